Background: an optimization exercise with open tools, aiming at small area. Do not read the settings as production practice.
In this exercise RTL edits were held to simulation tests only and were not proved equivalent to the original.
The runs stand in the order in which they began. Some may have run side by side, so a run need not build on the results above it, and the first need not be the original design.
Some runs may be left out. An edit can pass the tests and still lose a function that they never use.

==> design/flow/design.v <==
`timescale 1ns / 1ps
module SpeedM(
	clk120,
 	rst_n,
 	Hall_a,
 	Hall_b,
 	Hall_c,
 	Speed_Value,
 	sv_h,
 	time_sv
    );
input clk120,rst_n;
input Hall_a,Hall_b,Hall_c;
output reg [30:0] Speed_Value;  
output reg [31:0] sv_h;		 
output reg[30:0] time_sv;		 
wire hallwave;
assign hallwave=(Hall_a^Hall_b)^Hall_c;
reg hallwave1,hallwave2,hallwave3,hallwave4;
always @(posedge clk120 or negedge rst_n)
   if(!rst_n) begin
	  hallwave1 <= 1'b0;
   	  hallwave2 <= 1'b0;
      hallwave3 <= 1'b0;
	  hallwave4 <= 1'b0;
	end
   else  begin
      hallwave1 <= hallwave;
	  hallwave2 <= hallwave1;
	  hallwave3 <= hallwave2;
	  hallwave4 <= hallwave3;
   end
wire hallwave_neg = hallwave4 & ~hallwave3;
wire hallwave_pos = ~hallwave4 & hallwave3;
wire hallwave_pn = hallwave_neg | hallwave_pos;
parameter SV_IDLE_PN = 3'd0,WT_POS_PN = 3'd1,WT_POS2_PN = 3'd2,
          SpeedZero_PN = 3'd3; 
reg[29:0] SVCnt_PN;
reg[29:0] SVMema_PN[1:0];
reg SV_EN_FLAG_PN;
reg [2:0] SVstate_PN;
always @(posedge clk120 or negedge rst_n)			 
  if(!rst_n)
  	begin
  	  SVCnt_PN <=30'd0;
  	  SVMema_PN[0] <= 30'd0;
      SVMema_PN[1] <= 30'd0;
	  SV_EN_FLAG_PN <= 1'b0;			 
	  SVstate_PN <= SV_IDLE_PN;
  	end
  else 
  	begin
  	  case(SVstate_PN)
  		SV_IDLE_PN:
  	    begin
		  if(hallwave_pn) 
		    begin
   		  	  SVstate_PN <= WT_POS_PN;
			  SVCnt_PN <=30'b0;
			end
          else if(SVCnt_PN > 30'd240000)	 
		    begin
			  SVstate_PN <= WT_POS_PN;
			  SVCnt_PN <= 30'd0;
			 end
		  else 
            begin		  
		      SVstate_PN <= SV_IDLE_PN;
			  SVCnt_PN <= SVCnt_PN + 1'b1;		  
            end				
        end
        WT_POS_PN:
        begin
		  if(hallwave_pn)
		    begin
		      SVstate_PN <= WT_POS2_PN;	
			  SVCnt_PN <=30'b0;
            end				
          else if(SVCnt_PN > 30'd240000)  
		    begin
		      SVstate_PN <= SpeedZero_PN;
			  SVCnt_PN <= 30'd0;
			end
		  else
            begin
			   SVstate_PN <= WT_POS_PN;
			   SVCnt_PN <= SVCnt_PN + 1'b1;
			end
		end
		WT_POS2_PN:
	    begin
          if(hallwave_pn)
		  	begin
		  	  SV_EN_FLAG_PN <= 1'b1;
		      SVstate_PN <= WT_POS2_PN;		      
              SVMema_PN[0] <= SVCnt_PN;
              SVMema_PN[1] <= SVMema_PN[0];
	          SVCnt_PN <= 30'd0;
          	end	
          else if(SVCnt_PN > 30'd240000)  
		  	begin 
			  SVCnt_PN <= 30'd0;
			  SVstate_PN <= SpeedZero_PN;
		  	end
		  else 
		  	begin
			  SVCnt_PN <= SVCnt_PN + 1'b1;
			  SVstate_PN <=  WT_POS2_PN;    	
          	end				
       	end
       	SpeedZero_PN:
       	begin
       	  SV_EN_FLAG_PN <= 1'b0;				 
       	  SVstate_PN <= SV_IDLE_PN;      	  
       	end
       	default:
       	begin
       	  SV_EN_FLAG_PN <= 1'b0;				 
       	  SVstate_PN <= SV_IDLE_PN;    	
       	end
      endcase
  	end
parameter Filter_IDLE = 2'd0,FILTER_A = 2'd1;
reg [1:0] Filter_State;
always @ (posedge clk120 or negedge rst_n)
if(!rst_n)
  begin
    Filter_State <= Filter_IDLE; 
    Speed_Value <= 31'd0;
  end
else 
  begin
	case(Filter_State)
	Filter_IDLE:
	  begin	    
	  	if(SV_EN_FLAG_PN == 1'b1)
	  	  Filter_State <= FILTER_A;
	  	else 
	  	  begin
	  		Filter_State <= Filter_IDLE;
	  		Speed_Value <= 31'd0;
	  	  end	  		
	  end
	FILTER_A:
	  begin
	  	Speed_Value <= {1'b0,SVMema_PN[0]} + {1'b0,SVMema_PN[1]};
	  	Filter_State <= Filter_IDLE;	  		
	  end
	default:
      begin
      	Filter_State <= Filter_IDLE;       	    	
      end
    endcase 	
  end
parameter SV_IDLE_H = 3'd0,WT_NEG_H = 3'd1,WT_POS_H = 3'd2,WT_POS2_H = 3'd3; 
parameter COUNT0 = 6'd0,COUNT1 = 6'd1,COUNT2 = 6'd2,COUNT3 = 6'd3, COUNT4 = 6'd4,COUNT5 = 6'd5,COUNT6 = 6'd6,COUNT7 = 6'd7,
		  COUNT8 = 6'd8,COUNT9 = 6'd9,COUNT10 = 6'd10,COUNT11 = 6'd11,COUNT12 = 6'd12,COUNT13 = 6'd13, COUNT14 = 6'd14,COUNT15 = 6'd15,
		  COUNT16 = 6'd16,COUNT17 = 6'd17,COUNT18 = 6'd18,COUNT19 = 6'd19,COUNT20 = 6'd20,COUNT21 = 6'd21,COUNT22 = 6'd22,COUNT23 = 6'd23, 
		  COUNT24 = 6'd24,COUNT25 = 6'd25,COUNT26 = 6'd26,COUNT27 = 6'd27,COUNT28 = 6'd28,COUNT29 = 6'd29,COUNT30 = 6'd30,COUNT31 = 6'd31,
		  COUNT32 = 6'd32,COUNT33 = 6'd33,COUNT34 = 6'd34,COUNT35 = 6'd35;
reg[5:0] cnt_count; 		 
reg [35:0] count_start_flag;
reg[5:0] refresh_flag;
reg[2:0] SVstate_H;
reg[28:0] SVCnt_H;
always @(posedge clk120 or negedge rst_n)			 
  if(!rst_n)
  	begin
  	  cnt_count <= COUNT0;
	  count_start_flag  <= 36'b0; 	   
	  refresh_flag <= 6'd60;
	  SVstate_H <= SV_IDLE_H;
	  SVCnt_H <=29'd0;
  	end
  else 
  	begin
  	  case(SVstate_H)
  		SV_IDLE_H:
  		begin
  		  cnt_count <= COUNT0;
  		  count_start_flag  <= 36'b0;	 
		  refresh_flag <= 6'b111111;	 
		  SVstate_H <= WT_NEG_H;
		  SVCnt_H <=29'd0;
  		end
  		WT_NEG_H:
  	    begin
		  if(hallwave_pn) 
		    begin
   		  	  SVstate_H <= WT_POS_H;
			  SVCnt_H <=29'd0;
			end
          	else if(SVCnt_H > 29'd400008)		 
		    begin
			  SVstate_H <= WT_POS_H;
			  SVCnt_H <= 29'd0;
			 end
		  else 
			  SVCnt_H <= SVCnt_H + 1'b1;			
        end
        WT_POS_H:
        begin
		  if(hallwave_pn)
		    begin
		      SVstate_H <= WT_POS2_H;	
			  SVCnt_H <=29'b0;
            end				
          else if(SVCnt_H > 29'd400008)
		    begin
		      SVstate_H <= SV_IDLE_H;	 
			  SVCnt_H <= 29'd0;
			end
		  else
			   SVCnt_H <= SVCnt_H + 1'b1;
		end
		WT_POS2_H:
		begin
		  case(cnt_count)		 
		  	COUNT0:
		  	begin
		  	  count_start_flag[0]  <= 1'b1;
		  	  if(hallwave_pn)
		  	  	begin
		  	  	  cnt_count <= COUNT1;
		  	  	  SVCnt_H <= 29'd0;
		  	  	  if(count_start_flag[1] == 1'b1) refresh_flag <= 6'd1;  
		  	  	  else refresh_flag <= 6'd60;		 
		  	  	end
		  	  else if(SVCnt_H > 29'd400008)
		  	  	begin 
				  SVCnt_H <= 29'd0;
				  SVstate_H <= SV_IDLE_H;
				end
			  else 
			  	begin
			  	  SVCnt_H <= SVCnt_H + 1'b1;
			  	  refresh_flag <= 6'd60;			  	 	
			  	end 
		  	end
		  	COUNT1:
		  	begin
		  	  count_start_flag[1] <= 1'b1;	 
		  	  if(hallwave_pn)
		  	  	begin
		  	  	  cnt_count <= COUNT2;
		  	  	  SVCnt_H <= 29'd0;
		  	  	  if(count_start_flag[2] == 1'b1) refresh_flag <= 6'd2;  
		  	  	  else refresh_flag <= 6'd60;		 
		  	  	end		  	  	
		  	  else if(SVCnt_H > 29'd400008)
		  	  	begin 
				  SVCnt_H <= 29'd0;
				  SVstate_H <= SV_IDLE_H;
				end
			  else
			  	begin
			  	  SVCnt_H <= SVCnt_H + 1'b1;
			  	  refresh_flag <= 6'd60;			  	 	
			  	end 
		  	end
		  	COUNT2:
		  	begin
		  	  count_start_flag[2] <= 1'b1;	 
		  	  if(hallwave_pn)
		  	  	begin
		  	  	  cnt_count <= COUNT3;
		  	  	  SVCnt_H <= 29'd0;
		  	  	  if(count_start_flag[3] == 1'b1) refresh_flag <= 6'd3;  
		  	  	  else refresh_flag <= 6'd60;		 
		  	  	end		  	  
		  	  else if(SVCnt_H > 29'd400008)
		  	  	begin 
				  SVCnt_H <= 29'd0;
				  SVstate_H <= SV_IDLE_H;
				end
			  else 
				begin
			  	  SVCnt_H <= SVCnt_H + 1'b1;
			  	  refresh_flag <= 6'd60;
			  	end
		  	end
		  	COUNT3:
		  	begin
		  	  count_start_flag[3] <= 1'b1;	 
		  	  if(hallwave_pn)
		  	  	begin
		  	  	  cnt_count <= COUNT4;
		  	  	  SVCnt_H <= 29'd0;
		  	  	  if(count_start_flag[4] == 1'b1) refresh_flag <= 6'd4;  
		  	  	  else refresh_flag <= 6'd60;		 
		  	  	end
		  	  else if(SVCnt_H > 29'd400008)
		  	  	begin 
				  SVCnt_H <= 29'd0;
				  SVstate_H <= SV_IDLE_H;
				end
			  else 
				begin
			  	  SVCnt_H <= SVCnt_H + 1'b1;
			  	  refresh_flag <= 6'd60;
			  	end
		  	end
		  	COUNT4:
		  	begin
		  	  count_start_flag[4] <= 1'b1;	 
		  	  if(hallwave_pn)
		  	  	begin
		  	  	  cnt_count <= COUNT5;
		  	  	  SVCnt_H <= 29'd0;
		  	  	  if(count_start_flag[5] == 1'b1) refresh_flag <= 6'd5;  
		  	  	  else refresh_flag <= 6'd60;		 
		  	  	end
		  	  else if(SVCnt_H > 29'd400008)
		  	  	begin 
				  SVCnt_H <= 29'd0;
				  SVstate_H <= SV_IDLE_H;
				end
			  else 
				begin
			  	  SVCnt_H <= SVCnt_H + 1'b1;
			  	  refresh_flag <= 6'd60;
			  	end
		  	end
		  	COUNT5:
		  	begin
		  	  count_start_flag[5] <= 1'b1;	 
		  	  if(hallwave_pn)
		  	  	begin
		  	  	  cnt_count <= COUNT6;
		  	  	  SVCnt_H <= 29'd0;
		  	  	  if(count_start_flag[6] == 1'b1) refresh_flag <= 6'd6;  
		  	  	  else refresh_flag <= 6'd60;		 
		  	  	end
		  	  else if(SVCnt_H > 29'd400008)
		  	  	begin 
				  SVCnt_H <= 29'd0;
				  SVstate_H <= SV_IDLE_H;
				end
			  else 
				begin
			  	  SVCnt_H <= SVCnt_H + 1'b1;
			  	  refresh_flag <= 6'd60;
			  	end
		  	end
		  	COUNT6:
		  	begin
		  	  count_start_flag[6] <= 1'b1;	 
		  	  if(hallwave_pn)
		  	  	begin
		  	  	  cnt_count <= COUNT7;
		  	  	  SVCnt_H <= 29'd0;
		  	  	  if(count_start_flag[7] == 1'b1) refresh_flag <= 6'd7;  
		  	  	  else refresh_flag <= 6'd60;		 
		  	  	end
		  	  else if(SVCnt_H > 29'd400008)
		  	  	begin 
				  SVCnt_H <= 29'd0;
				  SVstate_H <= SV_IDLE_H;
				end
			  else 
				begin
			  	  SVCnt_H <= SVCnt_H + 1'b1;
			  	  refresh_flag <= 6'd60;
			  	end
		  	end
		  	COUNT7:
		  	begin
		  	  count_start_flag[7] <= 1'b1;	 
		  	  if(hallwave_pn)
		  	  	begin
		  	  	  cnt_count <= COUNT8;
		  	  	  SVCnt_H <= 29'd0;
		  	  	  if(count_start_flag[8] == 1'b1) refresh_flag <= 6'd8;  
		  	  	  else refresh_flag <= 6'd60;		 
		  	  	end
		  	  else if(SVCnt_H > 29'd400008)
		  	  	begin 
				  SVCnt_H <= 29'd0;
				  SVstate_H <= SV_IDLE_H;
				end
			  else 
				begin
			  	  SVCnt_H <= SVCnt_H + 1'b1;
			  	  refresh_flag <= 6'd60;
			  	end
		  	end
		  	COUNT8:
		  	begin
		  	  count_start_flag[8] <= 1'b1;	 
		  	  if(hallwave_pn)
		  	  	begin
		  	  	  cnt_count <= COUNT9;
		  	  	  SVCnt_H <= 29'd0;
		  	  	  if(count_start_flag[9] == 1'b1) refresh_flag <= 6'd9;  
		  	  	  else refresh_flag <= 6'd60;		 
		  	  	end
		  	  else if(SVCnt_H > 29'd400008)
		  	  	begin 
				  SVCnt_H <= 29'd0;
				  SVstate_H <= SV_IDLE_H;
				end
			  else 
				begin
			  	  SVCnt_H <= SVCnt_H + 1'b1;
			  	  refresh_flag <= 6'd60;
			  	end
		  	end
		  	COUNT9:
		  	begin
		  	  count_start_flag[9] <= 1'b1;	 
		  	  if(hallwave_pn)
		  	  	begin
		  	  	  cnt_count <= COUNT10;
		  	  	  SVCnt_H <= 29'd0;
		  	  	  if(count_start_flag[10] == 1'b1) refresh_flag <= 6'd10;  
		  	  	  else refresh_flag <= 6'd60;		 
		  	  	end
		  	  else if(SVCnt_H > 29'd400008)
		  	  	begin 
				  SVCnt_H <= 29'd0;
				  SVstate_H <= SV_IDLE_H;
				end
			  else 
				begin
			  	  SVCnt_H <= SVCnt_H + 1'b1;
			  	  refresh_flag <= 6'd60;
			  	end
		  	end
		  	COUNT10:
		  	begin
		  	  count_start_flag[10] <= 1'b1;	 
		  	  if(hallwave_pn)
		  	  	begin
		  	  	  cnt_count <= COUNT11;
		  	  	  SVCnt_H <= 29'd0;
		  	  	  if(count_start_flag[11] == 1'b1) refresh_flag <= 6'd11;  
		  	  	  else refresh_flag <= 6'd60;		 
		  	  	end
		  	  else if(SVCnt_H > 29'd400008)
		  	  	begin 
				  SVCnt_H <= 29'd0;
				  SVstate_H <= SV_IDLE_H;
				end
			  else 
				begin
			  	  SVCnt_H <= SVCnt_H + 1'b1;
			  	  refresh_flag <= 6'd60;
			  	end
		  	end
		  	COUNT11:
		  	begin
		  	  count_start_flag[11] <= 1'b1;	 
		  	  if(hallwave_pn)
		  	  	begin
		  	  	  cnt_count <= COUNT12;
		  	  	  SVCnt_H <= 29'd0;
		  	  	  if(count_start_flag[12] == 1'b1) refresh_flag <= 6'd12;  
		  	  	  else refresh_flag <= 6'd60;		 
		  	  	end
		  	  else if(SVCnt_H > 29'd400008)
		  	  	begin 
				  SVCnt_H <= 29'd0;
				  SVstate_H <= SV_IDLE_H;
				end
			  else 
				begin
			  	  SVCnt_H <= SVCnt_H + 1'b1;
			  	  refresh_flag <= 6'd60;
			  	end
		  	end
		  	COUNT12:
		  	begin
		  	  count_start_flag[12] <= 1'b1;	 
		  	  if(hallwave_pn)
		  	  	begin
		  	  	  cnt_count <= COUNT13;
		  	  	  SVCnt_H <= 29'd0;
		  	  	  if(count_start_flag[13] == 1'b1) refresh_flag <= 6'd13;  
		  	  	  else refresh_flag <= 6'd60;		 
		  	  	end
		  	  else if(SVCnt_H > 29'd400008)
		  	  	begin 
				  SVCnt_H <= 29'd0;
				  SVstate_H <= SV_IDLE_H;
				end
			  else 
				begin
			  	  SVCnt_H <= SVCnt_H + 1'b1;
			  	  refresh_flag <= 6'd60;
			  	end
		  	end
		  	COUNT13:
		  	begin
		  	  count_start_flag[13] <= 1'b1;	 
		  	  if(hallwave_pn)
		  	  	begin
		  	  	  cnt_count <= COUNT14;
		  	  	  SVCnt_H <= 29'd0;
		  	  	  if(count_start_flag[14] == 1'b1) refresh_flag <= 6'd14;  
		  	  	  else refresh_flag <= 6'd60;		 
		  	  	end
		  	  else if(SVCnt_H > 29'd400008)
		  	  	begin 
				  SVCnt_H <= 29'd0;
				  SVstate_H <= SV_IDLE_H;
				end
			  else 
				begin
			  	  SVCnt_H <= SVCnt_H + 1'b1;
			  	  refresh_flag <= 6'd60;
			  	end
		  	end
		  	COUNT14:
		  	begin
		  	  count_start_flag[14] <= 1'b1;	 
		  	  if(hallwave_pn)
		  	  	begin
		  	  	  cnt_count <= COUNT15;
		  	  	  SVCnt_H <= 29'd0;
		  	  	  if(count_start_flag[15] == 1'b1) refresh_flag <= 6'd15;  
		  	  	  else refresh_flag <= 6'd60;		 
		  	  	end
		  	  else if(SVCnt_H > 29'd400008)
		  	  	begin 
				  SVCnt_H <= 29'd0;
				  SVstate_H <= SV_IDLE_H;
				end
			  else 
				begin
			  	  SVCnt_H <= SVCnt_H + 1'b1;
			  	  refresh_flag <= 6'd60;
			  	end
		  	end
		  	COUNT15:
		  	begin
		  	  count_start_flag[15] <= 1'b1;	 
		  	  if(hallwave_pn)
		  	  	begin
		  	  	  cnt_count <= COUNT16;
		  	  	  SVCnt_H <= 29'd0;
		  	  	  if(count_start_flag[16] == 1'b1) refresh_flag <= 6'd16;  
		  	  	  else refresh_flag <= 6'd60;		 
		  	  	end
		  	  else if(SVCnt_H > 29'd400008)
		  	  	begin 
				  SVCnt_H <= 29'd0;
				  SVstate_H <= SV_IDLE_H;
				end
			  else 
				begin
			  	  SVCnt_H <= SVCnt_H + 1'b1;
			  	  refresh_flag <= 6'd60;
			  	end
		  	end
		  	COUNT16:
		  	begin
		  	  count_start_flag[16] <= 1'b1;	 
		  	  if(hallwave_pn)
		  	  	begin
		  	  	  cnt_count <= COUNT17;
		  	  	  SVCnt_H <= 29'd0;
		  	  	  if(count_start_flag[17] == 1'b1) refresh_flag <= 6'd17;  
		  	  	  else refresh_flag <= 6'd60;		 
		  	  	end
		  	  else if(SVCnt_H > 29'd400008)
		  	  	begin 
				  SVCnt_H <= 29'd0;
				  SVstate_H <= SV_IDLE_H;
				end
			  else 
				begin
			  	  SVCnt_H <= SVCnt_H + 1'b1;
			  	  refresh_flag <= 6'd60;
			  	end
		  	end
		  	COUNT17:
		  	begin
		  	  count_start_flag[17] <= 1'b1;	 
		  	  if(hallwave_pn)
		  	  	begin
		  	  	  cnt_count <= COUNT18;
		  	  	  SVCnt_H <= 29'd0;
		  	  	  if(count_start_flag[18] == 1'b1) refresh_flag <= 6'd18;  
		  	  	  else refresh_flag <= 6'd60;		 
		  	  	end
		  	  else if(SVCnt_H > 29'd400008)
		  	  	begin 
				  SVCnt_H <= 29'd0;
				  SVstate_H <= SV_IDLE_H;
				end
			  else 
				begin
			  	  SVCnt_H <= SVCnt_H + 1'b1;
			  	  refresh_flag <= 6'd60;
			  	end
		  	end
		  	COUNT18:
		  	begin
		  	  count_start_flag[18] <= 1'b1;	 
		  	  if(hallwave_pn)
		  	  	begin
		  	  	  cnt_count <= COUNT19;
		  	  	  SVCnt_H <= 29'd0;
		  	  	  if(count_start_flag[19] == 1'b1) refresh_flag <= 6'd19;  
		  	  	  else refresh_flag <= 6'd60;		 
		  	  	end
		  	  else if(SVCnt_H > 29'd400008)
		  	  	begin 
				  SVCnt_H <= 29'd0;
				  SVstate_H <= SV_IDLE_H;
				end
			  else 
				begin
			  	  SVCnt_H <= SVCnt_H + 1'b1;
			  	  refresh_flag <= 6'd60;
			  	end
		  	end
		  	COUNT19:
		  	begin
		  	  count_start_flag[19] <= 1'b1;	 
		  	  if(hallwave_pn)
		  	  	begin
		  	  	  cnt_count <= COUNT20;
		  	  	  SVCnt_H <= 29'd0;
		  	  	  if(count_start_flag[20] == 1'b1) refresh_flag <= 6'd20;  
		  	  	  else refresh_flag <= 6'd60;		 
		  	  	end
		  	  else if(SVCnt_H > 29'd400008)
		  	  	begin 
				  SVCnt_H <= 29'd0;
				  SVstate_H <= SV_IDLE_H;
				end
			  else 
				begin
			  	  SVCnt_H <= SVCnt_H + 1'b1;
			  	  refresh_flag <= 6'd60;
			  	end
		  	end
		  	COUNT20:
		  	begin
		  	  count_start_flag[20] <= 1'b1;	 
		  	  if(hallwave_pn)
		  	  	begin
		  	  	  cnt_count <= COUNT21;
		  	  	  SVCnt_H <= 29'd0;
		  	  	  if(count_start_flag[21] == 1'b1) refresh_flag <= 6'd21;  
		  	  	  else refresh_flag <= 6'd60;		 
		  	  	end
		  	  else if(SVCnt_H > 29'd400008)
		  	  	begin 
				  SVCnt_H <= 29'd0;
				  SVstate_H <= SV_IDLE_H;
				end
			  else 
				begin
			  	  SVCnt_H <= SVCnt_H + 1'b1;
			  	  refresh_flag <= 6'd60;
			  	end
		  	end
		  	COUNT21:
		  	begin
		  	  count_start_flag[21] <= 1'b1;	 
		  	  if(hallwave_pn)
		  	  	begin
		  	  	  cnt_count <= COUNT22;
		  	  	  SVCnt_H <= 29'd0;
		  	  	  if(count_start_flag[22] == 1'b1) refresh_flag <= 6'd22;  
		  	  	  else refresh_flag <= 6'd60;		 
		  	  	end
		  	  else if(SVCnt_H > 29'd400008)
		  	  	begin 
				  SVCnt_H <= 29'd0;
				  SVstate_H <= SV_IDLE_H;
				end
			  else 
				begin
			  	  SVCnt_H <= SVCnt_H + 1'b1;
			  	  refresh_flag <= 6'd60;
			  	end
		  	end
		  	COUNT22:
		  	begin
		  	  count_start_flag[22] <= 1'b1;	 
		  	  if(hallwave_pn)
		  	  	begin
		  	  	  cnt_count <= COUNT23;
		  	  	  SVCnt_H <= 29'd0;
		  	  	  if(count_start_flag[23] == 1'b1) refresh_flag <= 6'd23;  
		  	  	  else refresh_flag <= 6'd60;		 
		  	  	end
		  	  else if(SVCnt_H > 29'd400008)
		  	  	begin 
				  SVCnt_H <= 29'd0;
				  SVstate_H <= SV_IDLE_H;
				end
			  else 
				begin
			  	  SVCnt_H <= SVCnt_H + 1'b1;
			  	  refresh_flag <= 6'd60;
			  	end
		  	end
		  	COUNT23:
		  	begin
		  	  count_start_flag[23] <= 1'b1;	 
		  	  if(hallwave_pn)
		  	  	begin
		  	  	  cnt_count <= COUNT24;
		  	  	  SVCnt_H <= 29'd0;
		  	  	  if(count_start_flag[24] == 1'b1) refresh_flag <= 6'd24;  
		  	  	  else refresh_flag <= 6'd60;		 
		  	  	end
		  	  else if(SVCnt_H > 29'd400008)
		  	  	begin 
				  SVCnt_H <= 29'd0;
				  SVstate_H <= SV_IDLE_H;
				end
			  else 
				begin
			  	  SVCnt_H <= SVCnt_H + 1'b1;
			  	  refresh_flag <= 6'd60;
			  	end
		  	end
		  	COUNT24:
		  	begin
		  	  count_start_flag[24] <= 1'b1;	 
		  	  if(hallwave_pn)
		  	  	begin
		  	  	  cnt_count <= COUNT25;
		  	  	  SVCnt_H <= 29'd0;
		  	  	  if(count_start_flag[25] == 1'b1) refresh_flag <= 6'd25;  
		  	  	  else refresh_flag <= 6'd60;		 
		  	  	end
		  	  else if(SVCnt_H > 29'd400008)
		  	  	begin 
				  SVCnt_H <= 29'd0;
				  SVstate_H <= SV_IDLE_H;
				end
			  else 
				begin
			  	  SVCnt_H <= SVCnt_H + 1'b1;
			  	  refresh_flag <= 6'd60;
			  	end
		  	end
		  	COUNT25:
		  	begin
		  	  count_start_flag[25] <= 1'b1;	 
		  	  if(hallwave_pn)
		  	  	begin
		  	  	  cnt_count <= COUNT26;
		  	  	  SVCnt_H <= 29'd0;
		  	  	  if(count_start_flag[26] == 1'b1) refresh_flag <= 6'd26;  
		  	  	  else refresh_flag <= 6'd60;		 
		  	  	end
		  	  else if(SVCnt_H > 29'd400008)
		  	  	begin 
				  SVCnt_H <= 29'd0;
				  SVstate_H <= SV_IDLE_H;
				end
			  else 
				begin
			  	  SVCnt_H <= SVCnt_H + 1'b1;
			  	  refresh_flag <= 6'd60;
			  	end
		  	end
		  	COUNT26:
		  	begin
		  	  count_start_flag[26] <= 1'b1;	 
		  	  if(hallwave_pn)
		  	  	begin
		  	  	  cnt_count <= COUNT27;
		  	  	  SVCnt_H <= 29'd0;
		  	  	  if(count_start_flag[27] == 1'b1) refresh_flag <= 6'd27;  
		  	  	  else refresh_flag <= 6'd60;		 
		  	  	end
		  	  else if(SVCnt_H > 29'd400008)
		  	  	begin 
				  SVCnt_H <= 29'd0;
				  SVstate_H <= SV_IDLE_H;
				end
			  else 
				begin
			  	  SVCnt_H <= SVCnt_H + 1'b1;
			  	  refresh_flag <= 6'd60;
			  	end
		  	end
		  	COUNT27:
		  	begin
		  	  count_start_flag[27] <= 1'b1;	 
		  	  if(hallwave_pn)
		  	  	begin
		  	  	  cnt_count <= COUNT28;
		  	  	  SVCnt_H <= 29'd0;
		  	  	  if(count_start_flag[28] == 1'b1) refresh_flag <= 6'd28;  
		  	  	  else refresh_flag <= 6'd60;		 
		  	  	end
		  	  else if(SVCnt_H > 29'd400008)
		  	  	begin 
				  SVCnt_H <= 29'd0;
				  SVstate_H <= SV_IDLE_H;
				end
			  else 
				begin
			  	  SVCnt_H <= SVCnt_H + 1'b1;
			  	  refresh_flag <= 6'd60;
			  	end
		  	end
		  	COUNT28:
		  	begin
		  	  count_start_flag[28] <= 1'b1;	 
		  	  if(hallwave_pn)
		  	  	begin
		  	  	  cnt_count <= COUNT29;
		  	  	  SVCnt_H <= 29'd0;
		  	  	  if(count_start_flag[29] == 1'b1) refresh_flag <= 6'd29;  
		  	  	  else refresh_flag <= 6'd60;		 
		  	  	end
		  	  else if(SVCnt_H > 29'd400008)
		  	  	begin 
				  SVCnt_H <= 29'd0;
				  SVstate_H <= SV_IDLE_H;
				end
			  else 
				begin
			  	  SVCnt_H <= SVCnt_H + 1'b1;
			  	  refresh_flag <= 6'd60;
			  	end
		  	end
		  	COUNT29:
		  	begin
		  	  count_start_flag[29] <= 1'b1;	 
		  	  if(hallwave_pn)
		  	  	begin
		  	  	  cnt_count <= COUNT30;
		  	  	  SVCnt_H <= 29'd0;
		  	  	  if(count_start_flag[30] == 1'b1) refresh_flag <= 6'd30;  
		  	  	  else refresh_flag <= 6'd60;		 
		  	  	end
		  	  else if(SVCnt_H > 29'd400008)
		  	  	begin 
				  SVCnt_H <= 29'd0;
				  SVstate_H <= SV_IDLE_H;
				end
			  else 
				begin
			  	  SVCnt_H <= SVCnt_H + 1'b1;
			  	  refresh_flag <= 6'd60;
			  	end
		  	end
		  	COUNT30:
		  	begin
		  	  count_start_flag[30] <= 1'b1;	 
		  	  if(hallwave_pn)
		  	  	begin
		  	  	  cnt_count <= COUNT31;
		  	  	  SVCnt_H <= 29'd0;
		  	  	  if(count_start_flag[31] == 1'b1) refresh_flag <= 6'd31;  
		  	  	  else refresh_flag <= 6'd60;		 
		  	  	end
		  	  else if(SVCnt_H > 29'd400008)
		  	  	begin 
				  SVCnt_H <= 29'd0;
				  SVstate_H <= SV_IDLE_H;
				end
			  else 
				begin
			  	  SVCnt_H <= SVCnt_H + 1'b1;
			  	  refresh_flag <= 6'd60;
			  	end
		  	end
		  	COUNT31:
		  	begin
		  	  count_start_flag[31] <= 1'b1;	 
		  	  if(hallwave_pn)
		  	  	begin
		  	  	  cnt_count <= COUNT32;
		  	  	  SVCnt_H <= 29'd0;
		  	  	  if(count_start_flag[32] == 1'b1) refresh_flag <= 6'd32;  
		  	  	  else refresh_flag <= 6'd60;		 
		  	  	end
		  	  else if(SVCnt_H > 29'd400008)
		  	  	begin 
				  SVCnt_H <= 29'd0;
				  SVstate_H <= SV_IDLE_H;
				end
			  else 
				begin
			  	  SVCnt_H <= SVCnt_H + 1'b1;
			  	  refresh_flag <= 6'd60;
			  	end
		  	end
		  	COUNT32:
		  	begin
		  	  count_start_flag[32] <= 1'b1;	 
		  	  if(hallwave_pn)
		  	  	begin
		  	  	  cnt_count <= COUNT33;
		  	  	  SVCnt_H <= 29'd0;
		  	  	  if(count_start_flag[33] == 1'b1) refresh_flag <= 6'd33;  
		  	  	  else refresh_flag <= 6'd60;		 
		  	  	end
		  	  else if(SVCnt_H > 29'd400008)
		  	  	begin 
				  SVCnt_H <= 29'd0;
				  SVstate_H <= SV_IDLE_H;
				end
			  else 
				begin
			  	  SVCnt_H <= SVCnt_H + 1'b1;
			  	  refresh_flag <= 6'd60;
			  	end
		  	end
		  	COUNT33:
		  	begin
		  	  count_start_flag[33] <= 1'b1;	 
		  	  if(hallwave_pn)
		  	  	begin
		  	  	  cnt_count <= COUNT34;
		  	  	  SVCnt_H <= 29'd0;
		  	  	  if(count_start_flag[34] == 1'b1) refresh_flag <= 6'd34;  
		  	  	  else refresh_flag <= 6'd60;		 
		  	  	end
		  	  else if(SVCnt_H > 29'd400008)
		  	  	begin 
				  SVCnt_H <= 29'd0;
				  SVstate_H <= SV_IDLE_H;
				end
			  else 
				begin
			  	  SVCnt_H <= SVCnt_H + 1'b1;
			  	  refresh_flag <= 6'd60;
			  	end
		  	end
		  	COUNT34:
		  	begin
		  	  count_start_flag[34] <= 1'b1;	 
		  	  if(hallwave_pn)
		  	  	begin
		  	  	  cnt_count <= COUNT35;
		  	  	  SVCnt_H <= 29'd0;
		  	  	  if(count_start_flag[35] == 1'b1) refresh_flag <= 6'd35;  
		  	  	  else refresh_flag <= 6'd60;		 
		  	  	end
		  	  else if(SVCnt_H > 29'd400008)
		  	  	begin 
				  SVCnt_H <= 29'd0;
				  SVstate_H <= SV_IDLE_H;
				end
			  else 
				begin
			  	  SVCnt_H <= SVCnt_H + 1'b1;
			  	  refresh_flag <= 6'd60;
			  	end
		  	end
		  	COUNT35:
		  	begin
		  	  count_start_flag[35] <= 1'b1;	 
		  	  if(hallwave_pn)
		  	  	begin
		  	  	  cnt_count <= COUNT0;
		  	  	  SVCnt_H <= 29'd0;
		  	  	  if(count_start_flag[0] == 1'b1) refresh_flag <= 6'd0;  
		  	  	  else refresh_flag <= 6'd60;		 
		  	  	end
		  	  else if(SVCnt_H > 29'd400008)
		  	  	begin 
				  SVCnt_H <= 29'd0;
				  SVstate_H <= SV_IDLE_H;
				end
			  else 
				begin
			  	  SVCnt_H <= SVCnt_H + 1'b1;
			  	  refresh_flag <= 6'd60;
			  	end
		  	end
		  	default:
		  	begin
		  	  SVCnt_H <= 29'd0;
			  SVstate_H <= SV_IDLE_H;
			  refresh_flag <= 6'd60;	
		  	end
		  endcase
		end
		default:
		begin
		  SVstate_H <= SV_IDLE_H;
		  SVCnt_H <= 29'd0;			
		end
	  endcase
	end
reg[31:0] count_cnt[35:0];
reg[30:0] sv_h_cnt;		 
reg [35:0] ref_flag;
always @(posedge clk120 or negedge rst_n)
  if(!rst_n)
  	begin
  	  sv_h <= 32'd0;
  	  ref_flag <= 36'b0;
  	  sv_h_cnt <= 31'd0;
  	  time_sv <= 31'd0;
  	end
  else 
  	begin
  	  case(refresh_flag)
  	  	6'd60:
  	  	begin
		  ref_flag <= 36'b0;  	
  	  	end
  	  	6'd0:
  	  	begin
  	  	  ref_flag[0] <= 1'b1;sv_h <= count_cnt[0];time_sv <= sv_h_cnt;
  	  	end
  	  	6'd1:
  	  	begin
  	  	  ref_flag[1] <= 1'b1;sv_h <= count_cnt[1];time_sv <= sv_h_cnt;
  	  	end
  	  	6'd2:
  	  	begin
  	  	  ref_flag[2] <= 1'b1;sv_h <= count_cnt[2];time_sv <= sv_h_cnt;
  	  	end
  	  	6'd3:
  	  	begin
  	  	  ref_flag[3] <= 1'b1;sv_h <= count_cnt[3];time_sv <= sv_h_cnt;
  	  	end
  	  	6'd4:
  	  	begin
  	  	  ref_flag[4] <= 1'b1;sv_h <= count_cnt[4];time_sv <= sv_h_cnt;
  	  	end
  	  	6'd5:
  	  	begin
  	  	  ref_flag[5] <= 1'b1;sv_h <= count_cnt[5];time_sv <= sv_h_cnt;
  	  	end
  	  	6'd6:
  	  	begin
  	  	  ref_flag[6] <= 1'b1;sv_h <= count_cnt[6];time_sv <= sv_h_cnt;
  	  	end
  	  	6'd7:
  	  	begin
  	  	  ref_flag[7] <= 1'b1;sv_h <= count_cnt[7];time_sv <= sv_h_cnt;
  	  	end
  	  	6'd8:
  	  	begin
  	  	  ref_flag[8] <= 1'b1;sv_h <= count_cnt[8];time_sv <= sv_h_cnt;
  	  	end
  	  	6'd9:
  	  	begin
  	  	  ref_flag[9] <= 1'b1;sv_h <= count_cnt[9];time_sv <= sv_h_cnt;
  	  	end
  	  	6'd10:
  	  	begin
  	  	  ref_flag[10] <= 1'b1;sv_h <= count_cnt[10];time_sv <= sv_h_cnt;
  	  	end
  	  	6'd11:
  	  	begin
  	  	  ref_flag[11] <= 1'b1;sv_h <= count_cnt[11];time_sv <= sv_h_cnt;
  	  	end
  	  	6'd12:
  	  	begin
  	  	  ref_flag[12] <= 1'b1;sv_h <= count_cnt[12];time_sv <= sv_h_cnt;
  	  	end
  	  	6'd13:
  	  	begin
  	  	  ref_flag[13] <= 1'b1;sv_h <= count_cnt[13];time_sv <= sv_h_cnt;
  	  	end
  	  	6'd14:
  	  	begin
  	  	  ref_flag[14] <= 1'b1;sv_h <= count_cnt[14];time_sv <= sv_h_cnt;
  	  	end
  	  	6'd15:
  	  	begin
  	  	  ref_flag[15] <= 1'b1;sv_h <= count_cnt[15];time_sv <= sv_h_cnt;
  	  	end
  	  	6'd16:
  	  	begin
  	  	  ref_flag[16] <= 1'b1;sv_h <= count_cnt[16];time_sv <= sv_h_cnt;
  	  	end
  	  	6'd17:
  	  	begin
  	  	  ref_flag[17] <= 1'b1;sv_h <= count_cnt[17];time_sv <= sv_h_cnt;
  	  	end
  	  	6'd18:
  	  	begin
  	  	  ref_flag[18] <= 1'b1;sv_h <= count_cnt[18];time_sv <= sv_h_cnt;
  	  	end
  	  	6'd19:
  	  	begin
  	  	  ref_flag[19] <= 1'b1;sv_h <= count_cnt[19];time_sv <= sv_h_cnt;
  	  	end
  	  	6'd20:
  	  	begin
  	  	  ref_flag[20] <= 1'b1;sv_h <= count_cnt[20];time_sv <= sv_h_cnt;
  	  	end
  	  	6'd21:
  	  	begin
  	  	  ref_flag[21] <= 1'b1;sv_h <= count_cnt[21];time_sv <= sv_h_cnt;
  	  	end
  	  	6'd22:
  	  	begin
  	  	  ref_flag[22] <= 1'b1;sv_h <= count_cnt[22];time_sv <= sv_h_cnt;
  	  	end
  	  	6'd23:
  	  	begin
  	  	  ref_flag[23] <= 1'b1;sv_h <= count_cnt[23];time_sv <= sv_h_cnt;
  	  	end
  	  	6'd24:
  	  	begin
  	  	  ref_flag[24] <= 1'b1;sv_h <= count_cnt[24];time_sv <= sv_h_cnt;
  	  	end
  	  	6'd25:
  	  	begin
  	  	  ref_flag[25] <= 1'b1;sv_h <= count_cnt[25];time_sv <= sv_h_cnt;
  	  	end
  	  	6'd26:
  	  	begin
  	  	  ref_flag[26] <= 1'b1;sv_h <= count_cnt[26];time_sv <= sv_h_cnt;
  	  	end
  	  	6'd27:
  	  	begin
  	  	  ref_flag[27] <= 1'b1;sv_h <= count_cnt[27];time_sv <= sv_h_cnt;
  	  	end
  	  	6'd28:
  	  	begin
  	  	  ref_flag[28] <= 1'b1;sv_h <= count_cnt[28];time_sv <= sv_h_cnt;
  	  	end
  	  	6'd29:
  	  	begin
  	  	  ref_flag[29] <= 1'b1;sv_h <= count_cnt[29];time_sv <= sv_h_cnt;
  	  	end
  	  	6'd30:
  	  	begin
  	  	  ref_flag[30] <= 1'b1;sv_h <= count_cnt[30];time_sv <= sv_h_cnt;
  	  	end
  	  	6'd31:
  	  	begin
  	  	  ref_flag[31] <= 1'b1;sv_h <= count_cnt[31];time_sv <= sv_h_cnt;
  	  	end
  	  	6'd32:
  	  	begin
  	  	  ref_flag[32] <= 1'b1;sv_h <= count_cnt[32];time_sv <= sv_h_cnt;
  	  	end
  	  	6'd33:
  	  	begin
  	  	  ref_flag[33] <= 1'b1;sv_h <= count_cnt[33];time_sv <= sv_h_cnt;
  	  	end
  	  	6'd34:
  	  	begin
  	  	  ref_flag[34] <= 1'b1;sv_h <= count_cnt[34];time_sv <= sv_h_cnt;
  	  	end
  	  	6'd35:
  	  	begin
  	  	  ref_flag[35] <= 1'b1;sv_h <= count_cnt[35];time_sv <= sv_h_cnt;
  	  	end
  	  	6'b111111:
  	  	begin
  	  	  ref_flag <= 36'b0;
	  	  sv_h <= 32'd0;
  	  	end
  	  	default:begin
  	  	  ref_flag <= 36'b0;
	  	  sv_h <= 32'd0;
  	  	end
  	  endcase
  	  sv_h_cnt <= sv_h_cnt + 1'b1;  		
  	end
always @(posedge clk120 or negedge rst_n)
  if(!rst_n)
  	count_cnt[0] <= 32'd0;	  	  	
  else 
  	begin
  	  if(count_start_flag[0] == 1'b1)
  	  	begin if(ref_flag[0] == 1'b1)   count_cnt[0] <= 32'd0;		  	  	  
  	  	  else count_cnt[0] <= count_cnt[0] + 1'b1;
  	  	end
  	  else 
  	  	count_cnt[0] <= 32'd0;	
	end
always @(posedge clk120 or negedge rst_n)
  if(!rst_n)
  	count_cnt[1] <= 32'd0;	  	  	
  else 
  	begin
  	  if(count_start_flag[1] == 1'b1)
  	  	begin if(ref_flag[1] == 1'b1)   count_cnt[1] <= 32'd0;		  	  	  
  	  	  else count_cnt[1] <= count_cnt[1] + 1'b1;
  	  	end
  	  else 
  	  	count_cnt[1] <= 32'd0;	
	end
always @(posedge clk120 or negedge rst_n)
  if(!rst_n)
  	count_cnt[2] <= 32'd0;	  	  	
  else 
  	begin
  	  if(count_start_flag[2] == 1'b1)
  	  	begin if(ref_flag[2] == 1'b1)   count_cnt[2] <= 32'd0;		  	  	  
  	  	  else count_cnt[2] <= count_cnt[2] + 1'b1;
  	  	end
  	  else 
  	  	count_cnt[2] <= 32'd0;	
	end
always @(posedge clk120 or negedge rst_n)
  if(!rst_n)
  	count_cnt[3] <= 32'd0;	  	  	
  else 
  	begin
  	  if(count_start_flag[3] == 1'b1)
  	  	begin if(ref_flag[3] == 1'b1)   count_cnt[3] <= 32'd0;		  	  	  
  	  	  else count_cnt[3] <= count_cnt[3] + 1'b1;
  	  	end
  	  else 
  	  	count_cnt[3] <= 32'd0;	
	end
always @(posedge clk120 or negedge rst_n)
  if(!rst_n)
  	count_cnt[4] <= 32'd0;	  	  	
  else 
  	begin
  	  if(count_start_flag[4] == 1'b1)
  	  	begin if(ref_flag[4] == 1'b1)   count_cnt[4] <= 32'd0;		  	  	  
  	  	  else count_cnt[4] <= count_cnt[4] + 1'b1;
  	  	end
  	  else 
  	  	count_cnt[4] <= 32'd0;	
	end
always @(posedge clk120 or negedge rst_n)
  if(!rst_n)
  	count_cnt[5] <= 32'd0;	  	  	
  else 
  	begin
  	  if(count_start_flag[5] == 1'b1)
  	  	begin if(ref_flag[5] == 1'b1)   count_cnt[5] <= 32'd0;		  	  	  
  	  	  else count_cnt[5] <= count_cnt[5] + 1'b1;
  	  	end
  	  else 
  	  	count_cnt[5] <= 32'd0;	
	end
always @(posedge clk120 or negedge rst_n)
  if(!rst_n)
  	count_cnt[6] <= 32'd0;	  	  	
  else 
  	begin
  	  if(count_start_flag[6] == 1'b1)
  	  	begin if(ref_flag[6] == 1'b1)   count_cnt[6] <= 32'd0;		  	  	  
  	  	  else count_cnt[6] <= count_cnt[6] + 1'b1;
  	  	end
  	  else 
  	  	count_cnt[6] <= 32'd0;	
	end
always @(posedge clk120 or negedge rst_n)
  if(!rst_n)
  	count_cnt[7] <= 32'd0;	  	  	
  else 
  	begin
  	  if(count_start_flag[7] == 1'b1)
  	  	begin if(ref_flag[7] == 1'b1)   count_cnt[7] <= 32'd0;		  	  	  
  	  	  else count_cnt[7] <= count_cnt[7] + 1'b1;
  	  	end
  	  else 
  	  	count_cnt[7] <= 32'd0;	
	end
always @(posedge clk120 or negedge rst_n)
  if(!rst_n)
  	count_cnt[8] <= 32'd0;	  	  	
  else 
  	begin
  	  if(count_start_flag[8] == 1'b1)
  	  	begin if(ref_flag[8] == 1'b1)   count_cnt[8] <= 32'd0;		  	  	  
  	  	  else count_cnt[8] <= count_cnt[8] + 1'b1;
  	  	end
  	  else 
  	  	count_cnt[8] <= 32'd0;	
	end
always @(posedge clk120 or negedge rst_n)
  if(!rst_n)
  	count_cnt[9] <= 32'd0;	  	  	
  else 
  	begin
  	  if(count_start_flag[9] == 1'b1)
  	  	begin if(ref_flag[9] == 1'b1)   count_cnt[9] <= 32'd0;		  	  	  
  	  	  else count_cnt[9] <= count_cnt[9] + 1'b1;
  	  	end
  	  else 
  	  	count_cnt[9] <= 32'd0;	
	end
always @(posedge clk120 or negedge rst_n)
  if(!rst_n)
  	count_cnt[10] <= 32'd0;	  	  	
  else 
  	begin
  	  if(count_start_flag[10] == 1'b1)
  	  	begin if(ref_flag[10] == 1'b1)   count_cnt[10] <= 32'd0;		  	  	  
  	  	  else count_cnt[10] <= count_cnt[10] + 1'b1;
  	  	end
  	  else 
  	  	count_cnt[10] <= 32'd0;	
	end
always @(posedge clk120 or negedge rst_n)
  if(!rst_n)
  	count_cnt[11] <= 32'd0;	  	  	
  else 
  	begin
  	  if(count_start_flag[11] == 1'b1)
  	  	begin if(ref_flag[11] == 1'b1)   count_cnt[11] <= 32'd0;		  	  	  
  	  	  else count_cnt[11] <= count_cnt[11] + 1'b1;
  	  	end
  	  else 
  	  	count_cnt[11] <= 32'd0;	
	end
always @(posedge clk120 or negedge rst_n)
  if(!rst_n)
  	count_cnt[12] <= 32'd0;	  	  	
  else 
  	begin
  	  if(count_start_flag[12] == 1'b1)
  	  	begin if(ref_flag[12] == 1'b1)   count_cnt[12] <= 32'd0;		  	  	  
  	  	  else count_cnt[12] <= count_cnt[12] + 1'b1;
  	  	end
  	  else 
  	  	count_cnt[12] <= 32'd0;	
	end
always @(posedge clk120 or negedge rst_n)
  if(!rst_n)
  	count_cnt[13] <= 32'd0;	  	  	
  else 
  	begin
  	  if(count_start_flag[13] == 1'b1)
  	  	begin if(ref_flag[13] == 1'b1)   count_cnt[13] <= 32'd0;		  	  	  
  	  	  else count_cnt[13] <= count_cnt[13] + 1'b1;
  	  	end
  	  else 
  	  	count_cnt[13] <= 32'd0;	
	end
always @(posedge clk120 or negedge rst_n)
  if(!rst_n)
  	count_cnt[14] <= 32'd0;	  	  	
  else 
  	begin
  	  if(count_start_flag[14] == 1'b1)
  	  	begin if(ref_flag[14] == 1'b1)   count_cnt[14] <= 32'd0;		  	  	  
  	  	  else count_cnt[14] <= count_cnt[14] + 1'b1;
  	  	end
  	  else 
  	  	count_cnt[14] <= 32'd0;	
	end
always @(posedge clk120 or negedge rst_n)
  if(!rst_n)
  	count_cnt[15] <= 32'd0;	  	  	
  else 
  	begin
  	  if(count_start_flag[15] == 1'b1)
  	  	begin if(ref_flag[15] == 1'b1)   count_cnt[15] <= 32'd0;		  	  	  
  	  	  else count_cnt[15] <= count_cnt[15] + 1'b1;
  	  	end
  	  else 
  	  	count_cnt[15] <= 32'd0;	
	end
always @(posedge clk120 or negedge rst_n)
  if(!rst_n)
  	count_cnt[16] <= 32'd0;	  	  	
  else 
  	begin
  	  if(count_start_flag[16] == 1'b1)
  	  	begin if(ref_flag[16] == 1'b1)   count_cnt[16] <= 32'd0;		  	  	  
  	  	  else count_cnt[16] <= count_cnt[16] + 1'b1;
  	  	end
  	  else 
  	  	count_cnt[16] <= 32'd0;	
	end
always @(posedge clk120 or negedge rst_n)
  if(!rst_n)
  	count_cnt[17] <= 32'd0;	  	  	
  else 
  	begin
  	  if(count_start_flag[17] == 1'b1)
  	  	begin if(ref_flag[17] == 1'b1)   count_cnt[17] <= 32'd0;		  	  	  
  	  	  else count_cnt[17] <= count_cnt[17] + 1'b1;
  	  	end
  	  else 
  	  	count_cnt[17] <= 32'd0;	
	end
always @(posedge clk120 or negedge rst_n)
  if(!rst_n)
  	count_cnt[18] <= 32'd0;	  	  	
  else 
  	begin
  	  if(count_start_flag[18] == 1'b1)
  	  	begin if(ref_flag[18] == 1'b1)   count_cnt[18] <= 32'd0;		  	  	  
  	  	  else count_cnt[18] <= count_cnt[18] + 1'b1;
  	  	end
  	  else 
  	  	count_cnt[18] <= 32'd0;	
	end
always @(posedge clk120 or negedge rst_n)
  if(!rst_n)
  	count_cnt[19] <= 32'd0;	  	  	
  else 
  	begin
  	  if(count_start_flag[19] == 1'b1)
  	  	begin if(ref_flag[19] == 1'b1)   count_cnt[19] <= 32'd0;		  	  	  
  	  	  else count_cnt[19] <= count_cnt[19] + 1'b1;
  	  	end
  	  else 
  	  	count_cnt[19] <= 32'd0;	
	end
always @(posedge clk120 or negedge rst_n)
  if(!rst_n)
  	count_cnt[20] <= 32'd0;	  	  	
  else 
  	begin
  	  if(count_start_flag[20] == 1'b1)
  	  	begin if(ref_flag[20] == 1'b1)   count_cnt[20] <= 32'd0;		  	  	  
  	  	  else count_cnt[20] <= count_cnt[20] + 1'b1;
  	  	end
  	  else 
  	  	count_cnt[20] <= 32'd0;	
	end
always @(posedge clk120 or negedge rst_n)
  if(!rst_n)
  	count_cnt[21] <= 32'd0;	  	  	
  else 
  	begin
  	  if(count_start_flag[21] == 1'b1)
  	  	begin if(ref_flag[21] == 1'b1)   count_cnt[21] <= 32'd0;		  	  	  
  	  	  else count_cnt[21] <= count_cnt[21] + 1'b1;
  	  	end
  	  else 
  	  	count_cnt[21] <= 32'd0;	
	end
always @(posedge clk120 or negedge rst_n)
  if(!rst_n)
  	count_cnt[22] <= 32'd0;	  	  	
  else 
  	begin
  	  if(count_start_flag[22] == 1'b1)
  	  	begin if(ref_flag[22] == 1'b1)   count_cnt[22] <= 32'd0;		  	  	  
  	  	  else count_cnt[22] <= count_cnt[22] + 1'b1;
  	  	end
  	  else 
  	  	count_cnt[22] <= 32'd0;	
	end
always @(posedge clk120 or negedge rst_n)
  if(!rst_n)
  	count_cnt[23] <= 32'd0;	  	  	
  else 
  	begin
  	  if(count_start_flag[23] == 1'b1)
  	  	begin if(ref_flag[23] == 1'b1)   count_cnt[23] <= 32'd0;		  	  	  
  	  	  else count_cnt[23] <= count_cnt[23] + 1'b1;
  	  	end
  	  else 
  	  	count_cnt[23] <= 32'd0;	
	end
always @(posedge clk120 or negedge rst_n)
  if(!rst_n)
  	count_cnt[24] <= 32'd0;	  	  	
  else 
  	begin
  	  if(count_start_flag[24] == 1'b1)
  	  	begin if(ref_flag[24] == 1'b1)   count_cnt[24] <= 32'd0;		  	  	  
  	  	  else count_cnt[24] <= count_cnt[24] + 1'b1;
  	  	end
  	  else 
  	  	count_cnt[24] <= 32'd0;	
	end
always @(posedge clk120 or negedge rst_n)
  if(!rst_n)
  	count_cnt[25] <= 32'd0;	  	  	
  else 
  	begin
  	  if(count_start_flag[25] == 1'b1)
  	  	begin if(ref_flag[25] == 1'b1)   count_cnt[25] <= 32'd0;		  	  	  
  	  	  else count_cnt[25] <= count_cnt[25] + 1'b1;
  	  	end
  	  else 
  	  	count_cnt[25] <= 32'd0;	
	end
always @(posedge clk120 or negedge rst_n)
  if(!rst_n)
  	count_cnt[26] <= 32'd0;	  	  	
  else 
  	begin
  	  if(count_start_flag[26] == 1'b1)
  	  	begin if(ref_flag[26] == 1'b1)   count_cnt[26] <= 32'd0;		  	  	  
  	  	  else count_cnt[26] <= count_cnt[26] + 1'b1;
  	  	end
  	  else 
  	  	count_cnt[26] <= 32'd0;	
	end
always @(posedge clk120 or negedge rst_n)
  if(!rst_n)
  	count_cnt[27] <= 32'd0;	  	  	
  else 
  	begin
  	  if(count_start_flag[27] == 1'b1)
  	  	begin if(ref_flag[27] == 1'b1)   count_cnt[27] <= 32'd0;		  	  	  
  	  	  else count_cnt[27] <= count_cnt[27] + 1'b1;
  	  	end
  	  else 
  	  	count_cnt[27] <= 32'd0;	
	end
always @(posedge clk120 or negedge rst_n)
  if(!rst_n)
  	count_cnt[28] <= 32'd0;	  	  	
  else 
  	begin
  	  if(count_start_flag[28] == 1'b1)
  	  	begin if(ref_flag[28] == 1'b1)   count_cnt[28] <= 32'd0;		  	  	  
  	  	  else count_cnt[28] <= count_cnt[28] + 1'b1;
  	  	end
  	  else 
  	  	count_cnt[28] <= 32'd0;	
	end
always @(posedge clk120 or negedge rst_n)
  if(!rst_n)
  	count_cnt[29] <= 32'd0;	  	  	
  else 
  	begin
  	  if(count_start_flag[29] == 1'b1)
  	  	begin if(ref_flag[29] == 1'b1)   count_cnt[29] <= 32'd0;		  	  	  
  	  	  else count_cnt[29] <= count_cnt[29] + 1'b1;
  	  	end
  	  else 
  	  	count_cnt[29] <= 32'd0;	
	end
always @(posedge clk120 or negedge rst_n)
  if(!rst_n)
  	count_cnt[30] <= 32'd0;	  	  	
  else 
  	begin
  	  if(count_start_flag[30] == 1'b1)
  	  	begin if(ref_flag[30] == 1'b1)   count_cnt[30] <= 32'd0;		  	  	  
  	  	  else count_cnt[30] <= count_cnt[30] + 1'b1;
  	  	end
  	  else 
  	  	count_cnt[30] <= 32'd0;	
	end
always @(posedge clk120 or negedge rst_n)
  if(!rst_n)
  	count_cnt[31] <= 32'd0;	  	  	
  else 
  	begin
  	  if(count_start_flag[31] == 1'b1)
  	  	begin if(ref_flag[31] == 1'b1)   count_cnt[31] <= 32'd0;		  	  	  
  	  	  else count_cnt[31] <= count_cnt[31] + 1'b1;
  	  	end
  	  else 
  	  	count_cnt[31] <= 32'd0;	
	end
always @(posedge clk120 or negedge rst_n)
  if(!rst_n)
  	count_cnt[32] <= 32'd0;	  	  	
  else 
  	begin
  	  if(count_start_flag[32] == 1'b1)
  	  	begin if(ref_flag[32] == 1'b1)   count_cnt[32] <= 32'd0;		  	  	  
  	  	  else count_cnt[32] <= count_cnt[32] + 1'b1;
  	  	end
  	  else 
  	  	count_cnt[32] <= 32'd0;	
	end
always @(posedge clk120 or negedge rst_n)
  if(!rst_n)
  	count_cnt[33] <= 32'd0;	  	  	
  else 
  	begin
  	  if(count_start_flag[33] == 1'b1)
  	  	begin if(ref_flag[33] == 1'b1)   count_cnt[33] <= 32'd0;		  	  	  
  	  	  else count_cnt[33] <= count_cnt[33] + 1'b1;
  	  	end
  	  else 
  	  	count_cnt[33] <= 32'd0;	
	end
always @(posedge clk120 or negedge rst_n)
  if(!rst_n)
  	count_cnt[34] <= 32'd0;	  	  	
  else 
  	begin
  	  if(count_start_flag[34] == 1'b1)
  	  	begin if(ref_flag[34] == 1'b1)   count_cnt[34] <= 32'd0;		  	  	  
  	  	  else count_cnt[34] <= count_cnt[34] + 1'b1;
  	  	end
  	  else 
  	  	count_cnt[34] <= 32'd0;	
	end
always @(posedge clk120 or negedge rst_n)
  if(!rst_n)
  	count_cnt[35] <= 32'd0;	  	  	
  else 
  	begin
  	  if(count_start_flag[35] == 1'b1)
  	  	begin if(ref_flag[35] == 1'b1)   count_cnt[35] <= 32'd0;		  	  	  
  	  	  else count_cnt[35] <= count_cnt[35] + 1'b1;
  	  	end
  	  else 
  	  	count_cnt[35] <= 32'd0;	
	end
endmodule
==> design/flow/run.sh <==
#!/bin/bash
# synth_recipe.tcl (not shown) runs the flow's synth.tcl, then flattens the netlist and writes it again
# the make line also repeats each setting of config.mk as NAME=value (left out here)
make -C /OpenROAD-flow-scripts/flow DESIGN_CONFIG=/design/flow/config.mk WORK_HOME=/design/flow/orfs CLKGATE_MAP_FILE= SYNTH_SCRIPT=/design/flow/synth_recipe.tcl finish
==> design/flow/config.mk <==
export PLATFORM = sky130hd
export DESIGN_NAME = SpeedM
export DESIGN_NICKNAME = SpeedM
export VERILOG_FILES = /design/flow/design.v
export SDC_FILE = /design/flow/constraint.sdc
export NUM_CORES = 4
export LEC_CHECK = 0
export CAP_MARGIN = 20
export CORE_MARGIN = 2
export CORE_UTILIZATION = 40
export SLEW_MARGIN = 20
==> design/flow/constraint.sdc <==
create_clock -name core_clock -period 8.0 [get_ports {clk120}]
set_input_delay 1.6000 -clock core_clock [delete_from_list [all_inputs] [get_ports {clk120}]]
set_output_delay 1.6000 -clock core_clock [all_outputs]
set_load 0.01 [all_outputs]
==> results of run 1 <==
layer usage:
layer / GRT usage / share of wire / wire length (um)
met5: 0 / 0.000044 / 14
met4: 0.275 / 0.10 / 32700
met2: 0.491 / 0.44 / 138000
met3: 0.0435 / 0.062 / 19400
met1: 0.409 / 0.40 / 125000
stage by stage:
step	instance area (sq um)	setup WS (ns)	util	instances	hold slack [ns]
global placement	80300	3.88	0.424	10500	0.333
global route	86300	3.99	0.455	10800	0.366
CTS	86200	3.81	0.455	10800	0.348
detailed placement	80300	3.80	0.424	10500	0.335
finish	86300	4.12	0.455	10800	0.346
floorplan	76200	5.15	-	8060	0.331
layout by cell type (no fill, tap or decap), types with 28 or more instances in the layout:
master	Yosys	final
nand3_1	541	541
clkbuf_1	275	39
nor3_1	76	74
or3_1	229	229
inv_1	227	227
and2_1	28	28
a22o_1	148	148
clkbuf_8	0	42
a21oi_1	264	264
mux2_2	84	84
clkbuf_16	0	173
nor2_4	0	31
buf_4	0	119
a222oi_1	34	34
o21ai_0	283	283
nand2b_1	76	72
nor4_2	30	30
and3_1	141	141
or2_2	60	60
dfrtp_1	1487	1485
and4_1	72	72
xnor2_1	369	368
ha_1	71	71
a221oi_1	99	98
a22oi_1	328	328
nand4_1	246	246
nor4_1	69	69
nor2_1	1296	1260
xor2_1	596	595
nand2_1	590	590
clkdlybuf4s50_1	0	97
area by class of cell:
type	count	area, sq um	share of cell area
Clock buffer	254	5050	0.0585
Antenna cell	5	12.5	0.000145
Multi-Input combinational cell	6003	37000	0.429
Clock inverter	59	851	0.00986
Sequential cell	1491	37300	0.432
Tap cell	2511	3140	0.0364
Timing Repair Buffer	225	2060	0.0239
Inverter	227	852	0.00987
flip-flops by register name, indices dropped and copies added (netlist names), 29 cells and up:
register and count:
count_cnt 1152, SVMema_PN 60, count_start_flag 36, ref_flag 36, sv_h 32, Speed_Value 31
sv_h_cnt 31, time_sv 31, SVCnt_PN 30, SVCnt_H 29
cell families after synthesis:
kind of cell,count (synthesis),synth area share
and+or+nand+nor,3531,0.225
muxes,102,0.0154
AOI/OAI and AO/OA,1322,0.118
buffers and inverters,566,0.0284
adders and majority gates,72,0.0119
other,1,0.0000492
DFF,1491,0.490
xor gates and xnor gates,965,0.111
worst max path at each step:
stage / cells past startpoint / endpoint / from / slack, ns
floorplan: 10 / Speed_Value[18] / SVMema_PN[0][0] / 5.15
global placement: 9 / sv_h[1] / refresh_flag[5] / 3.88
detailed placement: 9 / sv_h[1] / refresh_flag[5] / 3.80
CTS: 9 / sv_h[1] / refresh_flag[5] / 3.81
global route: 9 / sv_h[31] / refresh_flag[5] / 3.99
finish: 9 / sv_h[31] / refresh_flag[5] / 4.12
==> flow_summary.ini, run 1 <==
[worst_setup_path]
worstRegToRegCells = 9
path_delay_family = simple AND/OR/NAND/NOR gates
cp_max_fo = 41
crit_path_max_incr_delay_ns = 0.97
worst_path_max_delay_cell = dfstp_2
end_kind = register
r2r_slack_ns = 4.12
cp_data_arrival_time_ns = 4.56
worst-path-buf-inv = 1
worstSetupPathType = register to register
timing.rr.start = refresh_flag[5]
crit_chain = nor2b_1 -> nand2_1 -> nor2_4 -> buf_4 -> a22o_1 -> a221oi_1 -> nand4_1 -> nor4_1 -> nand3_1
timing.rr.end = sv_h[31]
cp.required_ns = 8.68
start_kind = register

[cts]
cts_resized = 0
cts_setup_buffers = 0
htree_levels = 4
cts_buffers = 170
insertion_delay_ns = 0.87
cts_max_path_buffers = 3
cts_sinks = 1491
cts_tree = done
cts.reportedPaths.clkPinSlew_ns = 0.05
ctsHoldBuffers = 0
cts-root-buf = clkbuf_16

[timing]
tightest_slew_ns = 1.16
fmax_ghz = 0.258
slew_headroom = 0.224
setup_violations = 0
min_period_ns = 3.88
slew_viol_final = 0
hold_violations = 0
fin_tns_setup_ns = 0
finalCritPeriodShare = 0.485
finClkSkew_ns = 0.0557
grt_setup_unrepaired = no

[logic_synthesis]
synth-main-ff-cell = dfrtp_1
syn-instance-count = 8050
yosysUniqueCellTypes = 83
synth.most_common_cell = dfrtp_1
synth_edf_count = 0
netlist_top_cells_count = dfrtp_1 (1487), nor2_1 (1296), xor2_1 (596), nand2_1 (590), nand3_1 (541)
yosysSeqAreaShare = 0.490
async_flop_share = 1.00
synth_seq_cells = 1491
synth_area_sq_mm = 0.0762
yosysTopAreaCell = dfrtp_1
yosys-top-cells-area = dfrtp_1 (49%), xor2_1 (6.9%), nor2_1 (6.4%)
netlist.area_leader.share = 0.489
ys_warn_count = 3
post_synth.cell_area_avg_sq_um = 9.46

[die]
rows = 160
die_h_um = 440
ioPinCount = 99
start_util = 0.402
core_area_sq_mm = 0.190
dieWidth_um = 440
die-area_sq_mm = 0.194

[global_route]
grt_antenna_before_repair = 11
grt_max_degree = 169
grt_use_total = 0.323
grt_pass1_wl_um = 451000
grt_pass1_vias = 61700
grt_overflow_total = 0

[route]
remaining_drc_errors = 0
drt_pass1_iterations = 9
first_iter_violations = 7104
drt_wl_total_um = 315000
avgViaCountPerCell = 5.99
postRouteAntennaNets = 0
wl_per_cell_um = 29.3
vias = 64500

[worst_hold_path]
holdPathEnd = hallwave2
hp-start = hallwave1
hold_class = register to register
hold_depth = 0

[placed_design]
hpwl_um = 236000
routabilityCongestion = 1.02
io_buffers = 98

[final_layout]
area_delta_synth_final_pct = 13.3
nFillCells = 18000
nets = 8195
drive_gt1_frac = 0.0800

[status]
outcome = no timing/DRC/antenna violations

[flow_run]
max-cap-violations = 0
Power of run 1 is not shown: the default activity estimate is doubtful for this run.
==> run 2: changes to the inputs <==
==> design/flow/design.v (replaced) <==
`timescale 1ns / 1ps
module SpeedM(
	clk120,
	rst_n,
	Hall_a,
	Hall_b,
	Hall_c,
	Speed_Value,
	sv_h,
	time_sv
    );
input clk120,rst_n;
input Hall_a,Hall_b,Hall_c;
output [30:0] Speed_Value;
output [31:0] sv_h;
output reg [30:0] time_sv;
wire hallwave = (Hall_a ^ Hall_b) ^ Hall_c;
reg hallwave1, hallwave2, hallwave3, hallwave4;
always @(posedge clk120 or negedge rst_n)
  if (!rst_n) begin
    hallwave1 <= 1'b0;
    hallwave2 <= 1'b0;
    hallwave3 <= 1'b0;
    hallwave4 <= 1'b0;
  end else begin
    hallwave1 <= hallwave;
    hallwave2 <= hallwave1;
    hallwave3 <= hallwave2;
    hallwave4 <= hallwave3;
  end
wire hallwave_pn = hallwave4 ^ hallwave3;
localparam SV_IDLE_PN = 2'd0, WT_POS_PN = 2'd1, WT_POS2_PN = 2'd2, SpeedZero_PN = 2'd3;
reg [17:0] SVCnt_PN;
reg [17:0] SVMema0, SVMema1;
reg        SV_EN_FLAG_PN;
reg [1:0]  SVstate_PN;
wire pn_timeout = (SVCnt_PN > 18'd240000);
always @(posedge clk120 or negedge rst_n)
  if (!rst_n) begin
    SVCnt_PN <= 18'd0;
    SVMema0 <= 18'd0;
    SVMema1 <= 18'd0;
    SV_EN_FLAG_PN <= 1'b0;
    SVstate_PN <= SV_IDLE_PN;
  end else begin
    case (SVstate_PN)
      SV_IDLE_PN, WT_POS_PN: begin
        if (hallwave_pn) begin
          SVstate_PN <= (SVstate_PN == SV_IDLE_PN) ? WT_POS_PN : WT_POS2_PN;
          SVCnt_PN <= 18'd0;
        end else if (pn_timeout) begin
          SVstate_PN <= (SVstate_PN == SV_IDLE_PN) ? WT_POS_PN : SpeedZero_PN;
          SVCnt_PN <= 18'd0;
        end else
          SVCnt_PN <= SVCnt_PN + 1'b1;
      end
      WT_POS2_PN: begin
        if (hallwave_pn) begin
          SV_EN_FLAG_PN <= 1'b1;
          SVMema0 <= SVCnt_PN;
          SVMema1 <= SVMema0;
          SVCnt_PN <= 18'd0;
        end else if (pn_timeout) begin
          SVCnt_PN <= 18'd0;
          SVstate_PN <= SpeedZero_PN;
        end else
          SVCnt_PN <= SVCnt_PN + 1'b1;
      end
      default: begin
        SV_EN_FLAG_PN <= 1'b0;
        SVstate_PN <= SV_IDLE_PN;
      end
    endcase
  end
reg        Filter_State;
reg [18:0] SpeedV;
always @(posedge clk120 or negedge rst_n)
  if (!rst_n) begin
    Filter_State <= 1'b0;
    SpeedV <= 19'd0;
  end else if (Filter_State) begin
    SpeedV <= {1'b0, SVMema0} + {1'b0, SVMema1};
    Filter_State <= 1'b0;
  end else if (SV_EN_FLAG_PN)
    Filter_State <= 1'b1;
  else
    SpeedV <= 19'd0;
assign Speed_Value = {12'd0, SpeedV};
localparam SV_IDLE_H = 2'd0, WT_NEG_H = 2'd1, WT_POS_H = 2'd2, WT_POS2_H = 2'd3;
reg [1:0]  SVstate_H;
reg [18:0] SVCnt_H;
reg [5:0]  cnt_count;    
reg        lapped;       
reg        first;        
reg        rep;          
reg        clr;          
reg [35:0] ref_flag;     
reg [30:0] sv_h_cnt;     
reg [23:0] sv_hr;
wire h_timeout = (SVCnt_H > 19'd400008);
wire last_pos  = (cnt_count == 6'd35);
always @(posedge clk120 or negedge rst_n)
  if (!rst_n) begin
    SVstate_H <= SV_IDLE_H;
    SVCnt_H <= 19'd0;
    cnt_count <= 6'd0;
    lapped <= 1'b0;
    first <= 1'b0;
    rep <= 1'b0;
    clr <= 1'b0;
  end else begin
    first <= 1'b0;
    rep <= 1'b0;
    clr <= (SVstate_H != WT_POS2_H);
    case (SVstate_H)
      SV_IDLE_H: begin
        cnt_count <= 6'd0;
        lapped <= 1'b0;
        SVCnt_H <= 19'd0;
        SVstate_H <= WT_NEG_H;
      end
      WT_NEG_H: begin
        if (hallwave_pn || h_timeout) begin
          SVstate_H <= WT_POS_H;
          SVCnt_H <= 19'd0;
        end else
          SVCnt_H <= SVCnt_H + 1'b1;
      end
      WT_POS_H: begin
        if (hallwave_pn) begin
          SVstate_H <= WT_POS2_H;
          SVCnt_H <= 19'd0;
          first <= 1'b1;
        end else if (h_timeout) begin
          SVstate_H <= SV_IDLE_H;
          SVCnt_H <= 19'd0;
        end else
          SVCnt_H <= SVCnt_H + 1'b1;
      end
      default: begin
        if (hallwave_pn) begin
          SVCnt_H <= 19'd0;
          cnt_count <= last_pos ? 6'd0 : cnt_count + 1'b1;
          if (last_pos) lapped <= 1'b1;
          if (last_pos || lapped) rep <= 1'b1;
          else first <= 1'b1;
        end else if (h_timeout) begin
          SVCnt_H <= 19'd0;
          SVstate_H <= SV_IDLE_H;
        end else
          SVCnt_H <= SVCnt_H + 1'b1;
      end
    endcase
  end
reg [23:0] wstart [0:35];
wire [23:0] now_next = sv_h_cnt[23:0] + 1'b1;
integer i;
always @(posedge clk120)
  for (i = 0; i < 36; i = i + 1)
    if (ref_flag[i] || (first && cnt_count == i))
      wstart[i] <= now_next;
wire [23:0] win_count = sv_h_cnt[23:0] - wstart[cnt_count];
always @(posedge clk120 or negedge rst_n)
  if (!rst_n) begin
    sv_hr <= 24'd0;
    ref_flag <= 36'b0;
    sv_h_cnt <= 31'd0;
    time_sv <= 31'd0;
  end else begin
    if (rep) begin
      ref_flag[cnt_count] <= 1'b1;
      sv_hr <= win_count;
      time_sv <= sv_h_cnt;
    end else begin
      ref_flag <= 36'b0;
      if (clr) sv_hr <= 24'd0;
    end
    sv_h_cnt <= sv_h_cnt + 1'b1;
  end
assign sv_h = {8'd0, sv_hr};
endmodule
==> flow_summary.ini, run 2 <==
[logic_synthesis]
netlist.area_leader.share = 0.597
synth_seq_cells = 1098
syn-instance-count = 2876
synth.most_common_cell = edfxtp_1
synth_area_sq_mm = 0.0435
yosysSeqAreaShare = 0.731
synth_edf_count = 864
netlist_top_cells_count = edfxtp_1 (864), a22oi_1 (380), dfrtp_1 (234), nand2_1 (199), nor2_1 (154)
async_flop_share = 0.213
synth-main-ff-cell = edfxtp_1
yosysUniqueCellTypes = 89
yosys-top-cells-area = edfxtp_1 (60%), dfrtp_1 (13%), a22oi_1 (6.6%)
ys_warn_count = 2
yosysTopAreaCell = edfxtp_1
post_synth.cell_area_avg_sq_um = 15.1

[worst_setup_path]
timing.rr.start = cnt_count[0]
start_kind = register
r2r_slack_ns = 1.62
timing.rr.end = sv_hr[23]
worstSetupPathType = register to register
cp_data_arrival_time_ns = 6.95
end_kind = register
worstRegToRegCells = 20
cp.required_ns = 8.57
cp_max_fo = 19

[final_layout]
regMostFlops = wstart
largestRegisters = wstart (864), ref_flag (36)
final_cell_mix = edfxtp_1 (864), a22oi_1 (380), dfrtp_1 (233)
nets = 3126
utilization = 0.466
final_common_cell = edfxtp_1
largest_register_ff_count = 864
antenna_cells = 0
area_delta_synth_final_pct = 15.3
drive_gt1_frac = 0.138

[global_route]
grt_pass1_wl_um = 198000
grt_pass1_vias = 27000
grt_max_degree = 126
grt_antenna_before_repair = 2
grt_use_total = 0.248
grt_overflow_total = 0

[route]
drt_wl_total_um = 140000
drt_pass1_iterations = 6
vias = 28100
wl_per_cell_um = 30.8
postRouteAntennaNets = 0
remaining_drc_errors = 0
first_iter_violations = 4063
avgViaCountPerCell = 6.17

[die]
start_util = 0.405
core_area_sq_mm = 0.108
ioPinCount = 99
dieWidth_um = 334
rows = 120
die-area_sq_mm = 0.111
die_h_um = 334

[worst_hold_path]
hp-start = hallwave1
hold_class = register to register
hold_depth = 0
holdPathEnd = hallwave2

[timing]
slew_headroom = 0.219
fin_tns_setup_ns = 0
tightest_slew_ns = 1.17
setup_violations = 0
finalCritPeriodShare = 0.797
slew_viol_final = 0
fmax_ghz = 0.157
whs_ns = 0.348
min_period_ns = 6.38
finClkSkew_ns = 0.0551
hold_violations = 0
grt_setup_unrepaired = no

[cts]
cts-root-buf = clkbuf_16
htree_levels = 3
insertion_delay_ns = 0.70
cts.reportedPaths.clkPinSlew_ns = 0.07
ctsHoldBuffers = 0
cts_sinks = 1098
cts_resized = 0
cts_buffers = 106
cts_max_path_buffers = 3
cts_tree = done
cts_setup_buffers = 0

[placed_design]
io_buffers = 78
routabilityCongestion = 0.889
hpwl_um = 82300

[flow_run]
max-cap-violations = 0

[status]
outcome = no timing/DRC/antenna violations
[run 2: logic make-up (layout without fill, tap and decap cells)]
group | Yosys count | after routing | synth area share
buffers and inverters | 190 | 445 | 0.0226
DFF | 1098 | 1098 | 0.731
adders and majority gates | 62 | 62 | 0.0182
other | 1 | 20 | 0.0000862
muxes | 70 | 70 | 0.0180
xor gates and xnor gates | 84 | 84 | 0.0169
and+or+nand+nor | 657 | 657 | 0.0756
AOI/OAI and AO/OA | 714 | 714 | 0.117
[run 2: worst max-delay path: stages (launching register included)]
cell	delay [ns]
dfrtp_1	0.47
inv_1	0.17
ha_1	0.58
or3b_1	0.54
nor2_2	0.74
buf_4	0.33
buf_4	0.35
a22oi_1	0.15
nand2_1	0.09
nor4_1	0.06
o2111ai_1	0.32
mux2i_1	0.19
ha_1	0.41
nand4_1	0.18
or3_1	0.34
a211o_1	0.27
a31oi_1	0.35
o21ai_0	0.23
o21ai_0	0.25
xnor2_1	0.15
o21ai_1	0.07
[run 2: layer usage]
layer  wire, um  track usage  share of wire  vias up
li1           -            -              -    11600
met4       5350       0.0905          0.038        0
met2      64900        0.395           0.46     1842
met5          0            0              0        -
met3      16100       0.0558           0.11      301
met1      53800        0.334           0.38    14400
[run 2: layout make-up]
cell class	instances	area, sq um
Sequential cell	1098	31800
Tap cell	1403	1760
Multi-Input combinational cell	1607	11100
Fill cell	9097	57400
Inverter	39	146
Clock inverter	68	731
Clock buffer	131	2810
Timing Repair Buffer	207	1820
[run 2: how the worst max path moves through the flow]
stage	startpoint	cells past startpoint	slack, ns	to
after floorplan	cnt_count[0]	23	3.36	sv_hr[22]
after global placement	cnt_count[1]	18	1.79	sv_hr[23]
after detailed placement	cnt_count[0]	20	1.77	sv_hr[23]
after CTS	cnt_count[0]	20	1.76	sv_hr[23]
after global routing	cnt_count[0]	20	1.33	sv_hr[23]
final	cnt_count[0]	20	1.62	sv_hr[23]
[run 2: metrics by stage]
stage                     std cells  cell area (sq um)  setup WS [ns]
final                          4553              50100           1.62
after global routing           4553              50100           1.33
after CTS                      4550              50100           1.76
after detailed placement       4351              46500           1.77
after global placement         4351              46500           1.79
after floorplan                2895              43600           3.36
Power of run 2 is not shown: the default activity estimate is doubtful for this run.
==> run 3: changes to the inputs <==
==> design/flow/design.v (replaced) <==
`timescale 1ns / 1ps
module SpeedM(
	clk120,
	rst_n,
	Hall_a,
	Hall_b,
	Hall_c,
	Speed_Value,
	sv_h,
	time_sv
    );
input clk120,rst_n;
input Hall_a,Hall_b,Hall_c;
output [30:0] Speed_Value;
output [31:0] sv_h;
output reg [30:0] time_sv;
wire hallwave = (Hall_a ^ Hall_b) ^ Hall_c;
reg hallwave1, hallwave2, hallwave3, hallwave4;
always @(posedge clk120 or negedge rst_n)
  if (!rst_n) begin
    hallwave1 <= 1'b0;
    hallwave2 <= 1'b0;
    hallwave3 <= 1'b0;
    hallwave4 <= 1'b0;
  end else begin
    hallwave1 <= hallwave;
    hallwave2 <= hallwave1;
    hallwave3 <= hallwave2;
    hallwave4 <= hallwave3;
  end
wire hallwave_pn = hallwave4 ^ hallwave3;
localparam SV_IDLE_PN = 2'd0, WT_POS_PN = 2'd1, WT_POS2_PN = 2'd2, SpeedZero_PN = 2'd3;
reg [17:0] SVCnt_PN;
reg [17:0] SVMema0, SVMema1;
reg        SV_EN_FLAG_PN;
reg [1:0]  SVstate_PN;
wire pn_timeout = (SVCnt_PN > 18'd240000);
always @(posedge clk120 or negedge rst_n)
  if (!rst_n) begin
    SVCnt_PN <= 18'd0;
    SVMema0 <= 18'd0;
    SV_EN_FLAG_PN <= 1'b0;
    SVstate_PN <= SV_IDLE_PN;
  end else begin
    case (SVstate_PN)
      SV_IDLE_PN, WT_POS_PN: begin
        if (hallwave_pn) begin
          SVstate_PN <= (SVstate_PN == SV_IDLE_PN) ? WT_POS_PN : WT_POS2_PN;
          SVCnt_PN <= 18'd0;
        end else if (pn_timeout) begin
          SVstate_PN <= (SVstate_PN == SV_IDLE_PN) ? WT_POS_PN : SpeedZero_PN;
          SVCnt_PN <= 18'd0;
        end else
          SVCnt_PN <= SVCnt_PN + 1'b1;
      end
      WT_POS2_PN: begin
        if (hallwave_pn) begin
          SV_EN_FLAG_PN <= 1'b1;
          SVMema0 <= SVCnt_PN;
          SVCnt_PN <= 18'd0;
        end else if (pn_timeout) begin
          SVCnt_PN <= 18'd0;
          SVstate_PN <= SpeedZero_PN;
        end else
          SVCnt_PN <= SVCnt_PN + 1'b1;
      end
      default: begin
        SV_EN_FLAG_PN <= 1'b0;
        SVstate_PN <= SV_IDLE_PN;
      end
    endcase
  end
always @(posedge clk120)
  if (SVstate_PN == WT_POS2_PN && hallwave_pn)
    SVMema1 <= SVMema0;
reg        Filter_State;
reg [18:0] SpeedV;
always @(posedge clk120 or negedge rst_n)
  if (!rst_n) begin
    Filter_State <= 1'b0;
    SpeedV <= 19'd0;
  end else if (Filter_State) begin
    SpeedV <= {1'b0, SVMema0} + {1'b0, SVMema1};
    Filter_State <= 1'b0;
  end else if (SV_EN_FLAG_PN)
    Filter_State <= 1'b1;
  else
    SpeedV <= 19'd0;
assign Speed_Value = {12'd0, SpeedV};
localparam SV_IDLE_H = 2'd0, WT_NEG_H = 2'd1, WT_POS_H = 2'd2, WT_POS2_H = 2'd3;
reg [1:0]  SVstate_H;
reg [5:0]  cnt_count;    
reg        lapped;       
reg        first;        
reg        rep;          
reg        clr;          
reg [5:0]  runlen;       
reg [30:0] sv_h_cnt;     
reg [23:0] sv_hr;
reg [18:0] since;
wire last_pos  = (cnt_count == 6'd35);
wire run_on   = (runlen != 6'd0);    
wire run_full = (runlen == 6'd36);   
wire h_timeout = (SVstate_H != WT_POS2_H) ? (since > 19'd400009) :
                 !(first || rep || run_on) && (lapped ? (since > 19'd400007) : (since > 19'd400008));
always @(posedge clk120 or negedge rst_n)
  if (!rst_n) begin
    SVstate_H <= SV_IDLE_H;
    rep <= 1'b0;
  end else begin
    rep <= 1'b0;
    case (SVstate_H)
      SV_IDLE_H: SVstate_H <= WT_NEG_H;
      WT_NEG_H:  if (hallwave_pn || h_timeout) SVstate_H <= WT_POS_H;
      WT_POS_H: begin
        if (hallwave_pn) SVstate_H <= WT_POS2_H;
        else if (h_timeout) SVstate_H <= SV_IDLE_H;
      end
      default: begin
        if (hallwave_pn) begin
          if (last_pos || lapped) rep <= 1'b1;
        end else if (h_timeout)
          SVstate_H <= SV_IDLE_H;
      end
    endcase
  end
always @(posedge clk120) begin
  first <= 1'b0;
  clr <= (SVstate_H != WT_POS2_H);
  case (SVstate_H)
    SV_IDLE_H: begin
      cnt_count <= 6'd0;
      lapped <= 1'b0;
    end
    WT_POS_H:
      if (hallwave_pn) first <= 1'b1;
    WT_POS2_H:
      if (hallwave_pn) begin
        cnt_count <= last_pos ? 6'd0 : cnt_count + 1'b1;
        if (last_pos) lapped <= 1'b1;
        if (!(last_pos || lapped)) first <= 1'b1;
      end
    default: ;
  endcase
end
always @(posedge clk120)
  if (rep) begin
    if (!run_full) runlen <= runlen + 1'b1;
  end else
    runlen <= 6'd0;
localparam [18:0] MEMBER = 19'h7ffff;
reg [18:0] ring [0:35];
reg [23:0] wcnt;         
wire adv = (SVstate_H == WT_POS2_H) && hallwave_pn;    
wire        ring_we = first | rep;
wire [18:0] ring_wd = first ? since : (run_on ? MEMBER : since + 1'b1);
integer i;
always @(posedge clk120) begin
  if (adv) begin
    for (i = 0; i < 34; i = i + 1)
      ring[i] <= ring[i + 1];
    ring[34] <= ring_we ? ring_wd : ring[35];
    ring[35] <= ring[0];
  end else if (ring_we)
    ring[35] <= ring_wd;
end
reg [35:1] zt;
reg [5:0]  zc;
always @* begin
  zt[35] = 1'b0;
  zt[1] = &ring[1][18:16];
  for (i = 2; i < 35; i = i + 1)
    zt[i] = zt[i - 1] & (&ring[i][18:16]);
  zc = 6'd0;
  for (i = 1; i < 35; i = i + 1)
    if (zt[i] && !zt[i + 1])
      zc = zc | i;
end
wire        rd_member = &ring[0][18:16];
wire [23:0] rd_diff   = rd_member ? 24'd0 : {5'd0, ring[0]} + {18'd0, zc};
always @(posedge clk120) begin
  if (first && cnt_count == 6'd0)
    wcnt <= 24'd0;
  else if ((rep && runlen >= 6'd35) || run_full)
    wcnt <= 24'd0;
  else if (rep)
    wcnt <= wcnt + 1'b1 - rd_diff;
  else
    wcnt <= wcnt + 1'b1;
  if (SVstate_H != WT_POS2_H) begin
    if (SVstate_H == SV_IDLE_H || hallwave_pn || h_timeout)
      since <= 19'd1;
    else
      since <= since + 1'b1;
  end else if (first || (run_on && !rep))
    since <= 19'd1;
  else
    since <= since + 1'b1;
end
always @(posedge clk120 or negedge rst_n)
  if (!rst_n) begin
    sv_hr <= 24'd0;
    sv_h_cnt <= 31'd0;
    time_sv <= 31'd0;
  end else begin
    if (rep) begin
      sv_hr <= wcnt;
      time_sv <= sv_h_cnt;
    end else if (clr)
      sv_hr <= 24'd0;
    sv_h_cnt <= sv_h_cnt + 1'b1;
  end
assign sv_h = {8'd0, sv_hr};
endmodule
==> flow_summary.ini, run 3 <==
[global_route]
grt_antenna_before_repair = 2
grt_pass1_vias = 16600
grt_max_degree = 187
grt_use_total = 0.128
grt_pass1_wl_um = 89700
grt_overflow_total = 0

[timing]
min_period_ns = 6.57
hold_violations = 0
slew_viol_final = 0
tightest_slew_ns = 0.944
setup_violations = 0
fmax_ghz = 0.152
finalCritPeriodShare = 0.821
finClkSkew_ns = 0.0297
slew_headroom = 0.366
grt_setup_unrepaired = no
setup_ws_ns = 1.43

[worst_setup_path]
cp_max_fo = 7
r2r_slack_ns = 1.43
cp.required_ns = 8.53
cp_data_arrival_time_ns = 7.10
start_kind = register
startpoint = ring[1][18]
timing.rr.start = ring[1][18]
end_kind = register
worstSetupPathType = register to register

[logic_synthesis]
synth_compound_area_frac = 0.0594
netlist_top_cells_count = edfxtp_1 (690), dfrtp_1 (152), nor2_1 (141), nand2_1 (115), nand3_1 (88)
synth_mux_area_frac = 0.0229
synth_area_sq_mm = 0.0338
yosys.area_share.xor_xnor = 0.0327
synth_simple_gate_area_frac = 0.0778
synth_seq_cells = 912
syn-instance-count = 2098
netlist.area_leader.share = 0.613
synth.most_common_cell = edfxtp_1
yosys-top-cells-area = edfxtp_1 (61%), dfrtp_1 (11%), dfxtp_1 (4.1%)
async_flop_share = 0.167
synth_edf_count = 690
yosysTopAreaCell = edfxtp_1
post_synth.cell_area_avg_sq_um = 16.1
synth-main-ff-cell = edfxtp_1
synth-adder-area-share = 0.0255
yosysUniqueCellTypes = 74
yosysSeqAreaShare = 0.767
synth_top_family_by_area = simple AND/OR/NAND/NOR gates
ys_warn_count = 2

[final_layout]
regMostFlops = ring
area_delta_synth_final_pct = 15.7
nFillCells = 7082
final_cell_mix = edfxtp_1 (690), dfrtp_1 (151), nor2_1 (141)
final_common_cell = edfxtp_1
nets = 2308
drive_gt1_frac = 0.108
largestRegisters = ring (684), sv_h_cnt (31), time_sv (31)
largest_register_ff_count = 684

[die]
rows = 106
start_util = 0.404
dieWidth_um = 295
ioPinCount = 99
core_area_sq_mm = 0.0837
die-area_sq_mm = 0.0868
die_h_um = 295

[worst_hold_path]
hp-start = hallwave1
hold_class = register to register

[cts]
cts-root-buf = clkbuf_16
insertion_delay_ns = 0.66
cts.reportedPaths.clkPinSlew_ns = 0.06
cts_buffers = 93
ctsHoldBuffers = 0
cts_setup_buffers = 0
cts_tree = done
cts_resized = 0
cts_max_path_buffers = 3
htree_levels = 3
cts_sinks = 912

[route]
wl_per_cell_um = 16.2
wl_met3_um = 2210
avgViaCountPerCell = 4.94
detailroute.wirelength.met2_um = 24600
remaining_drc_errors = 0
vias = 17000
m1WireLength_um = 28000
first_iter_violations = 1499
drt_pass1_iterations = 7
top_layer_used = met4
postRouteAntennaNets = 0
drt_wl_total_um = 56000

[placed_design]
place_ws_ns = 1.48
routabilityCongestion = 0.797
io_buffers = 78
hpwl_um = 33500

[flow_run]
max-cap-violations = 0

[status]
outcome = no timing/DRC/antenna violations
## run 3: critical path: stages (launching register included)
cell	delay, ns
edfxtp_1	0.34
nand3_1	0.18
nor4_4	0.48
nand4_1	0.22
or2_1	0.36
nor4_2	0.35
nand2_1	0.16
o31ai_1	0.22
ha_1	0.21
inv_1	0.05
fa_1	0.39
nor2b_1	0.13
o21ai_0	0.12
a21boi_0	0.19
o21ai_0	0.15
a21oi_1	0.30
nand3_1	0.13
xnor2_1	0.16
nand2_1	0.08
ha_1	0.37
a21o_1	0.23
or4_1	0.43
o311a_1	0.33
o2111a_1	0.27
nor3b_1	0.24
mux2_2	0.37
## run 3: area by class of cell
class,count,area (sq um),share of cell area
well taps,1134,1420,0.0363
diodes,1,2.50,0.0000640
flip-flops and latches,912,25900,0.663
clock inverters,61,732,0.0187
inverters,38,146,0.00374
repair buffers,93,943,0.0241
clock buffers,114,2450,0.0626
multi-input cells,1098,7470,0.191
## run 3: path summary, 6_finish.rpt
path	end	cells past startpoint
hold reg to reg	hallwave2	0
setup / recovery	wcnt[21]	25
max in group asynchronous	rep	2
hold / removal	hallwave2	0
setup reg to reg	wcnt[21]	25
min in group asynchronous	sv_h_cnt[22]	1
## run 3: logic make-up after synthesis
kind of cell               after synthesis
adders and majority gates               67
and+or+nand+nor                        526
AOI/OAI and AO/OA                      289
other                                    2
muxes                                   69
buffers and inverters                  107
DFF                                    912
xor gates and xnor gates               126
## run 3: metrics by stage
stage | instance area (sq um) | setup TNS [ns] | util | instances | hold WS (ns)
3_5_place_dp | 35900 | 0 | 0.429 | 3274 | 0.339
5_1_grt | 39100 | 0 | 0.467 | 3450 | 0.357
2_1_floorplan | 33900 | -2256.86 | - | 2117 | 0.331
3_3_place_gp | 35900 | 0 | 0.429 | 3274 | 0.339
6_report | 39100 | 0 | 0.467 | 3451 | 0.351
4_1_cts | 39100 | 0 | 0.467 | 3449 | 0.354
## run 3: layer usage
layer	vias up	GRT usage
met5	-	0
met4	0	0.0399
met3	97	0.0261
met2	308	0.187
met1	8499	0.191
li1	8130	-
Power of run 3 is not shown: the default activity estimate is doubtful for this run.
==> run 4: changes to the inputs <==
==> design/flow/flow/run.sh (new file) <==
#!/bin/bash
# Standard ORFS layout (standard.sh, standard synthesis unchanged) with
# two changes: clock tree synthesis without dummy loads, and port buffers of
# the smallest buffer cell. Each tool's output is in the ORFS logs; make's own
# output goes to make_finish.log here.
set -euo pipefail
cd "$(dirname "$0")/.."
export CTS_ARGS="-sink_clustering_enable -repair_clock_nets -dont_use_dummy_load -sink_clustering_size 30 -sink_clustering_max_diameter 80 -buf_list sky130_fd_sc_hd__clkbuf_16"
export BUFFER_PORTS_ARGS="-buffer_cell sky130_fd_sc_hd__buf_1"
bash standard.sh finish > make_finish.log 2>&1
==> design/flow/standard.sh (new file) <==
#!/bin/bash
# synth_recipe.tcl (not shown) runs the flow's synth.tcl, then flattens the netlist and writes it again
# the make line also repeats each setting of config.mk as NAME=value (left out here)
make -C /OpenROAD-flow-scripts/flow DESIGN_CONFIG=/design/flow/config.mk WORK_HOME=/design/flow/orfs CLKGATE_MAP_FILE= SYNTH_SCRIPT=/design/flow/synth_recipe.tcl "${@:-finish}"
--- a/design/flow/config.mk
+++ b/design/flow/config.mk
@@ -8,4 +8,8 @@
 export CAP_MARGIN = 20
 export CORE_MARGIN = 2
 export CORE_UTILIZATION = 40
+export CTS_BUF_LIST = sky130_fd_sc_hd__clkbuf_16
+export CTS_CLUSTER_DIAMETER = 80
+export CTS_CLUSTER_SIZE = 30
+export GPL_TIMING_DRIVEN = 0
 export SLEW_MARGIN = 20
removed: design/flow/run.sh
==> flow_summary.ini, run 4 <==
[placed_design]
routabilityCongestion = 0.813
place_ws_ns = 0.960
io_buffers = 78
hpwl_um = 37700

[final_layout]
nFillCells = 7304
final_common_cell = edfxtp_1
area_delta_synth_final_pct = 10.0
largest_register_ff_count = 684
largestRegisters = ring (684), sv_h_cnt (31), time_sv (31)
final_cell_mix = edfxtp_1 (690), dfrtp_1 (152), nor2_1 (141)
nets = 2335
regMostFlops = ring
drive_gt1_frac = 0.0809

[timing]
grt_setup_unrepaired = no
setup_violations = 0
min_period_ns = 7.01
finalCritPeriodShare = 0.876
hold_violations = 0
setup_ws_ns = 0.990
finClkSkew_ns = 0.0703
fmax_ghz = 0.143
slew_headroom = 0.285
slew_viol_final = 0
tightest_slew_ns = 1.06

[cts]
cts_sinks = 912
cts_resized = 0
htree_levels = 2
cts-root-buf = clkbuf_16
cts_tree = done
cts.reportedPaths.clkPinSlew_ns = 0.10
cts_max_path_buffers = 3
cts_setup_buffers = 0
cts_buffers = 41
insertion_delay_ns = 0.62
ctsHoldBuffers = 0

[logic_synthesis]
synth_edf_count = 690
yosys-top-cells-area = edfxtp_1 (61%), dfrtp_1 (11%), dfxtp_1 (4.1%)
netlist_top_cells_count = edfxtp_1 (690), dfrtp_1 (152), nor2_1 (141), nand2_1 (115), nand3_1 (88)
synth_area_sq_mm = 0.0338
synth-main-ff-cell = edfxtp_1
post_synth.cell_area_avg_sq_um = 16.1
yosysUniqueCellTypes = 74
synth_seq_cells = 912
syn-instance-count = 2098
netlist.area_leader.share = 0.613
ys_warn_count = 2
yosysTopAreaCell = edfxtp_1
async_flop_share = 0.167
synth.most_common_cell = edfxtp_1
yosysSeqAreaShare = 0.767

[worst_setup_path]
timing.rr.end = wcnt[21]
crit_path_max_incr_delay_ns = 0.51
timing.rr.start = ring[5][18]
cp.depth = 26
worstSetupPathType = register to register
cp_max_fo = 7
worst-path-buf-inv = 2
cp.required_ns = 8.48
worstRegToRegCells = 26
endpoint = wcnt[21]
r2r_slack_ns = 0.99
worst_path_max_delay_cell = nor4_2
cp_data_arrival_time_ns = 7.49
start_kind = register
path_delay_family = simple AND/OR/NAND/NOR gates
end_kind = register
startpoint = ring[5][18]

[die]
core_area_sq_mm = 0.0837
die-area_sq_mm = 0.0868
ioPinCount = 99
dieWidth_um = 295
die_h_um = 295
start_util = 0.404
rows = 106

[route]
drt_pass1_iterations = 5
remaining_drc_errors = 0
drt_wl_total_um = 56500
avgViaCountPerCell = 5.01
vias = 17100
first_iter_violations = 1166
wl_per_cell_um = 16.6
postRouteAntennaNets = 0

[global_route]
grt_overflow_total = 0
grt_max_degree = 40
grt_antenna_before_repair = 4
grt_pass1_wl_um = 89700
grt_use_total = 0.128
grt_pass1_vias = 16500

[worst_hold_path]
hold_depth = 0
hold_class = register to register

[flow_run]
max-cap-violations = 0

[status]
outcome = no timing/DRC/antenna violations
[run 4: cell counts after synthesis]
No cell type changed its count.
[run 4: worst min-delay path by stage]
stage,end,slack [ns],startpoint
4_1_cts,hallwave3,0.36,hallwave2
3_5_place_dp,hallwave3,0.33,hallwave2
3_3_place_gp,hallwave3,0.34,hallwave2
2_1_floorplan,hallwave2,0.33,hallwave1
5_1_grt,hallwave2,0.38,hallwave1
6_report,hallwave3,0.35,hallwave2
[run 4: cell families after synthesis]
kind of cell	share of synthesized area
DFF	0.767
and+or+nand+nor	0.0778
AOI/OAI and AO/OA	0.0594
xor gates and xnor gates	0.0327
buffers and inverters	0.0144
muxes	0.0229
adders and majority gates	0.0255
other	0.000222
[run 4: per-stage QoR]
step	instance area (sq um)	hold WS (ns)	TNS, ns	utilization	cells
2_1_floorplan	33900	0.331	-2256.86	-	2117
3_3_place_gp	35600	0.343	-4583.61	0.426	3329
3_5_place_dp	36100	0.335	0	0.432	3354
4_1_cts	37200	0.359	0	0.444	3395
5_1_grt	37200	0.380	0	0.444	3395
6_report	37200	0.355	0	0.444	3401
[run 4: cell type report]
type | instances | area (sq um) | share of cell area
inverter | 38 | 146 | 0.00394
clock buffer | 41 | 1030 | 0.0276
tap | 1134 | 1420 | 0.0382
antenna | 6 | 15.0 | 0.000404
buffer | 69 | 363 | 0.00976
timing repair buffer | 103 | 817 | 0.0220
sequential | 912 | 25900 | 0.697
multi-input combinational | 1098 | 7460 | 0.201
[run 4: layer usage]
metal | wire length (um) | GRT usage | vias up | share of wire
li1 | - | - | 8108 | -
met1 | 28100 | 0.191 | 8626 | 0.50
met2 | 25300 | 0.198 | 262 | 0.45
met3 | 2160 | 0.0201 | 57 | 0.038
met4 | 985 | 0.0314 | 2 | 0.017
met5 | 7 | 0 | - | 0.00012
[run 4: worst reg2reg max path, stage by stage (launching register included)]
cell and delay (ns):
edfxtp_1 0.36, nand3_1 0.15, nor4_2 0.51, nand4_1 0.26, or2_1 0.26, buf_2 0.17
nor4_2 0.31, nand2_1 0.18, o31ai_1 0.41, ha_1 0.24, inv_1 0.05, fa_1 0.40
nor2b_1 0.13, o21ai_0 0.12, a21boi_0 0.22, o21ai_0 0.17, a21oi_1 0.32, nand3_1 0.13
xnor2_1 0.20, nand2_1 0.08, ha_1 0.35, a21o_1 0.24, or4_1 0.43, o311a_1 0.35
o2111a_1 0.28, nor3b_1 0.20, mux2_2 0.36
Power of run 4 is not shown: the default activity estimate is doubtful for this run.
==> run 5: changes to the inputs <==
==> design/flow/flow/run.sh (replaced) <==
#!/bin/bash
# The standard ORFS layout (standard.sh, with the standard synthesis
# unchanged) with three changes:
#  - after the floorplan, OpenROAD's restructure re-maps the combinational
#    logic for area (registers untouched), with a Liberty file that leaves out
#    the platform's don't-use cells;
#  - clock tree synthesis without dummy loads, larger sink clusters;
#  - port buffers of the smallest buffer cell.
# Each step's output goes to a log file in this folder (and ORFS's own logs).
set -euo pipefail
cd "$(dirname "$0")/.."
export CTS_ARGS="-sink_clustering_enable -repair_clock_nets -dont_use_dummy_load -sink_clustering_size 30 -sink_clustering_max_diameter 80 -buf_list sky130_fd_sc_hd__clkbuf_16"
export BUFFER_PORTS_ARGS="-buffer_cell sky130_fd_sc_hd__buf_1"
bash standard.sh floorplan > make_floorplan.log 2>&1
mkdir -p rsz_work
export RES=$PWD/orfs/results/sky130hd/SpeedM/base
export RSZ_WORK=$PWD/rsz_work
export RSZ_LIB=$PWD/rsz_work/lib_no_dont_use.lib
python3 flow/filter_lib.py "$FLOW_HOME/platforms/sky130hd/config.mk" \
  "$FLOW_HOME/platforms/sky130hd/lib/sky130_fd_sc_hd__tt_025C_1v80.lib" "$RSZ_LIB" > filter_lib.log 2>&1
openroad -no_init -exit flow/restructure.tcl > restructure.log 2>&1
rm -f "$RSZ_LIB"
bash standard.sh finish > make_finish.log 2>&1
==> design/flow/flow/filter_lib.py (new file) <==
"""Write a copy of a Liberty file without the platform's don't-use cells.

usage: python3 filter_lib.py PLATFORM_CONFIG_MK IN.lib OUT.lib
"""
import fnmatch
import re
import sys

cfg, src, dst = sys.argv[1:4]
text = open(cfg).read()
m = re.search(r'DONT_USE_CELLS \+= \\(.*?)\n\s*\n', text, re.S)
patterns = m.group(1).replace('\\', ' ').split()
lib = open(src).read()
out = []
pos = 0
dropped = 0
for cm in re.finditer(r'\n\s*cell\s*\(\s*"?([\w]+)"?\s*\)\s*\{', lib):
    if cm.start() < pos:
        continue
    name = cm.group(1)
    if not any(fnmatch.fnmatch(name, p) for p in patterns):
        continue
    # find the matching closing brace of this cell group
    depth = 0
    i = cm.end() - 1
    while True:
        c = lib[i]
        if c == '{':
            depth += 1
        elif c == '}':
            depth -= 1
            if depth == 0:
                break
        i += 1
    out.append(lib[pos:cm.start()])
    pos = i + 1
    dropped += 1
out.append(lib[pos:])
open(dst, 'w').write(''.join(out))
print(f"dropped {dropped} don't-use cells")
==> design/flow/flow/restructure.tcl (new file) <==
# Area recovery on the combinational logic of the floorplanned design:
# OpenROAD's restructure (ABC) re-maps the logic cones between registers;
# registers, ports and the floorplan are left as they are.
set plat $::env(FLOW_HOME)/platforms/sky130hd
set res $::env(RES)
read_liberty $plat/lib/sky130_fd_sc_hd__tt_025C_1v80.lib
read_db $res/2_floorplan.odb
read_sdc $res/2_floorplan.sdc
source $plat/setRC.tcl
report_design_area
restructure -target area -liberty_file $::env(RSZ_LIB) \
  -tielo_port sky130_fd_sc_hd__conb_1/LO -tiehi_port sky130_fd_sc_hd__conb_1/HI \
  -work_dir $::env(RSZ_WORK)
report_design_area
write_db $res/2_floorplan.odb
==> flow_summary.ini, run 5 <==
[status]
outcome = no timing/DRC/antenna violations

[route]
drt_pass1_iterations = 6
drt_wl_total_um = 51600
wl_per_cell_um = 15.7
postRouteAntennaNets = 0
vias = 16200
avgViaCountPerCell = 4.92
first_iter_violations = 1373
remaining_drc_errors = 0

[cts]
cts_tree = done
cts_max_path_buffers = 3
cts-root-buf = clkbuf_16
cts_buffers = 38
insertion_delay_ns = 0.58
htree_levels = 2
cts_sinks = 912
cts.reportedPaths.clkPinSlew_ns = 0.11
ctsHoldBuffers = 0

[placed_design]
place_area_sq_mm = 0.0342
hpwl_um = 33200
routabilityCongestion = 0.787
io_buffers = 78

[flow_run]
max-cap-violations = 0

[worst_setup_path]
cp_max_fo = 5
r2r_slack_ns = 0.70
worst_path_max_delay_cell = or4_4
crit_top_cell = nand2_1
crit_path_max_incr_delay_ns = 0.51
cp_data_arrival_time_ns = 7.80
cp.required_ns = 8.51
timing.rr.start = ring[22][18]
end_kind = register
worstRegToRegCells = 40
start_kind = register
timing.rr.end = wcnt[23]
worstSetupPathType = register to register

[final_layout]
regMostFlops = ring
largest_register_ff_count = 684
nFillCells = 7391
fin_area_sq_mm = 0.0353
largestRegisters = ring (684), sv_h_cnt (31), time_sv (31)
final_common_cell = edfxtp_1
nets = 2157
area_delta_synth_final_pct = 4.59
drive_gt1_frac = 0.0540
final_cell_mix = edfxtp_1 (690), clkinv_1 (198), dfrtp_1 (151)

[timing]
tightest_slew_ns = 0.976
setup_violations = 0
min_period_ns = 7.30
fmax_ghz = 0.137
fin_tns_setup_ns = 0
slew_headroom = 0.347
finalCritPeriodShare = 0.912
finClkSkew_ns = 0.0486
hold_violations = 0
slew_viol_final = 0

[logic_synthesis]
ys_warn_count = 2
async_flop_share = 0.167
synth_area_sq_mm = 0.0338
yosysUniqueCellTypes = 74
synth_seq_cells = 912
syn-instance-count = 2098
yosys-top-cells-area = edfxtp_1 (61%), dfrtp_1 (11%), dfxtp_1 (4.1%)
netlist.area_leader.share = 0.613
netlist_top_cells_count = edfxtp_1 (690), dfrtp_1 (152), nor2_1 (141), nand2_1 (115), nand3_1 (88)
post_synth.cell_area_avg_sq_um = 16.1
synth_edf_count = 690
yosysTopAreaCell = edfxtp_1
synth-main-ff-cell = edfxtp_1
yosysSeqAreaShare = 0.767
synth.most_common_cell = edfxtp_1

[worst_hold_path]
holdPathEnd = hallwave3
hold_depth = 0
hold_class = register to register
hp-start = hallwave2

[die]
die_h_um = 295
ioPinCount = 99
dieWidth_um = 295
start_util = 0.404
die-area_sq_mm = 0.0868
rows = 106
core_area_sq_mm = 0.0837

[global_route]
grt_overflow_total = 0
grt_use_total = 0.116
grt_pass1_vias = 15600
grt_pass1_wl_um = 82000
grt_antenna_before_repair = 0
grt_max_degree = 66
[run 5: cell counts after synthesis]
No cell type changed its count.
[run 5: metal layers]
layer  GRT usage  wire length (um)  vias up
met5           0                 0        -
met2       0.176             22900      316
met4      0.0330              1090        0
li1            -                 -     7694
met3      0.0244              2750       75
met1       0.168             24800     8066
[run 5: worst max-delay path: cells and delay by family, from the launching register on]
| kind | cells | cell delay, ns |
|---|---|---|
| simple gates | 28 | 4.71 |
| compound gates | 9 | 1.85 |
| flops | 1 | 0.38 |
| buf+inv | 3 | 0.28 |
[run 5: cell type report]
class / count / area, sq um / area share
Inverter: 201 / 757 / 0.0214
Timing Repair Buffer: 120 / 1090 / 0.0308
Sequential cell: 912 / 25900 / 0.734
Tap cell: 1134 / 1420 / 0.0401
Antenna cell: 1 / 2.50 / 0.0000708
Multi-Input combinational cell: 876 / 5180 / 0.147
Buffer: 3 / 11.3 / 0.000319
Clock buffer: 38 / 951 / 0.0269
[run 5: what timing repair did]
item,4_1_cts,5_1_grt
endpoints found under the setup margin,5,10
buffers inserted,1,4
gates cloned,0,0
resized for setup,6,34
pin swaps,1,7
[run 5: how the worst max path moves through the flow]
| stage | startpoint | end | slack, ns | cells after the start |
|---|---|---|---|---|
| 2_1_floorplan | SVstate_H[1] | ring[0][0] | -3.39 | 5 |
| 3_3_place_gp | hallwave3 | cnt_count[0] | -51.86 | 5 |
| 3_5_place_dp | ring[22][18] | wcnt[23] | -0.57 | 44 |
| 4_1_cts | ring[22][18] | wcnt[23] | 0.02 | 44 |
| 5_1_grt | ring[22][18] | wcnt[23] | -0.02 | 38 |
| 6_report | ring[22][18] | wcnt[23] | 0.70 | 40 |
[run 5: stage by stage]
step	utilization	worst slack (ns)	hold slack, ns	std cells
global placement	0.399	-51.86	0.338	3204
finish	0.422	0.705	0.365	3285
detailed placement	0.409	-0.570	0.343	3241
global route	0.422	-0.0213	0.376	3284
floorplan	-	-3.39	0.331	2117
CTS	0.421	0.0235	0.368	3280
[run 5: kinds of logic after synthesis]
family          count (synthesis)  share of synthesized area
compound gates                289                     0.0594
xor+xnor                      126                     0.0327
fa+ha+maj                      67                     0.0255
buf+inv                       107                     0.0144
flops                         912                      0.767
mux                            69                     0.0229
other cells                     2                   0.000222
simple gates                  526                     0.0778
Power of run 5 is not shown: the default activity estimate is doubtful for this run.
==> run 6: changes to the inputs <==
--- a/design/flow/config.mk
+++ b/design/flow/config.mk
@@ -7,7 +7,7 @@
 export LEC_CHECK = 0
 export CAP_MARGIN = 20
 export CORE_MARGIN = 2
-export CORE_UTILIZATION = 40
+export CORE_UTILIZATION = 60
 export CTS_BUF_LIST = sky130_fd_sc_hd__clkbuf_16
 export CTS_CLUSTER_DIAMETER = 80
 export CTS_CLUSTER_SIZE = 30
==> flow_summary.ini, run 6 <==
[logic_synthesis]
yosysTopAreaCell = edfxtp_1
async_flop_share = 0.167
syn-instance-count = 2098
ys_warn_count = 2
synth-main-ff-cell = edfxtp_1
synth_seq_cells = 912
post_synth.cell_area_avg_sq_um = 16.1
netlist.area_leader.share = 0.613
yosysUniqueCellTypes = 74
yosys-top-cells-area = edfxtp_1 (61%), dfrtp_1 (11%), dfxtp_1 (4.1%)
netlist_top_cells_count = edfxtp_1 (690), dfrtp_1 (152), nor2_1 (141), nand2_1 (115), nand3_1 (88)
yosysSeqAreaShare = 0.767
synth_edf_count = 690
synth.most_common_cell = edfxtp_1
synth_area_sq_mm = 0.0338

[final_layout]
antenna_cells = 0
utilization = 0.631
nFillCells = 4027
largest_register_ff_count = 684
drive_gt1_frac = 0.0571
multi_input_area_sq_mm = 0.00518
final_common_cell = edfxtp_1
regArea_sq_mm = 0.0259
fin_area_sq_mm = 0.0350
largestRegisters = ring (684), sv_h_cnt (31), time_sv (31)
regMostFlops = ring
nets = 2163
final_cell_mix = edfxtp_1 (690), clkinv_1 (198), dfrtp_1 (151)
area_delta_synth_final_pct = 3.49

[route]
postRouteAntennaNets = 0
avgViaCountPerCell = 5.41
remaining_drc_errors = 0
wl_per_cell_um = 17.0
vias = 15700
first_iter_violations = 1238
drt_pass1_iterations = 6
drt_wl_total_um = 49300

[cts]
cts.reportedPaths.clkPinSlew_ns = 0.11
cts_max_path_buffers = 3
cts_buffers = 39
cts_tree = done
htree_levels = 2
insertion_delay_ns = 0.60
cts-root-buf = clkbuf_16
cts_sinks = 912
ctsHoldBuffers = 0

[global_route]
grt_overflow_total = 0
grt_max_degree = 54
grt_antenna_before_repair = 0
grt_pass1_wl_um = 79200
grt_use_total = 0.171
grt_pass1_vias = 15100

[worst_setup_path]
worstSetupPathType = register to register
start_kind = register
worstRegToRegCells = 37
crit_path_max_incr_delay_ns = 0.52
timing.rr.end = wcnt[23]
timing.rr.start = ring[21][18]
startpoint = ring[21][18]
cp_max_fo = 5
crit_top_cell = nor2_1
end_kind = register
r2r_slack_ns = 0.66
cp_data_arrival_time_ns = 7.83
worst_path_max_delay_cell = or4_1
cp.required_ns = 8.49

[timing]
slew_viol_final = 0
tightest_slew_ns = 0.869
fmax_ghz = 0.136
finalCritPeriodShare = 0.917
setup_violations = 0
min_period_ns = 7.34
slew_headroom = 0.418
hold_violations = 0
finClkSkew_ns = 0.0402

[worst_hold_path]
hold_class = register to register
holdPathEnd = hallwave3
hold_depth = 0
hp-start = hallwave2

[die]
dieWidth_um = 241
die-area_sq_mm = 0.0582
start_util = 0.610
rows = 86
die_h_um = 241
core_area_sq_mm = 0.0554
ioPinCount = 99

[placed_design]
place_area_sq_mm = 0.0338
routabilityCongestion = 0.803
io_buffers = 78
hpwl_um = 31500

[status]
outcome = no timing/DRC/antenna violations

[flow_run]
max-cap-violations = 0
## run 6: cell type report
cell class | count | share of cell area
buffer | 3 | 0.000322
sequential | 912 | 0.741
inverter | 201 | 0.0216
clock buffer | 39 | 0.0279
timing repair buffer | 125 | 0.0339
tap | 748 | 0.0268
multi-input combinational | 876 | 0.148
## run 6: kinds of logic (layout without fill, tap and decap cells)
| family | count (synthesis) | after routing | synth area share |
|---|---|---|---|
| buf+inv | 107 | 368 | 0.0144 |
| fa+ha+maj | 67 | 0 | 0.0255 |
| mux | 69 | 0 | 0.0229 |
| xor+xnor | 126 | 15 | 0.0327 |
| other cells | 2 | 41 | 0.000222 |
| compound gates | 289 | 474 | 0.0594 |
| simple gates | 526 | 346 | 0.0778 |
| flops | 912 | 912 | 0.767 |
## run 6: per-stage QoR
stage / instances / TNS [ns] / setup WS (ns) / hold slack, ns
after CTS: 2898 / 0 / 0.0502 / 0.361
final: 2904 / 0 / 0.665 / 0.361
after floorplan: 2117 / -2256.86 / -3.39 / 0.331
after detailed placement: 2858 / -0.329 / -0.247 / 0.336
after global placement: 2818 / - / -53.11 / 0.339
after global routing: 2904 / -0.0217 / -0.0132 / 0.381
## run 6: critical path, delay by kind of cell (launching register included)
family          cells  cell delay (ns)
compound gates     15             2.83
simple gates       21             3.93
flops               1             0.37
buf+inv             1             0.09
## run 6: timing repair
item,CTS,global route
endpoints found under the setup margin,3,10
pin swaps,1,9
buffers inserted,1,6
gates resized for setup,5,35
## run 6: routing by layer
layer  GRT usage  wire (um)  share of wire
met4      0.0455        983          0.020
met5           0          0              0
met1       0.264      24100           0.49
met3      0.0243       1680          0.034
met2       0.260      22500           0.46
## run 6: worst max-delay path by stage
stage / to / slack (ns) / cells past startpoint
CTS: wcnt[23] / 0.05 / 44
floorplan: ring[0][0] / -3.39 / 5
global placement: cnt_count[0] / -53.11 / 5
finish: wcnt[23] / 0.66 / 37
detailed placement: wcnt[23] / -0.25 / 45
global route: wcnt[23] / -0.01 / 44
Power of run 6 is not shown: the default activity estimate is doubtful for this run.
==> run 7: changes to the inputs <==
==> design/flow/config.mk (replaced) <==
export PLATFORM = sky130hd
export DESIGN_NAME = SpeedM
export DESIGN_NICKNAME = SpeedM
export VERILOG_FILES = /design/flow/design.v
export SDC_FILE = /design/flow/constraint.sdc
export NUM_CORES = 4
export LEC_CHECK = 0
export CAP_MARGIN = 10
export CORE_MARGIN = 2
export CORE_UTILIZATION = 40
export CTS_BUF_LIST = sky130_fd_sc_hd__clkbuf_16
export CTS_CLUSTER_DIAMETER = 80
export CTS_CLUSTER_SIZE = 30
export GPL_TIMING_DRIVEN = 0
export SLEW_MARGIN = 10
==> flow_summary.ini, run 7 <==
[worst_setup_path]
worstRegToRegCells = 44
startpoint = ring[22][18]
worstSetupPathType = register to register
start_kind = register
timing.rr.start = ring[22][18]
end_kind = register
r2r_slack_ns = 0.64
timing.rr.end = wcnt[23]
cp.required_ns = 8.52
crit_path_max_incr_delay_ns = 0.52
crit_top_cell = nand2_1
cp_data_arrival_time_ns = 7.87
worst_path_max_delay_cell = or4_4
cp_max_fo = 5
endpoint = wcnt[23]

[cts]
cts_tree = done
cts_sinks = 912
ctsHoldBuffers = 0
cts_buffers = 37
insertion_delay_ns = 0.60
cts.reportedPaths.clkPinSlew_ns = 0.11
cts_max_path_buffers = 3
cts-root-buf = clkbuf_16
htree_levels = 2

[logic_synthesis]
syn-instance-count = 2098
netlist.area_leader.share = 0.613
yosysTopAreaCell = edfxtp_1
synth_area_sq_mm = 0.0338
yosysUniqueCellTypes = 74
synth.most_common_cell = edfxtp_1
yosys-top-cells-area = edfxtp_1 (61%), dfrtp_1 (11%), dfxtp_1 (4.1%)
async_flop_share = 0.167
synth-main-ff-cell = edfxtp_1
netlist_top_cells_count = edfxtp_1 (690), dfrtp_1 (152), nor2_1 (141), nand2_1 (115), nand3_1 (88)
ys_warn_count = 2
synth_edf_count = 690
post_synth.cell_area_avg_sq_um = 16.1
yosysSeqAreaShare = 0.767
synth_seq_cells = 912

[route]
drt_pass1_iterations = 5
vias = 16100
first_iter_violations = 1225
avgViaCountPerCell = 4.90
wl_per_cell_um = 15.7
postRouteAntennaNets = 0
remaining_drc_errors = 0
drt_wl_total_um = 51500

[final_layout]
regMostFlops = ring
antenna_cells = 0
final_cell_mix = edfxtp_1 (690), clkinv_1 (197), dfrtp_1 (151)
nets = 2156
final_common_cell = edfxtp_1
nFillCells = 7387
drive_gt1_frac = 0.0554
largest_register_ff_count = 684
regArea_sq_mm = 0.0259
fin_area_sq_mm = 0.0353
area_delta_synth_final_pct = 4.46
multi_input_area_sq_mm = 0.00521
largestRegisters = ring (684), sv_h_cnt (31), time_sv (31)
utilization = 0.422

[placed_design]
io_buffers = 78
place_area_sq_mm = 0.0341
routabilityCongestion = 0.787
hpwl_um = 33000

[timing]
slew_headroom = 0.369
finalCritPeriodShare = 0.919
slew_viol_final = 0
finClkSkew_ns = 0.0535
setup_violations = 0
hold_violations = 0
min_period_ns = 7.36
fmax_ghz = 0.136
tightest_slew_ns = 0.943

[global_route]
grt_max_degree = 68
grt_overflow_total = 0
grt_antenna_before_repair = 1
grt_use_total = 0.115
grt_pass1_wl_um = 81500
grt_pass1_vias = 15700

[flow_run]
max-cap-violations = 0

[status]
outcome = no timing/DRC/antenna violations

[die]
ioPinCount = 99
start_util = 0.404
dieWidth_um = 295
die-area_sq_mm = 0.0868
die_h_um = 295
rows = 106
core_area_sq_mm = 0.0837

[worst_hold_path]
hold_class = register to register
[run 7: worst max-delay path, delay by kind of cell, from the launching register on]
| kind | cells | cell delay (ns) |
|---|---|---|
| buf+inv | 3 | 0.23 |
| compound gates | 13 | 1.99 |
| flops | 1 | 0.37 |
| simple gates | 28 | 4.69 |
[run 7: logic make-up (layout without fill, tap and decap cells)]
kind of cell,Yosys count,after routing,synth area share
buf+inv,107,361,0.0144
compound gates,289,474,0.0594
flops,912,912,0.767
simple gates,526,346,0.0778
xor+xnor,126,15,0.0327
mux,69,0,0.0229
other cells,2,41,0.000222
fa+ha+maj,67,0,0.0255
[run 7: routing by layer]
layer,GRT usage,vias up,wire length [um]
li1,-,7674,-
met1,0.166,8053,24900
met2,0.177,280,23000
met3,0.0227,71,2530
met4,0.0338,0,1030
met5,0,-,0
[run 7: cell type report]
| class | count | share of cell area |
|---|---|---|
| Sequential cell | 912 | 0.735 |
| Tap cell | 1134 | 0.0402 |
| Buffer | 3 | 0.000319 |
| Clock buffer | 37 | 0.0262 |
| Multi-Input combinational cell | 876 | 0.148 |
| Timing Repair Buffer | 120 | 0.0296 |
| Inverter | 201 | 0.0215 |
[run 7: repair_timing]
item | in CTS | in global routing
pin swaps | 1 | 10
gates resized for setup | 7 | 37
buffers inserted | 1 | 8
setup endpoints to repair | 5 | 9
[run 7: worst min-delay path by stage]
stage              start   endpoint  slack [ns]  cells past startpoint
2_1_floorplan  hallwave1  hallwave2        0.33                      0
3_5_place_dp   hallwave2  hallwave3        0.34                      0
5_1_grt        hallwave2  hallwave3        0.38                      0
6_report       hallwave2  hallwave3        0.36                      0
3_3_place_gp   hallwave2  hallwave3        0.34                      0
4_1_cts        hallwave2  hallwave3        0.36                      0
[run 7: through the flow]
stage / hold WS (ns) / setup WS, ns / TNS [ns] / std cells
after floorplan: 0.331 / -3.39 / -2256.86 / 2117
after global placement: 0.338 / -51.86 / - / 3204
after detailed placement: 0.338 / -0.554 / -1.44 / 3237
after CTS: 0.363 / 0.0415 / 0 / 3275
after global routing: 0.381 / -0.0821 / -0.0821 / 3283
final: 0.360 / 0.645 / 0 / 3283
Power of run 7 is not shown: the default activity estimate is doubtful for this run.
==> run 8: changes to the inputs <==
--- a/design/flow/design.v
+++ b/design/flow/design.v
@@ -94,15 +94,13 @@
 reg        first;        
 reg        rep;          
 reg        clr;          
-reg [5:0]  runlen;       
+reg        run_on;       
 reg [30:0] sv_h_cnt;     
 reg [23:0] sv_hr;
 reg [18:0] since;
 wire last_pos  = (cnt_count == 6'd35);
-wire run_on   = (runlen != 6'd0);    
-wire run_full = (runlen == 6'd36);   
-wire h_timeout = (SVstate_H != WT_POS2_H) ? (since > 19'd400009) :
-                 !(first || rep || run_on) && (lapped ? (since > 19'd400007) : (since > 19'd400008));
+wire h_timeout = (SVstate_H != WT_POS2_H) ? (since > 19'd400008) :
+                 !(first || rep || run_on) && (since > 19'd400007);
 always @(posedge clk120 or negedge rst_n)
   if (!rst_n) begin
     SVstate_H <= SV_IDLE_H;
@@ -144,27 +142,23 @@
   endcase
 end
 always @(posedge clk120)
-  if (rep) begin
-    if (!run_full) runlen <= runlen + 1'b1;
-  end else
-    runlen <= 6'd0;
+  run_on <= rep;
 localparam [18:0] MEMBER = 19'h7ffff;
-reg [18:0] ring [0:35];
+reg [18:0] ring [0:34];
 reg [23:0] wcnt;         
 wire adv = (SVstate_H == WT_POS2_H) && hallwave_pn;    
 wire        ring_we = first | rep;
-wire [18:0] ring_wd = first ? since : (run_on ? MEMBER : since + 1'b1);
+wire [18:0] ring_wd = run_on ? MEMBER : since;
 integer i;
 always @(posedge clk120) begin
   if (adv) begin
     for (i = 0; i < 34; i = i + 1)
       ring[i] <= ring[i + 1];
-    ring[34] <= ring_we ? ring_wd : ring[35];
-    ring[35] <= ring[0];
+    ring[34] <= ring_we ? ring_wd : ring[0];
   end else if (ring_we)
-    ring[35] <= ring_wd;
-end
-reg [35:1] zt;
+    ring[0] <= ring_wd;
+end
+reg [35:1] zt;    
 reg [5:0]  zc;
 always @* begin
   zt[35] = 1'b0;
@@ -177,25 +171,28 @@
       zc = zc | i;
 end
 wire        rd_member = &ring[0][18:16];
-wire [23:0] rd_diff   = rd_member ? 24'd0 : {5'd0, ring[0]} + {18'd0, zc};
+wire        run_full = run_on && zt[34] && (rep || rd_member);
+wire        bump = adv && last_pos && !lapped;
 always @(posedge clk120) begin
-  if (first && cnt_count == 6'd0)
+  if (first && clr)                  
     wcnt <= 24'd0;
-  else if ((rep && runlen >= 6'd35) || run_full)
+  else if (run_full)
     wcnt <= 24'd0;
-  else if (rep)
-    wcnt <= wcnt + 1'b1 - rd_diff;
+  else if (rep && !rd_member)
+    wcnt <= wcnt - {5'd0, ring[0]} - {18'd0, zc};
   else
     wcnt <= wcnt + 1'b1;
   if (SVstate_H != WT_POS2_H) begin
     if (SVstate_H == SV_IDLE_H || hallwave_pn || h_timeout)
-      since <= 19'd1;
+      since <= 19'd0;
     else
       since <= since + 1'b1;
-  end else if (first || (run_on && !rep))
+  end else if (first)
+    since <= {18'd0, bump};
+  else if (run_on && !rep)
     since <= 19'd1;
   else
-    since <= since + 1'b1;
+    since <= since + {bump, !bump};
 end
 always @(posedge clk120 or negedge rst_n)
   if (!rst_n) begin
--- a/design/flow/flow/run.sh
+++ b/design/flow/flow/run.sh
@@ -5,12 +5,15 @@
 #    logic for area (registers untouched), with a Liberty file that leaves out
 #    the platform's don't-use cells;
 #  - clock tree synthesis without dummy loads, larger sink clusters;
-#  - port buffers of the smallest buffer cell.
+#  - port buffers of the smallest buffer cell;
+#  - before ORFS's repair_design, location-clustered buffer trees for the
+#    high-fanout signal nets (flow/fanout_tree.tcl, an ORFS PRE_RESIZE hook).
 # Each step's output goes to a log file in this folder (and ORFS's own logs).
 set -euo pipefail
 cd "$(dirname "$0")/.."
 export CTS_ARGS="-sink_clustering_enable -repair_clock_nets -dont_use_dummy_load -sink_clustering_size 30 -sink_clustering_max_diameter 80 -buf_list sky130_fd_sc_hd__clkbuf_16"
 export BUFFER_PORTS_ARGS="-buffer_cell sky130_fd_sc_hd__buf_1"
+export PRE_RESIZE_TCL="$PWD/flow/fanout_tree.tcl"
 bash standard.sh floorplan > make_floorplan.log 2>&1
 mkdir -p rsz_work
 export RES=$PWD/orfs/results/sky130hd/SpeedM/base
==> design/flow/flow/fanout_tree.tcl (new file) <==
# Buffer trees for the high-fanout signal nets, built before ORFS's own
# repair_design (which then fixes whatever is left): the loads of each net with
# at least 80 of them are split into clusters of at most 175 by recursive
# bisection of their locations, and each cluster gets one buffer placed at its
# centre. Clock nets are left to clock tree synthesis.
proc tree_bisect { items depth } {
  if { $depth == 0 || [llength $items] < 2 } { return [list $items] }
  set xs {}; set ys {}
  foreach it $items { lappend xs [lindex $it 0]; lappend ys [lindex $it 1] }
  set w [expr {[tcl::mathfunc::max {*}$xs] - [tcl::mathfunc::min {*}$xs]}]
  set h [expr {[tcl::mathfunc::max {*}$ys] - [tcl::mathfunc::min {*}$ys]}]
  set items [lsort -integer -index [expr {$w >= $h ? 0 : 1}] $items]
  set n [expr {[llength $items] / 2}]
  return [concat [tree_bisect [lrange $items 0 [expr {$n - 1}]] [expr {$depth - 1}]] \
                 [tree_bisect [lrange $items $n end] [expr {$depth - 1}]]]
}
set tree_nets {}
foreach net [get_nets *] {
  set loads {}
  set clock 0
  foreach pin [get_pins -of_objects $net] {
    if { [get_property $pin direction] != "input" } { continue }
    if { [get_property $pin lib_pin_name] == "CLK" } { set clock 1 }
    lappend loads $pin
  }
  if { !$clock && [llength $loads] >= 80 } { lappend tree_nets [list $net $loads] }
}
foreach entry $tree_nets {
  lassign $entry net loads
  set n [llength $loads]
  set depth 0
  while { $n > 175 * (1 << $depth) } { incr depth }
  set cell [expr {$n > 120 * (1 << $depth) ? "sky130_fd_sc_hd__buf_16" : "sky130_fd_sc_hd__buf_8"}]
  set items {}
  foreach pin $loads {
    lassign [[sta::sta_to_db_inst [get_cells -of_objects $pin]] getLocation] x y
    lappend items [list $x $y $pin]
  }
  set k 0
  foreach grp [tree_bisect $items $depth] {
    set pins {}; set sx 0; set sy 0
    foreach it $grp { lappend pins [lindex $it 2]; incr sx [lindex $it 0]; incr sy [lindex $it 1] }
    set cx [ord::dbu_to_microns [expr {$sx / [llength $grp]}]]
    set cy [ord::dbu_to_microns [expr {$sy / [llength $grp]}]]
    insert_buffer -buffer_cell $cell -net $net -load_pins $pins -location [list $cx $cy]
    incr k
  }
  puts "fanout tree: [get_full_name $net]: $n loads, $k x $cell"
}
==> design/flow/config.mk (replaced) <==
export PLATFORM = sky130hd
export DESIGN_NAME = SpeedM
export DESIGN_NICKNAME = SpeedM
export VERILOG_FILES = /design/flow/design.v
export SDC_FILE = /design/flow/constraint.sdc
export NUM_CORES = 4
export LEC_CHECK = 0
export CAP_MARGIN = 20
export CORE_MARGIN = 2
export CORE_UTILIZATION = 40
export CTS_BUF_LIST = sky130_fd_sc_hd__clkbuf_16
export CTS_CLUSTER_DIAMETER = 80
export CTS_CLUSTER_SIZE = 30
export GPL_TIMING_DRIVEN = 0
export SLEW_MARGIN = 20
==> flow_summary.ini, run 8 <==
[status]
outcome = no timing/DRC/antenna violations

[worst_setup_path]
cp_max_fo = 5
crit_path_max_incr_delay_ns = 0.47
cp_data_arrival_time_ns = 7.87
worstSetupPathType = register to register
startpoint = ring[1][18]
start_kind = register
worst_path_max_delay_cell = nor4_4
end_kind = register
cp.required_ns = 8.51
timing.rr.start = ring[1][18]
worstRegToRegCells = 28

[placed_design]
routabilityCongestion = 0.876
place_ws_ns = -0.115
io_buffers = 78
place_area_sq_mm = 0.0329
hpwl_um = 31300

[logic_synthesis]
yosysTopAreaCell = edfxtp_1
synth_top_family_by_area = simple AND/OR/NAND/NOR gates
netlist.area_leader.share = 0.614
synth_seq_cells = 888
ys_warn_count = 2
yosysSeqAreaShare = 0.770
yosys-top-cells-area = edfxtp_1 (61%), dfrtp_1 (12%), dfxtp_1 (4.0%)
synth_compound_area_frac = 0.0607
yosys.area_share.xor_xnor = 0.0243
synth_simple_gate_area_frac = 0.0698
synth.most_common_cell = edfxtp_1
async_flop_share = 0.171
syn-instance-count = 2076
netlist_top_cells_count = edfxtp_1 (671), dfrtp_1 (152), nor2_1 (151), nand2_1 (119)
synth_edf_count = 671
yosysUniqueCellTypes = 71
post_synth.cell_area_avg_sq_um = 15.8
synth_area_sq_mm = 0.0328
synth_mux_area_frac = 0.0223
synth-main-ff-cell = edfxtp_1
synth-adder-area-share = 0.0320

[worst_hold_path]
hold_depth = 0
hold_class = register to register
hp-start = hallwave2

[timing]
finClkSkew_ns = 0.0545
hold_violations = 0
tightest_slew_ns = 1.08
setup_violations = 0
min_period_ns = 7.36
setup_ws_ns = 0.642
slew_viol_final = 0
fmax_ghz = 0.136
slew_headroom = 0.279
whs_ns = 0.350
finalCritPeriodShare = 0.920
grt_setup_unrepaired = no

[cts]
cts_sinks = 888
cts_tree = done
htree_levels = 2
cts-root-buf = clkbuf_16
ctsHoldBuffers = 0
cts_max_path_buffers = 3
insertion_delay_ns = 0.59
cts.reportedPaths.clkPinSlew_ns = 0.11
cts_buffers = 38

[global_route]
grt_pass1_wl_um = 81400
grt_overflow_total = 0
grt_pass1_vias = 15200
grt_max_degree = 168
grt_antenna_before_repair = 2
grt_use_total = 0.119

[route]
avgViaCountPerCell = 5.00
drt_wl_total_um = 51500
vias = 15800
first_iter_violations = 1346
wl_per_cell_um = 16.3
drt_pass1_iterations = 5
remaining_drc_errors = 0
postRouteAntennaNets = 0

[final_layout]
utilization = 0.415
fin_area_sq_mm = 0.0339
nFillCells = 7241
largestRegisters = ring (665), sv_h_cnt (31), time_sv (31)
regMostFlops = ring
area_delta_synth_final_pct = 3.28
final_common_cell = edfxtp_1
drive_gt1_frac = 0.0298
largest_register_ff_count = 665
final_cell_mix = edfxtp_1 (671), clkinv_1 (207), nor2_1 (159)
antenna_cells = 0
nets = 2086

[die]
die_h_um = 290
ioPinCount = 99
die-area_sq_mm = 0.0843
dieWidth_um = 290
rows = 105
core_area_sq_mm = 0.0816
start_util = 0.402

[flow_run]
max-cap-violations = 0
==> run 8: changes by cell type after synthesis, moves of 10 or more <==
cell,change
a22o_1,-28
and3_1,-14
xor2_1,-19
a21oi_1,+17
o22a_1,-21
inv_1,+50
o21ai_0,+41
edfxtp_1,-19
a211oi_1,+15
xnor2_1,-16
nor2_1,+10
==> run 8: timing repair <==
action | in CTS | in global routing
pin swaps | 0 | 0
buffers inserted | 0 | 0
gates resized for setup | 1 | 3
setup endpoints to repair | 3 | 8
==> run 8: kinds of logic (layout without fill, tap and decap cells) <==
logic type | after synthesis | count (layout)
AOI/OAI and AO/OA | 315 | 450
and+or+nand+nor | 481 | 345
muxes | 65 | 0
adders and majority gates | 79 | 0
xor gates and xnor gates | 91 | 16
DFF | 888 | 888
other | 1 | 40
buffers and inverters | 156 | 340
==> run 8: metrics by stage <==
stage                     setup TNS, ns  instances
after floorplan                -2012.24       2095
after global placement                -       3098
after detailed placement         -0.142       3111
after CTS                             0       3149
after global routing                  0       3149
final                                 0       3149
==> run 8: worst paths after layout <==
| path | to | slack (ns) |
|---|---|---|
| setup / recovery | wcnt[22] | 0.64 |
| hold / removal | hallwave3 | 0.35 |
| setup reg to reg | wcnt[22] | 0.64 |
| hold reg to reg | hallwave3 | 0.35 |
| max in group asynchronous | rep | 5.91 |
| min in group asynchronous | sv_hr[22] | 1.52 |
==> run 8: layout make-up <==
cell class | count | area, sq um | share of cell area
multi-input combinational | 851 | 5000 | 0.148
sequential | 888 | 25300 | 0.746
inverter | 208 | 786 | 0.0232
buffer | 3 | 11.3 | 0.000332
clock buffer | 38 | 951 | 0.0281
tap | 1070 | 1340 | 0.0395
timing repair buffer | 91 | 529 | 0.0156
==> run 8: layer usage <==
| metal | GRT usage | vias to the layer above | share of wire | wire (um) |
|---|---|---|---|---|
| met5 | 0 | - | 0 | 0 |
| met4 | 0.0333 | 0 | 0.020 | 1030 |
| met3 | 0.0208 | 70 | 0.046 | 2390 |
| met2 | 0.184 | 320 | 0.45 | 23200 |
| met1 | 0.173 | 7855 | 0.48 | 24900 |
| li1 | - | 7507 | - | - |
==> run 8: critical path: cells and delay by family (launching register included) <==
family,cells,cell delay (ns)
AOI/OAI and AO/OA,15,3.98
buffers and inverters,3,0.37
DFF,1,0.44
and+or+nand+nor,10,2.47
Power of run 8 is not shown: the default activity estimate is doubtful for this run.
==> run 9: changes to the inputs <==
--- a/design/flow/design.v
+++ b/design/flow/design.v
@@ -94,11 +94,13 @@
 reg        first;        
 reg        rep;          
 reg        clr;          
-reg        run_on;       
+reg [5:0]  runlen;       
 reg [30:0] sv_h_cnt;     
 reg [23:0] sv_hr;
 reg [18:0] since;
 wire last_pos  = (cnt_count == 6'd35);
+wire run_on   = (runlen != 6'd0);    
+wire run_full = (runlen == 6'd36);   
 wire h_timeout = (SVstate_H != WT_POS2_H) ? (since > 19'd400008) :
                  !(first || rep || run_on) && (since > 19'd400007);
 always @(posedge clk120 or negedge rst_n)
@@ -142,7 +144,10 @@
   endcase
 end
 always @(posedge clk120)
-  run_on <= rep;
+  if (rep) begin
+    if (!run_full) runlen <= runlen + 1'b1;
+  end else
+    runlen <= 6'd0;
 localparam [18:0] MEMBER = 19'h7ffff;
 reg [18:0] ring [0:34];
 reg [23:0] wcnt;         
@@ -171,12 +176,11 @@
       zc = zc | i;
 end
 wire        rd_member = &ring[0][18:16];
-wire        run_full = run_on && zt[34] && (rep || rd_member);
 wire        bump = adv && last_pos && !lapped;
 always @(posedge clk120) begin
-  if (first && clr)                  
+  if (first && cnt_count == 6'd0)
     wcnt <= 24'd0;
-  else if (run_full)
+  else if ((rep && runlen >= 6'd35) || run_full)
     wcnt <= 24'd0;
   else if (rep && !rd_member)
     wcnt <= wcnt - {5'd0, ring[0]} - {18'd0, zc};
--- a/design/flow/flow/run.sh
+++ b/design/flow/flow/run.sh
@@ -5,15 +5,12 @@
 #    logic for area (registers untouched), with a Liberty file that leaves out
 #    the platform's don't-use cells;
 #  - clock tree synthesis without dummy loads, larger sink clusters;
-#  - port buffers of the smallest buffer cell;
-#  - before ORFS's repair_design, location-clustered buffer trees for the
-#    high-fanout signal nets (flow/fanout_tree.tcl, an ORFS PRE_RESIZE hook).
+#  - port buffers of the smallest buffer cell.
 # Each step's output goes to a log file in this folder (and ORFS's own logs).
 set -euo pipefail
 cd "$(dirname "$0")/.."
 export CTS_ARGS="-sink_clustering_enable -repair_clock_nets -dont_use_dummy_load -sink_clustering_size 30 -sink_clustering_max_diameter 80 -buf_list sky130_fd_sc_hd__clkbuf_16"
 export BUFFER_PORTS_ARGS="-buffer_cell sky130_fd_sc_hd__buf_1"
-export PRE_RESIZE_TCL="$PWD/flow/fanout_tree.tcl"
 bash standard.sh floorplan > make_floorplan.log 2>&1
 mkdir -p rsz_work
 export RES=$PWD/orfs/results/sky130hd/SpeedM/base
removed: design/flow/flow/fanout_tree.tcl
==> flow_summary.ini, run 9 <==
[status]
outcome = no timing/DRC/antenna violations

[logic_synthesis]
yosysTopAreaCell = edfxtp_1
synth_area_sq_mm = 0.0332
async_flop_share = 0.170
yosysSeqAreaShare = 0.764
post_synth.cell_area_avg_sq_um = 15.6
yosys-top-cells-area = edfxtp_1 (61%), dfrtp_1 (11%), dfxtp_1 (4.2%)
syn-instance-count = 2126
synth_seq_cells = 893
synth.most_common_cell = edfxtp_1
netlist_top_cells_count = edfxtp_1 (671), dfrtp_1 (152), nor2_1 (147), nand2_1 (117), inv_1 (94)
synth-main-ff-cell = edfxtp_1
yosysUniqueCellTypes = 76
netlist.area_leader.share = 0.607
ys_warn_count = 2
synth_edf_count = 671

[cts]
cts_resized = 0
cts.reportedPaths.clkPinSlew_ns = 0.10
cts_buffers = 41
cts_setup_buffers = 0
ctsHoldBuffers = 0
cts_sinks = 893
cts_max_path_buffers = 3
htree_levels = 2
cts-root-buf = clkbuf_16
insertion_delay_ns = 0.61
cts_tree = done

[worst_setup_path]
r2r_slack_ns = 1.28
worst-path-buf-inv = 3
start_kind = register
end_kind = register
timing.rr.end = wcnt[21]
timing.rr.start = ring[1][17]
crit_top_cell = nor2_1
path_delay_family = simple AND/OR/NAND/NOR gates
cp_data_arrival_time_ns = 7.16
worst_path_max_delay_cell = edfxtp_1
cp.required_ns = 8.44
worstSetupPathType = register to register
worstRegToRegCells = 35
cp_max_fo = 4
crit_path_max_incr_delay_ns = 0.44

[timing]
whs_ns = 0.340
min_period_ns = 6.72
fin_tns_setup_ns = 0
finClkSkew_ns = 0.105
tightest_slew_ns = 1.02
setup_violations = 0
hold_violations = 0
grt_setup_unrepaired = no
slew_headroom = 0.320
slew_viol_final = 0
fmax_ghz = 0.149
finalCritPeriodShare = 0.840

[route]
remaining_drc_errors = 0
wl_per_cell_um = 15.8
first_iter_violations = 1133
vias = 16000
drt_wl_total_um = 51200
drt_pass1_iterations = 7
avgViaCountPerCell = 4.92
postRouteAntennaNets = 0

[die]
dieWidth_um = 292
core_area_sq_mm = 0.0821
start_util = 0.404
ioPinCount = 99
die-area_sq_mm = 0.0853
rows = 105
die_h_um = 292

[global_route]
grt_use_total = 0.118
grt_overflow_total = 0
grt_pass1_wl_um = 82500
grt_antenna_before_repair = 5
grt_max_degree = 60
grt_pass1_vias = 15600

[worst_hold_path]
hold_depth = 0
hp-start = ring[16][12]
hold_class = register to register
holdPathEnd = ring[15][12]

[final_layout]
final_common_cell = edfxtp_1
fin_cells = 3247
nets = 2183
regMostFlops = ring
largestRegisters = ring (665), sv_h_cnt (31), time_sv (31)
largest_register_ff_count = 665
final_cell_mix = edfxtp_1 (671), clkinv_1 (211), nor2_1 (174)
area_delta_synth_final_pct = 4.56
drive_gt1_frac = 0.0391

[placed_design]
placed_cells = 3205
io_buffers = 78
routabilityCongestion = 0.827
hpwl_um = 34100

[flow_run]
max-cap-violations = 0
[run 9: cell count changes after synthesis, sizes merged, moves of 5 or more]
cell    before  now
or3          8   13
dfxtp       65   70
nor3        27   35
nand3       83   70
clkbuf      38   45
inv         89   94
buf         29   24
nand4       15   21
and3        23   38
mux2i        0    7
xnor2       56   63
a22o        18   12
[run 9: cells by family after synthesis]
logic type / share of synthesized area
fa+ha+maj: 0.0327
buf+inv: 0.0208
mux: 0.0242
simple gates: 0.0726
other cells: 0.000113
xor+xnor: 0.0248
flops: 0.764
compound gates: 0.0613
[run 9: worst max-delay path by stage]
stage                             from     endpoint  slack [ns]  cells past startpoint
after floorplan           SVstate_H[1]  ring[10][0]       -3.11                      5
after global placement       hallwave3    since[14]      -52.25                     13
after detailed placement   ring[1][17]     wcnt[21]        1.32                     35
after CTS                  ring[1][17]     wcnt[21]        1.26                     35
after global routing       ring[1][17]     wcnt[17]        0.42                     35
final                      ring[1][17]     wcnt[21]        1.28                     35
[run 9: per-stage QoR]
step                      utilization  setup WS (ns)  instance area, sq um
after floorplan                     -          -3.11                 33300
after global placement          0.400         -52.25                 32900
after detailed placement        0.410           1.32                 33700
after CTS                       0.423           1.26                 34700
after global routing            0.423          0.417                 34700
final                           0.423           1.28                 34700
[run 9: layout make-up]
type,count,area (sq um)
fill,7283,47400
multi-input combinational,912,5120
clock buffer,41,1030
inverter,212,797
sequential,893,25400
tap,1070,1340
timing repair buffer,115,1070
buffer,3,11.3
antenna,1,2.50
[run 9: worst register-to-register path, delay by kind of cell, from the launching register on]
kind                   cells  cell delay, ns
and+or+nand+nor           20            2.94
DFF                        1            0.44
AOI/OAI and AO/OA         12            2.88
buffers and inverters      3            0.30
[run 9: layer usage]
metal | vias to the layer above | share of wire | wire length (um) | GRT usage
met2 | 231 | 0.45 | 23000 | 0.185
met1 | 7947 | 0.50 | 25400 | 0.173
met4 | 0 | 0.023 | 1170 | 0.0336
li1 | 7727 | - | - | -
met3 | 76 | 0.031 | 1590 | 0.0166
met5 | - | 0 | 0 | 0
Power of run 9 is not shown: the default activity estimate is doubtful for this run.
==> run 10: changes to the inputs <==
--- a/design/flow/design.v
+++ b/design/flow/design.v
@@ -94,13 +94,11 @@
 reg        first;        
 reg        rep;          
 reg        clr;          
-reg [5:0]  runlen;       
+reg        run_on;       
 reg [30:0] sv_h_cnt;     
 reg [23:0] sv_hr;
 reg [18:0] since;
 wire last_pos  = (cnt_count == 6'd35);
-wire run_on   = (runlen != 6'd0);    
-wire run_full = (runlen == 6'd36);   
 wire h_timeout = (SVstate_H != WT_POS2_H) ? (since > 19'd400008) :
                  !(first || rep || run_on) && (since > 19'd400007);
 always @(posedge clk120 or negedge rst_n)
@@ -144,10 +142,7 @@
   endcase
 end
 always @(posedge clk120)
-  if (rep) begin
-    if (!run_full) runlen <= runlen + 1'b1;
-  end else
-    runlen <= 6'd0;
+  run_on <= rep;
 localparam [18:0] MEMBER = 19'h7ffff;
 reg [18:0] ring [0:34];
 reg [23:0] wcnt;         
@@ -176,11 +171,12 @@
       zc = zc | i;
 end
 wire        rd_member = &ring[0][18:16];
+wire        run_full = run_on && zt[34] && (rep || rd_member);
 wire        bump = adv && last_pos && !lapped;
 always @(posedge clk120) begin
-  if (first && cnt_count == 6'd0)
+  if (first && clr)                  
     wcnt <= 24'd0;
-  else if ((rep && runlen >= 6'd35) || run_full)
+  else if (run_full)
     wcnt <= 24'd0;
   else if (rep && !rd_member)
     wcnt <= wcnt - {5'd0, ring[0]} - {18'd0, zc};
--- a/design/flow/flow/run.sh
+++ b/design/flow/flow/run.sh
@@ -1,16 +1,19 @@
 #!/bin/bash
 # The standard ORFS layout (standard.sh, with the standard synthesis
-# unchanged) with three changes:
+# unchanged) with four changes:
 #  - after the floorplan, OpenROAD's restructure re-maps the combinational
 #    logic for area (registers untouched), with a Liberty file that leaves out
 #    the platform's don't-use cells;
 #  - clock tree synthesis without dummy loads, larger sink clusters;
-#  - port buffers of the smallest buffer cell.
+#  - port buffers of the smallest buffer cell;
+#  - before ORFS's repair_design, location-clustered buffer trees for the
+#    high-fanout signal nets (flow/fanout_tree.tcl, an ORFS PRE_RESIZE hook).
 # Each step's output goes to a log file in this folder (and ORFS's own logs).
 set -euo pipefail
 cd "$(dirname "$0")/.."
 export CTS_ARGS="-sink_clustering_enable -repair_clock_nets -dont_use_dummy_load -sink_clustering_size 30 -sink_clustering_max_diameter 80 -buf_list sky130_fd_sc_hd__clkbuf_16"
 export BUFFER_PORTS_ARGS="-buffer_cell sky130_fd_sc_hd__buf_1"
+export PRE_RESIZE_TCL="$PWD/flow/fanout_tree.tcl"
 bash standard.sh floorplan > make_floorplan.log 2>&1
 mkdir -p rsz_work
 export RES=$PWD/orfs/results/sky130hd/SpeedM/base
==> design/flow/flow/fanout_tree.tcl (new file) <==
# Buffer trees for the high-fanout signal nets, built before ORFS's own
# repair_design (which then fixes whatever is left): the loads of each net with
# at least 80 of them are split into clusters of at most 175 by recursive
# bisection of their locations, and each cluster gets one buffer placed at its
# centre. Clock nets are left to clock tree synthesis.
proc tree_bisect { items depth } {
  if { $depth == 0 || [llength $items] < 2 } { return [list $items] }
  set xs {}; set ys {}
  foreach it $items { lappend xs [lindex $it 0]; lappend ys [lindex $it 1] }
  set w [expr {[tcl::mathfunc::max {*}$xs] - [tcl::mathfunc::min {*}$xs]}]
  set h [expr {[tcl::mathfunc::max {*}$ys] - [tcl::mathfunc::min {*}$ys]}]
  set items [lsort -integer -index [expr {$w >= $h ? 0 : 1}] $items]
  set n [expr {[llength $items] / 2}]
  return [concat [tree_bisect [lrange $items 0 [expr {$n - 1}]] [expr {$depth - 1}]] \
                 [tree_bisect [lrange $items $n end] [expr {$depth - 1}]]]
}
set tree_nets {}
foreach net [get_nets *] {
  set loads {}
  set clock 0
  foreach pin [get_pins -of_objects $net] {
    if { [get_property $pin direction] != "input" } { continue }
    if { [get_property $pin lib_pin_name] == "CLK" } { set clock 1 }
    lappend loads $pin
  }
  if { !$clock && [llength $loads] >= 80 } { lappend tree_nets [list $net $loads] }
}
foreach entry $tree_nets {
  lassign $entry net loads
  set n [llength $loads]
  set depth 0
  while { $n > 175 * (1 << $depth) } { incr depth }
  set cell [expr {$n > 120 * (1 << $depth) ? "sky130_fd_sc_hd__buf_16" : "sky130_fd_sc_hd__buf_8"}]
  set items {}
  foreach pin $loads {
    lassign [[sta::sta_to_db_inst [get_cells -of_objects $pin]] getLocation] x y
    lappend items [list $x $y $pin]
  }
  set k 0
  foreach grp [tree_bisect $items $depth] {
    set pins {}; set sx 0; set sy 0
    foreach it $grp { lappend pins [lindex $it 2]; incr sx [lindex $it 0]; incr sy [lindex $it 1] }
    set cx [ord::dbu_to_microns [expr {$sx / [llength $grp]}]]
    set cy [ord::dbu_to_microns [expr {$sy / [llength $grp]}]]
    insert_buffer -buffer_cell $cell -net $net -load_pins $pins -location [list $cx $cy]
    incr k
  }
  puts "fanout tree: [get_full_name $net]: $n loads, $k x $cell"
}
==> flow_summary.ini, run 10 <==
[final_layout]
antenna_cells = 0
largest_register_ff_count = 665
nFillCells = 7241
area_delta_synth_final_pct = 3.28
final_cell_mix = edfxtp_1 (671), clkinv_1 (207), nor2_1 (159)
largestRegisters = ring (665), sv_h_cnt (31), time_sv (31)
nets = 2086
drive_gt1_frac = 0.0298
fin_area_sq_mm = 0.0339
utilization = 0.415
final_common_cell = edfxtp_1
regMostFlops = ring

[route]
postRouteAntennaNets = 0
vias = 15800
wl_per_cell_um = 16.3
drt_pass1_iterations = 5
avgViaCountPerCell = 5.00
drt_wl_total_um = 51500
remaining_drc_errors = 0
first_iter_violations = 1346

[cts]
cts_tree = done
cts_max_path_buffers = 3
cts_buffers = 38
ctsHoldBuffers = 0
htree_levels = 2
cts.reportedPaths.clkPinSlew_ns = 0.11
cts_setup_buffers = 0
insertion_delay_ns = 0.59
cts_sinks = 888
cts-root-buf = clkbuf_16

[die]
start_util = 0.402
die_h_um = 290
ioPinCount = 99
core_area_sq_mm = 0.0816
die-area_sq_mm = 0.0843
rows = 105
dieWidth_um = 290

[global_route]
grt_use_total = 0.119
grt_busiest_layer = met2
grt_antenna_before_repair = 2
grt_pass1_wl_um = 81400
met2_usage = 0.184
gr-usage-met3 = 0.0208
grtUsageMet1 = 0.173
grt_max_degree = 168
grt_pass1_vias = 15200
grt_overflow_total = 0

[worst_hold_path]
hold_class = register to register
hold_depth = 0

[placed_design]
routabilityCongestion = 0.876
place_ws_ns = -0.115
io_buffers = 78
place_area_sq_mm = 0.0329
hpwl_um = 31300

[logic_synthesis]
netlist_top_cells_count = edfxtp_1 (671), dfrtp_1 (152), nor2_1 (151), nand2_1 (119)
synth_edf_count = 671
yosysUniqueCellTypes = 71
ys_warn_count = 2
yosys-top-cells-area = edfxtp_1 (61%), dfrtp_1 (12%), dfxtp_1 (4.0%)
syn-instance-count = 2076
synth_area_sq_mm = 0.0328
post_synth.cell_area_avg_sq_um = 15.8
synth_seq_cells = 888
yosysTopAreaCell = edfxtp_1
synth.most_common_cell = edfxtp_1
async_flop_share = 0.171
netlist.area_leader.share = 0.614
synth-main-ff-cell = edfxtp_1
yosysSeqAreaShare = 0.770

[worst_setup_path]
cp.required_ns = 8.51
end_kind = register
worstSetupPathType = register to register
cp_max_fo = 5
path_delay_family = compound AO/OA/AOI/OAI gates
start_kind = register
cp_data_arrival_time_ns = 7.87
worst_path_max_delay_cell = nor4_4
crit_path_max_incr_delay_ns = 0.47
cp.depth = 28
worst-path-buf-inv = 3
worstRegToRegCells = 28

[status]
outcome = no timing/DRC/antenna violations

[timing]
whs_ns = 0.350
tightest_slew_ns = 1.08
setup_violations = 0
grt_setup_unrepaired = no
slew_headroom = 0.279
fmax_ghz = 0.136
min_period_ns = 7.36
finalCritPeriodShare = 0.920
finClkSkew_ns = 0.0545
setup_ws_ns = 0.642
slew_viol_final = 0
hold_violations = 0

[flow_run]
max-cap-violations = 0
==> run 10: cell types whose count changed after synthesis, sizes merged, moves of 7 or more <==
cell / delta
and3: -15
nand3: +13
nor3: -8
clkbuf: -7
mux2i: -7
xnor2: -7
==> run 10: cells by family after synthesis <==
kind of cell / count (synthesis) / synth area share
AOI/OAI and AO/OA: 315 / 0.0607
xor gates and xnor gates: 91 / 0.0243
adders and majority gates: 79 / 0.0320
buffers and inverters: 156 / 0.0209
DFF: 888 / 0.770
muxes: 65 / 0.0223
other: 1 / 0.000114
and+or+nand+nor: 481 / 0.0698
==> run 10: layout make-up <==
cell class,count,area [sq um],area share
multi-input combinational,851,5000,0.148
buffer,3,11.3,0.000332
tap,1070,1340,0.0395
timing repair buffer,91,529,0.0156
clock buffer,38,951,0.0281
sequential,888,25300,0.746
inverter,208,786,0.0232
==> run 10: what timing repair did <==
| action | CTS | global route |
|---|---|---|
| setup endpoints to repair | 3 | 8 |
| resized for setup | 1 | 3 |
| cloned | 0 | 0 |
==> run 10: worst paths after layout <==
| path | startpoint | endpoint | slack, ns |
|---|---|---|---|
| worst max-delay path | ring[1][18] | wcnt[22] | 0.64 |
| worst min-delay path | hallwave2 | hallwave3 | 0.35 |
| worst max register to register | ring[1][18] | wcnt[22] | 0.64 |
| worst min register to register | hallwave2 | hallwave3 | 0.35 |
| max in group asynchronous | rst_n | rep | 5.91 |
| min in group asynchronous | rst_n | sv_hr[22] | 1.52 |
==> run 10: per-layer routing <==
layer  vias up  routed length [um]
met2       320               23200
met1      7855               24900
met4         0                1030
met3        70                2390
li1       7507                   -
met5         -                   0
==> run 10: metrics by stage <==
| stage | TNS (ns) | std cells |
|---|---|---|
| 6_report | 0 | 3149 |
| 5_1_grt | 0 | 3149 |
| 2_1_floorplan | -2012.24 | 2095 |
| 4_1_cts | 0 | 3149 |
| 3_3_place_gp | - | 3098 |
| 3_5_place_dp | -0.142 | 3111 |
Power of run 10 is not shown: the default activity estimate is doubtful for this run.
==> run 11: changes to the inputs <==
--- a/design/flow/flow/run.sh
+++ b/design/flow/flow/run.sh
@@ -11,7 +11,7 @@
 # Each step's output goes to a log file in this folder (and ORFS's own logs).
 set -euo pipefail
 cd "$(dirname "$0")/.."
-export CTS_ARGS="-sink_clustering_enable -repair_clock_nets -dont_use_dummy_load -sink_clustering_size 30 -sink_clustering_max_diameter 80 -buf_list sky130_fd_sc_hd__clkbuf_16"
+export CTS_ARGS="-sink_clustering_enable -repair_clock_nets -dont_use_dummy_load -sink_clustering_size 30 -sink_clustering_max_diameter 100 -buf_list sky130_fd_sc_hd__clkbuf_16"
 export BUFFER_PORTS_ARGS="-buffer_cell sky130_fd_sc_hd__buf_1"
 export PRE_RESIZE_TCL="$PWD/flow/fanout_tree.tcl"
 bash standard.sh floorplan > make_floorplan.log 2>&1
--- a/design/flow/config.mk
+++ b/design/flow/config.mk
@@ -9,7 +9,7 @@
 export CORE_MARGIN = 2
 export CORE_UTILIZATION = 40
 export CTS_BUF_LIST = sky130_fd_sc_hd__clkbuf_16
-export CTS_CLUSTER_DIAMETER = 80
+export CTS_CLUSTER_DIAMETER = 100
 export CTS_CLUSTER_SIZE = 30
 export GPL_TIMING_DRIVEN = 0
 export SLEW_MARGIN = 20
==> flow_summary.ini, run 11 <==
[status]
outcome = no timing/DRC/antenna violations

[cts]
cts.reportedPaths.clkPinSlew_ns = 0.11
cts_sinks = 888
cts_tree = done
cts_max_path_buffers = 3
cts_buffers = 36
cts_setup_buffers = 0
ctsHoldBuffers = 0
htree_levels = 2
insertion_delay_ns = 0.58
cts-root-buf = clkbuf_16

[die]
ioPinCount = 99
core_area_sq_mm = 0.0816
die_h_um = 290
die-area_sq_mm = 0.0843
rows = 105
start_util = 0.402
dieWidth_um = 290

[timing]
finalCritPeriodShare = 0.922
setup_violations = 0
tightest_slew_ns = 1.12
grt_setup_unrepaired = no
finClkSkew_ns = 0.0755
hold_violations = 0
min_period_ns = 7.38
slew_headroom = 0.252
fmax_ghz = 0.136
slew_viol_final = 0

[worst_setup_path]
worst_path_max_delay_cell = nor4_4
cp.required_ns = 8.50
startpoint = ring[1][16]
path_delay_family = compound AO/OA/AOI/OAI gates
timing.rr.start = ring[1][16]
worst-path-buf-inv = 3
worstRegToRegCells = 28
r2r_slack_ns = 0.62
crit_path_max_incr_delay_ns = 0.47
cp_data_arrival_time_ns = 7.88
cp.depth = 28
worstSetupPathType = register to register
cp_max_fo = 5
end_kind = register
timing.rr.end = wcnt[22]
start_kind = register

[global_route]
met2_usage = 0.184
grt_max_degree = 168
grt_overflow_total = 0
grtUsageMet1 = 0.171
grt_busiest_layer = met2
gr-usage-met3 = 0.0213
grt_pass1_wl_um = 81200
grt_use_total = 0.118
grt_antenna_before_repair = 2
grt_pass1_vias = 15200

[route]
postRouteAntennaNets = 0
drt_wl_total_um = 51400
wl_per_cell_um = 16.3
vias = 15800
remaining_drc_errors = 0
drt_pass1_iterations = 5
first_iter_violations = 1372
avgViaCountPerCell = 5.00

[final_layout]
nFillCells = 7247
fin_area_sq_mm = 0.0338
nets = 2084
fin_cells = 3149
final_common_cell = edfxtp_1
largestRegisters = ring (665), sv_h_cnt (31), time_sv (31)
area_delta_synth_final_pct = 3.14
final_cell_mix = edfxtp_1 (671), clkinv_1 (207), nor2_1 (159)
utilization = 0.415
largest_register_ff_count = 665
regMostFlops = ring
drive_gt1_frac = 0.0289

[logic_synthesis]
synth.most_common_cell = edfxtp_1
async_flop_share = 0.171
netlist.area_leader.share = 0.614
yosys-top-cells-area = edfxtp_1 (61%), dfrtp_1 (12%), dfxtp_1 (4.0%)
synth_seq_cells = 888
yosysSeqAreaShare = 0.770
netlist_top_cells_count = edfxtp_1 (671), dfrtp_1 (152), nor2_1 (151), nand2_1 (119)
ys_warn_count = 2
synth_edf_count = 671
yosysUniqueCellTypes = 71
synth_area_sq_mm = 0.0328
syn-instance-count = 2076
post_synth.cell_area_avg_sq_um = 15.8
yosysTopAreaCell = edfxtp_1
synth-main-ff-cell = edfxtp_1

[worst_hold_path]
hold_depth = 0
holdPathEnd = hallwave2
hold_class = register to register
hp-start = hallwave1

[flow_run]
max-cap-violations = 0

[placed_design]
io_buffers = 78
place_area_sq_mm = 0.0329
placed_cells = 3111
hpwl_um = 31300
routabilityCongestion = 0.876
run 11: cell types whose count changed in the layout (fill, tap and decap cells not counted):
| cell | previous run | this run |
|---|---|---|
| clkbuf_16 | 38 | 36 |
| diode_2 | 0 | 2 |
run 11: layout make-up:
type                    count  area [sq um]  share of cell area
diodes                      2          5.00            0.000148
plain buffers               3          11.3            0.000333
clock buffers              36           901              0.0266
inverters                 208           786              0.0232
multi-input cells         851          5000               0.148
flip-flops and latches    888         25300               0.747
well taps                1070          1340              0.0396
repair buffers             91           529              0.0156
run 11: timing repair:
action | 4_1_cts | 5_1_grt
pin swaps | 0 | 0
resized for setup | 1 | 3
setup endpoints to repair | 3 | 7
run 11: worst reg2reg max path: cells and delay by family, from the launching register on:
family                 cells  cell delay, ns
buffers and inverters      3            0.38
AND/OR/NAND/NOR           10            2.47
AO/OA/AOI/OAI             15            4.01
flip-flops                 1            0.45
run 11: worst max path at each step:
stage             endpoint  slack, ns
2_1_floorplan  ring[10][0]      -3.11
3_3_place_gp     since[16]     -51.50
3_5_place_dp      wcnt[22]      -0.11
5_1_grt           wcnt[22]      0.006
4_1_cts           wcnt[22]       0.16
6_report          wcnt[22]       0.62
run 11: per-stage QoR:
stage | setup TNS (ns) | setup slack [ns] | hold slack (ns)
2_1_floorplan | -2012.24 | -3.11 | 0.331
3_3_place_gp | - | -51.50 | 0.336
3_5_place_dp | -0.142 | -0.115 | 0.335
4_1_cts | 0 | 0.159 | 0.360
5_1_grt | 0 | 0.00593 | 0.361
6_report | 0 | 0.621 | 0.359
run 11: cells by family after synthesis:
| family | after synthesis | share of synthesized area |
|---|---|---|
| flops | 888 | 0.770 |
| buf+inv | 156 | 0.0209 |
| fa+ha+maj | 79 | 0.0320 |
| xor+xnor | 91 | 0.0243 |
| compound gates | 315 | 0.0607 |
| mux | 65 | 0.0223 |
| other cells | 1 | 0.000114 |
| simple gates | 481 | 0.0698 |
run 11: routing by layer:
metal | wire (um) | vias up | part of all wire
met4 | 1160 | 0 | 0.023
met1 | 24400 | 7850 | 0.48
met5 | 0 | - | 0
met2 | 23300 | 320 | 0.45
li1 | - | 7505 | -
met3 | 2480 | 75 | 0.048
Power of run 11 is not shown: the default activity estimate is doubtful for this run.
==> run 12: changes to the inputs <==
--- a/design/flow/design.v
+++ b/design/flow/design.v
@@ -147,17 +147,15 @@
 reg [18:0] ring [0:34];
 reg [23:0] wcnt;         
 wire adv = (SVstate_H == WT_POS2_H) && hallwave_pn;    
-wire        ring_we = first | rep;
+wire        ring_we = first | rep;                      
 wire [18:0] ring_wd = run_on ? MEMBER : since;
 integer i;
-always @(posedge clk120) begin
-  if (adv) begin
+always @(posedge clk120)
+  if (ring_we) begin
     for (i = 0; i < 34; i = i + 1)
       ring[i] <= ring[i + 1];
-    ring[34] <= ring_we ? ring_wd : ring[0];
-  end else if (ring_we)
-    ring[0] <= ring_wd;
-end
+    ring[34] <= ring_wd;
+  end
 reg [35:1] zt;    
 reg [5:0]  zc;
 always @* begin
==> flow_summary.ini, run 12 <==
[logic_synthesis]
yosysTopAreaCell = edfxtp_1
netlist_top_cells_count = edfxtp_1 (690), dfrtp_1 (152), nor2_1 (101), nand2_1 (99), nand3_1 (90)
ys_warn_count = 2
synth_seq_cells = 888
synth.most_common_cell = edfxtp_1
netlist.area_leader.share = 0.630
post_synth.cell_area_avg_sq_um = 16.3
syn-instance-count = 2012
yosys-top-cells-area = edfxtp_1 (63%), dfrtp_1 (12%), dfxtp_1 (2.8%)
yosysSeqAreaShare = 0.774
synth_area_sq_mm = 0.0329
synth-main-ff-cell = edfxtp_1
synth_edf_count = 690
async_flop_share = 0.171
yosysUniqueCellTypes = 88

[cts]
ctsHoldBuffers = 0
cts_sinks = 888
cts_max_path_buffers = 3
cts_setup_buffers = 0
cts.reportedPaths.clkPinSlew_ns = 0.11
cts-root-buf = clkbuf_16
insertion_delay_ns = 0.57
cts_tree = done
htree_levels = 2
cts_buffers = 36

[global_route]
grt_overflow_total = 0
grt_pass1_wl_um = 76300
grt_pass1_vias = 15000
grt_max_degree = 168
grt_use_total = 0.109
grt_antenna_before_repair = 0

[worst_setup_path]
cp_data_arrival_time_ns = 7.81
crit_top_cell = nor2_1
cp.required_ns = 8.52
worst_path_max_delay_cell = nor4_1
cp_max_fo = 4
worstSetupPathType = register to register
crit_path_max_incr_delay_ns = 0.53
end_kind = register
start_kind = register

[final_layout]
antenna_cells = 0
area_delta_synth_final_pct = 2.54
nets = 2046
drive_gt1_frac = 0.0270
final_cell_mix = edfxtp_1 (690), nor2_1 (186), clkinv_1 (167)
largestRegisters = ring (665), sv_h_cnt (31), time_sv (31)
regMostFlops = ring
largest_register_ff_count = 665
final_common_cell = edfxtp_1
nFillCells = 7312

[worst_hold_path]
hold_class = register to register

[status]
outcome = no timing/DRC/antenna violations

[placed_design]
hpwl_um = 29400
routabilityCongestion = 0.798
io_buffers = 78

[timing]
hold_violations = 0
setup_violations = 0
tightest_slew_ns = 0.937
whs_ns = 0.365
finClkSkew_ns = 0.0681
grt_setup_unrepaired = no
finalCritPeriodShare = 0.910
slew_headroom = 0.374
slew_viol_final = 0
min_period_ns = 7.28
fmax_ghz = 0.137

[die]
dieWidth_um = 291
ioPinCount = 99
die_h_um = 291
start_util = 0.402
die-area_sq_mm = 0.0845
rows = 105
core_area_sq_mm = 0.0817

[route]
first_iter_violations = 1362
postRouteAntennaNets = 0
vias = 15400
drt_wl_total_um = 47800
drt_pass1_iterations = 5
avgViaCountPerCell = 4.96
wl_per_cell_um = 15.4
remaining_drc_errors = 0

[flow_run]
max-cap-violations = 0
[run 12: changes by cell type in the layout (fill, tap and decap cells not counted), moves of 19 or more]
cell / change
dfxtp_1: -19
clkinv_1: -40
nor2_1: +27
a21oi_1: -28
a22o_1: -30
o22a_1: +27
edfxtp_1: +19
[run 12: stage by stage]
stage | util | cells | cell area, sq um | TNS (ns) | setup slack [ns]
2_1_floorplan | - | 2031 | 33000 | 0 | 1.68
3_5_place_dp | 0.401 | 3073 | 32800 | -0.0321 | -0.0321
4_1_cts | 0.412 | 3109 | 33700 | 0 | 0.341
5_1_grt | 0.413 | 3109 | 33700 | 0 | 0.0319
6_report | 0.413 | 3109 | 33700 | 0 | 0.717
3_3_place_gp | 0.398 | 3062 | 32500 | - | -16.33
[run 12: final timing paths]
kind	startpoint	endpoint	slack (ns)	depth (start not counted)
min in group asynchronous	rst_n	sv_h_cnt[2]	1.57	2
max in group asynchronous	rst_n	SpeedV[9]	5.78	2
max reg2reg	ring[10][18]	wcnt[19]	0.72	30
max	ring[10][18]	wcnt[19]	0.72	30
min reg2reg	hallwave2	hallwave3	0.37	0
min	hallwave2	hallwave3	0.37	0
[run 12: cells by family after synthesis]
family	after synthesis	share of synthesized area
AOI/OAI and AO/OA	301	0.0644
xor gates and xnor gates	81	0.0216
adders and majority gates	79	0.0319
buffers and inverters	142	0.0193
DFF	888	0.774
muxes	50	0.0170
other	1	0.000114
and+or+nand+nor	470	0.0721
[run 12: critical path, delay by kind of cell (launching register included)]
family	cells	cell delay, ns
compound gates	9	2.23
buf+inv	2	0.36
flops	1	0.38
simple gates	19	4.26
[run 12: metal layers]
metal  wire [um]  vias to the layer above  GRT usage
li1            -                     7361          -
met1       22200                     7682      0.153
met2       22600                      325      0.175
met3        2090                       62     0.0177
met4         937                        0     0.0307
met5           0                        -          0
[run 12: layout make-up]
| class | count | area [sq um] | share of cell area |
|---|---|---|---|
| plain buffers | 3 | 11.3 | 0.000334 |
| clock buffers | 36 | 901 | 0.0267 |
| inverters | 168 | 632 | 0.0187 |
| multi-input cells | 855 | 4880 | 0.145 |
| flip-flops and latches | 888 | 25400 | 0.755 |
| well taps | 1070 | 1340 | 0.0397 |
| repair buffers | 89 | 515 | 0.0153 |
[run 12: timing repair]
| item | CTS | global route |
|---|---|---|
| resized for setup | 1 | 2 |
| hold endpoints to repair | 0 | 0 |
| cloned | 0 | 0 |
| endpoints found under the setup margin | 1 | 5 |
Power of run 12 is not shown: the default activity estimate is doubtful for this run.

-- separate check: timing with driven ports --
The flow's constraints put no driver on any port. The routed layouts listed below were extracted and timed again, unchanged, in two steps. Step 1, drivers: a clkbuf_16 drives clk120 and a buf_2 each remaining input, both assumed. Step 2 moves the port delays by t, midway between the first and last clock arrival at a register: inputs arrive t later, outputs are due t later. That takes back most of the time a late clock gives input paths. a / b / c = no drivers / after step 1 / after step 2; a / b = the first two.
run	shift t [ns]	setup WS [ns]	latest minus earliest clock arrival (ns)
run 1	0.944	4.118 / 4.091 / 4.118	0.056 / 0.056
run 2	0.759	1.623 / 1.623 / 1.623	0.066 / 0.066
run 3	0.699	1.429 / 1.429 / 1.429	0.030 / 0.030
run 4	0.632	0.990 / 0.990 / 0.990	0.098 / 0.098
run 5	0.631	0.705 / 0.705 / 0.705	0.078 / 0.077
run 6	0.635	0.665 / 0.665 / 0.665	0.041 / 0.041
run 7	0.633	0.645 / 0.645 / 0.645	0.054 / 0.054
run 8	0.627	0.642 / 0.642 / 0.642	0.072 / 0.071
run 9	0.617	1.282 / 1.282 / 1.282	0.110 / 0.110
run 10	0.627	0.642 / 0.642 / 0.642	0.072 / 0.071
run 11	0.607	0.621 / 0.621 / 0.621	0.098 / 0.098
run 12	0.594	0.717 / 0.717 / 0.717	0.075 / 0.075
After both steps every run listed still meets setup and hold.
